This design comes from an exercise in tuning for small area and a short achievable clock period on the open sky130 flow, not from production work.
Only simulation tests tie the RTL to the original design; equivalence was not proved.
Order is by start time. A run may have started before the one above it ended, and the first run may already hold edits.
The series may have gaps, and a smaller design here may also do less where the tests do not look.

## flow/run.sh

```bash
#!/bin/bash
# synth_recipe.tcl (not shown) runs the flow's synth.tcl, then flattens the netlist and writes it again
# the make line also repeats each setting of config.mk as NAME=value (left out here)
make -C /OpenROAD-flow-scripts/flow DESIGN_CONFIG=/design/flow/config.mk WORK_HOME=/design/flow/orfs CLKGATE_MAP_FILE= SYNTH_SCRIPT=/design/flow/synth_recipe.tcl finish
```

## flow/config.mk

```make
export PLATFORM = sky130hd
export DESIGN_NAME = systolic_array
export DESIGN_NICKNAME = systolic_array
export VERILOG_FILES = /design/flow/design.v
export SDC_FILE = /design/flow/constraint.sdc
export NUM_CORES = 4
export LEC_CHECK = 0
export CAP_MARGIN = 20
export CORE_MARGIN = 2
export CORE_UTILIZATION = 45
export PLACE_DENSITY = 0.6
export SLEW_MARGIN = 20
```

## flow/constraint.sdc

```tcl
create_clock -name core_clock -period 7.5 [get_ports {clk}]
set_input_delay 1.5000 -clock core_clock [delete_from_list [all_inputs] [get_ports {clk}]]
set_output_delay 1.5000 -clock core_clock [all_outputs]
set_load 0.01 [all_outputs]
```

## flow/design.v

```verilog
module  Zero_detection #(
    parameter   WIDTH_A = 16,                      
    parameter   WIDTH_B = 16,                      
    parameter   WIDTH_T = 2                        
)(
    input   wire   [WIDTH_A-1:0]    A,             
    input   wire   [WIDTH_B-1:0]    B,             
    input   wire   [WIDTH_T-1:0]    Thres,         
    output  wire                    Zero
);
    parameter   EXP_W           = 5;                         
    parameter   exponent_max    = WIDTH_A-2;                 
    parameter   exponent_min    = WIDTH_A-EXP_W-1;           
    wire                                    Zero_exact;
    wire                                    a_chk, b_chk, neg_chk;
    reg     [WIDTH_A-1:0]                   A_zero, A_one;
    reg     [WIDTH_B-1:0]                   B_zero, B_one;
    reg     [exponent_max:exponent_min]     A_exp, B_exp;
    wire                                    Threshold;
    integer                                 i,j,k,m;
    assign  Zero_exact  =   ((A==0) || (B==0))  ? 1 : 0;
            always @(*) begin
                if (Thres != 0) begin
                    A_exp   = A[exponent_max:exponent_min];
                    B_exp   = B[exponent_max:exponent_min];
                    for (m = exponent_min; m <= exponent_max; m = m + 1) begin
                        if (m < exponent_min + Thres) begin
                            A_exp[m]    = 1'b0;
                            B_exp[m]    = 1'b0;
                        end
                    end
                end
                else begin
                    A_exp   = {(exponent_max-exponent_min+1){1'b1}};
                    B_exp   = {(exponent_max-exponent_min+1){1'b1}};
                end
            end
            assign  a_chk   = (A_exp == {(exponent_max-exponent_min+1){1'b0}});
            assign  b_chk   = (B_exp == {(exponent_max-exponent_min+1){1'b0}});
            assign  neg_chk = a_chk & b_chk;
        assign Zero = Zero_exact | neg_chk;
endmodule
module Adder_ideal #(
	parameter 	WIDTH_A = 16,
	parameter 	WIDTH_B = 16
)(
	input	wire	[WIDTH_A-1:0]					A,
	input	wire	[WIDTH_B-1:0]					B,
	input	wire									Carry,
	output	wire	[((WIDTH_A) > (WIDTH_B) ? (WIDTH_A) : (WIDTH_B))-1:0]	OUT
);
	parameter BITS = ((WIDTH_A) > (WIDTH_B) ? (WIDTH_A) : (WIDTH_B));
	wire	signed	[BITS-1:0]			a;
	wire	signed	[BITS-1:0]			b;
	wire	signed						carry;
	wire	signed	[BITS-1:0]			sum;
	assign	a = {{{BITS-WIDTH_A}{A[WIDTH_A-1]}}, A};	
	assign	b = {{{BITS-WIDTH_B}{B[WIDTH_B-1]}}, B};	
	assign	carry = Carry;
	assign 	sum = a + b + carry;
	assign	OUT = sum;
endmodule
module Adder_generic #(
    parameter   WIDTH_A         = 16,
    parameter   WIDTH_B         = 16,
    parameter   WIDTH_OUT       = 16,
    parameter   AA_APPROX       = 1,
    parameter   A_APPROX        = 1,
    parameter   ADD_TYPE        = 0,
    parameter   SIGNED          = 0
)(
    input   wire    [WIDTH_A-1:0]   A,
    input   wire    [WIDTH_B-1:0]   B,
    input   wire                    Carry,
    output  wire    [WIDTH_OUT-1:0] OUT
);
    generate
        if(ADD_TYPE == 0) begin
            Adder_ideal #(
                .WIDTH_A(WIDTH_A),
                .WIDTH_B(WIDTH_B)
            ) a0 (
                .A(A),
                .B(B),
                .Carry(Carry),
                .OUT(OUT)
            );
        end
    endgenerate
endmodule
module Multiplier_ideal #(
	parameter	SIGNED = 0,
	parameter	WIDTH_A = 16,
	parameter	WIDTH_B = 16,
	parameter	WIDTH_MUL = WIDTH_A + WIDTH_B,
	parameter	STAGE = 0
)(
	input	wire					clk,
	input	wire					rst_n,
	input	wire					pip_en,
	input	wire	[WIDTH_A-1:0]	A,
	input	wire	[WIDTH_B-1:0]	B,
	output	wire	[WIDTH_MUL-1:0]	OUT
);
	wire	signed	[WIDTH_A-1:0]			A_sign;
	wire	signed	[WIDTH_B-1:0]			B_sign;
	reg				[WIDTH_MUL-1:0]			Buffer [0:STAGE];
	reg		signed	[WIDTH_MUL-1:0]			OUT_sign;
	always @(*) begin
		if(SIGNED)
			Buffer[0] = $signed(A) * $signed(B);
		else 
			Buffer[0] = A * B;
	end
	genvar i;
	generate
		for(i=1; i<STAGE+1; i=i+1) begin
			always @(posedge clk or negedge rst_n) begin
				if(!rst_n) begin
					Buffer[i] <= '0;
				end
				else if(pip_en) begin
					Buffer[i] <= Buffer[i-1];
				end
			end
		end
	endgenerate
	assign OUT = Buffer[STAGE];
endmodule
module Multiplier_generic #(
    parameter   WIDTH_A     = 16,
    parameter   WIDTH_B     = 16,
    parameter   MM_APPROX   = 1,
    parameter   M_APPROX    = 1,
    parameter   MUL_TYPE    = 0,
    parameter   WIDTH_MUL   = WIDTH_A + WIDTH_B,
    parameter   SIGNED      = 0,
    parameter   STAGE       = 0
)(
    input   wire                    clk,
    input   wire                    rst_n,
    input   wire                    pipeline_en,
    input   wire    [WIDTH_A-1:0]   A,
    input   wire    [WIDTH_B-1:0]   B,
    output  wire    [WIDTH_MUL-1:0] OUT
);
    generate
        if(MUL_TYPE == 0) begin
            Multiplier_ideal #(
                .SIGNED(SIGNED),
                .WIDTH_A(WIDTH_A),
                .WIDTH_B(WIDTH_B),
                .WIDTH_MUL(WIDTH_MUL),
                .STAGE(STAGE)
            ) m0 (
                .clk(clk),
                .rst_n(rst_n),
                .pip_en(pipeline_en),
                .A(A),
                .B(B),
                .OUT(OUT)
            );
        end
    endgenerate
endmodule
module processing_element_os #(                          
    parameter   WIDTH_A             = 16,                
    parameter   WIDTH_B             = 16,                
    parameter   WIDTH_MAC           = 48,                
    parameter   WIDTH_T             = 2,                 
    parameter   ZERO_GATING_MULT    = 1,                 
    parameter   ZERO_GATING_ADD     = 1,                 
    parameter   MM_APPROX           = 1,                 
    parameter   M_APPROX            = 1,                 
    parameter   AA_APPROX           = 1,                 
    parameter   A_APPROX            = 1,                 
    parameter   MUL_TYPE            = 0,                 
    parameter   ADD_TYPE            = 0,                 
    parameter   STAGE               = 0,                 
    parameter   ARITHMETIC          = 0,                 
    parameter   SIGNED              = 0,                
    parameter   INTERMEDIATE_PIPELINE_STAGE = 0
)(
    input   wire                    clk,
    input   wire                    rst_n,
    input   wire    [WIDTH_A-1:0]   act,                 
    input   wire    [WIDTH_B-1:0]   wei,                 
    input   wire    [WIDTH_MAC-1:0] MAC_IN,              
    input   wire                    pipeline_en,         
    input   wire                    reg_clear,           
    input   wire                    cell_en,             
    input   wire                    cell_sc_en,          
    input   wire                    c_switch,            
    input   wire                    cscan_en,            
    input   wire    [WIDTH_T-1:0]   Thres,               
    output  wire                    cell_out,            
    output  wire                    c_switch_out,
    output  wire    [WIDTH_A-1:0]   wei_out,             
    output  wire    [WIDTH_B-1:0]   act_out,             
    output  wire    [WIDTH_MAC-1:0] MAC_out             
);
    parameter   ZERO_DETECTION  = ZERO_GATING_ADD | ZERO_GATING_MULT;
    parameter   MUL_W           = (ARITHMETIC==0)   ?   (WIDTH_A+WIDTH_B) : WIDTH_MAC;
    reg     [WIDTH_MAC-1:0]         mac_reg;             
    wire    [WIDTH_MAC-1:0]         mac_out_fma, mac_value, mac_out_adder;          
    wire    [WIDTH_A-1:0]           act_zd;
    wire    [WIDTH_B-1:0]           wei_zd;
    reg     [WIDTH_A-1:0]           act_reg;
    reg     [WIDTH_B-1:0]           wei_reg;
    reg                             cell_reg;
    wire                            pipeline_in;
    wire                            Zero_detected;
    wire    [MUL_W-1:0]             mul_value;
    reg                             mac_is_finish;
    wire                            zero, mac_is_valid;
    reg     [STAGE:0]               pipe_valid, zero_pipe;
    wire                            zero_chk;
    wire                            acc_read_en;
    reg     [WIDTH_MAC-1:0]         mac_buffer;
    integer                         i;
    assign  mac_value       = mac_reg;                           
    assign  pipeline_in     = pipeline_en && cell_en;            
    assign  c_switch_out    = 1'b0;                              
    assign  wei_out         = wei_reg;                           
    assign  act_out         = act_reg;                           
    assign  act_zd          = zero  ? {WIDTH_A{1'b0}} : act;
    assign  wei_zd          = zero  ? {WIDTH_B{1'b0}} : wei;
    assign  mac_is_valid    = pipe_valid[STAGE];                 
    assign  zero            = ZERO_DETECTION    ? Zero_detected : 1'b0;
    assign  acc_read_en     = mac_is_valid && ~zero_chk; 
    assign  zero_chk        = zero_pipe[STAGE];                  
    Zero_detection #(
        .WIDTH_A(WIDTH_A),
        .WIDTH_B(WIDTH_B),
        .WIDTH_T(WIDTH_T)
    ) zd0 (
        .A(act),
        .B(wei),
        .Thres(Thres),
        .Zero(Zero_detected)
    );
    generate
        begin                                                    
            Adder_generic #(
                .WIDTH_A(WIDTH_MAC),
                .WIDTH_B(MUL_W),
                .WIDTH_OUT(WIDTH_MAC),
                .AA_APPROX(AA_APPROX),
                .A_APPROX(A_APPROX),
                .ADD_TYPE(ADD_TYPE),
                .SIGNED(1'b1)
            ) a0 (
                .A(mac_reg),
                .B(mul_value),
                .Carry(0),
                .OUT(mac_out_adder)
            );
            Multiplier_generic #(
                .WIDTH_A(WIDTH_A),
                .WIDTH_B(WIDTH_B),
                .MM_APPROX(MM_APPROX),
                .M_APPROX(M_APPROX),
                .MUL_TYPE(MUL_TYPE),
                .WIDTH_MUL(WIDTH_A+WIDTH_B),
                .SIGNED(1'b1),
                .STAGE(STAGE)
            ) m0 (
                .clk(clk),
                .rst_n(rst_n),
                .pipeline_en(pipeline_in),
                .A(act_reg),
                .B(wei_reg),
                .OUT(mul_value)
            );
        end
    endgenerate
    always @(posedge clk or negedge rst_n) begin
        if(!rst_n) begin
            cell_reg        <= 1'b0;
        end
        else begin
            if(reg_clear)
                cell_reg    <= 1'b0;
            else 
                cell_reg    <= cell_en;
        end
    end
    assign cell_out = cell_reg;
    always @(posedge clk or negedge rst_n) begin
        if(!rst_n) begin
            mac_buffer        <= {WIDTH_MAC{1'b0}};
        end
        else begin
            if(reg_clear) 
                mac_buffer    <= {WIDTH_MAC{1'b0}};
            else if(cscan_en)
                mac_buffer    <= MAC_IN;
            else if(mac_is_valid && ~cscan_en && pipeline_in)                                        
                mac_buffer    <= mac_reg;
        end
    end
    assign  MAC_out = mac_buffer;
    always @(posedge clk or negedge rst_n) begin
        if(!rst_n) begin
            pipe_valid  <= {(STAGE+1){1'b0}};
        end 
        else begin
            if(reg_clear)
                pipe_valid  <= {(STAGE+1){1'b0}};
            else if(pipeline_in)
                pipe_valid  <= {pipe_valid[STAGE-1:0], pipeline_in};     
        end
    end
    always @(posedge clk or negedge rst_n) begin
        if(!rst_n) begin
            zero_pipe  <= {(STAGE+1){1'b0}};
        end
        else begin
            if(reg_clear)
                zero_pipe  <= {(STAGE+1){1'b0}};
            else if(pipeline_in)
                zero_pipe  <= {zero_pipe[STAGE-1:0], Zero_detected};         
        end
    end
    always @(posedge clk or negedge rst_n) begin
        if(!rst_n) begin
            mac_reg         <= {WIDTH_MAC{1'b0}};
            mac_is_finish   <= 1'b0; 
        end
        else begin
            if(reg_clear) begin
                mac_reg         <= {WIDTH_MAC{1'b0}};
                mac_is_finish   <= 1'b0; 
            end
            else if (acc_read_en && pipeline_in) begin
                mac_reg         <= mac_out_adder;     
                mac_is_finish   <= 1'b1;   
            end
        end
    end
    always @(posedge clk or negedge rst_n) begin
        if(!rst_n) begin
            act_reg       <= {WIDTH_A{1'b0}};
            wei_reg       <= {WIDTH_B{1'b0}};
        end
        else begin
            if(reg_clear) begin
                act_reg       <= {WIDTH_A{1'b0}};
                wei_reg       <= {WIDTH_B{1'b0}};
            end
            else if(pipeline_in) begin
                act_reg       <= act;                                    
                wei_reg       <= wei;                                    
            end
        end
    end
endmodule
module systolic_array #(
    parameter   WIDTH_A                     = 16,                
    parameter   WIDTH_B                     = 16,                
    parameter   WIDTH_MAC                   = 48,                
    parameter   WIDTH_T                     = 2,                 
    parameter   ZERO_GATING_MULT            = 1,                 
    parameter   ZERO_GATING_ADD             = 1,                 
    parameter   MM_APPROX                   = 1,                 
    parameter   M_APPROX                    = 1,                 
    parameter   AA_APPROX                   = 1,                 
    parameter   A_APPROX                    = 1,                 
    parameter   MUL_TYPE                    = 0,                 
    parameter   ADD_TYPE                    = 0,                 
    parameter   STAGE                       = 1,                 
    parameter   ARITHMETIC                  = 0,                 
    parameter   SIGNED                      = 0,                
    parameter   INTERMEDIATE_PIPELINE_STAGE = 1,
    parameter   x_axis                      = 3,                 
    parameter   y_axis                      = 3,                 
    parameter   PE_TYPE                     = 0
)(
    input   wire                    clk,
    input   wire                    rst_n,
    input   wire    [WIDTH_A*y_axis-1:0]            act_flat,    
    input   wire    [WIDTH_B*x_axis-1:0]            wei_flat,    
    input   wire                    pipeline_en,                 
    input   wire                    reg_clear,                   
    input   wire                    cell_en,                     
    input   wire                    cscan_en,                    
    input   wire    [WIDTH_T-1:0]   Thres,                       
    output  wire                    cell_out,                    
    output  wire    [WIDTH_MAC*y_axis*x_axis-1:0]   MAC_out_flat     
);
    wire    [WIDTH_A-1:0]       act [0:y_axis-1];
    wire    [WIDTH_B-1:0]       wei [0:x_axis-1];
    wire    [WIDTH_MAC-1:0]     MAC_IN  [0:y_axis-1];
    wire    [WIDTH_MAC-1:0]     MAC_out [0:y_axis-1][0:x_axis-1];
    wire                        cell_sc_en  = 1'b0;          
    wire                        c_switch    = 1'b0;          
    wire                        c_switch_out;
    genvar fx, fy;
    generate
        for(fy = 0; fy < y_axis; fy = fy + 1) begin : g_flat_y
            assign  act[fy]     = act_flat[WIDTH_A*fy +: WIDTH_A];
            assign  MAC_IN[fy]  = {WIDTH_MAC{1'b0}};         
            for(fx = 0; fx < x_axis; fx = fx + 1) begin : g_flat_x
                assign  MAC_out_flat[WIDTH_MAC*(fy*x_axis+fx) +: WIDTH_MAC] = MAC_out[fy][fx];
            end
        end
        for(fx = 0; fx < x_axis; fx = fx + 1) begin : g_flat_w
            assign  wei[fx]     = wei_flat[WIDTH_B*fx +: WIDTH_B];
        end
    endgenerate
    wire    [WIDTH_A-1:0]       act_in[0:y_axis-1][0:x_axis];
    wire    [WIDTH_B-1:0]       wei_in[0:y_axis][0:x_axis-1];    
    wire    [WIDTH_MAC-1:0]     mac_in[0:y_axis][0:x_axis];
    wire    [WIDTH_MAC-1:0]     mac_in_ws[0:y_axis][0:x_axis];
    wire    [WIDTH_MAC-1:0]     mac_in_is[0:y_axis][0:x_axis];
    wire                        cell_en_in[0:y_axis][0:x_axis-1];
    wire                        cell_sc_en_in[0:y_axis][0:x_axis-1];
     wire                       cell_en_in_is[0:y_axis-1][0:x_axis];
    wire                        c_switch_out_wire[0:y_axis-1][0:x_axis-1];
    assign  cell_out        =   cell_en_in[y_axis][x_axis-1];
    assign  c_switch_out    =   c_switch_out_wire[y_axis-1][x_axis-1];   
    genvar x;
    generate
        for(x = 0; x < x_axis; x = x + 1) begin
            assign  wei_in[0][x]            =   wei[x];
            assign  cell_en_in[0][x]        =   cell_en;
            assign  cell_sc_en_in[0][x]     =   cell_sc_en;
            assign  mac_in_ws[0][x]         =   MAC_IN[x];
        end
    endgenerate
    genvar y;
    generate
        for(y = 0; y < y_axis; y = y + 1) begin
            assign  act_in[y][0]            =   act[y];
            assign  mac_in[y][x_axis]       =   MAC_IN[y];
            assign  cell_en_in_is[y][0]     =   cell_sc_en;
            assign  mac_in_is[y][0]         =   MAC_IN[y];
        end
    endgenerate
    genvar ox,oy;
    generate
        for(oy = 0; oy < y_axis; oy = oy + 1) begin
            for(ox = 0; ox < x_axis; ox = ox + 1) begin
                assign  MAC_out[oy][ox] =   (PE_TYPE == 2)    ?   mac_in_ws[oy+1][ox]   :  
                                            (PE_TYPE == 1)    ?   mac_in_is[oy][ox+1]   :
                                            mac_in[oy][ox];
            end
        end
    endgenerate
    genvar i, j;
    generate
        if(PE_TYPE == 0) begin                   
            for(i = 0; i < y_axis; i = i + 1) begin
                for(j = 0; j < x_axis; j = j + 1) begin
                    processing_element_os #(
                        .WIDTH_A(WIDTH_A),
                        .WIDTH_B(WIDTH_B),
                        .WIDTH_MAC(WIDTH_MAC),
                        .WIDTH_T(WIDTH_T),
                        .ZERO_GATING_MULT(ZERO_GATING_MULT),
                        .ZERO_GATING_ADD(ZERO_GATING_ADD),
                        .MM_APPROX(MM_APPROX),
                        .M_APPROX(M_APPROX),
                        .AA_APPROX(AA_APPROX),
                        .A_APPROX(A_APPROX),
                        .MUL_TYPE(MUL_TYPE),
                        .ADD_TYPE(ADD_TYPE),
                        .STAGE(STAGE),
                        .ARITHMETIC(ARITHMETIC),
                        .SIGNED(SIGNED),
                        .INTERMEDIATE_PIPELINE_STAGE(INTERMEDIATE_PIPELINE_STAGE)
                    ) PE_OS (
                        .clk(clk),
                        .rst_n(rst_n),
                        .act(act_in[i][j]),
                        .wei(wei_in[i][j]),
                        .MAC_IN({WIDTH_MAC{1'b0}}),
                        .pipeline_en(pipeline_en),
                        .reg_clear(reg_clear),
                        .cell_en(cell_en_in[i][j]),
                        .cell_sc_en(cell_sc_en_in[i][j]),
                        .c_switch(c_switch),
                        .cscan_en(cscan_en),
                        .Thres(Thres),
                        .cell_out(cell_en_in[i+1][j]),
                        .c_switch_out(c_switch_out_wire[i][j]),
                        .wei_out(wei_in[i+1][j]),
                        .act_out(act_in[i][j+1]),
                        .MAC_out(mac_in[i][j])
                    );
                end
            end
        end
    endgenerate
endmodule
```

==> results_dict.tcl, run 1 <==
set metrics [dict create \
    fraction_of_final_layout_cells_with_drive_strength_greater_than_1_pct 4.16 \
    synth_fp_nets 21894 \
    grt_antenna_before_repair 18 \
    synth_top_cell_area_share_pct 28.9 \
    initial_core_util_pct 45.2 \
    critPathKind "reg2reg" \
    cts.htree.levels 4 \
    drv_slew 0 \
    num-fill-cells 34495 \
    grt_overflow 0 \
    critPathRequiredTime_ns 8.28 \
    synth-seq-cells 1467 \
    detail_route.wirelength_um 452000 \
    layoutNonFillerInstCount 23357 \
    via_count_of_the_first_global_routing_pass 127595 \
    detail_route.iter0.violations 7665 \
    tightest_slew_ns 1.15 \
    synth.lib_cells_used.distinct 91 \
    slew_headroom_pct 23.4 \
    yosys_warnings 6 \
    fin_crit_sh_pct 94.5 \
    asyncSetResetFlopFracSynth_pct 100 \
    drt-pass1-iter-count 6 \
    final_nets 22040 \
    cts_inserted_buffers 184 \
    routedWlPerCell_um 19.4 \
    critPathLaunchType "flip-flop" \
    fraction_of_the_yosys_area_taken_by_sequential_cells_pct 22.4 \
    port_buffers 536 \
    drv_cap 0 \
    critical_path_peak_fanout 15 \
    fp-row-count 221 \
    result_of_the_run "no timing/DRC/antenna violations" \
    post_drt_via_cell_ratio 5.31 \
    synth_cells 18262 \
    setup_repair_after_global_routing_missed_its_margin "no" \
    number_of_flops_mapped_to_enable_cells_by_yosys 0 \
    cts_buffer_depth 4 \
    numPlacedInstances 23015 \
    tritoncts "yes" \
    yosysTopAreaCell "fa_1" \
    design.die.area_um2 370000 \
    netlist_top_cells_area "fa_1 (29%), dfrtp_1 (22%), ha_1 (8.9%)" \
    insertion_delay_of_the_later_clocked_pin_in_the_worst_skew_pair_ns 0.92 \
    flow.area_growth_from_synthesis_pct 10.6 \
    finalHoldViolCount 0 \
    setup_viol 0 \
    hold_class "reg2reg" \
    multi_input_area_um2 114000 \
    largest_net_degree_at_the_start_of_global_routing 180 \
    post_synth.cell_area_avg_um2 8.99 \
    setup_tns_ns 0 \
    post-route-min-period_ns 7.09 \
    postRouteAntennaNets 0 \
    worst_setup_path_end_kind "flip-flop" \
    critPathArrivalTime_ns 7.87 \
    drc_errors 0 \
    io_pins 537 \
    die_w_um 608 \
    dp_hpwl_um 355000 \
    postCtsHoldBufs 0 \
    timing.clock.skew_ns 0.0460 \
    core_area_um2 363000 \
    path_clk_slew_ns 0.06 \
    max_clock_freq_ghz 0.141 \
    gp_congestion 0.916 \
    synth_ff_type "dfrtp_1" \
    wire_length_of_the_first_global_routing_pass_um 731000 \
    total_routing_usage_gr_pct 24.7 \
    seq_area_um2 36700 \
    tritoncts_num_sinks 1467 \
    clk_root_buffer_cell "clkbuf_16" \
    dr_total_vias 123949 \
    syn-cell-area_um2 164000 \
    floorplan.die.height_um 608 \
]
## metrics by stage
| stage | instance area (um2) | utilization, % | hold WS, ns | worst slack, ns |
|---|---|---|---|---|
| detailed placement | 175000 | 48.2 | 0.469 | 0.292 |
| global route | 182000 | 50.0 | 0.512 | 0.00881 |
| floorplan | 164000 | - | 0.443 | 0.731 |
| CTS | 181000 | 50.0 | 0.482 | 0.270 |
| global placement | 175000 | 48.2 | 0.462 | 0.462 |
| finish | 182000 | 50.0 | 0.473 | 0.415 |
## layout make-up
type | instances | share of cell area [%]
antenna | 12 | 0.0165
clock buffer | 239 | 2.86
clock inverter | 90 | 0.755
inverter | 2703 | 5.59
multi-input combinational | 13179 | 62.8
sequential | 1467 | 20.2
tap | 4794 | 3.30
timing repair buffer | 873 | 4.47
## worst paths after layout
kind                                                           startpoint        end  slack (ns)  cells after the start
min reg2reg                                                     flip-flop  flip-flop        0.47                      2
min                                                             flip-flop  flip-flop        0.47                      2
min in group asynchronous                                           rst_n  async pin        0.55                      1
max reg2reg                genblk6.genblk1[0].genblk1[1].PE_OS.act_reg[5]  flip-flop        0.41                     22
max in group asynchronous                                           rst_n  async pin        5.20                      3
max                        genblk6.genblk1[0].genblk1[1].PE_OS.act_reg[5]  flip-flop        0.41                     22
## layer usage
| metal | GRT usage [%] | wire, um | vias to the layer above | share of wire [%] |
|---|---|---|---|---|
| li1 | - | - | 58108 | - |
| met1 | 33.7 | 199000 | 62430 | 44 |
| met2 | 41.1 | 215000 | 2750 | 48 |
| met3 | 2.93 | 21800 | 655 | 4.8 |
| met4 | 7.97 | 16200 | 6 | 3.6 |
| met5 | 0 | 39 | - | 0.0086 |
## cell usage in the layout, fill, tap and decap left out, types with 68 or more instances in the layout
| master | n |
|---|---|
| a211oi_1 | 94 |
| a21o_1 | 335 |
| a21oi_1 | 1395 |
| a22o_1 | 182 |
| a31oi_1 | 68 |
| and2_1 | 1124 |
| buf_4 | 321 |
| clkbuf_16 | 186 |
| clkdlybuf4s50_1 | 532 |
| dfrtp_1 | 1464 |
| fa_1 | 2367 |
| ha_1 | 1161 |
| inv_1 | 2702 |
| nand2_1 | 3394 |
| nand2b_1 | 142 |
| nand3_1 | 132 |
| nor2_1 | 454 |
| nor3_1 | 93 |
| nor4_1 | 74 |
| o21a_1 | 83 |
| o21ai_0 | 560 |
| o21bai_1 | 104 |
| xnor2_1 | 442 |
| xor2_1 | 213 |
## critical path, stage by stage (launching register included)
cell and delay, ns:
dfrtp_1 0.81, buf_4 0.26, and2_1 0.15, fa_1 0.45
fa_1 0.50, ha_1 0.20, fa_1 0.49, inv_1 0.06
fa_1 0.49, fa_1 0.49, inv_1 0.05, ha_1 0.21
a2111oi_1 0.43, o31ai_1 0.23, o31ai_2 0.31, o2111ai_1 0.18
a21oi_1 0.34, o21ai_1 0.17, and4_1 0.23, a2111oi_1 0.50
a21oi_1 0.17, xnor2_1 0.19, o21ai_1 0.08
## cells by family (layout without fill, tap and decap cells)
logic type / after synthesis / count (layout) / synth area share, %
AO/OA/AOI/OAI: 3166 / 3166 / 11.8
XOR/XNOR: 655 / 655 / 3.50
adder cells (fa/ha/maj): 3528 / 3528 / 37.7
buffers and inverters: 3616 / 3905 / 8.28
flip-flops: 1467 / 1467 / 22.4
multiplexers: 20 / 20 / 0.133
other: 0 / 12 / 0
AND/OR/NAND/NOR: 5810 / 5810 / 16.2
## cell usage after synthesis (16+ instances only)
cell type,count
nand3_1,133
a31oi_1,68
xor2_1,213
o21bai_1,104
buf_1,48
fa_1,2367
or4_1,19
nor2b_1,67
a22o_1,182
o211ai_1,25
nor2_1,463
and3_1,70
o21ai_0,560
dfrtp_1,1467
a211oi_1,95
xnor2_1,442
a21oi_1,1396
or2_2,31
ha_1,1161
and2_1,1127
and4_1,16
a211o_1,33
nand2_1,3400
o21a_1,83
nand4_1,59
inv_1,2703
a2111oi_0,17
nor4_1,74
clkbuf_1,859
a21o_1,335
o31ai_1,59
nand2b_1,146
nor3_1,94
or3_1,60
## repair_timing
action                                  4_1_cts  5_1_grt
endpoints found under the setup margin        0        5
resized for setup                             0        4
setup buffers                                 0        1
Power of run 1 is not shown: the default activity estimate is doubtful for this run.
==> inputs of run 2 (changes only) <==
==> flow/design.v (replaced) <==
module Zero_detection (
    input  wire [15:0] A,
    input  wire [15:0] B,
    input  wire [1:0]  Thres,
    output wire        Zero
);
    wire a_hi = |A[14:13];
    wire b_hi = |B[14:13];
    wire a_e1 = a_hi | A[12] | A[11];
    wire a_e2 = a_hi | A[12];
    wire b_e1 = b_hi | B[12] | B[11];
    wire b_e2 = b_hi | B[12];
    wire neg  = (Thres == 2'd1) ? ~(a_e1 | b_e1) :
                (Thres == 2'd2) ? ~(a_e2 | b_e2) :
                (Thres == 2'd3) ? ~(a_hi | b_hi) : 1'b0;
    assign Zero = ~|A | ~|B | neg;
endmodule
module booth_mul_cs (
    input  wire [15:0] a,
    input  wire [15:0] b,
    output wire [31:0] s,
    output wire [31:0] c
);
    wire one0 = b[0] ^ 1'b0;
    wire two0 = (b[1] & ~b[0] & ~1'b0) | (~b[1] & b[0] & 1'b0);
    wire neg0 = b[1];
    wire pp0_0 = ((one0 & a[0]) | (two0 & 1'b0)) ^ neg0;
    wire pp0_1 = ((one0 & a[1]) | (two0 & a[0])) ^ neg0;
    wire pp0_2 = ((one0 & a[2]) | (two0 & a[1])) ^ neg0;
    wire pp0_3 = ((one0 & a[3]) | (two0 & a[2])) ^ neg0;
    wire pp0_4 = ((one0 & a[4]) | (two0 & a[3])) ^ neg0;
    wire pp0_5 = ((one0 & a[5]) | (two0 & a[4])) ^ neg0;
    wire pp0_6 = ((one0 & a[6]) | (two0 & a[5])) ^ neg0;
    wire pp0_7 = ((one0 & a[7]) | (two0 & a[6])) ^ neg0;
    wire pp0_8 = ((one0 & a[8]) | (two0 & a[7])) ^ neg0;
    wire pp0_9 = ((one0 & a[9]) | (two0 & a[8])) ^ neg0;
    wire pp0_10 = ((one0 & a[10]) | (two0 & a[9])) ^ neg0;
    wire pp0_11 = ((one0 & a[11]) | (two0 & a[10])) ^ neg0;
    wire pp0_12 = ((one0 & a[12]) | (two0 & a[11])) ^ neg0;
    wire pp0_13 = ((one0 & a[13]) | (two0 & a[12])) ^ neg0;
    wire pp0_14 = ((one0 & a[14]) | (two0 & a[13])) ^ neg0;
    wire pp0_15 = ((one0 & a[15]) | (two0 & a[14])) ^ neg0;
    wire pp0_16 = ~(((one0 | two0) & a[15]) ^ neg0);
    wire one1 = b[2] ^ b[1];
    wire two1 = (b[3] & ~b[2] & ~b[1]) | (~b[3] & b[2] & b[1]);
    wire neg1 = b[3];
    wire pp1_0 = ((one1 & a[0]) | (two1 & 1'b0)) ^ neg1;
    wire pp1_1 = ((one1 & a[1]) | (two1 & a[0])) ^ neg1;
    wire pp1_2 = ((one1 & a[2]) | (two1 & a[1])) ^ neg1;
    wire pp1_3 = ((one1 & a[3]) | (two1 & a[2])) ^ neg1;
    wire pp1_4 = ((one1 & a[4]) | (two1 & a[3])) ^ neg1;
    wire pp1_5 = ((one1 & a[5]) | (two1 & a[4])) ^ neg1;
    wire pp1_6 = ((one1 & a[6]) | (two1 & a[5])) ^ neg1;
    wire pp1_7 = ((one1 & a[7]) | (two1 & a[6])) ^ neg1;
    wire pp1_8 = ((one1 & a[8]) | (two1 & a[7])) ^ neg1;
    wire pp1_9 = ((one1 & a[9]) | (two1 & a[8])) ^ neg1;
    wire pp1_10 = ((one1 & a[10]) | (two1 & a[9])) ^ neg1;
    wire pp1_11 = ((one1 & a[11]) | (two1 & a[10])) ^ neg1;
    wire pp1_12 = ((one1 & a[12]) | (two1 & a[11])) ^ neg1;
    wire pp1_13 = ((one1 & a[13]) | (two1 & a[12])) ^ neg1;
    wire pp1_14 = ((one1 & a[14]) | (two1 & a[13])) ^ neg1;
    wire pp1_15 = ((one1 & a[15]) | (two1 & a[14])) ^ neg1;
    wire pp1_16 = ~(((one1 | two1) & a[15]) ^ neg1);
    wire one2 = b[4] ^ b[3];
    wire two2 = (b[5] & ~b[4] & ~b[3]) | (~b[5] & b[4] & b[3]);
    wire neg2 = b[5];
    wire pp2_0 = ((one2 & a[0]) | (two2 & 1'b0)) ^ neg2;
    wire pp2_1 = ((one2 & a[1]) | (two2 & a[0])) ^ neg2;
    wire pp2_2 = ((one2 & a[2]) | (two2 & a[1])) ^ neg2;
    wire pp2_3 = ((one2 & a[3]) | (two2 & a[2])) ^ neg2;
    wire pp2_4 = ((one2 & a[4]) | (two2 & a[3])) ^ neg2;
    wire pp2_5 = ((one2 & a[5]) | (two2 & a[4])) ^ neg2;
    wire pp2_6 = ((one2 & a[6]) | (two2 & a[5])) ^ neg2;
    wire pp2_7 = ((one2 & a[7]) | (two2 & a[6])) ^ neg2;
    wire pp2_8 = ((one2 & a[8]) | (two2 & a[7])) ^ neg2;
    wire pp2_9 = ((one2 & a[9]) | (two2 & a[8])) ^ neg2;
    wire pp2_10 = ((one2 & a[10]) | (two2 & a[9])) ^ neg2;
    wire pp2_11 = ((one2 & a[11]) | (two2 & a[10])) ^ neg2;
    wire pp2_12 = ((one2 & a[12]) | (two2 & a[11])) ^ neg2;
    wire pp2_13 = ((one2 & a[13]) | (two2 & a[12])) ^ neg2;
    wire pp2_14 = ((one2 & a[14]) | (two2 & a[13])) ^ neg2;
    wire pp2_15 = ((one2 & a[15]) | (two2 & a[14])) ^ neg2;
    wire pp2_16 = ~(((one2 | two2) & a[15]) ^ neg2);
    wire one3 = b[6] ^ b[5];
    wire two3 = (b[7] & ~b[6] & ~b[5]) | (~b[7] & b[6] & b[5]);
    wire neg3 = b[7];
    wire pp3_0 = ((one3 & a[0]) | (two3 & 1'b0)) ^ neg3;
    wire pp3_1 = ((one3 & a[1]) | (two3 & a[0])) ^ neg3;
    wire pp3_2 = ((one3 & a[2]) | (two3 & a[1])) ^ neg3;
    wire pp3_3 = ((one3 & a[3]) | (two3 & a[2])) ^ neg3;
    wire pp3_4 = ((one3 & a[4]) | (two3 & a[3])) ^ neg3;
    wire pp3_5 = ((one3 & a[5]) | (two3 & a[4])) ^ neg3;
    wire pp3_6 = ((one3 & a[6]) | (two3 & a[5])) ^ neg3;
    wire pp3_7 = ((one3 & a[7]) | (two3 & a[6])) ^ neg3;
    wire pp3_8 = ((one3 & a[8]) | (two3 & a[7])) ^ neg3;
    wire pp3_9 = ((one3 & a[9]) | (two3 & a[8])) ^ neg3;
    wire pp3_10 = ((one3 & a[10]) | (two3 & a[9])) ^ neg3;
    wire pp3_11 = ((one3 & a[11]) | (two3 & a[10])) ^ neg3;
    wire pp3_12 = ((one3 & a[12]) | (two3 & a[11])) ^ neg3;
    wire pp3_13 = ((one3 & a[13]) | (two3 & a[12])) ^ neg3;
    wire pp3_14 = ((one3 & a[14]) | (two3 & a[13])) ^ neg3;
    wire pp3_15 = ((one3 & a[15]) | (two3 & a[14])) ^ neg3;
    wire pp3_16 = ~(((one3 | two3) & a[15]) ^ neg3);
    wire one4 = b[8] ^ b[7];
    wire two4 = (b[9] & ~b[8] & ~b[7]) | (~b[9] & b[8] & b[7]);
    wire neg4 = b[9];
    wire pp4_0 = ((one4 & a[0]) | (two4 & 1'b0)) ^ neg4;
    wire pp4_1 = ((one4 & a[1]) | (two4 & a[0])) ^ neg4;
    wire pp4_2 = ((one4 & a[2]) | (two4 & a[1])) ^ neg4;
    wire pp4_3 = ((one4 & a[3]) | (two4 & a[2])) ^ neg4;
    wire pp4_4 = ((one4 & a[4]) | (two4 & a[3])) ^ neg4;
    wire pp4_5 = ((one4 & a[5]) | (two4 & a[4])) ^ neg4;
    wire pp4_6 = ((one4 & a[6]) | (two4 & a[5])) ^ neg4;
    wire pp4_7 = ((one4 & a[7]) | (two4 & a[6])) ^ neg4;
    wire pp4_8 = ((one4 & a[8]) | (two4 & a[7])) ^ neg4;
    wire pp4_9 = ((one4 & a[9]) | (two4 & a[8])) ^ neg4;
    wire pp4_10 = ((one4 & a[10]) | (two4 & a[9])) ^ neg4;
    wire pp4_11 = ((one4 & a[11]) | (two4 & a[10])) ^ neg4;
    wire pp4_12 = ((one4 & a[12]) | (two4 & a[11])) ^ neg4;
    wire pp4_13 = ((one4 & a[13]) | (two4 & a[12])) ^ neg4;
    wire pp4_14 = ((one4 & a[14]) | (two4 & a[13])) ^ neg4;
    wire pp4_15 = ((one4 & a[15]) | (two4 & a[14])) ^ neg4;
    wire pp4_16 = ~(((one4 | two4) & a[15]) ^ neg4);
    wire one5 = b[10] ^ b[9];
    wire two5 = (b[11] & ~b[10] & ~b[9]) | (~b[11] & b[10] & b[9]);
    wire neg5 = b[11];
    wire pp5_0 = ((one5 & a[0]) | (two5 & 1'b0)) ^ neg5;
    wire pp5_1 = ((one5 & a[1]) | (two5 & a[0])) ^ neg5;
    wire pp5_2 = ((one5 & a[2]) | (two5 & a[1])) ^ neg5;
    wire pp5_3 = ((one5 & a[3]) | (two5 & a[2])) ^ neg5;
    wire pp5_4 = ((one5 & a[4]) | (two5 & a[3])) ^ neg5;
    wire pp5_5 = ((one5 & a[5]) | (two5 & a[4])) ^ neg5;
    wire pp5_6 = ((one5 & a[6]) | (two5 & a[5])) ^ neg5;
    wire pp5_7 = ((one5 & a[7]) | (two5 & a[6])) ^ neg5;
    wire pp5_8 = ((one5 & a[8]) | (two5 & a[7])) ^ neg5;
    wire pp5_9 = ((one5 & a[9]) | (two5 & a[8])) ^ neg5;
    wire pp5_10 = ((one5 & a[10]) | (two5 & a[9])) ^ neg5;
    wire pp5_11 = ((one5 & a[11]) | (two5 & a[10])) ^ neg5;
    wire pp5_12 = ((one5 & a[12]) | (two5 & a[11])) ^ neg5;
    wire pp5_13 = ((one5 & a[13]) | (two5 & a[12])) ^ neg5;
    wire pp5_14 = ((one5 & a[14]) | (two5 & a[13])) ^ neg5;
    wire pp5_15 = ((one5 & a[15]) | (two5 & a[14])) ^ neg5;
    wire pp5_16 = ~(((one5 | two5) & a[15]) ^ neg5);
    wire one6 = b[12] ^ b[11];
    wire two6 = (b[13] & ~b[12] & ~b[11]) | (~b[13] & b[12] & b[11]);
    wire neg6 = b[13];
    wire pp6_0 = ((one6 & a[0]) | (two6 & 1'b0)) ^ neg6;
    wire pp6_1 = ((one6 & a[1]) | (two6 & a[0])) ^ neg6;
    wire pp6_2 = ((one6 & a[2]) | (two6 & a[1])) ^ neg6;
    wire pp6_3 = ((one6 & a[3]) | (two6 & a[2])) ^ neg6;
    wire pp6_4 = ((one6 & a[4]) | (two6 & a[3])) ^ neg6;
    wire pp6_5 = ((one6 & a[5]) | (two6 & a[4])) ^ neg6;
    wire pp6_6 = ((one6 & a[6]) | (two6 & a[5])) ^ neg6;
    wire pp6_7 = ((one6 & a[7]) | (two6 & a[6])) ^ neg6;
    wire pp6_8 = ((one6 & a[8]) | (two6 & a[7])) ^ neg6;
    wire pp6_9 = ((one6 & a[9]) | (two6 & a[8])) ^ neg6;
    wire pp6_10 = ((one6 & a[10]) | (two6 & a[9])) ^ neg6;
    wire pp6_11 = ((one6 & a[11]) | (two6 & a[10])) ^ neg6;
    wire pp6_12 = ((one6 & a[12]) | (two6 & a[11])) ^ neg6;
    wire pp6_13 = ((one6 & a[13]) | (two6 & a[12])) ^ neg6;
    wire pp6_14 = ((one6 & a[14]) | (two6 & a[13])) ^ neg6;
    wire pp6_15 = ((one6 & a[15]) | (two6 & a[14])) ^ neg6;
    wire pp6_16 = ~(((one6 | two6) & a[15]) ^ neg6);
    wire one7 = b[14] ^ b[13];
    wire two7 = (b[15] & ~b[14] & ~b[13]) | (~b[15] & b[14] & b[13]);
    wire neg7 = b[15];
    wire pp7_0 = ((one7 & a[0]) | (two7 & 1'b0)) ^ neg7;
    wire pp7_1 = ((one7 & a[1]) | (two7 & a[0])) ^ neg7;
    wire pp7_2 = ((one7 & a[2]) | (two7 & a[1])) ^ neg7;
    wire pp7_3 = ((one7 & a[3]) | (two7 & a[2])) ^ neg7;
    wire pp7_4 = ((one7 & a[4]) | (two7 & a[3])) ^ neg7;
    wire pp7_5 = ((one7 & a[5]) | (two7 & a[4])) ^ neg7;
    wire pp7_6 = ((one7 & a[6]) | (two7 & a[5])) ^ neg7;
    wire pp7_7 = ((one7 & a[7]) | (two7 & a[6])) ^ neg7;
    wire pp7_8 = ((one7 & a[8]) | (two7 & a[7])) ^ neg7;
    wire pp7_9 = ((one7 & a[9]) | (two7 & a[8])) ^ neg7;
    wire pp7_10 = ((one7 & a[10]) | (two7 & a[9])) ^ neg7;
    wire pp7_11 = ((one7 & a[11]) | (two7 & a[10])) ^ neg7;
    wire pp7_12 = ((one7 & a[12]) | (two7 & a[11])) ^ neg7;
    wire pp7_13 = ((one7 & a[13]) | (two7 & a[12])) ^ neg7;
    wire pp7_14 = ((one7 & a[14]) | (two7 & a[13])) ^ neg7;
    wire pp7_15 = ((one7 & a[15]) | (two7 & a[14])) ^ neg7;
    wire pp7_16 = ~(((one7 | two7) & a[15]) ^ neg7);
    wire s0 = neg5 ^ pp0_10;
    wire k0 = neg5 & pp0_10;
    wire s1 = pp0_11 ^ pp1_9;
    wire k1 = pp0_11 & pp1_9;
    wire s2 = neg6 ^ pp0_12 ^ pp1_10;
    wire k2 = (neg6 & pp0_12) | (neg6 & pp1_10) | (pp0_12 & pp1_10);
    wire s3 = pp2_8 ^ pp3_6;
    wire k3 = pp2_8 & pp3_6;
    wire s4 = pp0_13 ^ pp1_11 ^ pp2_9;
    wire k4 = (pp0_13 & pp1_11) | (pp0_13 & pp2_9) | (pp1_11 & pp2_9);
    wire s5 = pp3_7 ^ pp4_5;
    wire k5 = pp3_7 & pp4_5;
    wire s6 = neg7 ^ pp0_14 ^ pp1_12;
    wire k6 = (neg7 & pp0_14) | (neg7 & pp1_12) | (pp0_14 & pp1_12);
    wire s7 = pp2_10 ^ pp3_8 ^ pp4_6;
    wire k7 = (pp2_10 & pp3_8) | (pp2_10 & pp4_6) | (pp3_8 & pp4_6);
    wire s8 = pp5_4 ^ pp6_2;
    wire k8 = pp5_4 & pp6_2;
    wire s9 = pp0_15 ^ pp1_13 ^ pp2_11;
    wire k9 = (pp0_15 & pp1_13) | (pp0_15 & pp2_11) | (pp1_13 & pp2_11);
    wire s10 = pp3_9 ^ pp4_7 ^ pp5_5;
    wire k10 = (pp3_9 & pp4_7) | (pp3_9 & pp5_5) | (pp4_7 & pp5_5);
    wire s11 = pp6_3 ^ pp7_1;
    wire k11 = pp6_3 & pp7_1;
    wire s12 = ~(pp0_16 ^ pp1_14);
    wire k12 = pp0_16 | pp1_14;
    wire s13 = pp2_12 ^ pp3_10 ^ pp4_8;
    wire k13 = (pp2_12 & pp3_10) | (pp2_12 & pp4_8) | (pp3_10 & pp4_8);
    wire s14 = pp5_6 ^ pp6_4 ^ pp7_2;
    wire k14 = (pp5_6 & pp6_4) | (pp5_6 & pp7_2) | (pp6_4 & pp7_2);
    wire s15 = ~(pp1_15 ^ pp2_13);
    wire k15 = pp1_15 | pp2_13;
    wire s16 = pp3_11 ^ pp4_9 ^ pp5_7;
    wire k16 = (pp3_11 & pp4_9) | (pp3_11 & pp5_7) | (pp4_9 & pp5_7);
    wire s17 = pp6_5 ^ pp7_3;
    wire k17 = pp6_5 & pp7_3;
    wire s18 = pp1_16 ^ pp2_14 ^ pp3_12;
    wire k18 = (pp1_16 & pp2_14) | (pp1_16 & pp3_12) | (pp2_14 & pp3_12);
    wire s19 = pp4_10 ^ pp5_8 ^ pp6_6;
    wire k19 = (pp4_10 & pp5_8) | (pp4_10 & pp6_6) | (pp5_8 & pp6_6);
    wire s20 = ~(pp2_15 ^ pp3_13);
    wire k20 = pp2_15 | pp3_13;
    wire s21 = pp4_11 ^ pp5_9;
    wire k21 = pp4_11 & pp5_9;
    wire s22 = pp2_16 ^ pp3_14 ^ pp4_12;
    wire k22 = (pp2_16 & pp3_14) | (pp2_16 & pp4_12) | (pp3_14 & pp4_12);
    wire s23 = ~pp3_15;
    wire k23 = pp3_15;
    wire s24 = neg3 ^ pp0_6;
    wire k24 = neg3 & pp0_6;
    wire s25 = pp0_7 ^ pp1_5;
    wire k25 = pp0_7 & pp1_5;
    wire s26 = neg4 ^ pp0_8 ^ pp1_6;
    wire k26 = (neg4 & pp0_8) | (neg4 & pp1_6) | (pp0_8 & pp1_6);
    wire s27 = pp2_4 ^ pp3_2;
    wire k27 = pp2_4 & pp3_2;
    wire s28 = pp0_9 ^ pp1_7 ^ pp2_5;
    wire k28 = (pp0_9 & pp1_7) | (pp0_9 & pp2_5) | (pp1_7 & pp2_5);
    wire s29 = pp3_3 ^ pp4_1;
    wire k29 = pp3_3 & pp4_1;
    wire s30 = pp1_8 ^ pp2_6 ^ pp3_4;
    wire k30 = (pp1_8 & pp2_6) | (pp1_8 & pp3_4) | (pp2_6 & pp3_4);
    wire s31 = pp4_2 ^ pp5_0 ^ s0;
    wire k31 = (pp4_2 & pp5_0) | (pp4_2 & s0) | (pp5_0 & s0);
    wire s32 = pp2_7 ^ pp3_5 ^ pp4_3;
    wire k32 = (pp2_7 & pp3_5) | (pp2_7 & pp4_3) | (pp3_5 & pp4_3);
    wire s33 = pp5_1 ^ k0 ^ s1;
    wire k33 = (pp5_1 & k0) | (pp5_1 & s1) | (k0 & s1);
    wire s34 = pp4_4 ^ pp5_2 ^ pp6_0;
    wire k34 = (pp4_4 & pp5_2) | (pp4_4 & pp6_0) | (pp5_2 & pp6_0);
    wire s35 = k1 ^ s2 ^ s3;
    wire k35 = (k1 & s2) | (k1 & s3) | (s2 & s3);
    wire s36 = pp5_3 ^ pp6_1 ^ k2;
    wire k36 = (pp5_3 & pp6_1) | (pp5_3 & k2) | (pp6_1 & k2);
    wire s37 = k3 ^ s4 ^ s5;
    wire k37 = (k3 & s4) | (k3 & s5) | (s4 & s5);
    wire s38 = pp7_0 ^ k4 ^ k5;
    wire k38 = (pp7_0 & k4) | (pp7_0 & k5) | (k4 & k5);
    wire s39 = s6 ^ s7 ^ s8;
    wire k39 = (s6 & s7) | (s6 & s8) | (s7 & s8);
    wire s40 = k6 ^ k7 ^ k8;
    wire k40 = (k6 & k7) | (k6 & k8) | (k7 & k8);
    wire s41 = s9 ^ s10 ^ s11;
    wire k41 = (s9 & s10) | (s9 & s11) | (s10 & s11);
    wire s42 = k9 ^ k10 ^ k11;
    wire k42 = (k9 & k10) | (k9 & k11) | (k10 & k11);
    wire s43 = s12 ^ s13 ^ s14;
    wire k43 = (s12 & s13) | (s12 & s14) | (s13 & s14);
    wire s44 = k12 ^ k13 ^ k14;
    wire k44 = (k12 & k13) | (k12 & k14) | (k13 & k14);
    wire s45 = s15 ^ s16 ^ s17;
    wire k45 = (s15 & s16) | (s15 & s17) | (s16 & s17);
    wire s46 = pp7_4 ^ k15 ^ k16;
    wire k46 = (pp7_4 & k15) | (pp7_4 & k16) | (k15 & k16);
    wire s47 = k17 ^ s18 ^ s19;
    wire k47 = (k17 & s18) | (k17 & s19) | (s18 & s19);
    wire s48 = pp6_7 ^ pp7_5 ^ k18;
    wire k48 = (pp6_7 & pp7_5) | (pp6_7 & k18) | (pp7_5 & k18);
    wire s49 = k19 ^ s20 ^ s21;
    wire k49 = (k19 & s20) | (k19 & s21) | (s20 & s21);
    wire s50 = pp5_10 ^ pp6_8 ^ pp7_6;
    wire k50 = (pp5_10 & pp6_8) | (pp5_10 & pp7_6) | (pp6_8 & pp7_6);
    wire s51 = k20 ^ k21 ^ s22;
    wire k51 = (k20 & k21) | (k20 & s22) | (k21 & s22);
    wire s52 = pp4_13 ^ pp5_11 ^ pp6_9;
    wire k52 = (pp4_13 & pp5_11) | (pp4_13 & pp6_9) | (pp5_11 & pp6_9);
    wire s53 = pp7_7 ^ k22 ^ s23;
    wire k53 = (pp7_7 & k22) | (pp7_7 & s23) | (k22 & s23);
    wire s54 = pp3_16 ^ pp4_14 ^ pp5_12;
    wire k54 = (pp3_16 & pp4_14) | (pp3_16 & pp5_12) | (pp4_14 & pp5_12);
    wire s55 = pp6_10 ^ pp7_8 ^ k23;
    wire k55 = (pp6_10 & pp7_8) | (pp6_10 & k23) | (pp7_8 & k23);
    wire s56 = ~(pp4_15 ^ pp5_13);
    wire k56 = pp4_15 | pp5_13;
    wire s57 = pp6_11 ^ pp7_9;
    wire k57 = pp6_11 & pp7_9;
    wire s58 = pp4_16 ^ pp5_14 ^ pp6_12;
    wire k58 = (pp4_16 & pp5_14) | (pp4_16 & pp6_12) | (pp5_14 & pp6_12);
    wire s59 = ~pp5_15;
    wire k59 = pp5_15;
    wire s60 = neg2 ^ pp0_4;
    wire k60 = neg2 & pp0_4;
    wire s61 = pp0_5 ^ pp1_3;
    wire k61 = pp0_5 & pp1_3;
    wire s62 = pp1_4 ^ pp2_2 ^ pp3_0;
    wire k62 = (pp1_4 & pp2_2) | (pp1_4 & pp3_0) | (pp2_2 & pp3_0);
    wire s63 = pp2_3 ^ pp3_1 ^ k24;
    wire k63 = (pp2_3 & pp3_1) | (pp2_3 & k24) | (pp3_1 & k24);
    wire s64 = pp4_0 ^ k25 ^ s26;
    wire k64 = (pp4_0 & k25) | (pp4_0 & s26) | (k25 & s26);
    wire s65 = k26 ^ k27 ^ s28;
    wire k65 = (k26 & k27) | (k26 & s28) | (k27 & s28);
    wire s66 = k28 ^ k29 ^ s30;
    wire k66 = (k28 & k29) | (k28 & s30) | (k29 & s30);
    wire s67 = k30 ^ s32 ^ k31;
    wire k67 = (k30 & s32) | (k30 & k31) | (s32 & k31);
    wire s68 = k32 ^ s34 ^ k33;
    wire k68 = (k32 & s34) | (k32 & k33) | (s34 & k33);
    wire s69 = k34 ^ k35 ^ s36;
    wire k69 = (k34 & k35) | (k34 & s36) | (k35 & s36);
    wire s70 = k36 ^ k37 ^ s38;
    wire k70 = (k36 & k37) | (k36 & s38) | (k37 & s38);
    wire s71 = k38 ^ k39 ^ s40;
    wire k71 = (k38 & k39) | (k38 & s40) | (k39 & s40);
    wire s72 = k40 ^ k41 ^ s42;
    wire k72 = (k40 & k41) | (k40 & s42) | (k41 & s42);
    wire s73 = k42 ^ k43 ^ s44;
    wire k73 = (k42 & k43) | (k42 & s44) | (k43 & s44);
    wire s74 = k44 ^ k45 ^ s46;
    wire k74 = (k44 & k45) | (k44 & s46) | (k45 & s46);
    wire s75 = k46 ^ k47 ^ s48;
    wire k75 = (k46 & k47) | (k46 & s48) | (k47 & s48);
    wire s76 = s50 ^ k48 ^ k49;
    wire k76 = (s50 & k48) | (s50 & k49) | (k48 & k49);
    wire s77 = k50 ^ s52 ^ k51;
    wire k77 = (k50 & s52) | (k50 & k51) | (s52 & k51);
    wire s78 = k52 ^ s54 ^ k53;
    wire k78 = (k52 & s54) | (k52 & k53) | (s54 & k53);
    wire s79 = k54 ^ s56 ^ s57;
    wire k79 = (k54 & s56) | (k54 & s57) | (s56 & s57);
    wire s80 = pp7_10 ^ k56 ^ k57;
    wire k80 = (pp7_10 & k56) | (pp7_10 & k57) | (k56 & k57);
    wire s81 = pp6_13 ^ pp7_11 ^ k58;
    wire k81 = (pp6_13 & pp7_11) | (pp6_13 & k58) | (pp7_11 & k58);
    wire s82 = pp5_16 ^ pp6_14 ^ pp7_12;
    wire k82 = (pp5_16 & pp6_14) | (pp5_16 & pp7_12) | (pp6_14 & pp7_12);
    wire s83 = ~pp6_15;
    wire k83 = pp6_15;
    wire s84 = neg1 ^ pp0_2;
    wire k84 = neg1 & pp0_2;
    wire s85 = pp0_3 ^ pp1_1;
    wire k85 = pp0_3 & pp1_1;
    wire s86 = pp1_2 ^ pp2_0 ^ s60;
    wire k86 = (pp1_2 & pp2_0) | (pp1_2 & s60) | (pp2_0 & s60);
    wire s87 = pp2_1 ^ k60 ^ s61;
    wire k87 = (pp2_1 & k60) | (pp2_1 & s61) | (k60 & s61);
    wire s88 = k61 ^ s62 ^ s24;
    wire k88 = (k61 & s62) | (k61 & s24) | (s62 & s24);
    wire s89 = k62 ^ s25 ^ s63;
    wire k89 = (k62 & s25) | (k62 & s63) | (s25 & s63);
    wire s90 = s27 ^ k63 ^ s64;
    wire k90 = (s27 & k63) | (s27 & s64) | (k63 & s64);
    wire s91 = s29 ^ k64 ^ s65;
    wire k91 = (s29 & k64) | (s29 & s65) | (k64 & s65);
    wire s92 = k65 ^ s66 ^ s31;
    wire k92 = (k65 & s66) | (k65 & s31) | (s66 & s31);
    wire s93 = k66 ^ s33 ^ s67;
    wire k93 = (k66 & s33) | (k66 & s67) | (s33 & s67);
    wire s94 = s35 ^ k67 ^ s68;
    wire k94 = (s35 & k67) | (s35 & s68) | (k67 & s68);
    wire s95 = s37 ^ k68 ^ s69;
    wire k95 = (s37 & k68) | (s37 & s69) | (k68 & s69);
    wire s96 = s39 ^ k69 ^ s70;
    wire k96 = (s39 & k69) | (s39 & s70) | (k69 & s70);
    wire s97 = s41 ^ k70 ^ s71;
    wire k97 = (s41 & k70) | (s41 & s71) | (k70 & s71);
    wire s98 = s43 ^ k71 ^ s72;
    wire k98 = (s43 & k71) | (s43 & s72) | (k71 & s72);
    wire s99 = s45 ^ k72 ^ s73;
    wire k99 = (s45 & k72) | (s45 & s73) | (k72 & s73);
    wire s100 = s47 ^ k73 ^ s74;
    wire k100 = (s47 & k73) | (s47 & s74) | (k73 & s74);
    wire s101 = s49 ^ k74 ^ s75;
    wire k101 = (s49 & k74) | (s49 & s75) | (k74 & s75);
    wire s102 = s51 ^ k75 ^ s76;
    wire k102 = (s51 & k75) | (s51 & s76) | (k75 & s76);
    wire s103 = s53 ^ k76 ^ s77;
    wire k103 = (s53 & k76) | (s53 & s77) | (k76 & s77);
    wire s104 = s55 ^ k77 ^ s78;
    wire k104 = (s55 & k77) | (s55 & s78) | (k77 & s78);
    wire s105 = k55 ^ s79 ^ k78;
    wire k105 = (k55 & s79) | (k55 & k78) | (s79 & k78);
    wire s106 = s58 ^ k79 ^ s80;
    wire k106 = (s58 & k79) | (s58 & s80) | (k79 & s80);
    wire s107 = s59 ^ k80 ^ s81;
    wire k107 = (s59 & k80) | (s59 & s81) | (k80 & s81);
    wire s108 = k59 ^ s82 ^ k81;
    wire k108 = (k59 & s82) | (k59 & k81) | (s82 & k81);
    wire s109 = pp7_13 ^ k82 ^ s83;
    wire k109 = (pp7_13 & k82) | (pp7_13 & s83) | (k82 & s83);
    wire s110 = pp6_16 ^ pp7_14 ^ k83;
    wire k110 = (pp6_16 & pp7_14) | (pp6_16 & k83) | (pp7_14 & k83);
    wire s111 = ~pp7_15;
    wire k111 = pp7_15;
    assign s = {1'b0, pp7_16, s111, k109, s109, k107, k106, s106, k104, k103, k102, k101, k100, k99, k98, k97, k96, k95, k94, k93, k92, k91, k90, k89, k88, k87, k86, k85, k84, pp1_0, pp0_1, neg0};
    assign c = {1'b0, k111, k110, s110, k108, s108, s107, k105, s105, s104, s103, s102, s101, s100, s99, s98, s97, s96, s95, s94, s93, s92, s91, s90, s89, s88, s87, s86, s85, s84, 1'b0, pp0_0};
endmodule
module processing_element_os (
    input  wire        clk,
    input  wire        rst_n,
    input  wire [15:0] a_in,
    input  wire [15:0] w_in,
    input  wire        step,       
    input  wire        clr,        
    input  wire        bclr,       
    input  wire        valid1,     
    input  wire        aval,       
    input  wire        wval,       
    input  wire [1:0]  thr,        
    output reg  [15:0] act,
    output reg  [15:0] wei,
    output reg  [47:0] buf_q
);
    reg  [31:0] ps, pc;
    reg         zf;
    reg  [47:0] mac;
    wire [31:0] s, c;
    booth_mul_cs m0 (.a(act), .b(wei), .s(s), .c(c));
    wire zero;
    Zero_detection zd0 (.A(act), .B(wei), .Thres(thr), .Zero(zero));
    always @(posedge clk) begin
        if (step) begin
            act <= a_in;
            wei <= w_in;
            ps  <= s;
            pc  <= c;
            zf  <= zero | ~aval | ~wval;
        end
    end
    wire [31:0] x  = mac[31:0] ^ ps ^ pc;
    wire [32:0] y  = {(mac[31:0] & ps) | (mac[31:0] & pc) | (ps & pc), 1'b0};
    wire        inc = y[32] & x[31];
    wire        dec = ~y[32] & ~x[31];
    wire [47:0] opa = {mac[47:32], ~x[31], x[30:0]};
    wire [47:0] opb = {{15{dec}}, inc | dec, y[31:0]};
    wire [47:0] sum = opa + opb;
    always @(posedge clk or negedge rst_n) begin
        if (!rst_n)
            mac <= 48'd0;
        else if (clr)
            mac <= 48'd0;
        else if (step & valid1 & ~zf)
            mac <= sum;
    end
    always @(posedge clk or negedge rst_n) begin
        if (!rst_n)
            buf_q <= 48'd0;
        else if (bclr)
            buf_q <= 48'd0;
        else if (step & valid1)
            buf_q <= mac;
    end
endmodule
module systolic_array (
    input  wire         clk,
    input  wire         rst_n,
    input  wire [47:0]  act_flat,
    input  wire [47:0]  wei_flat,
    input  wire         pipeline_en,
    input  wire         reg_clear,
    input  wire         cell_en,
    input  wire         cscan_en,
    input  wire [1:0]   Thres,
    output wire         cell_out,
    output wire [431:0] MAC_out_flat
);
    wire [2:0] cel;            
    wire [2:0] wv;             
    wire [2:0] c_in = {cel[1], cel[0], cell_en};
    wire [2:0] step = c_in & {3{pipeline_en}};
    wire       bclr = reg_clear | cscan_en;
    wire [15:0] act [0:2][0:2];
    wire [15:0] wei [0:2][0:2];
    genvar y, x;
    generate
        for (y = 0; y < 3; y = y + 1) begin : g_row
            reg       cell_r;
            reg [2:0] v;           
            reg [1:0] thr;         
            always @(posedge clk or negedge rst_n) begin
                if (!rst_n) begin
                    cell_r <= 1'b0;
                    v      <= 3'b000;
                end else if (reg_clear) begin
                    cell_r <= 1'b0;
                    v      <= 3'b000;
                end else begin
                    cell_r <= c_in[y];
                    if (step[y])
                        v <= {v[1:0], 1'b1};
                end
            end
            assign cel[y] = cell_r;
            always @(posedge clk) begin
                if (step[y])
                    thr <= Thres;
            end
            if (y == 0) begin : g_w0
                assign wv[0] = v[0];
            end else begin : g_wn
                reg wv_r;
                always @(posedge clk or negedge rst_n) begin
                    if (!rst_n)
                        wv_r <= 1'b0;
                    else if (reg_clear)
                        wv_r <= 1'b0;
                    else if (step[y])
                        wv_r <= wv[y-1];
                end
                assign wv[y] = wv_r;
            end
            for (x = 0; x < 3; x = x + 1) begin : g_col
                processing_element_os pe (
                    .clk    (clk),
                    .rst_n  (rst_n),
                    .a_in   (x == 0 ? act_flat[16*y +: 16] : act[y][x-1]),
                    .w_in   (y == 0 ? wei_flat[16*x +: 16] : wei[y-1][x]),
                    .step   (step[y]),
                    .clr    (reg_clear),
                    .bclr   (bclr),
                    .valid1 (v[1]),
                    .aval   (v[x]),
                    .wval   (wv[y]),
                    .thr    (thr),
                    .act    (act[y][x]),
                    .wei    (wei[y][x]),
                    .buf_q  (MAC_out_flat[48*(3*y+x) +: 48])
                );
            end
        end
    endgenerate
    assign cell_out = cel[2];
endmodule
==> results_dict.tcl, run 2 <==
set metrics [dict create \
    post_dp_cell_area_um2 149000 \
    synth_ff_type "dfrtp_1" \
    slowest_delay_ns 0.75 \
    fin_crit_sh_pct 63.5 \
    most-common-layout-cells "nand2_1 (3081), a21oi_1 (1673), fa_1 (1062), dfrtp_1 (878), inv_1 (872)" \
    num-fill-cells 28761 \
    grt_antenna_before_repair 26 \
    fp-row-count 204 \
    timing.critical_path.slowest_stage_cell "a211oi_1" \
    cts_inserted_buffers 201 \
    max_clock_freq_ghz 0.210 \
    finalHoldViolCount 0 \
    dr_total_vias 114129 \
    post_synth.cell_area_avg_um2 9.04 \
    timing.clock.skew_ns 0.0591 \
    setup_repair_after_global_routing_missed_its_margin "no" \
    critPathRequiredTime_ns 8.29 \
    floorplan.die.height_um 562 \
    gp_congestion 0.900 \
    dp_hpwl_um 303000 \
    synth_top_cell_area_share_pct 18.3 \
    critPathArrivalTime_ns 5.56 \
    crit_path_cell_trace "fa_1 > ha_1 > fa_1 > a21oi_1 > o21bai_1 > a2111oi_0 > o21bai_1 > a211oi_1 > o21ai_0 > a21oi_1 > o21ai_0 > a21oi_1 > xnor2_1 > a21oi_1 > o22ai_1" \
    setup_viol 0 \
    yosys_warnings 2 \
    design.die.area_um2 316000 \
    path_clk_slew_ns 0.06 \
    synth.lib_cells_used.distinct 95 \
    slew_headroom_pct 24.2 \
    total_routing_usage_gr_pct 26.6 \
    fraction_of_final_layout_cells_with_drive_strength_greater_than_1_pct 5.48 \
    detail_route.wirelength_um 428000 \
    yosysTopAreaCell "edfxtp_1" \
    postCtsHoldBufs 0 \
    tritoncts "yes" \
    postRouteAntennaNets 0 \
    post_drt_via_cell_ratio 5.86 \
    setup_tns_ns 0 \
    drv_slew 0 \
    fin_ws_ns 2.73 \
    final_area_um2 156000 \
    synth-seq-cells 1730 \
    die_w_um 562 \
    wire_length_of_the_first_global_routing_pass_um 664000 \
    ctsResizeCount 0 \
    critPathMostFrequentCell "a21oi_1" \
    critPathLaunchType "flip-flop" \
    result_of_the_run "no timing/DRC/antenna violations" \
    insertion_delay_of_the_later_clocked_pin_in_the_worst_skew_pair_ns 0.91 \
    worst_setup_path_end_kind "flip-flop" \
    initial_core_util_pct 45.3 \
    clk_root_buffer_cell "clkbuf_16" \
    drv_cap 0 \
    flow.area_growth_from_synthesis_pct 11.1 \
    hold_class "reg2reg" \
    cts_buffer_depth 4 \
    core_area_um2 309000 \
    critical_path_peak_fanout 5 \
    routedWlPerCell_um 21.9 \
    synth_fp_nets 17285 \
    syn-cell-area_um2 140000 \
    drc_errors 0 \
    grt_overflow 0 \
    tritoncts_num_sinks 1730 \
    detail_route.iter0.violations 11929 \
    synth_cells 15498 \
    fraction_of_the_yosys_area_taken_by_sequential_cells_pct 33.9 \
    layout_commonest_cell "nand2_1" \
    tightest_slew_ns 1.14 \
    worst_setup_slack_post_dpl_ns 2.20 \
    critical_path.n_buffers_inverters 0 \
    cts_setup_buffers 0 \
    critPathKind "reg2reg" \
    port_buffers 536 \
    io_pins 537 \
    most_common_cell_in_the_netlist "nand2_1" \
    post-route-min-period_ns 4.77 \
    synth.top_cells.by_count "nand2_1 (3084), a21oi_1 (1673), clkbuf_1 (1363)" \
    asyncSetResetFlopFracSynth_pct 50.8 \
    netlist_top_cells_area "edfxtp_1 (18%), dfrtp_1 (16%), fa_1 (15%)" \
    cts.htree.levels 4 \
    worst_path_dominant_cell_family "compound AO/OA/AOI/OAI gates" \
    via_count_of_the_first_global_routing_pass 107907 \
    largest_net_degree_at_the_start_of_global_routing 168 \
    final_nets 16971 \
    drt-pass1-iter-count 7 \
    number_of_flops_mapped_to_enable_cells_by_yosys 852 \
]
==> run 2: cell families (layout without fill, tap and decap cells) <==
family                     after synthesis  in the layout  synth area share, %
DFF                                   1730           1730                 33.9
xor gates and xnor gates               642            642                 4.01
AOI/OAI and AO/OA                     4479           4479                 20.6
buffers and inverters                 2293           2151                 6.14
muxes                                  183            183                 1.32
adders and majority gates             1734           1734                 21.1
and+or+nand+nor                       4437           4437                 12.9
other                                    0              7                    0
==> run 2: metrics by stage <==
| step | util (%) | instances | hold slack [ns] |
|---|---|---|---|
| floorplan | - | 15498 | 0.424 |
| global placement | 48.0 | 19096 | 0.492 |
| detailed placement | 48.0 | 19099 | 0.504 |
| CTS | 50.3 | 19474 | 0.518 |
| global route | 50.3 | 19483 | 0.536 |
| finish | 50.3 | 19483 | 0.515 |
==> run 2: area by class of cell <==
cell class	instances	area, um2	area share, %
multi-input combinational	11475	84300	54.1
clock inverter	108	1280	0.822
sequential	1730	47600	30.6
inverter	875	3300	2.12
antenna	7	17.5	0.0113
clock buffer	267	5770	3.71
tap	4120	5150	3.31
timing repair buffer	901	8300	5.33
==> run 2: metal layers <==
metal	part of all wire (%)	vias up	GRT usage, %
met2	44	4526	40.2
li1	-	53136	-
met4	3.7	14	9.02
met1	45	55810	39.0
met3	7.6	643	3.75
met5	0.022	-	0
==> run 2: tightest hold or removal path: stages, from the launching register on <==
cell	delay (ns)
dfrtp_1	0.37
nand2_1	0.05
o21ai_0	0.06
==> run 2: final timing paths <==
check | slack (ns) | endpoint | start | cells after the start
setup / recovery | 2.73 | g_row[0].g_col[2].pe.mac[47] | g_row[0].g_col[2].pe.mac[0] | 15
hold / removal | 0.51 | g_row[1].g_col[2].pe.mac[43] | g_row[1].g_col[2].pe.mac[43] | 2
setup reg to reg | 2.73 | g_row[0].g_col[2].pe.mac[47] | g_row[0].g_col[2].pe.mac[0] | 15
hold reg to reg | 0.51 | g_row[1].g_col[2].pe.mac[43] | g_row[1].g_col[2].pe.mac[43] | 2
max in group asynchronous | 5.20 | g_row[0].g_col[0].pe.buf_q[31] | rst_n | 3
min in group asynchronous | 0.67 | g_row[1].g_col[2].pe.mac[19] | rst_n | 1
Power of run 2 is not shown: the default activity estimate is doubtful for this run.
==> inputs of run 3 (changes only) <==
--- a/flow/config.mk
+++ b/flow/config.mk
@@ -6,7 +6,9 @@
 export NUM_CORES = 4
 export LEC_CHECK = 0
+export ABC_CLOCK_PERIOD_IN_PS = 3000
 export CAP_MARGIN = 20
 export CORE_MARGIN = 2
 export CORE_UTILIZATION = 45
 export PLACE_DENSITY = 0.6
+export SETUP_SLACK_MARGIN = 4.3
 export SLEW_MARGIN = 20
==> results_dict.tcl, run 3 <==
set metrics [dict create \
    die_w_um 562 \
    io_pins 537 \
    most_common_cell_in_the_netlist "nand2_1" \
    slowest_delay_ns 0.51 \
    dp_hpwl_um 299000 \
    reg2reg_to "g_row[1].g_col[0].pe.mac[35]" \
    wire_length_of_the_first_global_routing_pass_um 740000 \
    layout_commonest_cell "nand2_1" \
    timing.critical_path.slowest_stage_cell "fa_1" \
    synthSimpleGateAreaFrac_pct 12.9 \
    drc_errors 0 \
    fraction_of_final_layout_cells_with_drive_strength_greater_than_1_pct 29.0 \
    via_count_of_the_first_global_routing_pass 121124 \
    postRouteAntennaNets 0 \
    clk_root_buffer_cell "clkbuf_16" \
    worst_path_dominant_cell_family "compound AO/OA/AOI/OAI gates" \
    hold_class "reg2reg" \
    tightest_slew_ns 1.18 \
    synth_top_cell_area_share_pct 18.3 \
    asyncSetResetFlopFracSynth_pct 50.8 \
    largest_family_of_logic_cells_by_synthesized_area "adder cells" \
    met1_usage_pct 41.7 \
    slew_headroom_pct 21.5 \
    grt_use_met3_pct 6.27 \
    cts.htree.levels 4 \
    netlist_top_cells_area "edfxtp_1 (18%), dfrtp_1 (16%), fa_1 (15%)" \
    drv_cap 0 \
    reg2reg_depth 17 \
    synthAdderAreaFrac_pct 21.1 \
    timing.clock.skew_ns 0.0731 \
    synth-xor-area-share_pct 4.01 \
    finalHoldViolCount 0 \
    synth.top_cells.by_count "nand2_1 (3084), a21oi_1 (1673), clkbuf_1 (1363)" \
    worst-r2r-setup-slack_ns 3.47 \
    gp_congestion 0.895 \
    synth_fp_nets 17285 \
    detail_route.iter0.violations 15506 \
    critPathLaunchType "flip-flop" \
    worst_setup_path_end_kind "flip-flop" \
    crit_path_cell_trace "fa_1 > buf_6 > fa_2 > a211oi_2 > o21bai_1 > or2_4 > nand4_1 > nand2_1 > a2111o_1 > a31oi_4 > buf_6 > buf_6 > buf_4 > buf_6 > o31ai_2 > xor2_1 > a22o_1" \
    reg2reg_from "g_row[1].g_col[0].pe.mac[2]" \
    setup_viol 0 \
    insertion_delay_of_the_later_clocked_pin_in_the_worst_skew_pair_ns 0.95 \
    flow.area_growth_from_synthesis_pct 33.1 \
    synth.lib_cells_used.distinct 95 \
    total_routing_usage_gr_pct 29.8 \
    cts_inserted_buffers 203 \
    critPathArrivalTime_ns 4.81 \
    post-route-min-period_ns 4.03 \
    largest_net_degree_at_the_start_of_global_routing 141 \
    critical_path_depth 17 \
    most-common-layout-cells "nand2_1 (2899), a21oi_1 (1482), buf_4 (1334), edfxtp_1 (852), dfrtp_1 (834)" \
    dr_total_vias 127834 \
    fin_crit_sh_pct 53.7 \
    yosys_warnings 2 \
    grt.busiest_layer "met2" \
    tritoncts_num_sinks 1730 \
    yosysTopAreaCell "edfxtp_1" \
    synth_cells 15498 \
    muxShareOfSynthArea_pct 1.32 \
    num-fill-cells 25415 \
    seq_area_um2 47600 \
    crit_path_end "g_row[1].g_col[0].pe.mac[35]" \
    initial_core_util_pct 45.3 \
    synth_ff_type "dfrtp_1" \
    routedWlPerCell_um 23.4 \
    critical_path.n_buffers_inverters 5 \
    synth-seq-cells 1730 \
    cts_buffer_depth 4 \
    port_buffers 536 \
    startpoint "g_row[1].g_col[0].pe.mac[2]" \
    critical_path_peak_fanout 3 \
    final_nets 18784 \
    postCtsHoldBufs 0 \
    critPathKind "reg2reg" \
    met2_usage_pct 45.3 \
    critPathRequiredTime_ns 8.28 \
    detail_route.wirelength_um 498000 \
    tritoncts "yes" \
    floorplan.die.height_um 562 \
    path_clk_slew_ns 0.06 \
    design.die.area_um2 316000 \
    syn-cell-area_um2 140000 \
    fraction_of_the_yosys_area_taken_by_sequential_cells_pct 33.9 \
    grt_antenna_before_repair 35 \
    drv_slew 0 \
    grt_overflow 0 \
    multi_input_area_um2 96300 \
    setup_repair_after_global_routing_missed_its_margin "yes" \
    drt-pass1-iter-count 7 \
    fp-row-count 204 \
    critPathMostFrequentCell "buf_6" \
    post_synth.cell_area_avg_um2 9.04 \
    result_of_the_run "no timing/DRC/antenna violations" \
    max_clock_freq_ghz 0.248 \
    post_drt_via_cell_ratio 6.00 \
    number_of_flops_mapped_to_enable_cells_by_yosys 852 \
    core_area_um2 309000 \
    synth_compound_area_share_pct 20.6 \
    setup_tns_ns 0 \
]
==> run 3: cell counts after synthesis <==
Identical to the previous run, type by type.
==> run 3: stage by stage <==
step | area [um2] | setup slack [ns] | hold slack [ns] | cells | utilization [%]
after floorplan | 141000 | 0.753 | 0.424 | 15498 | -
final | 187000 | 3.47 | 0.516 | 21303 | 60.3
after detailed placement | 149000 | 2.49 | 0.511 | 19066 | 48.0
after global placement | 149000 | 2.52 | 0.498 | 19066 | 48.0
after CTS | 178000 | 3.49 | 0.520 | 20813 | 57.6
after global routing | 187000 | 3.33 | 0.534 | 21295 | 60.3
==> run 3: final cells by class <==
class | count | share of cell area [%]
Sequential cell | 1730 | 25.5
Multi-Input combinational cell | 11520 | 51.6
Antenna cell | 12 | 0.0161
Timing Repair Buffer | 2667 | 14.6
Clock buffer | 267 | 3.06
Tap cell | 4120 | 2.76
Inverter | 875 | 1.79
Clock inverter | 112 | 0.637
==> run 3: how the worst min path moves through the flow <==
stage                                               from                        endpoint  slack (ns)  cells after the start
after floorplan             g_row[0].g_col[0].pe.act[15]    g_row[0].g_col[1].pe.act[15]        0.42                      0
after global placement      g_row[1].g_col[2].pe.mac[34]    g_row[1].g_col[2].pe.mac[34]        0.50                      2
after detailed placement    g_row[0].g_col[2].pe.mac[32]    g_row[0].g_col[2].pe.mac[32]        0.51                      2
after CTS                 g_row[0].g_col[0].pe.buf_q[12]  g_row[0].g_col[0].pe.buf_q[12]        0.52                      2
after global routing       g_row[0].g_col[0].pe.buf_q[7]   g_row[0].g_col[0].pe.buf_q[7]        0.53                      2
final                     g_row[0].g_col[0].pe.buf_q[12]  g_row[0].g_col[0].pe.buf_q[12]        0.52                      2
==> run 3: worst min-delay path, delay by kind of cell, from the launching register on <==
| family | cells | cell delay [ns] |
|---|---|---|
| flip-flops | 1 | 0.37 |
| AND/OR/NAND/NOR | 1 | 0.05 |
| AO/OA/AOI/OAI | 1 | 0.05 |
==> run 3: cells by family after synthesis <==
family / Yosys count
adder cells (fa/ha/maj): 1734
buffers and inverters: 2293
AO/OA/AOI/OAI: 4479
XOR/XNOR: 642
multiplexers: 183
flip-flops: 1730
AND/OR/NAND/NOR: 4437
==> run 3: per-layer routing <==
layer	up-vias	share of wire [%]	routed length [um]
met2	6810	44	219000
met4	38	5.2	25900
li1	57004	-	-
met5	-	0.049	245
met3	1563	10	49900
met1	62419	41	204000
==> run 3: repair_timing <==
action / 4_1_cts / 5_1_grt
pin swaps: 1238 / 956
resized for setup: 3266 / 1236
setup endpoints to repair: 2035 / 910
setup buffers: 1254 / 455
cloned: 114 / 23
Power of run 3 is not shown: the default activity estimate is doubtful for this run.
==> inputs of run 4 (changes only) <==
==> flow/design.v (replaced) <==
module Zero_detection (
    input  wire [15:0] A,
    input  wire [15:0] B,
    input  wire [1:0]  Thres,
    output wire        Zero
);
    wire a_hi = |A[14:13];
    wire b_hi = |B[14:13];
    wire a_e1 = a_hi | A[12] | A[11];
    wire a_e2 = a_hi | A[12];
    wire b_e1 = b_hi | B[12] | B[11];
    wire b_e2 = b_hi | B[12];
    wire neg  = (Thres == 2'd1) ? ~(a_e1 | b_e1) :
                (Thres == 2'd2) ? ~(a_e2 | b_e2) :
                (Thres == 2'd3) ? ~(a_hi | b_hi) : 1'b0;
    assign Zero = ~|A | ~|B | neg;
endmodule
module booth_mul_cs (
    input  wire [15:0] a,
    input  wire [7:0]  bone,    
    input  wire [7:0]  btwo,    
    input  wire [7:0]  bneg,    
    output wire [31:0] r0,
    output wire [31:0] r1
);
    wire one0 = bone[0];
    wire two0 = btwo[0];
    wire neg0 = bneg[0];
    wire nz0 = one0 | two0;
    wire pp0_0 = ((one0 & a[0]) | (two0 & 1'b0)) ^ neg0;
    wire pp0_1 = ((one0 & a[1]) | (two0 & a[0])) ^ neg0;
    wire pp0_2 = ((one0 & a[2]) | (two0 & a[1])) ^ neg0;
    wire pp0_3 = ((one0 & a[3]) | (two0 & a[2])) ^ neg0;
    wire pp0_4 = ((one0 & a[4]) | (two0 & a[3])) ^ neg0;
    wire pp0_5 = ((one0 & a[5]) | (two0 & a[4])) ^ neg0;
    wire pp0_6 = ((one0 & a[6]) | (two0 & a[5])) ^ neg0;
    wire pp0_7 = ((one0 & a[7]) | (two0 & a[6])) ^ neg0;
    wire pp0_8 = ((one0 & a[8]) | (two0 & a[7])) ^ neg0;
    wire pp0_9 = ((one0 & a[9]) | (two0 & a[8])) ^ neg0;
    wire pp0_10 = ((one0 & a[10]) | (two0 & a[9])) ^ neg0;
    wire pp0_11 = ((one0 & a[11]) | (two0 & a[10])) ^ neg0;
    wire pp0_12 = ((one0 & a[12]) | (two0 & a[11])) ^ neg0;
    wire pp0_13 = ((one0 & a[13]) | (two0 & a[12])) ^ neg0;
    wire pp0_14 = ((one0 & a[14]) | (two0 & a[13])) ^ neg0;
    wire pp0_15 = ((one0 & a[15]) | (two0 & a[14])) ^ neg0;
    wire pp0_16 = ~(((one0 | two0) & a[15]) ^ neg0);
    wire one1 = bone[1];
    wire two1 = btwo[1];
    wire neg1 = bneg[1];
    wire nz1 = one1 | two1;
    wire pp1_0 = ((one1 & a[0]) | (two1 & 1'b0)) ^ neg1;
    wire pp1_1 = ((one1 & a[1]) | (two1 & a[0])) ^ neg1;
    wire pp1_2 = ((one1 & a[2]) | (two1 & a[1])) ^ neg1;
    wire pp1_3 = ((one1 & a[3]) | (two1 & a[2])) ^ neg1;
    wire pp1_4 = ((one1 & a[4]) | (two1 & a[3])) ^ neg1;
    wire pp1_5 = ((one1 & a[5]) | (two1 & a[4])) ^ neg1;
    wire pp1_6 = ((one1 & a[6]) | (two1 & a[5])) ^ neg1;
    wire pp1_7 = ((one1 & a[7]) | (two1 & a[6])) ^ neg1;
    wire pp1_8 = ((one1 & a[8]) | (two1 & a[7])) ^ neg1;
    wire pp1_9 = ((one1 & a[9]) | (two1 & a[8])) ^ neg1;
    wire pp1_10 = ((one1 & a[10]) | (two1 & a[9])) ^ neg1;
    wire pp1_11 = ((one1 & a[11]) | (two1 & a[10])) ^ neg1;
    wire pp1_12 = ((one1 & a[12]) | (two1 & a[11])) ^ neg1;
    wire pp1_13 = ((one1 & a[13]) | (two1 & a[12])) ^ neg1;
    wire pp1_14 = ((one1 & a[14]) | (two1 & a[13])) ^ neg1;
    wire pp1_15 = ((one1 & a[15]) | (two1 & a[14])) ^ neg1;
    wire pp1_16 = ~(((one1 | two1) & a[15]) ^ neg1);
    wire one2 = bone[2];
    wire two2 = btwo[2];
    wire neg2 = bneg[2];
    wire nz2 = one2 | two2;
    wire pp2_0 = ((one2 & a[0]) | (two2 & 1'b0)) ^ neg2;
    wire pp2_1 = ((one2 & a[1]) | (two2 & a[0])) ^ neg2;
    wire pp2_2 = ((one2 & a[2]) | (two2 & a[1])) ^ neg2;
    wire pp2_3 = ((one2 & a[3]) | (two2 & a[2])) ^ neg2;
    wire pp2_4 = ((one2 & a[4]) | (two2 & a[3])) ^ neg2;
    wire pp2_5 = ((one2 & a[5]) | (two2 & a[4])) ^ neg2;
    wire pp2_6 = ((one2 & a[6]) | (two2 & a[5])) ^ neg2;
    wire pp2_7 = ((one2 & a[7]) | (two2 & a[6])) ^ neg2;
    wire pp2_8 = ((one2 & a[8]) | (two2 & a[7])) ^ neg2;
    wire pp2_9 = ((one2 & a[9]) | (two2 & a[8])) ^ neg2;
    wire pp2_10 = ((one2 & a[10]) | (two2 & a[9])) ^ neg2;
    wire pp2_11 = ((one2 & a[11]) | (two2 & a[10])) ^ neg2;
    wire pp2_12 = ((one2 & a[12]) | (two2 & a[11])) ^ neg2;
    wire pp2_13 = ((one2 & a[13]) | (two2 & a[12])) ^ neg2;
    wire pp2_14 = ((one2 & a[14]) | (two2 & a[13])) ^ neg2;
    wire pp2_15 = ((one2 & a[15]) | (two2 & a[14])) ^ neg2;
    wire pp2_16 = ~(((one2 | two2) & a[15]) ^ neg2);
    wire one3 = bone[3];
    wire two3 = btwo[3];
    wire neg3 = bneg[3];
    wire nz3 = one3 | two3;
    wire pp3_0 = ((one3 & a[0]) | (two3 & 1'b0)) ^ neg3;
    wire pp3_1 = ((one3 & a[1]) | (two3 & a[0])) ^ neg3;
    wire pp3_2 = ((one3 & a[2]) | (two3 & a[1])) ^ neg3;
    wire pp3_3 = ((one3 & a[3]) | (two3 & a[2])) ^ neg3;
    wire pp3_4 = ((one3 & a[4]) | (two3 & a[3])) ^ neg3;
    wire pp3_5 = ((one3 & a[5]) | (two3 & a[4])) ^ neg3;
    wire pp3_6 = ((one3 & a[6]) | (two3 & a[5])) ^ neg3;
    wire pp3_7 = ((one3 & a[7]) | (two3 & a[6])) ^ neg3;
    wire pp3_8 = ((one3 & a[8]) | (two3 & a[7])) ^ neg3;
    wire pp3_9 = ((one3 & a[9]) | (two3 & a[8])) ^ neg3;
    wire pp3_10 = ((one3 & a[10]) | (two3 & a[9])) ^ neg3;
    wire pp3_11 = ((one3 & a[11]) | (two3 & a[10])) ^ neg3;
    wire pp3_12 = ((one3 & a[12]) | (two3 & a[11])) ^ neg3;
    wire pp3_13 = ((one3 & a[13]) | (two3 & a[12])) ^ neg3;
    wire pp3_14 = ((one3 & a[14]) | (two3 & a[13])) ^ neg3;
    wire pp3_15 = ((one3 & a[15]) | (two3 & a[14])) ^ neg3;
    wire pp3_16 = ~(((one3 | two3) & a[15]) ^ neg3);
    wire one4 = bone[4];
    wire two4 = btwo[4];
    wire neg4 = bneg[4];
    wire nz4 = one4 | two4;
    wire pp4_0 = ((one4 & a[0]) | (two4 & 1'b0)) ^ neg4;
    wire pp4_1 = ((one4 & a[1]) | (two4 & a[0])) ^ neg4;
    wire pp4_2 = ((one4 & a[2]) | (two4 & a[1])) ^ neg4;
    wire pp4_3 = ((one4 & a[3]) | (two4 & a[2])) ^ neg4;
    wire pp4_4 = ((one4 & a[4]) | (two4 & a[3])) ^ neg4;
    wire pp4_5 = ((one4 & a[5]) | (two4 & a[4])) ^ neg4;
    wire pp4_6 = ((one4 & a[6]) | (two4 & a[5])) ^ neg4;
    wire pp4_7 = ((one4 & a[7]) | (two4 & a[6])) ^ neg4;
    wire pp4_8 = ((one4 & a[8]) | (two4 & a[7])) ^ neg4;
    wire pp4_9 = ((one4 & a[9]) | (two4 & a[8])) ^ neg4;
    wire pp4_10 = ((one4 & a[10]) | (two4 & a[9])) ^ neg4;
    wire pp4_11 = ((one4 & a[11]) | (two4 & a[10])) ^ neg4;
    wire pp4_12 = ((one4 & a[12]) | (two4 & a[11])) ^ neg4;
    wire pp4_13 = ((one4 & a[13]) | (two4 & a[12])) ^ neg4;
    wire pp4_14 = ((one4 & a[14]) | (two4 & a[13])) ^ neg4;
    wire pp4_15 = ((one4 & a[15]) | (two4 & a[14])) ^ neg4;
    wire pp4_16 = ~(((one4 | two4) & a[15]) ^ neg4);
    wire one5 = bone[5];
    wire two5 = btwo[5];
    wire neg5 = bneg[5];
    wire nz5 = one5 | two5;
    wire pp5_0 = ((one5 & a[0]) | (two5 & 1'b0)) ^ neg5;
    wire pp5_1 = ((one5 & a[1]) | (two5 & a[0])) ^ neg5;
    wire pp5_2 = ((one5 & a[2]) | (two5 & a[1])) ^ neg5;
    wire pp5_3 = ((one5 & a[3]) | (two5 & a[2])) ^ neg5;
    wire pp5_4 = ((one5 & a[4]) | (two5 & a[3])) ^ neg5;
    wire pp5_5 = ((one5 & a[5]) | (two5 & a[4])) ^ neg5;
    wire pp5_6 = ((one5 & a[6]) | (two5 & a[5])) ^ neg5;
    wire pp5_7 = ((one5 & a[7]) | (two5 & a[6])) ^ neg5;
    wire pp5_8 = ((one5 & a[8]) | (two5 & a[7])) ^ neg5;
    wire pp5_9 = ((one5 & a[9]) | (two5 & a[8])) ^ neg5;
    wire pp5_10 = ((one5 & a[10]) | (two5 & a[9])) ^ neg5;
    wire pp5_11 = ((one5 & a[11]) | (two5 & a[10])) ^ neg5;
    wire pp5_12 = ((one5 & a[12]) | (two5 & a[11])) ^ neg5;
    wire pp5_13 = ((one5 & a[13]) | (two5 & a[12])) ^ neg5;
    wire pp5_14 = ((one5 & a[14]) | (two5 & a[13])) ^ neg5;
    wire pp5_15 = ((one5 & a[15]) | (two5 & a[14])) ^ neg5;
    wire pp5_16 = ~(((one5 | two5) & a[15]) ^ neg5);
    wire one6 = bone[6];
    wire two6 = btwo[6];
    wire neg6 = bneg[6];
    wire nz6 = one6 | two6;
    wire pp6_0 = ((one6 & a[0]) | (two6 & 1'b0)) ^ neg6;
    wire pp6_1 = ((one6 & a[1]) | (two6 & a[0])) ^ neg6;
    wire pp6_2 = ((one6 & a[2]) | (two6 & a[1])) ^ neg6;
    wire pp6_3 = ((one6 & a[3]) | (two6 & a[2])) ^ neg6;
    wire pp6_4 = ((one6 & a[4]) | (two6 & a[3])) ^ neg6;
    wire pp6_5 = ((one6 & a[5]) | (two6 & a[4])) ^ neg6;
    wire pp6_6 = ((one6 & a[6]) | (two6 & a[5])) ^ neg6;
    wire pp6_7 = ((one6 & a[7]) | (two6 & a[6])) ^ neg6;
    wire pp6_8 = ((one6 & a[8]) | (two6 & a[7])) ^ neg6;
    wire pp6_9 = ((one6 & a[9]) | (two6 & a[8])) ^ neg6;
    wire pp6_10 = ((one6 & a[10]) | (two6 & a[9])) ^ neg6;
    wire pp6_11 = ((one6 & a[11]) | (two6 & a[10])) ^ neg6;
    wire pp6_12 = ((one6 & a[12]) | (two6 & a[11])) ^ neg6;
    wire pp6_13 = ((one6 & a[13]) | (two6 & a[12])) ^ neg6;
    wire pp6_14 = ((one6 & a[14]) | (two6 & a[13])) ^ neg6;
    wire pp6_15 = ((one6 & a[15]) | (two6 & a[14])) ^ neg6;
    wire pp6_16 = ~(((one6 | two6) & a[15]) ^ neg6);
    wire one7 = bone[7];
    wire two7 = btwo[7];
    wire neg7 = bneg[7];
    wire nz7 = one7 | two7;
    wire pp7_0 = ((one7 & a[0]) | (two7 & 1'b0)) ^ neg7;
    wire pp7_1 = ((one7 & a[1]) | (two7 & a[0])) ^ neg7;
    wire pp7_2 = ((one7 & a[2]) | (two7 & a[1])) ^ neg7;
    wire pp7_3 = ((one7 & a[3]) | (two7 & a[2])) ^ neg7;
    wire pp7_4 = ((one7 & a[4]) | (two7 & a[3])) ^ neg7;
    wire pp7_5 = ((one7 & a[5]) | (two7 & a[4])) ^ neg7;
    wire pp7_6 = ((one7 & a[6]) | (two7 & a[5])) ^ neg7;
    wire pp7_7 = ((one7 & a[7]) | (two7 & a[6])) ^ neg7;
    wire pp7_8 = ((one7 & a[8]) | (two7 & a[7])) ^ neg7;
    wire pp7_9 = ((one7 & a[9]) | (two7 & a[8])) ^ neg7;
    wire pp7_10 = ((one7 & a[10]) | (two7 & a[9])) ^ neg7;
    wire pp7_11 = ((one7 & a[11]) | (two7 & a[10])) ^ neg7;
    wire pp7_12 = ((one7 & a[12]) | (two7 & a[11])) ^ neg7;
    wire pp7_13 = ((one7 & a[13]) | (two7 & a[12])) ^ neg7;
    wire pp7_14 = ((one7 & a[14]) | (two7 & a[13])) ^ neg7;
    wire pp7_15 = ((one7 & a[15]) | (two7 & a[14])) ^ neg7;
    wire pp7_16 = ~(((one7 | two7) & a[15]) ^ neg7);
    wire pp0_16_n = ~pp0_16;
    wire pp1_15_n = ~pp1_15;
    wire pp2_15_n = ~pp2_15;
    wire pp3_15_n = ~pp3_15;
    wire pp4_15_n = ~pp4_15;
    wire pp5_15_n = ~pp5_15;
    wire pp6_15_n = ~pp6_15;
    wire pp7_15_n = ~pp7_15;
    wire s0 = neg5 ^ pp0_10;
    wire k0 = neg5 & pp0_10;
    wire s1 = pp0_11 ^ pp1_9;
    wire k1 = pp0_11 & pp1_9;
    wire s2 = neg6 ^ pp0_12 ^ pp1_10;
    wire k2 = (neg6 & pp0_12) | (neg6 & pp1_10) | (pp0_12 & pp1_10);
    wire s3 = pp2_8 ^ pp3_6;
    wire k3 = pp2_8 & pp3_6;
    wire s4 = pp0_13 ^ pp1_11 ^ pp2_9;
    wire k4 = (pp0_13 & pp1_11) | (pp0_13 & pp2_9) | (pp1_11 & pp2_9);
    wire s5 = pp3_7 ^ pp4_5;
    wire k5 = pp3_7 & pp4_5;
    wire s6 = neg7 ^ pp0_14 ^ pp1_12;
    wire k6 = (neg7 & pp0_14) | (neg7 & pp1_12) | (pp0_14 & pp1_12);
    wire s7 = pp2_10 ^ pp3_8 ^ pp4_6;
    wire k7 = (pp2_10 & pp3_8) | (pp2_10 & pp4_6) | (pp3_8 & pp4_6);
    wire s8 = pp5_4 ^ pp6_2;
    wire k8 = pp5_4 & pp6_2;
    wire s9 = pp0_15 ^ pp1_13 ^ pp2_11;
    wire k9 = (pp0_15 & pp1_13) | (pp0_15 & pp2_11) | (pp1_13 & pp2_11);
    wire s10 = pp3_9 ^ pp4_7 ^ pp5_5;
    wire k10 = (pp3_9 & pp4_7) | (pp3_9 & pp5_5) | (pp4_7 & pp5_5);
    wire s11 = pp6_3 ^ pp7_1;
    wire k11 = pp6_3 & pp7_1;
    wire s12 = pp1_14 ^ pp2_12 ^ pp3_10;
    wire k12 = (pp1_14 & pp2_12) | (pp1_14 & pp3_10) | (pp2_12 & pp3_10);
    wire s13 = pp4_8 ^ pp5_6 ^ pp6_4;
    wire k13 = (pp4_8 & pp5_6) | (pp4_8 & pp6_4) | (pp5_6 & pp6_4);
    wire s14 = pp7_2 ^ pp0_16_n;
    wire k14 = pp7_2 & pp0_16_n;
    wire s15 = pp2_13 ^ pp3_11 ^ pp4_9;
    wire k15 = (pp2_13 & pp3_11) | (pp2_13 & pp4_9) | (pp3_11 & pp4_9);
    wire s16 = pp5_7 ^ pp6_5 ^ pp7_3;
    wire k16 = (pp5_7 & pp6_5) | (pp5_7 & pp7_3) | (pp6_5 & pp7_3);
    wire s17 = pp0_16 ^ pp1_15_n;
    wire k17 = pp0_16 & pp1_15_n;
    wire s18 = pp1_16 ^ pp2_14 ^ pp3_12;
    wire k18 = (pp1_16 & pp2_14) | (pp1_16 & pp3_12) | (pp2_14 & pp3_12);
    wire s19 = pp4_10 ^ pp5_8 ^ pp6_6;
    wire k19 = (pp4_10 & pp5_8) | (pp4_10 & pp6_6) | (pp5_8 & pp6_6);
    wire s20 = pp7_4 ^ pp1_15;
    wire k20 = pp7_4 & pp1_15;
    wire s21 = pp3_13 ^ pp4_11 ^ pp5_9;
    wire k21 = (pp3_13 & pp4_11) | (pp3_13 & pp5_9) | (pp4_11 & pp5_9);
    wire s22 = pp6_7 ^ pp7_5;
    wire k22 = pp6_7 & pp7_5;
    wire s23 = pp2_16 ^ pp3_14 ^ pp4_12;
    wire k23 = (pp2_16 & pp3_14) | (pp2_16 & pp4_12) | (pp3_14 & pp4_12);
    wire s24 = pp5_10 ^ pp6_8;
    wire k24 = pp5_10 & pp6_8;
    wire s25 = pp4_13 ^ pp5_11;
    wire k25 = pp4_13 & pp5_11;
    wire s26 = pp3_16 ^ pp4_14;
    wire k26 = pp3_16 & pp4_14;
    wire s27 = neg3 ^ pp0_6;
    wire k27 = neg3 & pp0_6;
    wire s28 = pp0_7 ^ pp1_5;
    wire k28 = pp0_7 & pp1_5;
    wire s29 = neg4 ^ pp0_8 ^ pp1_6;
    wire k29 = (neg4 & pp0_8) | (neg4 & pp1_6) | (pp0_8 & pp1_6);
    wire s30 = pp2_4 ^ pp3_2;
    wire k30 = pp2_4 & pp3_2;
    wire s31 = pp0_9 ^ pp1_7 ^ pp2_5;
    wire k31 = (pp0_9 & pp1_7) | (pp0_9 & pp2_5) | (pp1_7 & pp2_5);
    wire s32 = pp3_3 ^ pp4_1;
    wire k32 = pp3_3 & pp4_1;
    wire s33 = pp1_8 ^ pp2_6 ^ pp3_4;
    wire k33 = (pp1_8 & pp2_6) | (pp1_8 & pp3_4) | (pp2_6 & pp3_4);
    wire s34 = pp4_2 ^ pp5_0 ^ s0;
    wire k34 = (pp4_2 & pp5_0) | (pp4_2 & s0) | (pp5_0 & s0);
    wire s35 = pp2_7 ^ pp3_5 ^ pp4_3;
    wire k35 = (pp2_7 & pp3_5) | (pp2_7 & pp4_3) | (pp3_5 & pp4_3);
    wire s36 = pp5_1 ^ k0 ^ s1;
    wire k36 = (pp5_1 & k0) | (pp5_1 & s1) | (k0 & s1);
    wire s37 = pp4_4 ^ pp5_2 ^ pp6_0;
    wire k37 = (pp4_4 & pp5_2) | (pp4_4 & pp6_0) | (pp5_2 & pp6_0);
    wire s38 = k1 ^ s2 ^ s3;
    wire k38 = (k1 & s2) | (k1 & s3) | (s2 & s3);
    wire s39 = pp5_3 ^ pp6_1 ^ k2;
    wire k39 = (pp5_3 & pp6_1) | (pp5_3 & k2) | (pp6_1 & k2);
    wire s40 = k3 ^ s4 ^ s5;
    wire k40 = (k3 & s4) | (k3 & s5) | (s4 & s5);
    wire s41 = pp7_0 ^ k4 ^ k5;
    wire k41 = (pp7_0 & k4) | (pp7_0 & k5) | (k4 & k5);
    wire s42 = s6 ^ s7 ^ s8;
    wire k42 = (s6 & s7) | (s6 & s8) | (s7 & s8);
    wire s43 = k6 ^ k7 ^ k8;
    wire k43 = (k6 & k7) | (k6 & k8) | (k7 & k8);
    wire s44 = s9 ^ s10 ^ s11;
    wire k44 = (s9 & s10) | (s9 & s11) | (s10 & s11);
    wire s45 = k9 ^ k10 ^ k11;
    wire k45 = (k9 & k10) | (k9 & k11) | (k10 & k11);
    wire s46 = s12 ^ s13 ^ s14;
    wire k46 = (s12 & s13) | (s12 & s14) | (s13 & s14);
    wire s47 = k12 ^ k13 ^ k14;
    wire k47 = (k12 & k13) | (k12 & k14) | (k13 & k14);
    wire s48 = s15 ^ s16 ^ s17;
    wire k48 = (s15 & s16) | (s15 & s17) | (s16 & s17);
    wire s49 = k15 ^ k16 ^ k17;
    wire k49 = (k15 & k16) | (k15 & k17) | (k16 & k17);
    wire s50 = s18 ^ s19 ^ s20;
    wire k50 = (s18 & s19) | (s18 & s20) | (s19 & s20);
    wire s51 = pp2_15_n ^ k18 ^ k19;
    wire k51 = (pp2_15_n & k18) | (pp2_15_n & k19) | (k18 & k19);
    wire s52 = k20 ^ s21 ^ s22;
    wire k52 = (k20 & s21) | (k20 & s22) | (s21 & s22);
    wire s53 = pp7_6 ^ pp2_15 ^ k21;
    wire k53 = (pp7_6 & pp2_15) | (pp7_6 & k21) | (pp2_15 & k21);
    wire s54 = k22 ^ s23 ^ s24;
    wire k54 = (k22 & s23) | (k22 & s24) | (s23 & s24);
    wire s55 = pp6_9 ^ pp7_7 ^ pp3_15_n;
    wire k55 = (pp6_9 & pp7_7) | (pp6_9 & pp3_15_n) | (pp7_7 & pp3_15_n);
    wire s56 = k23 ^ k24 ^ s25;
    wire k56 = (k23 & k24) | (k23 & s25) | (k24 & s25);
    wire s57 = pp5_12 ^ pp6_10 ^ pp7_8;
    wire k57 = (pp5_12 & pp6_10) | (pp5_12 & pp7_8) | (pp6_10 & pp7_8);
    wire s58 = pp3_15 ^ k25 ^ s26;
    wire k58 = (pp3_15 & k25) | (pp3_15 & s26) | (k25 & s26);
    wire s59 = pp5_13 ^ pp6_11 ^ pp7_9;
    wire k59 = (pp5_13 & pp6_11) | (pp5_13 & pp7_9) | (pp6_11 & pp7_9);
    wire s60 = pp4_15_n ^ k26;
    wire k60 = pp4_15_n & k26;
    wire s61 = pp4_16 ^ pp5_14 ^ pp6_12;
    wire k61 = (pp4_16 & pp5_14) | (pp4_16 & pp6_12) | (pp5_14 & pp6_12);
    wire s62 = pp7_10 ^ pp4_15;
    wire k62 = pp7_10 & pp4_15;
    wire s63 = pp6_13 ^ pp7_11;
    wire k63 = pp6_13 & pp7_11;
    wire s64 = pp5_16 ^ pp6_14;
    wire k64 = pp5_16 & pp6_14;
    wire s65 = neg2 ^ pp0_4;
    wire k65 = neg2 & pp0_4;
    wire s66 = pp0_5 ^ pp1_3;
    wire k66 = pp0_5 & pp1_3;
    wire s67 = pp1_4 ^ pp2_2 ^ pp3_0;
    wire k67 = (pp1_4 & pp2_2) | (pp1_4 & pp3_0) | (pp2_2 & pp3_0);
    wire s68 = pp2_3 ^ pp3_1 ^ k27;
    wire k68 = (pp2_3 & pp3_1) | (pp2_3 & k27) | (pp3_1 & k27);
    wire s69 = pp4_0 ^ k28 ^ s29;
    wire k69 = (pp4_0 & k28) | (pp4_0 & s29) | (k28 & s29);
    wire s70 = k29 ^ k30 ^ s31;
    wire k70 = (k29 & k30) | (k29 & s31) | (k30 & s31);
    wire s71 = k31 ^ k32 ^ s33;
    wire k71 = (k31 & k32) | (k31 & s33) | (k32 & s33);
    wire s72 = k33 ^ s35 ^ k34;
    wire k72 = (k33 & s35) | (k33 & k34) | (s35 & k34);
    wire s73 = k35 ^ s37 ^ k36;
    wire k73 = (k35 & s37) | (k35 & k36) | (s37 & k36);
    wire s74 = k37 ^ k38 ^ s39;
    wire k74 = (k37 & k38) | (k37 & s39) | (k38 & s39);
    wire s75 = k39 ^ k40 ^ s41;
    wire k75 = (k39 & k40) | (k39 & s41) | (k40 & s41);
    wire s76 = k41 ^ k42 ^ s43;
    wire k76 = (k41 & k42) | (k41 & s43) | (k42 & s43);
    wire s77 = k43 ^ k44 ^ s45;
    wire k77 = (k43 & k44) | (k43 & s45) | (k44 & s45);
    wire s78 = k45 ^ k46 ^ s47;
    wire k78 = (k45 & k46) | (k45 & s47) | (k46 & s47);
    wire s79 = k47 ^ k48 ^ s49;
    wire k79 = (k47 & k48) | (k47 & s49) | (k48 & s49);
    wire s80 = k49 ^ k50 ^ s51;
    wire k80 = (k49 & k50) | (k49 & s51) | (k50 & s51);
    wire s81 = k51 ^ k52 ^ s53;
    wire k81 = (k51 & k52) | (k51 & s53) | (k52 & s53);
    wire s82 = s55 ^ k53 ^ k54;
    wire k82 = (s55 & k53) | (s55 & k54) | (k53 & k54);
    wire s83 = k55 ^ s57 ^ k56;
    wire k83 = (k55 & s57) | (k55 & k56) | (s57 & k56);
    wire s84 = k57 ^ s59 ^ k58;
    wire k84 = (k57 & s59) | (k57 & k58) | (s59 & k58);
    wire s85 = k59 ^ s61 ^ s62;
    wire k85 = (k59 & s61) | (k59 & s62) | (s61 & s62);
    wire s86 = pp5_15_n ^ k61 ^ k62;
    wire k86 = (pp5_15_n & k61) | (pp5_15_n & k62) | (k61 & k62);
    wire s87 = pp7_12 ^ pp5_15 ^ k63;
    wire k87 = (pp7_12 & pp5_15) | (pp7_12 & k63) | (pp5_15 & k63);
    wire s88 = pp7_13 ^ pp6_15_n;
    wire k88 = pp7_13 & pp6_15_n;
    wire s89 = pp6_16 ^ pp7_14;
    wire k89 = pp6_16 & pp7_14;
    wire s90 = neg1 ^ pp0_2;
    wire k90 = neg1 & pp0_2;
    wire s91 = pp0_3 ^ pp1_1;
    wire k91 = pp0_3 & pp1_1;
    wire s92 = pp1_2 ^ pp2_0 ^ s65;
    wire k92 = (pp1_2 & pp2_0) | (pp1_2 & s65) | (pp2_0 & s65);
    wire s93 = pp2_1 ^ k65 ^ s66;
    wire k93 = (pp2_1 & k65) | (pp2_1 & s66) | (k65 & s66);
    wire s94 = k66 ^ s67 ^ s27;
    wire k94 = (k66 & s67) | (k66 & s27) | (s67 & s27);
    wire s95 = k67 ^ s28 ^ s68;
    wire k95 = (k67 & s28) | (k67 & s68) | (s28 & s68);
    wire s96 = s30 ^ k68 ^ s69;
    wire k96 = (s30 & k68) | (s30 & s69) | (k68 & s69);
    wire s97 = s32 ^ k69 ^ s70;
    wire k97 = (s32 & k69) | (s32 & s70) | (k69 & s70);
    wire s98 = k70 ^ s71 ^ s34;
    wire k98 = (k70 & s71) | (k70 & s34) | (s71 & s34);
    wire s99 = k71 ^ s36 ^ s72;
    wire k99 = (k71 & s36) | (k71 & s72) | (s36 & s72);
    wire s100 = s38 ^ k72 ^ s73;
    wire k100 = (s38 & k72) | (s38 & s73) | (k72 & s73);
    wire s101 = s40 ^ k73 ^ s74;
    wire k101 = (s40 & k73) | (s40 & s74) | (k73 & s74);
    wire s102 = s42 ^ k74 ^ s75;
    wire k102 = (s42 & k74) | (s42 & s75) | (k74 & s75);
    wire s103 = s44 ^ k75 ^ s76;
    wire k103 = (s44 & k75) | (s44 & s76) | (k75 & s76);
    wire s104 = s46 ^ k76 ^ s77;
    wire k104 = (s46 & k76) | (s46 & s77) | (k76 & s77);
    wire s105 = s48 ^ k77 ^ s78;
    wire k105 = (s48 & k77) | (s48 & s78) | (k77 & s78);
    wire s106 = s50 ^ k78 ^ s79;
    wire k106 = (s50 & k78) | (s50 & s79) | (k78 & s79);
    wire s107 = s52 ^ k79 ^ s80;
    wire k107 = (s52 & k79) | (s52 & s80) | (k79 & s80);
    wire s108 = s54 ^ k80 ^ s81;
    wire k108 = (s54 & k80) | (s54 & s81) | (k80 & s81);
    wire s109 = s56 ^ k81 ^ s82;
    wire k109 = (s56 & k81) | (s56 & s82) | (k81 & s82);
    wire s110 = s58 ^ k82 ^ s83;
    wire k110 = (s58 & k82) | (s58 & s83) | (k82 & s83);
    wire s111 = s60 ^ k83 ^ s84;
    wire k111 = (s60 & k83) | (s60 & s84) | (k83 & s84);
    wire s112 = k60 ^ s85 ^ k84;
    wire k112 = (k60 & s85) | (k60 & k84) | (s85 & k84);
    wire s113 = s63 ^ k85 ^ s86;
    wire k113 = (s63 & k85) | (s63 & s86) | (k85 & s86);
    wire s114 = s64 ^ k86 ^ s87;
    wire k114 = (s64 & k86) | (s64 & s87) | (k86 & s87);
    wire s115 = k64 ^ s88 ^ k87;
    wire k115 = (k64 & s88) | (k64 & k87) | (s88 & k87);
    wire s116 = pp6_15 ^ k88 ^ s89;
    wire k116 = (pp6_15 & k88) | (pp6_15 & s89) | (k88 & s89);
    wire s117 = pp7_15_n ^ k89;
    wire k117 = pp7_15_n & k89;
    wire s118 = pp7_16 ^ pp7_15;
    wire k118 = pp7_16 & pp7_15;
    assign r0 = {k118, s118, k116, s116, k114, k113, s113, k111, k110, k109, k108, k107, k106, k105, k104, k103, k102, k101, k100, k99, k98, k97, k96, k95, k94, k93, k92, k91, k90, pp1_0, pp0_1, neg0};
    assign r1 = {1'b0, k117, s117, k115, s115, s114, k112, s112, s111, s110, s109, s108, s107, s106, s105, s104, s103, s102, s101, s100, s99, s98, s97, s96, s95, s94, s93, s92, s91, s90, 1'b0, pp0_0};
endmodule
module processing_element_os (
    input  wire        clk,
    input  wire        rst_n,
    input  wire [15:0] a_in,
    input  wire [23:0] w_in,       
    input  wire        step,       
    input  wire        clr,        
    input  wire        bclr,       
    input  wire        valid1,     
    input  wire        aval,       
    input  wire        wval,       
    input  wire [1:0]  thr,        
    output reg  [15:0] act,
    output reg  [23:0] wei,
    output reg  [47:0] buf_q
);
    reg  [31:0] q0, q1;
    reg         zf;
    reg  [23:0] mh;
    reg  [23:0] ml;
    reg         k;
    wire [7:0] one = wei[7:0];
    wire [7:0] two = wei[15:8];
    wire [7:0] neg = wei[23:16];
    wire [15:0] wdec;
    genvar i;
    generate
        for (i = 0; i < 8; i = i + 1) begin : g_dec
            assign wdec[2*i+1] = neg[i];
            if (i == 0) begin : g0
                assign wdec[0] = one[0];
            end else begin : gi
                assign wdec[2*i] = one[i] ^ neg[i-1];
            end
        end
    endgenerate
    wire [31:0] r0, r1;
    booth_mul_cs m0 (.a(act), .bone(one), .btwo(two), .bneg(neg), .r0(r0), .r1(r1));
    wire zero;
    Zero_detection zd0 (.A(act), .B(wdec), .Thres(thr), .Zero(zero));
    always @(posedge clk) begin
        if (step) begin
            act <= a_in;
            wei <= w_in;
            q0 <= r0;
            q1 <= r1;
            zf  <= zero | ~aval | ~wval;
        end
    end
    wire [31:0] m32 = {mh[7:0], ml};
    wire [31:0] x  = m32 ^ q0 ^ q1;
    wire [32:0] y  = {(m32 & q0) | (m32 & q1) | (q0 & q1), 1'b0};
    wire [1:0]  t  = y[32] + x[31];
    wire [2:0]  d  = {1'b0, t} - 3'd1;     
    wire [47:0] opa = {mh[23:8], ~x[31], x[30:0]};
    wire [47:0] opb = {{13{d[2]}}, d, y[31:0]};
    wire [24:0] lo = opa[23:0] + opb[23:0];
    wire [23:0] hi = opa[47:24] + opb[47:24] + k;
    always @(posedge clk or negedge rst_n) begin
        if (!rst_n) begin
            ml <= 24'd0;
            mh <= 24'd0;
            k  <= 1'b0;
        end else if (clr) begin
            ml <= 24'd0;
            mh <= 24'd0;
            k  <= 1'b0;
        end else if (step & valid1 & ~zf) begin
            ml <= lo[23:0];
            mh <= hi;
            k  <= lo[24];
        end
    end
    always @(posedge clk or negedge rst_n) begin
        if (!rst_n)
            buf_q <= 48'd0;
        else if (bclr)
            buf_q <= 48'd0;
        else if (step & valid1)
            buf_q <= {mh + k, ml};
    end
endmodule
module systolic_array (
    input  wire         clk,
    input  wire         rst_n,
    input  wire [47:0]  act_flat,
    input  wire [47:0]  wei_flat,
    input  wire         pipeline_en,
    input  wire         reg_clear,
    input  wire         cell_en,
    input  wire         cscan_en,
    input  wire [1:0]   Thres,
    output wire         cell_out,
    output wire [431:0] MAC_out_flat
);
    wire [2:0] cel;            
    wire [2:0] wv;             
    wire [2:0] c_in = {cel[1], cel[0], cell_en};
    wire [2:0] step = c_in & {3{pipeline_en}};
    wire       bclr = reg_clear | cscan_en;
    wire [15:0] act [0:2][0:2];
    wire [23:0] wei [0:2][0:2];    
    wire [23:0] wenc [0:2];
    genvar e, d;
    generate
        for (e = 0; e < 3; e = e + 1) begin : g_enc
            wire [15:0] b = wei_flat[16*e +: 16];
            for (d = 0; d < 8; d = d + 1) begin : g_dig
                wire bm = (d == 0) ? 1'b0 : b[(d == 0) ? 0 : 2*d-1];
                assign wenc[e][d]      = b[2*d] ^ bm;
                assign wenc[e][8 + d]  = (b[2*d+1] & ~b[2*d] & ~bm) | (~b[2*d+1] & b[2*d] & bm);
                assign wenc[e][16 + d] = b[2*d+1];
            end
        end
    endgenerate
    genvar y, x;
    generate
        for (y = 0; y < 3; y = y + 1) begin : g_row
            reg       cell_r;
            reg [2:0] v;           
            reg [1:0] thr;         
            always @(posedge clk or negedge rst_n) begin
                if (!rst_n) begin
                    cell_r <= 1'b0;
                    v      <= 3'b000;
                end else if (reg_clear) begin
                    cell_r <= 1'b0;
                    v      <= 3'b000;
                end else begin
                    cell_r <= c_in[y];
                    if (step[y])
                        v <= {v[1:0], 1'b1};
                end
            end
            assign cel[y] = cell_r;
            always @(posedge clk) begin
                if (step[y])
                    thr <= Thres;
            end
            if (y == 0) begin : g_w0
                assign wv[0] = v[0];
            end else begin : g_wn
                reg wv_r;
                always @(posedge clk or negedge rst_n) begin
                    if (!rst_n)
                        wv_r <= 1'b0;
                    else if (reg_clear)
                        wv_r <= 1'b0;
                    else if (step[y])
                        wv_r <= wv[y-1];
                end
                assign wv[y] = wv_r;
            end
            for (x = 0; x < 3; x = x + 1) begin : g_col
                processing_element_os pe (
                    .clk    (clk),
                    .rst_n  (rst_n),
                    .a_in   (x == 0 ? act_flat[16*y +: 16] : act[y][x-1]),
                    .w_in   (y == 0 ? wenc[x] : wei[y-1][x]),
                    .step   (step[y]),
                    .clr    (reg_clear),
                    .bclr   (bclr),
                    .valid1 (v[1]),
                    .aval   (v[x]),
                    .wval   (wv[y]),
                    .thr    (thr),
                    .act    (act[y][x]),
                    .wei    (wei[y][x]),
                    .buf_q  (MAC_out_flat[48*(3*y+x) +: 48])
                );
            end
        end
    endgenerate
    assign cell_out = cel[2];
endmodule
--- a/flow/config.mk
+++ b/flow/config.mk
@@ -6,9 +6,8 @@
 export NUM_CORES = 4
 export LEC_CHECK = 0
-export ABC_CLOCK_PERIOD_IN_PS = 3000
 export CAP_MARGIN = 20
 export CORE_MARGIN = 2
 export CORE_UTILIZATION = 45
 export PLACE_DENSITY = 0.6
-export SETUP_SLACK_MARGIN = 4.3
+export SETUP_SLACK_MARGIN = 4.2
 export SLEW_MARGIN = 20
==> results_dict.tcl, run 4 <==
set metrics [dict create \
    layoutNonFillerInstCount 18671 \
    cts.htree.levels 4 \
    worst_setup_slack_post_dpl_ns 2.03 \
    critPathRequiredTime_ns 8.28 \
    synthAdderAreaFrac_pct 22.7 \
    timing.critical_path.slowest_stage_cell "fa_1" \
    gp_congestion 0.903 \
    floorplan.die.height_um 556 \
    synth_top_cell_area_share_pct 20.5 \
    muxShareOfSynthArea_pct 0.0466 \
    numPlacedInstances 16886 \
    routedWlPerCell_um 24.1 \
    fin_crit_sh_pct 49.5 \
    worst-r2r-setup-slack_ns 3.79 \
    synth-seq-cells 1820 \
    critPathKind "reg2reg" \
    max_clock_freq_ghz 0.269 \
    yosysTopAreaCell "edfxtp_1" \
    tightest_slew_ns 1.16 \
    detail_route.iter0.violations 11399 \
    drv_slew 0 \
    cts_inserted_buffers 215 \
    drt-pass1-iter-count 9 \
    cts_buffer_depth 4 \
    io_pins 537 \
    synth_compound_area_share_pct 15.5 \
    number_of_flops_mapped_to_enable_cells_by_yosys 933 \
    synth_fp_nets 15078 \
    initial_core_util_pct 45.2 \
    largest_family_of_logic_cells_by_synthesized_area "adder cells" \
    top_layer_used "met5" \
    netlist_top_cells_area "edfxtp_1 (20%), dfrtp_1 (16%), fa_1 (16%)" \
    slowest_delay_ns 0.49 \
    drv_cap 0 \
    final_nets 16421 \
    most-common-layout-cells "nand2_1 (1246), buf_4 (1178), xnor2_1 (1068), inv_1 (1053), edfxtp_1 (933)" \
    synthSimpleGateAreaFrac_pct 8.30 \
    wire_length_of_the_first_global_routing_pass_um 675000 \
    synth_ff_type "edfxtp_1" \
    routedLengthMet1_um 182000 \
    critPathArrivalTime_ns 4.50 \
    fraction_of_final_layout_cells_with_drive_strength_greater_than_1_pct 21.0 \
    setup_viol 0 \
    drc_errors 0 \
    synth_cells 13147 \
    largest_register_ff_count 432 \
    dr_total_vias 109367 \
    largest-register "g_row.g_col.pe.buf_q" \
    hold_slack_ns 0.463 \
    synth.top_cells.by_count "nand2_1 (1255), inv_1 (1137), xnor2_1 (1123)" \
    detailroute.wirelength.met2_um 207000 \
    grt_antenna_before_repair 31 \
    fin_ws_ns 3.79 \
    die_w_um 556 \
    timing.hold.worst_path_depth 0 \
    via_count_of_the_first_global_routing_pass 111595 \
    slew_headroom_pct 22.7 \
    postRouteAntennaNets 0 \
    crit_path_cell_trace "fa_1 > inv_1 > fa_2 > inv_2 > fa_2 > a211oi_2 > o211ai_1 > a41oi_2 > o21bai_1 > a21o_1 > a21o_1 > a221o_1 > buf_4 > xor2_1 > a22o_1" \
    path_clk_slew_ns 0.06 \
    tritoncts "yes" \
    dp_hpwl_um 292000 \
    fraction_of_the_yosys_area_taken_by_sequential_cells_pct 36.7 \
    syn-cell-area_um2 137000 \
    flow.area_growth_from_synthesis_pct 24.7 \
    clk_root_buffer_cell "clkbuf_16" \
    synth-xor-area-share_pct 11.1 \
    finalHoldViolCount 0 \
    result_of_the_run "no timing/DRC/antenna violations" \
    fp-row-count 202 \
    asyncSetResetFlopFracSynth_pct 48.7 \
    most_common_cell_in_the_netlist "nand2_1" \
    timing.clock.skew_ns 0.0542 \
    setup_repair_after_global_routing_missed_its_margin "yes" \
    worst_setup_path_end_kind "flip-flop" \
    met3RoutedLength_um 41300 \
    critical_path_peak_fanout 2 \
    detail_route.wirelength_um 451000 \
    grt_overflow 0 \
    design.die.area_um2 309000 \
    insertion_delay_of_the_later_clocked_pin_in_the_worst_skew_pair_ns 0.94 \
    port_buffers 536 \
    post-route-min-period_ns 3.71 \
    critPathLaunchType "flip-flop" \
    total_routing_usage_gr_pct 28.1 \
    largest_net_degree_at_the_start_of_global_routing 186 \
    tritoncts_num_sinks 1820 \
    core_area_um2 303000 \
    synth.lib_cells_used.distinct 86 \
    hold_class "reg2reg" \
    reg2reg_depth 15 \
    post_drt_via_cell_ratio 5.86 \
    yosys_warnings 2 \
    layout_commonest_cell "nand2_1" \
    post_synth.cell_area_avg_um2 10.4 \
]
## run 4: per-stage QoR
step / cell area (um2) / utilization [%] / setup TNS [ns]
floorplan: 137000 / - / -8.25
finish: 171000 / 56.4 / 0
CTS: 165000 / 54.6 / 0
detailed placement: 145000 / 48.0 / 0
global route: 171000 / 56.4 / 0
global placement: 145000 / 48.0 / 0
## run 4: worst paths after layout
check / startpoint / to
hold / removal: g_row[0].g_col[2].pe.wei[17] / g_row[1].g_col[2].pe.wei[17]
setup reg to reg: g_row[0].g_col[2].pe.q1[24] / g_row[0].g_col[2].pe.mh[20]
setup / recovery: g_row[0].g_col[2].pe.q1[24] / g_row[0].g_col[2].pe.mh[20]
min in group asynchronous: rst_n / g_row[2].g_col[2].pe.buf_q[2]
hold reg to reg: g_row[0].g_col[2].pe.wei[17] / g_row[1].g_col[2].pe.wei[17]
max in group asynchronous: rst_n / g_row[0].g_col[2].pe.ml[9]
## run 4: layout make-up
| type | count | area (um2) |
|---|---|---|
| multi-input cells | 9259 | 84500 |
| repair buffers | 2038 | 19200 |
| clock buffers | 273 | 6070 |
| repair inverters | 1 | 5.00 |
| clock inverters | 129 | 1440 |
| flip-flops and latches | 1820 | 50300 |
| fillers | 25461 | 132000 |
| inverters | 1155 | 4380 |
| well taps | 3978 | 4980 |
| diodes | 18 | 45.0 |
## run 4: kinds of logic after synthesis
logic type	count (synthesis)
XOR/XNOR	1738
flip-flops	1820
adder cells (fa/ha/maj)	1827
AND/OR/NAND/NOR	2546
buffers and inverters	2083
multiplexers	6
AO/OA/AOI/OAI	3127
## run 4: metal layers
layer | up-vias | track usage, %
met1 | 54825 | 37.2
li1 | 48058 | -
met2 | 5227 | 44.4
met4 | 26 | 11.5
met5 | - | 0
met3 | 1231 | 6.62
## run 4: repair_timing
action,CTS,global route
setup endpoints to repair,1940,490
pin swaps,419,756
gates cloned,13,15
gates resized for setup,1029,858
hold buffers,0,0
buffers inserted,1118,219
## run 4: worst max-delay path, delay by kind of cell, from the launching register on
family / cells / cell delay, ns
adders and majority gates: 3 / 1.08
buffers and inverters: 3 / 0.29
xor gates and xnor gates: 1 / 0.13
AOI/OAI and AO/OA: 8 / 1.66
DFF: 1 / 0.42
Power of run 4 is not shown: the default activity estimate is doubtful for this run.
==> inputs of run 5 (changes only) <==
--- a/flow/design.v
+++ b/flow/design.v
@@ -22,5 +22,6 @@
     input  wire [7:0]  bneg,    
     output wire [31:0] r0,
-    output wire [31:0] r1
+    output wire [31:0] r1,
+    output wire [31:0] r2
 );
     wire one0 = bone[0];
@@ -380,64 +381,7 @@
     wire s89 = pp6_16 ^ pp7_14;
     wire k89 = pp6_16 & pp7_14;
-    wire s90 = neg1 ^ pp0_2;
-    wire k90 = neg1 & pp0_2;
-    wire s91 = pp0_3 ^ pp1_1;
-    wire k91 = pp0_3 & pp1_1;
-    wire s92 = pp1_2 ^ pp2_0 ^ s65;
-    wire k92 = (pp1_2 & pp2_0) | (pp1_2 & s65) | (pp2_0 & s65);
-    wire s93 = pp2_1 ^ k65 ^ s66;
-    wire k93 = (pp2_1 & k65) | (pp2_1 & s66) | (k65 & s66);
-    wire s94 = k66 ^ s67 ^ s27;
-    wire k94 = (k66 & s67) | (k66 & s27) | (s67 & s27);
-    wire s95 = k67 ^ s28 ^ s68;
-    wire k95 = (k67 & s28) | (k67 & s68) | (s28 & s68);
-    wire s96 = s30 ^ k68 ^ s69;
-    wire k96 = (s30 & k68) | (s30 & s69) | (k68 & s69);
-    wire s97 = s32 ^ k69 ^ s70;
-    wire k97 = (s32 & k69) | (s32 & s70) | (k69 & s70);
-    wire s98 = k70 ^ s71 ^ s34;
-    wire k98 = (k70 & s71) | (k70 & s34) | (s71 & s34);
-    wire s99 = k71 ^ s36 ^ s72;
-    wire k99 = (k71 & s36) | (k71 & s72) | (s36 & s72);
-    wire s100 = s38 ^ k72 ^ s73;
-    wire k100 = (s38 & k72) | (s38 & s73) | (k72 & s73);
-    wire s101 = s40 ^ k73 ^ s74;
-    wire k101 = (s40 & k73) | (s40 & s74) | (k73 & s74);
-    wire s102 = s42 ^ k74 ^ s75;
-    wire k102 = (s42 & k74) | (s42 & s75) | (k74 & s75);
-    wire s103 = s44 ^ k75 ^ s76;
-    wire k103 = (s44 & k75) | (s44 & s76) | (k75 & s76);
-    wire s104 = s46 ^ k76 ^ s77;
-    wire k104 = (s46 & k76) | (s46 & s77) | (k76 & s77);
-    wire s105 = s48 ^ k77 ^ s78;
-    wire k105 = (s48 & k77) | (s48 & s78) | (k77 & s78);
-    wire s106 = s50 ^ k78 ^ s79;
-    wire k106 = (s50 & k78) | (s50 & s79) | (k78 & s79);
-    wire s107 = s52 ^ k79 ^ s80;
-    wire k107 = (s52 & k79) | (s52 & s80) | (k79 & s80);
-    wire s108 = s54 ^ k80 ^ s81;
-    wire k108 = (s54 & k80) | (s54 & s81) | (k80 & s81);
-    wire s109 = s56 ^ k81 ^ s82;
-    wire k109 = (s56 & k81) | (s56 & s82) | (k81 & s82);
-    wire s110 = s58 ^ k82 ^ s83;
-    wire k110 = (s58 & k82) | (s58 & s83) | (k82 & s83);
-    wire s111 = s60 ^ k83 ^ s84;
-    wire k111 = (s60 & k83) | (s60 & s84) | (k83 & s84);
-    wire s112 = k60 ^ s85 ^ k84;
-    wire k112 = (k60 & s85) | (k60 & k84) | (s85 & k84);
-    wire s113 = s63 ^ k85 ^ s86;
-    wire k113 = (s63 & k85) | (s63 & s86) | (k85 & s86);
-    wire s114 = s64 ^ k86 ^ s87;
-    wire k114 = (s64 & k86) | (s64 & s87) | (k86 & s87);
-    wire s115 = k64 ^ s88 ^ k87;
-    wire k115 = (k64 & s88) | (k64 & k87) | (s88 & k87);
-    wire s116 = pp6_15 ^ k88 ^ s89;
-    wire k116 = (pp6_15 & k88) | (pp6_15 & s89) | (k88 & s89);
-    wire s117 = pp7_15_n ^ k89;
-    wire k117 = pp7_15_n & k89;
-    wire s118 = pp7_16 ^ pp7_15;
-    wire k118 = pp7_16 & pp7_15;
-    assign r0 = {k118, s118, k116, s116, k114, k113, s113, k111, k110, k109, k108, k107, k106, k105, k104, k103, k102, k101, k100, k99, k98, k97, k96, k95, k94, k93, k92, k91, k90, pp1_0, pp0_1, neg0};
-    assign r1 = {1'b0, k117, s117, k115, s115, s114, k112, s112, s111, s110, s109, s108, s107, s106, s105, s104, s103, s102, s101, s100, s99, s98, s97, s96, s95, s94, s93, s92, s91, s90, 1'b0, pp0_0};
+    assign r0 = {1'b0, pp7_16, pp7_15_n, pp6_15, k64, s64, s63, k60, s60, s58, s56, s54, s52, s50, s48, s46, s44, s42, s40, s38, k71, k70, s32, s30, k67, k66, pp2_1, pp1_2, pp0_3, neg1, pp0_1, neg0};
+    assign r1 = {1'b0, pp7_15, k89, k88, s88, k86, k85, s85, k83, k82, k81, k80, k79, k78, k77, k76, k75, k74, k73, k72, s36, s71, k69, k68, s28, s67, k65, pp2_0, pp1_1, pp0_2, 1'b0, pp0_0};
+    assign r2 = {1'b0, 1'b0, 1'b0, s89, k87, s87, s86, k84, s84, s83, s82, s81, s80, s79, s78, s77, s76, s75, s74, s73, s72, s34, s70, s69, s68, s27, s66, s65, 1'b0, pp1_0, 1'b0, 1'b0};
 endmodule
 module processing_element_os (
@@ -457,5 +401,5 @@
     output reg  [47:0] buf_q
 );
-    reg  [31:0] q0, q1;
+    reg  [31:0] q0, q1, q2;
     reg         zf;
     reg  [23:0] mh;
@@ -477,6 +421,6 @@
         end
     endgenerate
-    wire [31:0] r0, r1;
-    booth_mul_cs m0 (.a(act), .bone(one), .btwo(two), .bneg(neg), .r0(r0), .r1(r1));
+    wire [31:0] r0, r1, r2;
+    booth_mul_cs m0 (.a(act), .bone(one), .btwo(two), .bneg(neg), .r0(r0), .r1(r1), .r2(r2));
     wire zero;
     Zero_detection zd0 (.A(act), .B(wdec), .Thres(thr), .Zero(zero));
@@ -487,11 +431,14 @@
             q0 <= r0;
             q1 <= r1;
+            q2 <= r2;
             zf  <= zero | ~aval | ~wval;
         end
     end
     wire [31:0] m32 = {mh[7:0], ml};
-    wire [31:0] x  = m32 ^ q0 ^ q1;
-    wire [32:0] y  = {(m32 & q0) | (m32 & q1) | (q0 & q1), 1'b0};
-    wire [1:0]  t  = y[32] + x[31];
+    wire [31:0] x1 = m32 ^ q0 ^ q1;
+    wire [32:0] y1 = {(m32 & q0) | (m32 & q1) | (q0 & q1), 1'b0};
+    wire [31:0] x  = x1 ^ y1[31:0] ^ q2;
+    wire [32:0] y  = {(x1 & y1[31:0]) | (x1 & q2) | (y1[31:0] & q2), 1'b0};
+    wire [1:0]  t  = y1[32] + y[32] + x[31];
     wire [2:0]  d  = {1'b0, t} - 3'd1;     
     wire [47:0] opa = {mh[23:8], ~x[31], x[30:0]};
--- a/flow/config.mk
+++ b/flow/config.mk
@@ -10,4 +10,5 @@
 export CORE_UTILIZATION = 45
 export PLACE_DENSITY = 0.6
-export SETUP_SLACK_MARGIN = 4.2
+export SETUP_SLACK_MARGIN = 4.4
 export SLEW_MARGIN = 20
+export TNS_END_PERCENT = 10
==> results_dict.tcl, run 5 <==
set metrics [dict create \
    finalCoreUtilization_pct 53.0 \
    fraction_of_final_layout_cells_with_drive_strength_greater_than_1_pct 12.8 \
    fp-row-count 208 \
    synth.lib_cells_used.distinct 88 \
    setup_repair_after_global_routing_missed_its_margin "yes" \
    fin_ws_ns 3.25 \
    numPlacedInstances 17831 \
    design.die.area_um2 327000 \
    cts_buffer_depth 4 \
    critical_path_peak_fanout 2 \
    dr_total_vias 105979 \
    synth_ff_type "edfxtp_1" \
    largest_register_ff_count 432 \
    grt_overflow 0 \
    slew_headroom_pct 17.3 \
    netlist_top_cells_area "edfxtp_1 (24%), fa_1 (15%), dfrtp_1 (15%)" \
    routedWlPerCell_um 23.3 \
    layoutNonFillerInstCount 18742 \
    postCtsHoldBufs 0 \
    synth_cells 13721 \
    finalHoldViolCount 0 \
    fraction_of_the_yosys_area_taken_by_sequential_cells_pct 39.3 \
    critPathKind "reg2reg" \
    floorplan.die.height_um 572 \
    post-route-min-period_ns 4.25 \
    initial_core_util_pct 45.2 \
    tritoncts "yes" \
    most-common-layout-cells "inv_1 (1483), nand2_1 (1189), xnor2_1 (1176), edfxtp_1 (1158), a22oi_1 (1083)" \
    hold_slack_ns 0.462 \
    port_buffers 536 \
    critPathLaunchType "flip-flop" \
    drt-pass1-iter-count 8 \
    syn-cell-area_um2 145000 \
    path_clk_slew_ns 0.07 \
    drv_cap 0 \
    yosysTopAreaCell "edfxtp_1" \
    critPathRequiredTime_ns 8.27 \
    detail_route.iter0.violations 9726 \
    postRouteAntennaNets 0 \
    max_clock_freq_ghz 0.235 \
    gp_congestion 0.886 \
    die_w_um 572 \
    post_synth.cell_area_avg_um2 10.6 \
    most_common_cell_in_the_netlist "inv_1" \
    asyncSetResetFlopFracSynth_pct 43.4 \
    synth_fp_nets 15652 \
    number_of_flops_mapped_to_enable_cells_by_yosys 1158 \
    detail_route.wirelength_um 437000 \
    synth-seq-cells 2045 \
    dp_hpwl_um 300000 \
    core_area_um2 321000 \
    via_count_of_the_first_global_routing_pass 104234 \
    hold_class "reg2reg" \
    post_drt_via_cell_ratio 5.65 \
    insertion_delay_of_the_later_clocked_pin_in_the_worst_skew_pair_ns 0.94 \
    result_of_the_run "no timing/DRC/antenna violations" \
    wire_length_of_the_first_global_routing_pass_um 657000 \
    tightest_slew_ns 1.24 \
    clk_root_buffer_cell "clkbuf_16" \
    io_pins 537 \
    timing.clock.skew_ns 0.0704 \
    flow.area_growth_from_synthesis_pct 17.4 \
    setup_viol 0 \
    tritoncts_num_sinks 2045 \
    critPathArrivalTime_ns 5.02 \
    yosys_warnings 2 \
    total_routing_usage_gr_pct 26.1 \
    worst_setup_slack_post_dpl_ns 1.86 \
    synth_top_cell_area_share_pct 24.0 \
    cts_inserted_buffers 235 \
    largest-register "g_row.g_col.pe.buf_q" \
    final_nets 16153 \
    drc_errors 0 \
    layout_commonest_cell "inv_1" \
    drv_slew 0 \
    fin_crit_sh_pct 56.7 \
    cts.htree.levels 4 \
    synth.top_cells.by_count "inv_1 (1586), nand2_1 (1199), xnor2_1 (1186)" \
    grt_antenna_before_repair 27 \
    largest_net_degree_at_the_start_of_global_routing 193 \
    worst_setup_path_end_kind "flip-flop" \
]
[run 5: cell count changes after synthesis, moves of 19 or more]
cell	previous run	this run
inv_1	1137	1586
edfxtp_1	933	1158
xor2_1	615	508
xnor2_1	1123	1186
nand2_1	1255	1199
a21oi_1	757	706
a21o_1	234	193
o21ai_0	334	368
a22o_1	89	60
and3_1	74	94
clkinv_1	0	19
o21bai_1	65	46
[run 5: cells by family after synthesis]
logic type | after synthesis | share of synthesized area [%]
AO/OA/AOI/OAI | 3087 | 14.4
buffers and inverters | 2543 | 6.58
adder cells (fa/ha/maj) | 1827 | 21.5
multiplexers | 21 | 0.151
AND/OR/NAND/NOR | 2504 | 7.81
XOR/XNOR | 1694 | 10.2
flip-flops | 2045 | 39.3
[run 5: routing by layer]
metal	wire (um)	global-route usage, %	up-vias
li1	-	-	47915
met1	189000	37.4	53049
met2	192000	39.2	4285
met3	37300	5.16	726
met4	18100	9.87	4
met5	25	0	-
[run 5: metrics by stage]
step	setup TNS, ns	instance area [um2]
6_report	0	170000
4_1_cts	0	166000
3_3_place_gp	0	154000
2_1_floorplan	-745.01	145000
5_1_grt	0	170000
3_5_place_dp	0	154000
[run 5: cell type report]
| type | count | area (um2) |
|---|---|---|
| Antenna cell | 12 | 30.0 |
| Clock buffer | 305 | 6600 |
| Clock inverter | 135 | 1400 |
| Fill cell | 28259 | 151000 |
| Inverter | 1605 | 6050 |
| Multi-Input combinational cell | 9137 | 82500 |
| Sequential cell | 2045 | 57000 |
| Tap cell | 4305 | 5390 |
| Timing Repair Buffer | 1197 | 11100 |
| Timing Repair inverter | 1 | 5.00 |
[run 5: path summary, 6_finish.rpt]
path	startpoint	to	slack, ns	cells after the start
min in group asynchronous	rst_n	g_row[2].g_col[2].pe.buf_q[9]	0.60	1
worst max-delay path	g_row[1].g_col[2].pe.q0[24]	g_row[1].g_col[2].pe.mh[20]	3.25	15
worst max register to register	g_row[1].g_col[2].pe.q0[24]	g_row[1].g_col[2].pe.mh[20]	3.25	15
worst min-delay path	g_row[1].g_col[1].pe.act[0]	g_row[1].g_col[2].pe.act[0]	0.46	0
worst min register to register	g_row[1].g_col[1].pe.act[0]	g_row[1].g_col[2].pe.act[0]	0.46	0
max in group asynchronous	rst_n	g_row[0].g_col[0].pe.buf_q[44]	5.24	3
[run 5: worst max-delay path, cell delays in order, from the launching register on]
cell	delay (ns)
edfxtp_1	0.40
fa_1	0.57
fa_1	0.42
inv_2	0.07
fa_2	0.21
inv_2	0.04
fa_2	0.37
a21o_1	0.17
a21o_1	0.20
a2111oi_4	0.35
o211ai_1	0.19
a31o_2	0.31
a41o_1	0.21
o31ai_2	0.25
xor2_1	0.20
o22ai_1	0.10
[run 5: timing repair]
action                                  in CTS  in global routing
endpoints found under the setup margin    2561               1639
gates cloned                                 4                  1
buffers inserted                           199                249
pin swaps                                  332                388
gates resized for setup                    451                550
Power of run 5 is not shown: the default activity estimate is doubtful for this run.
==> inputs of run 6 (changes only) <==
--- a/flow/design.v
+++ b/flow/design.v
@@ -22,6 +22,5 @@
     input  wire [7:0]  bneg,    
     output wire [31:0] r0,
-    output wire [31:0] r1,
-    output wire [31:0] r2
+    output wire [31:0] r1
 );
     wire one0 = bone[0];
@@ -381,7 +380,64 @@
     wire s89 = pp6_16 ^ pp7_14;
     wire k89 = pp6_16 & pp7_14;
-    assign r0 = {1'b0, pp7_16, pp7_15_n, pp6_15, k64, s64, s63, k60, s60, s58, s56, s54, s52, s50, s48, s46, s44, s42, s40, s38, k71, k70, s32, s30, k67, k66, pp2_1, pp1_2, pp0_3, neg1, pp0_1, neg0};
-    assign r1 = {1'b0, pp7_15, k89, k88, s88, k86, k85, s85, k83, k82, k81, k80, k79, k78, k77, k76, k75, k74, k73, k72, s36, s71, k69, k68, s28, s67, k65, pp2_0, pp1_1, pp0_2, 1'b0, pp0_0};
-    assign r2 = {1'b0, 1'b0, 1'b0, s89, k87, s87, s86, k84, s84, s83, s82, s81, s80, s79, s78, s77, s76, s75, s74, s73, s72, s34, s70, s69, s68, s27, s66, s65, 1'b0, pp1_0, 1'b0, 1'b0};
+    wire s90 = neg1 ^ pp0_2;
+    wire k90 = neg1 & pp0_2;
+    wire s91 = pp0_3 ^ pp1_1;
+    wire k91 = pp0_3 & pp1_1;
+    wire s92 = pp1_2 ^ pp2_0 ^ s65;
+    wire k92 = (pp1_2 & pp2_0) | (pp1_2 & s65) | (pp2_0 & s65);
+    wire s93 = pp2_1 ^ k65 ^ s66;
+    wire k93 = (pp2_1 & k65) | (pp2_1 & s66) | (k65 & s66);
+    wire s94 = k66 ^ s67 ^ s27;
+    wire k94 = (k66 & s67) | (k66 & s27) | (s67 & s27);
+    wire s95 = k67 ^ s28 ^ s68;
+    wire k95 = (k67 & s28) | (k67 & s68) | (s28 & s68);
+    wire s96 = s30 ^ k68 ^ s69;
+    wire k96 = (s30 & k68) | (s30 & s69) | (k68 & s69);
+    wire s97 = s32 ^ k69 ^ s70;
+    wire k97 = (s32 & k69) | (s32 & s70) | (k69 & s70);
+    wire s98 = k70 ^ s71 ^ s34;
+    wire k98 = (k70 & s71) | (k70 & s34) | (s71 & s34);
+    wire s99 = k71 ^ s36 ^ s72;
+    wire k99 = (k71 & s36) | (k71 & s72) | (s36 & s72);
+    wire s100 = s38 ^ k72 ^ s73;
+    wire k100 = (s38 & k72) | (s38 & s73) | (k72 & s73);
+    wire s101 = s40 ^ k73 ^ s74;
+    wire k101 = (s40 & k73) | (s40 & s74) | (k73 & s74);
+    wire s102 = s42 ^ k74 ^ s75;
+    wire k102 = (s42 & k74) | (s42 & s75) | (k74 & s75);
+    wire s103 = s44 ^ k75 ^ s76;
+    wire k103 = (s44 & k75) | (s44 & s76) | (k75 & s76);
+    wire s104 = s46 ^ k76 ^ s77;
+    wire k104 = (s46 & k76) | (s46 & s77) | (k76 & s77);
+    wire s105 = s48 ^ k77 ^ s78;
+    wire k105 = (s48 & k77) | (s48 & s78) | (k77 & s78);
+    wire s106 = s50 ^ k78 ^ s79;
+    wire k106 = (s50 & k78) | (s50 & s79) | (k78 & s79);
+    wire s107 = s52 ^ k79 ^ s80;
+    wire k107 = (s52 & k79) | (s52 & s80) | (k79 & s80);
+    wire s108 = s54 ^ k80 ^ s81;
+    wire k108 = (s54 & k80) | (s54 & s81) | (k80 & s81);
+    wire s109 = s56 ^ k81 ^ s82;
+    wire k109 = (s56 & k81) | (s56 & s82) | (k81 & s82);
+    wire s110 = s58 ^ k82 ^ s83;
+    wire k110 = (s58 & k82) | (s58 & s83) | (k82 & s83);
+    wire s111 = s60 ^ k83 ^ s84;
+    wire k111 = (s60 & k83) | (s60 & s84) | (k83 & s84);
+    wire s112 = k60 ^ s85 ^ k84;
+    wire k112 = (k60 & s85) | (k60 & k84) | (s85 & k84);
+    wire s113 = s63 ^ k85 ^ s86;
+    wire k113 = (s63 & k85) | (s63 & s86) | (k85 & s86);
+    wire s114 = s64 ^ k86 ^ s87;
+    wire k114 = (s64 & k86) | (s64 & s87) | (k86 & s87);
+    wire s115 = k64 ^ s88 ^ k87;
+    wire k115 = (k64 & s88) | (k64 & k87) | (s88 & k87);
+    wire s116 = pp6_15 ^ k88 ^ s89;
+    wire k116 = (pp6_15 & k88) | (pp6_15 & s89) | (k88 & s89);
+    wire s117 = pp7_15_n ^ k89;
+    wire k117 = pp7_15_n & k89;
+    wire s118 = pp7_16 ^ pp7_15;
+    wire k118 = pp7_16 & pp7_15;
+    assign r0 = {k118, s118, k116, s116, k114, k113, s113, k111, k110, k109, k108, k107, k106, k105, k104, k103, k102, k101, k100, k99, k98, k97, k96, k95, k94, k93, k92, k91, k90, pp1_0, pp0_1, neg0};
+    assign r1 = {1'b0, k117, s117, k115, s115, s114, k112, s112, s111, s110, s109, s108, s107, s106, s105, s104, s103, s102, s101, s100, s99, s98, s97, s96, s95, s94, s93, s92, s91, s90, 1'b0, pp0_0};
 endmodule
 module processing_element_os (
@@ -401,9 +457,8 @@
     output reg  [47:0] buf_q
 );
-    reg  [31:0] q0, q1, q2;
+    reg  [31:0] q0, q1;
     reg         zf;
-    reg  [23:0] mh;
-    reg  [23:0] ml;
-    reg         k;
+    reg  [47:0] mac;
+    reg  [5:1] k;       
     wire [7:0] one = wei[7:0];
     wire [7:0] two = wei[15:8];
@@ -421,6 +476,6 @@
         end
     endgenerate
-    wire [31:0] r0, r1, r2;
-    booth_mul_cs m0 (.a(act), .bone(one), .btwo(two), .bneg(neg), .r0(r0), .r1(r1), .r2(r2));
+    wire [31:0] r0, r1;
+    booth_mul_cs m0 (.a(act), .bone(one), .btwo(two), .bneg(neg), .r0(r0), .r1(r1));
     wire zero;
     Zero_detection zd0 (.A(act), .B(wdec), .Thres(thr), .Zero(zero));
@@ -431,32 +486,41 @@
             q0 <= r0;
             q1 <= r1;
-            q2 <= r2;
             zf  <= zero | ~aval | ~wval;
         end
     end
-    wire [31:0] m32 = {mh[7:0], ml};
-    wire [31:0] x1 = m32 ^ q0 ^ q1;
-    wire [32:0] y1 = {(m32 & q0) | (m32 & q1) | (q0 & q1), 1'b0};
-    wire [31:0] x  = x1 ^ y1[31:0] ^ q2;
-    wire [32:0] y  = {(x1 & y1[31:0]) | (x1 & q2) | (y1[31:0] & q2), 1'b0};
-    wire [1:0]  t  = y1[32] + y[32] + x[31];
+    wire [31:0] m32 = mac[31:0];
+    wire [31:0] x  = m32 ^ q0 ^ q1;
+    wire [32:0] y  = {(m32 & q0) | (m32 & q1) | (q0 & q1), 1'b0};
+    wire [1:0]  t  = y[32] + x[31];
     wire [2:0]  d  = {1'b0, t} - 3'd1;     
-    wire [47:0] opa = {mh[23:8], ~x[31], x[30:0]};
+    wire [47:0] opa = {mac[47:32], ~x[31], x[30:0]};
     wire [47:0] opb = {{13{d[2]}}, d, y[31:0]};
-    wire [24:0] lo = opa[23:0] + opb[23:0];
-    wire [23:0] hi = opa[47:24] + opb[47:24] + k;
+    wire [8:0] sg0 = opa[7:0] + opb[7:0] + 1'b0;
+    wire [8:0] sg1 = opa[15:8] + opb[15:8] + k[1];
+    wire [8:0] sg2 = opa[23:16] + opb[23:16] + k[2];
+    wire [8:0] sg3 = opa[31:24] + opb[31:24] + k[3];
+    wire [8:0] sg4 = opa[39:32] + opb[39:32] + k[4];
+    wire [8:0] sg5 = opa[47:40] + opb[47:40] + k[5];
+    wire [47:0] kpend = (48'd1 << 8) & {48{k[1]}} | (48'd1 << 16) & {48{k[2]}} | (48'd1 << 24) & {48{k[3]}} | (48'd1 << 32) & {48{k[4]}} | (48'd1 << 40) & {48{k[5]}};
+    wire [47:0] macv  = mac + kpend;
     always @(posedge clk or negedge rst_n) begin
         if (!rst_n) begin
-            ml <= 24'd0;
-            mh <= 24'd0;
-            k  <= 1'b0;
+            mac <= 48'd0;
+            k   <= 5'd0;
         end else if (clr) begin
-            ml <= 24'd0;
-            mh <= 24'd0;
-            k  <= 1'b0;
+            mac <= 48'd0;
+            k   <= 5'd0;
         end else if (step & valid1 & ~zf) begin
-            ml <= lo[23:0];
-            mh <= hi;
-            k  <= lo[24];
+            mac[7:0] <= sg0[7:0];
+            k[1] <= sg0[8];
+            mac[15:8] <= sg1[7:0];
+            k[2] <= sg1[8];
+            mac[23:16] <= sg2[7:0];
+            k[3] <= sg2[8];
+            mac[31:24] <= sg3[7:0];
+            k[4] <= sg3[8];
+            mac[39:32] <= sg4[7:0];
+            k[5] <= sg4[8];
+            mac[47:40] <= sg5[7:0];
         end
     end
@@ -467,5 +531,5 @@
             buf_q <= 48'd0;
         else if (step & valid1)
-            buf_q <= {mh + k, ml};
+            buf_q <= macv;
     end
 endmodule
--- a/flow/config.mk
+++ b/flow/config.mk
@@ -10,5 +10,4 @@
 export CORE_UTILIZATION = 45
 export PLACE_DENSITY = 0.6
-export SETUP_SLACK_MARGIN = 4.4
+export SETUP_SLACK_MARGIN = 4.2
 export SLEW_MARGIN = 20
-export TNS_END_PERCENT = 10
==> results_dict.tcl, run 6 <==
set metrics [dict create \
    result_of_the_run "no timing/DRC/antenna violations" \
    drv_slew 0 \
    timing.clock.skew_ns 0.0489 \
    synth.top_cells.by_count "inv_1 (1204), fa_1 (1170), xnor2_1 (1158)" \
    met2_usage_pct 41.6 \
    reg2reg_depth 10 \
    critPathRequiredTime_ns 8.13 \
    grt.busiest_layer "met2" \
    gp_congestion 0.897 \
    finalHoldViolCount 0 \
    postRouteAntennaNets 0 \
    grt_overflow 0 \
    hold_class "reg2reg" \
    design.die.area_um2 314000 \
    asyncSetResetFlopFracSynth_pct 49.7 \
    core_area_um2 308000 \
    insertion_delay_of_the_later_clocked_pin_in_the_worst_skew_pair_ns 0.92 \
    setup_repair_after_global_routing_missed_its_margin "yes" \
    setup_viol 0 \
    layout_commonest_cell "inv_1" \
    critPathLaunchType "flip-flop" \
    largest_net_degree_at_the_start_of_global_routing 154 \
    synth_ff_type "edfxtp_1" \
    initial_core_util_pct 45.1 \
    fraction_of_final_layout_cells_with_drive_strength_greater_than_1_pct 16.4 \
    grt_antenna_before_repair 36 \
    post_drt_via_cell_ratio 5.88 \
    critPathArrivalTime_ns 3.99 \
    tritoncts_num_sinks 1856 \
    synth_cells 13001 \
    dr_total_vias 108189 \
    cts.htree.levels 4 \
    seq_area_um2 51200 \
    post_synth.cell_area_avg_um2 10.7 \
    drv_cap 0 \
    timing.hold.worst_path_depth 2 \
    yosysTopAreaCell "edfxtp_1" \
    fin_crit_sh_pct 44.8 \
    drc_errors 0 \
    dp_hpwl_um 293000 \
    critical_path_peak_fanout 4 \
    most_common_cell_in_the_netlist "inv_1" \
    detail_route.iter0.violations 10468 \
    detail_route.wirelength_um 441000 \
    final_nets 16081 \
    die_w_um 560 \
    routedWlPerCell_um 24.0 \
    synth_top_cell_area_share_pct 20.1 \
    netlist_top_cells_area "edfxtp_1 (20%), fa_1 (17%), dfrtp_1 (17%)" \
    syn-cell-area_um2 139000 \
    synth.lib_cells_used.distinct 92 \
    most-common-layout-cells "inv_1 (1122), xnor2_1 (1105), fa_1 (1031), buf_4 (966), edfxtp_1 (933)" \
    drt-pass1-iter-count 10 \
    fraction_of_the_yosys_area_taken_by_sequential_cells_pct 36.7 \
    critPathKind "reg2reg" \
    tritoncts "yes" \
    grt_use_met3_pct 5.21 \
    met1_usage_pct 38.5 \
    slew_headroom_pct 30.9 \
    cts_buffer_depth 4 \
    tightest_slew_ns 1.04 \
    synth_fp_nets 15004 \
    cts_inserted_buffers 214 \
    synth-seq-cells 1856 \
    flow.area_growth_from_synthesis_pct 20.6 \
    post-route-min-period_ns 3.36 \
    port_buffers 536 \
    multi_input_area_um2 82500 \
    worst_setup_path_end_kind "flip-flop" \
    clk_root_buffer_cell "clkbuf_16" \
    via_count_of_the_first_global_routing_pass 110008 \
    max_clock_freq_ghz 0.297 \
    total_routing_usage_gr_pct 27.5 \
    setup_tns_ns 0 \
    path_clk_slew_ns 0.06 \
    floorplan.die.height_um 560 \
    num-fill-cells 26381 \
    wire_length_of_the_first_global_routing_pass_um 675000 \
    number_of_flops_mapped_to_enable_cells_by_yosys 933 \
    fp-row-count 204 \
    io_pins 537 \
    yosys_warnings 2 \
]
==> run 6: cell families (layout without fill, tap and decap cells) <==
logic type | Yosys count | in the layout | synth area share (%)
AO/OA/AOI/OAI | 3149 | 3149 | 15.7
XOR/XNOR | 1661 | 1661 | 10.5
adder cells (fa/ha/maj) | 1899 | 1899 | 23.4
buffers and inverters | 2156 | 3408 | 5.83
flip-flops | 1856 | 1856 | 36.7
multiplexers | 13 | 13 | 0.0953
other | 0 | 15 | 0
AND/OR/NAND/NOR | 2267 | 2275 | 7.81
==> run 6: area by class of cell <==
| class | instances | area share, % |
|---|---|---|
| multi-input combinational | 8997 | 49.1 |
| sequential | 1856 | 30.5 |
| timing repair buffer | 1787 | 10.3 |
| clock buffer | 296 | 3.64 |
| tap | 4120 | 3.07 |
| inverter | 1222 | 2.75 |
| clock inverter | 103 | 0.637 |
| antenna | 15 | 0.0224 |
==> run 6: stage by stage <==
| step | util, % | std cells | worst slack [ns] | cell area, um2 | hold WS (ns) |
|---|---|---|---|---|---|
| 2_1_floorplan | - | 13001 | 0.732 | 139000 | 0.424 |
| 3_3_place_gp | 47.9 | 16876 | 2.66 | 148000 | 0.479 |
| 5_1_grt | 54.4 | 18384 | 4.07 | 168000 | 0.531 |
| 6_report | 54.4 | 18396 | 4.14 | 168000 | 0.500 |
| 4_1_cts | 53.4 | 18263 | 4.02 | 165000 | 0.501 |
| 3_5_place_dp | 47.9 | 16879 | 2.63 | 148000 | 0.493 |
==> run 6: layer usage <==
layer / vias to the layer above / wire length [um] / share of wire [%]
met2: 5412 / 194000 / 44
li1: 47582 / - / -
met3: 1235 / 40000 / 9.1
met4: 30 / 22200 / 5.0
met5: - / 241 / 0.055
met1: 53930 / 185000 / 42
==> run 6: what timing repair did <==
| item | CTS | global route |
|---|---|---|
| hold buffers | 0 | 0 |
| buffers inserted | 979 | 110 |
| setup endpoints to repair | 905 | 384 |
| gates cloned | 6 | 8 |
| resized for setup | 660 | 611 |
| hold endpoints to repair | 0 | 0 |
| pin swaps | 54 | 323 |
==> run 6: path summary, 6_finish.rpt <==
check	start	end	slack, ns
worst min register to register	g_row[2].g_col[2].pe.buf_q[41]	g_row[2].g_col[2].pe.buf_q[41]	0.50
worst min-delay path	g_row[2].g_col[2].pe.buf_q[41]	g_row[2].g_col[2].pe.buf_q[41]	0.50
max in group asynchronous	rst_n	g_row[0].g_col[2].pe.buf_q[19]	4.98
min in group asynchronous	rst_n	g_row[2].g_col[0].pe.buf_q[32]	0.57
worst max register to register	g_row[1].g_col[0].pe.wei[2]	g_row[1].g_col[0].pe.q1[15]	4.14
worst max-delay path	g_row[1].g_col[0].pe.wei[2]	g_row[1].g_col[0].pe.q1[15]	4.14
==> run 6: critical path, cell delays in order, from the launching register on <==
cell	delay, ns
edfxtp_1	0.50
buf_4	0.19
buf_6	0.10
a22oi_2	0.19
xnor2_2	0.12
fa_2	0.43
fa_1	0.51
inv_1	0.05
fa_1	0.49
inv_1	0.07
fa_2	0.45
Power of run 6 is not shown: the default activity estimate is doubtful for this run.
==> inputs of run 7 (changes only) <==
--- a/flow/design.v
+++ b/flow/design.v
@@ -22,5 +22,6 @@
     input  wire [7:0]  bneg,    
     output wire [31:0] r0,
-    output wire [31:0] r1
+    output wire [31:0] r1,
+    output wire [31:0] r2
 );
     wire one0 = bone[0];
@@ -380,64 +381,7 @@
     wire s89 = pp6_16 ^ pp7_14;
     wire k89 = pp6_16 & pp7_14;
-    wire s90 = neg1 ^ pp0_2;
-    wire k90 = neg1 & pp0_2;
-    wire s91 = pp0_3 ^ pp1_1;
-    wire k91 = pp0_3 & pp1_1;
-    wire s92 = pp1_2 ^ pp2_0 ^ s65;
-    wire k92 = (pp1_2 & pp2_0) | (pp1_2 & s65) | (pp2_0 & s65);
-    wire s93 = pp2_1 ^ k65 ^ s66;
-    wire k93 = (pp2_1 & k65) | (pp2_1 & s66) | (k65 & s66);
-    wire s94 = k66 ^ s67 ^ s27;
-    wire k94 = (k66 & s67) | (k66 & s27) | (s67 & s27);
-    wire s95 = k67 ^ s28 ^ s68;
-    wire k95 = (k67 & s28) | (k67 & s68) | (s28 & s68);
-    wire s96 = s30 ^ k68 ^ s69;
-    wire k96 = (s30 & k68) | (s30 & s69) | (k68 & s69);
-    wire s97 = s32 ^ k69 ^ s70;
-    wire k97 = (s32 & k69) | (s32 & s70) | (k69 & s70);
-    wire s98 = k70 ^ s71 ^ s34;
-    wire k98 = (k70 & s71) | (k70 & s34) | (s71 & s34);
-    wire s99 = k71 ^ s36 ^ s72;
-    wire k99 = (k71 & s36) | (k71 & s72) | (s36 & s72);
-    wire s100 = s38 ^ k72 ^ s73;
-    wire k100 = (s38 & k72) | (s38 & s73) | (k72 & s73);
-    wire s101 = s40 ^ k73 ^ s74;
-    wire k101 = (s40 & k73) | (s40 & s74) | (k73 & s74);
-    wire s102 = s42 ^ k74 ^ s75;
-    wire k102 = (s42 & k74) | (s42 & s75) | (k74 & s75);
-    wire s103 = s44 ^ k75 ^ s76;
-    wire k103 = (s44 & k75) | (s44 & s76) | (k75 & s76);
-    wire s104 = s46 ^ k76 ^ s77;
-    wire k104 = (s46 & k76) | (s46 & s77) | (k76 & s77);
-    wire s105 = s48 ^ k77 ^ s78;
-    wire k105 = (s48 & k77) | (s48 & s78) | (k77 & s78);
-    wire s106 = s50 ^ k78 ^ s79;
-    wire k106 = (s50 & k78) | (s50 & s79) | (k78 & s79);
-    wire s107 = s52 ^ k79 ^ s80;
-    wire k107 = (s52 & k79) | (s52 & s80) | (k79 & s80);
-    wire s108 = s54 ^ k80 ^ s81;
-    wire k108 = (s54 & k80) | (s54 & s81) | (k80 & s81);
-    wire s109 = s56 ^ k81 ^ s82;
-    wire k109 = (s56 & k81) | (s56 & s82) | (k81 & s82);
-    wire s110 = s58 ^ k82 ^ s83;
-    wire k110 = (s58 & k82) | (s58 & s83) | (k82 & s83);
-    wire s111 = s60 ^ k83 ^ s84;
-    wire k111 = (s60 & k83) | (s60 & s84) | (k83 & s84);
-    wire s112 = k60 ^ s85 ^ k84;
-    wire k112 = (k60 & s85) | (k60 & k84) | (s85 & k84);
-    wire s113 = s63 ^ k85 ^ s86;
-    wire k113 = (s63 & k85) | (s63 & s86) | (k85 & s86);
-    wire s114 = s64 ^ k86 ^ s87;
-    wire k114 = (s64 & k86) | (s64 & s87) | (k86 & s87);
-    wire s115 = k64 ^ s88 ^ k87;
-    wire k115 = (k64 & s88) | (k64 & k87) | (s88 & k87);
-    wire s116 = pp6_15 ^ k88 ^ s89;
-    wire k116 = (pp6_15 & k88) | (pp6_15 & s89) | (k88 & s89);
-    wire s117 = pp7_15_n ^ k89;
-    wire k117 = pp7_15_n & k89;
-    wire s118 = pp7_16 ^ pp7_15;
-    wire k118 = pp7_16 & pp7_15;
-    assign r0 = {k118, s118, k116, s116, k114, k113, s113, k111, k110, k109, k108, k107, k106, k105, k104, k103, k102, k101, k100, k99, k98, k97, k96, k95, k94, k93, k92, k91, k90, pp1_0, pp0_1, neg0};
-    assign r1 = {1'b0, k117, s117, k115, s115, s114, k112, s112, s111, s110, s109, s108, s107, s106, s105, s104, s103, s102, s101, s100, s99, s98, s97, s96, s95, s94, s93, s92, s91, s90, 1'b0, pp0_0};
+    assign r0 = {1'b0, pp7_16, pp7_15_n, pp6_15, k64, s64, s63, k60, s60, s58, s56, s54, s52, s50, s48, s46, s44, s42, s40, s38, k71, k70, s32, s30, k67, k66, pp2_1, pp1_2, pp0_3, neg1, pp0_1, neg0};
+    assign r1 = {1'b0, pp7_15, k89, k88, s88, k86, k85, s85, k83, k82, k81, k80, k79, k78, k77, k76, k75, k74, k73, k72, s36, s71, k69, k68, s28, s67, k65, pp2_0, pp1_1, pp0_2, 1'b0, pp0_0};
+    assign r2 = {1'b0, 1'b0, 1'b0, s89, k87, s87, s86, k84, s84, s83, s82, s81, s80, s79, s78, s77, s76, s75, s74, s73, s72, s34, s70, s69, s68, s27, s66, s65, 1'b0, pp1_0, 1'b0, 1'b0};
 endmodule
 module processing_element_os (
@@ -457,5 +401,5 @@
     output reg  [47:0] buf_q
 );
-    reg  [31:0] q0, q1;
+    reg  [31:0] q0, q1, q2;
     reg         zf;
     reg  [47:0] mac;
@@ -476,6 +420,6 @@
         end
     endgenerate
-    wire [31:0] r0, r1;
-    booth_mul_cs m0 (.a(act), .bone(one), .btwo(two), .bneg(neg), .r0(r0), .r1(r1));
+    wire [31:0] r0, r1, r2;
+    booth_mul_cs m0 (.a(act), .bone(one), .btwo(two), .bneg(neg), .r0(r0), .r1(r1), .r2(r2));
     wire zero;
     Zero_detection zd0 (.A(act), .B(wdec), .Thres(thr), .Zero(zero));
@@ -486,11 +430,14 @@
             q0 <= r0;
             q1 <= r1;
+            q2 <= r2;
             zf  <= zero | ~aval | ~wval;
         end
     end
     wire [31:0] m32 = mac[31:0];
-    wire [31:0] x  = m32 ^ q0 ^ q1;
-    wire [32:0] y  = {(m32 & q0) | (m32 & q1) | (q0 & q1), 1'b0};
-    wire [1:0]  t  = y[32] + x[31];
+    wire [31:0] x1 = m32 ^ q0 ^ q1;
+    wire [32:0] y1 = {(m32 & q0) | (m32 & q1) | (q0 & q1), 1'b0};
+    wire [31:0] x  = x1 ^ y1[31:0] ^ q2;
+    wire [32:0] y  = {(x1 & y1[31:0]) | (x1 & q2) | (y1[31:0] & q2), 1'b0};
+    wire [1:0]  t  = y1[32] + y[32] + x[31];
     wire [2:0]  d  = {1'b0, t} - 3'd1;     
     wire [47:0] opa = {mac[47:32], ~x[31], x[30:0]};
==> results_dict.tcl, run 7 <==
set metrics [dict create \
    result_of_the_run "no timing/DRC/antenna violations" \
    setup_viol 0 \
    post_synth.cell_area_avg_um2 11.1 \
    cts_inserted_buffers 236 \
    synth_top_cell_area_share_pct 24.3 \
    largest_net_degree_at_the_start_of_global_routing 234 \
    fraction_of_final_layout_cells_with_drive_strength_greater_than_1_pct 10.1 \
    number_of_flops_mapped_to_enable_cells_by_yosys 1158 \
    post_dp_cell_area_um2 152000 \
    port_buffers 536 \
    synth-seq-cells 2081 \
    most_common_cell_in_the_netlist "xnor2_1" \
    tightest_slew_ns 1.16 \
    yosys_warnings 2 \
    slew_headroom_pct 22.9 \
    synth_cells 12856 \
    detail_route.wirelength_um 432000 \
    netlist_top_cells_area "edfxtp_1 (24%), fa_1 (17%), dfrtp_1 (16%)" \
    worst_hold_startpoint "g_row[1].g_col[1].pe.buf_q[40]" \
    most-common-layout-cells "xnor2_1 (1286), edfxtp_1 (1158), inv_1 (1126), a22oi_1 (1116), fa_1 (1116)" \
    timing.critical_path.slowest_stage_cell "fa_1" \
    reg2reg_from "g_row[1].g_col[0].pe.mac[8]" \
    grt_overflow 0 \
    min_delay_worst_endpoint "g_row[1].g_col[1].pe.buf_q[40]" \
    critPathArrivalTime_ns 4.12 \
    io_pins 537 \
    gp_congestion 0.884 \
    routedWlPerCell_um 24.4 \
    drt-pass1-iter-count 6 \
    postRouteAntennaNets 0 \
    layout_commonest_cell "xnor2_1" \
    critPathKind "reg2reg" \
    drv_slew 0 \
    timing.clock.skew_ns 0.0792 \
    finalHoldViolCount 0 \
    numPlacedInstances 16852 \
    cts_buffer_depth 4 \
    grt_antenna_before_repair 34 \
    critical_path.n_buffers_inverters 1 \
    fin_crit_sh_pct 44.1 \
    drc_errors 0 \
    synth_ff_type "edfxtp_1" \
    slowest_delay_ns 0.52 \
    worst_path_dominant_cell_family "adder cells" \
    core_area_um2 317000 \
    worst-r2r-setup-slack_ns 4.19 \
    reg2reg_to "g_row[1].g_col[0].pe.mac[14]" \
    detail_route.iter0.violations 9536 \
    critPathLaunchType "flip-flop" \
    synth.lib_cells_used.distinct 78 \
    hold_class "reg2reg" \
    drv_cap 0 \
    fraction_of_the_yosys_area_taken_by_sequential_cells_pct 40.4 \
    critical_path_peak_fanout 2 \
    layoutNonFillerInstCount 17700 \
    tritoncts "yes" \
    timing.hold.worst_path_depth 2 \
    setup_repair_after_global_routing_missed_its_margin "yes" \
    dp_hpwl_um 299000 \
    via_count_of_the_first_global_routing_pass 104333 \
    critPathRequiredTime_ns 8.32 \
    path_clk_slew_ns 0.06 \
    initial_core_util_pct 45.1 \
    reg2reg_depth 12 \
    cts.htree.levels 4 \
    wire_length_of_the_first_global_routing_pass_um 655000 \
    syn-cell-area_um2 143000 \
    fp-row-count 207 \
    hold_slack_ns 0.485 \
    clk_root_buffer_cell "clkbuf_16" \
    post-route-min-period_ns 3.31 \
    postCtsHoldBufs 0 \
    dr_total_vias 102366 \
    insertion_delay_of_the_later_clocked_pin_in_the_worst_skew_pair_ns 0.95 \
    floorplan.die.height_um 568 \
    crit_path_cell_trace "inv_2 > fa_1 > fa_1 > fa_2 > fa_2 > nor2b_2 > o21ai_2 > a21boi_2 > o21a_1 > nor2_2 > xnor2_2 > a22o_1" \
    total_routing_usage_gr_pct 26.4 \
    asyncSetResetFlopFracSynth_pct 44.4 \
    die_w_um 568 \
    max_clock_freq_ghz 0.302 \
    synth.top_cells.by_count "xnor2_1 (1289), fa_1 (1188), inv_1 (1168)" \
    yosysTopAreaCell "edfxtp_1" \
    final_area_um2 164000 \
    worst_setup_path_end_kind "flip-flop" \
    tritoncts_num_sinks 2081 \
    flow.area_growth_from_synthesis_pct 14.9 \
    final_nets 15304 \
    post_drt_via_cell_ratio 5.78 \
    synth_fp_nets 14859 \
    setup_tns_ns 0 \
    design.die.area_um2 323000 \
]
==> run 7: worst max-delay path by stage <==
| stage | startpoint | to | slack [ns] | cells after the start |
|---|---|---|---|---|
| after global placement | pipeline_en | g_row[1].g_col[0].pe.k[4] | 1.86 | 8 |
| after detailed placement | pipeline_en | g_row[1].g_col[0].pe.k[5] | 1.78 | 8 |
| after floorplan | pipeline_en | g_row[2].g_col[0].pe.mac[40] | -0.74 | 8 |
| after global routing | g_row[0].g_col[2].pe.mac[23] | g_row[0].g_col[2].pe.mac[30] | 4.01 | 12 |
| after CTS | g_row[1].g_col[1].pe.mac[24] | g_row[1].g_col[1].pe.mac[30] | 4.05 | 12 |
| final | g_row[1].g_col[0].pe.mac[8] | g_row[1].g_col[0].pe.mac[14] | 4.19 | 12 |
==> run 7: timing repair <==
| item | 4_1_cts | 5_1_grt |
|---|---|---|
| pin swaps | 74 | 200 |
| cloned | 3 | 2 |
| endpoints found under the hold margin | 0 | 0 |
| gates resized for setup | 674 | 290 |
| setup endpoints to repair | 1948 | 482 |
| buffers inserted | 160 | 222 |
==> run 7: worst min-delay path: stages, from the launching register on <==
cell,delay [ns]
dfrtp_1,0.34
nand2_1,0.04
o21ai_0,0.06
==> run 7: area by class of cell <==
cell class / instances / area (um2)
Clock buffer: 327 / 6920
Inverter: 1169 / 4420
Timing Repair inverter: 2 / 13.8
Fill cell: 27507 / 153000
Antenna cell: 14 / 35.0
Timing Repair Buffer: 1106 / 10100
Tap cell: 4180 / 5230
Multi-Input combinational cell: 8705 / 78500
Sequential cell: 2081 / 57900
Clock inverter: 116 / 1300
==> run 7: routing by layer <==
layer / up-vias / routed length [um] / global-route usage, %
met4: 29 / 18800 / 10.8
met3: 872 / 34800 / 4.68
met5: - / 215 / 0
met2: 4526 / 196000 / 41.1
li1: 45207 / - / -
met1: 51732 / 183000 / 36.5
==> run 7: kinds of logic (layout without fill, tap and decap cells) <==
logic type      after synthesis  in the layout  synth area share, %
xor+xnor                   1744           1744                 10.7
simple gates               2159           2161                 6.97
other cells                   0             14                    0
mux                           2              2               0.0140
compound gates             2899           2899                 13.6
buf+inv                    2072           2720                 5.44
flops                      2081           2081                 40.4
fa+ha+maj                  1899           1899                 22.8
==> run 7: through the flow <==
stage                     utilization [%]  setup slack, ns
after floorplan                         -           -0.741
after global placement               47.9             1.86
after detailed placement             48.0             1.78
after CTS                            50.9             4.05
after global routing                 51.8             4.01
final                                51.8             4.19
Power of run 7 is not shown: the default activity estimate is doubtful for this run.
==> inputs of run 8 (changes only) <==
--- a/flow/config.mk
+++ b/flow/config.mk
@@ -8,6 +8,6 @@
 export CAP_MARGIN = 20
 export CORE_MARGIN = 2
-export CORE_UTILIZATION = 45
-export PLACE_DENSITY = 0.6
+export CORE_UTILIZATION = 60
+export PLACE_DENSITY = 0.75
 export SETUP_SLACK_MARGIN = 4.2
 export SLEW_MARGIN = 20
==> results_dict.tcl, run 8 <==
set metrics [dict create \
    largest_net_degree_at_the_start_of_global_routing 234 \
    yosysTopAreaCell "edfxtp_1" \
    fin_crit_sh_pct 44.9 \
    cts_inserted_buffers 221 \
    die_w_um 492 \
    yosys_warnings 2 \
    path_clk_slew_ns 0.07 \
    post_dp_cell_area_um2 151000 \
    critical_path_peak_fanout 2 \
    grt_overflow 0 \
    seq_area_um2 57900 \
    cts_buffer_depth 3 \
    result_of_the_run "no timing/DRC/antenna violations" \
    drt-pass1-iter-count 6 \
    critPathLaunchType "flip-flop" \
    via_count_of_the_first_global_routing_pass 106413 \
    post_synth.cell_area_avg_um2 11.1 \
    design.die.area_um2 242000 \
    num-fill-cells 17191 \
    netlist_top_cells_area "edfxtp_1 (24%), fa_1 (17%), dfrtp_1 (16%)" \
    drv_cap 0 \
    most-common-layout-cells "xnor2_1 (1288), edfxtp_1 (1158), inv_1 (1130), fa_1 (1123), a22oi_1 (1116)" \
    setup_repair_after_global_routing_missed_its_margin "yes" \
    tritoncts_num_sinks 2081 \
    critPathRequiredTime_ns 8.28 \
    fraction_of_final_layout_cells_with_drive_strength_greater_than_1_pct 9.48 \
    total_routing_usage_gr_pct 33.7 \
    reg2reg_depth 13 \
    synth.lib_cells_used.distinct 78 \
    detail_route.wirelength_um 415000 \
    reg2reg_to "g_row[0].g_col[0].pe.mac[15]" \
    core_area_um2 238000 \
    timing.clock.skew_ns 0.0484 \
    synth_ff_type "edfxtp_1" \
    final_area_um2 162000 \
    dp_hpwl_um 281000 \
    post-route-min-period_ns 3.37 \
    worst-r2r-setup-slack_ns 4.13 \
    io_pins 537 \
    drc_errors 0 \
    fp-row-count 179 \
    detail_route.iter0.violations 10972 \
    asyncSetResetFlopFracSynth_pct 44.4 \
    insertion_delay_of_the_later_clocked_pin_in_the_worst_skew_pair_ns 0.90 \
    synth.top_cells.by_count "xnor2_1 (1289), fa_1 (1188), inv_1 (1168)" \
    most_common_cell_in_the_netlist "xnor2_1" \
    port_buffers 536 \
    wire_length_of_the_first_global_routing_pass_um 633000 \
    number_of_flops_mapped_to_enable_cells_by_yosys 1158 \
    multi_input_area_um2 78600 \
    slew_headroom_pct 12.3 \
    max_clock_freq_ghz 0.297 \
    synth-seq-cells 2081 \
    synth_fp_nets 14859 \
    initial_core_util_pct 60.2 \
    routedWlPerCell_um 25.0 \
    finalHoldViolCount 0 \
    postCtsHoldBufs 0 \
    critPathArrivalTime_ns 4.15 \
    worst_setup_path_end_kind "flip-flop" \
    hold_class "in2async" \
    final_nets 15225 \
    syn-cell-area_um2 143000 \
    setup_viol 0 \
    tightest_slew_ns 1.32 \
    cts.htree.levels 4 \
    clk_root_buffer_cell "clkbuf_16" \
    grt_antenna_before_repair 22 \
    synth_cells 12856 \
    floorplan.die.height_um 492 \
    drv_slew 0 \
    critPathKind "reg2reg" \
    postRouteAntennaNets 0 \
    dr_total_vias 104686 \
    synth_top_cell_area_share_pct 24.3 \
    layout_commonest_cell "xnor2_1" \
    fraction_of_the_yosys_area_taken_by_sequential_cells_pct 40.4 \
    flow.area_growth_from_synthesis_pct 13.3 \
    post_drt_via_cell_ratio 6.31 \
    gp_congestion 0.925 \
    reg2reg_from "g_row[0].g_col[0].pe.mac[8]" \
    tritoncts "yes" \
]
==> run 8: changes by cell type in the layout (fill, tap and decap cells not counted), moves of 8 or more <==
cell,previous run,this run
buf_12,59,44
buf_4,476,410
buf_6,21,31
clkbuf_1,42,34
clkbuf_16,253,229
clkbuf_8,34,22
clkinv_1,12,25
o21ai_0,581,571
==> run 8: cell families (layout without fill, tap and decap cells) <==
group                    after synthesis  in the layout  synth area share (%)
AO/OA/AOI/OAI                       2899           2899                  13.6
XOR/XNOR                            1744           1744                  10.7
adder cells (fa/ha/maj)             1899           1899                  22.8
buffers and inverters               2072           2632                  5.44
flip-flops                          2081           2081                  40.4
multiplexers                           2              2                0.0140
other                                  0              8                     0
AND/OR/NAND/NOR                     2159           2165                  6.97
==> run 8: how the worst max path moves through the flow <==
stage,from,to,cells after the start
global placement,pipeline_en,g_row[1].g_col[1].pe.mac[35],6
global route,g_row[0].g_col[2].pe.q1[16],g_row[0].g_col[2].pe.mac[22],12
CTS,g_row[0].g_col[0].pe.mac[8],g_row[0].g_col[0].pe.mac[14],12
floorplan,pipeline_en,g_row[2].g_col[0].pe.mac[40],8
finish,g_row[0].g_col[0].pe.mac[8],g_row[0].g_col[0].pe.mac[15],13
detailed placement,pipeline_en,g_row[1].g_col[2].pe.mac[11],6
==> run 8: timing repair <==
item	in CTS	in global routing
gates cloned	9	1
setup endpoints to repair	1990	603
resized for setup	665	316
buffers inserted	147	202
pin swaps	81	188
==> run 8: layout make-up <==
cell class              count  area share (%)
repair buffers           1037            5.85
diodes                      8          0.0124
repair inverters            3          0.0139
multi-input cells        8709            48.5
well taps                3167            2.44
inverters                1169            2.73
clock inverters           139           0.916
clock buffers             284            3.79
flip-flops and latches   2081            35.7
==> run 8: per-stage QoR <==
| stage | TNS, ns | util (%) | setup slack [ns] | hold slack, ns | instances |
|---|---|---|---|---|---|
| detailed placement | 0 | 63.4 | 1.66 | 0.480 | 15801 |
| CTS | 0 | 67.1 | 4.17 | 0.450 | 16380 |
| floorplan | -472.77 | - | -0.741 | 0.424 | 12856 |
| finish | 0 | 68.2 | 4.13 | 0.497 | 16597 |
| global placement | 0 | 63.3 | 1.81 | 0.478 | 15795 |
| global route | 0 | 68.2 | 4.03 | 0.490 | 16595 |
==> run 8: critical path, cell delays in order (launching register included) <==
cell,delay [ns]
dfrtp_1,0.37
inv_2,0.05
fa_1,0.54
fa_1,0.45
fa_2,0.42
buf_4,0.15
buf_6,0.11
nor2b_4,0.12
o21ai_2,0.07
a21boi_2,0.20
o21ai_2,0.13
a211oi_2,0.27
o21ai_1,0.10
a32o_1,0.25
==> run 8: layer usage <==
metal | global-route usage (%) | vias up | share of wire (%)
met3 | 6.85 | 1187 | 10
li1 | - | 45012 | -
met2 | 51.9 | 6199 | 46
met5 | 0 | - | 0.0077
met1 | 45.6 | 52282 | 38
met4 | 17.4 | 6 | 5.7
Power of run 8 is not shown: the default activity estimate is doubtful for this run.
==> inputs of run 9 (changes only) <==
--- a/flow/config.mk
+++ b/flow/config.mk
@@ -8,6 +8,6 @@
 export CAP_MARGIN = 20
 export CORE_MARGIN = 2
-export CORE_UTILIZATION = 60
-export PLACE_DENSITY = 0.75
-export SETUP_SLACK_MARGIN = 4.2
+export CORE_UTILIZATION = 45
+export PLACE_DENSITY = 0.6
+export SETUP_SLACK_MARGIN = 4.4
 export SLEW_MARGIN = 20
==> results_dict.tcl, run 9 <==
set metrics [dict create \
    cts_buffer_depth 4 \
    synth-seq-cells 2081 \
    detail_route.iter0.violations 10258 \
    fp-row-count 207 \
    netlist_top_cells_area "edfxtp_1 (24%), fa_1 (17%), dfrtp_1 (16%)" \
    post_drt_via_cell_ratio 5.75 \
    critPathKind "reg2reg" \
    critPathRequiredTime_ns 8.28 \
    tritoncts "yes" \
    detail_route.wirelength_um 444000 \
    initial_core_util_pct 45.1 \
    postCtsHoldBufs 0 \
    final_nets 15912 \
    yosysTopAreaCell "edfxtp_1" \
    hold_slack_ns 0.487 \
    worst-r2r-setup-slack_ns 4.22 \
    core_area_um2 317000 \
    gp_congestion 0.884 \
    critPathArrivalTime_ns 4.06 \
    tritoncts_num_sinks 2081 \
    asyncSetResetFlopFracSynth_pct 44.4 \
    fraction_of_final_layout_cells_with_drive_strength_greater_than_1_pct 18.1 \
    io_pins 537 \
    tightest_slew_ns 1.15 \
    syn-cell-area_um2 143000 \
    number_of_flops_mapped_to_enable_cells_by_yosys 1158 \
    floorplan.die.height_um 568 \
    routedWlPerCell_um 24.2 \
    max_clock_freq_ghz 0.305 \
    synth_compound_area_share_pct 13.6 \
    synth.top_cells.by_count "xnor2_1 (1289), fa_1 (1188), inv_1 (1168)" \
    hold_class "reg2reg" \
    critical_path_peak_fanout 2 \
    fin_ws_ns 4.22 \
    via_count_of_the_first_global_routing_pass 106658 \
    drv_slew 0 \
    synth_top_cell_area_share_pct 24.3 \
    worst_setup_path_end_kind "flip-flop" \
    clk_root_buffer_cell "clkbuf_16" \
    slew_headroom_pct 23.0 \
    setup_viol 0 \
    reg2reg_depth 12 \
    post-route-min-period_ns 3.28 \
    synthSimpleGateAreaFrac_pct 6.97 \
    insertion_delay_of_the_later_clocked_pin_in_the_worst_skew_pair_ns 0.96 \
    synth.lib_cells_used.distinct 78 \
    fraction_of_the_yosys_area_taken_by_sequential_cells_pct 40.4 \
    finalHoldViolCount 0 \
    cts_inserted_buffers 236 \
    worst_setup_slack_post_dpl_ns 1.78 \
    setup_repair_after_global_routing_missed_its_margin "yes" \
    drv_cap 0 \
    postRouteAntennaNets 0 \
    dr_total_vias 105332 \
    critPathLaunchType "flip-flop" \
    post_synth.cell_area_avg_um2 11.1 \
    die_w_um 568 \
    flow.area_growth_from_synthesis_pct 18.8 \
    reg2reg_to "g_row[0].g_col[2].pe.mac[22]" \
    design.die.area_um2 323000 \
    synth-xor-area-share_pct 10.7 \
    finalCoreUtilization_pct 53.6 \
    most_common_cell_in_the_netlist "xnor2_1" \
    drc_errors 0 \
    total_routing_usage_gr_pct 27.0 \
    multi_input_area_um2 79200 \
    largest_family_of_logic_cells_by_synthesized_area "adder cells" \
    num-fill-cells 27015 \
    synth_fp_nets 14859 \
    muxShareOfSynthArea_pct 0.0140 \
    worst_hold_startpoint "g_row[1].g_col[1].pe.buf_q[40]" \
    reg2reg_from "g_row[0].g_col[2].pe.q0[16]" \
    seq_area_um2 58000 \
    wire_length_of_the_first_global_routing_pass_um 668000 \
    fin_crit_sh_pct 43.8 \
    port_buffers 536 \
    result_of_the_run "no timing/DRC/antenna violations" \
    min_delay_worst_endpoint "g_row[1].g_col[1].pe.buf_q[40]" \
    most-common-layout-cells "xnor2_1 (1279), edfxtp_1 (1158), a22oi_1 (1116), inv_1 (1104), fa_1 (1094)" \
    synth_ff_type "edfxtp_1" \
    cts.htree.levels 4 \
    layout_commonest_cell "xnor2_1" \
    synthAdderAreaFrac_pct 22.8 \
    synth_cells 12856 \
    timing.hold.worst_path_depth 2 \
    yosys_warnings 2 \
    largest_net_degree_at_the_start_of_global_routing 234 \
    grt_antenna_before_repair 19 \
    timing.clock.skew_ns 0.0796 \
    drt-pass1-iter-count 7 \
    grt_overflow 0 \
    path_clk_slew_ns 0.07 \
    dp_hpwl_um 299000 \
]
-- run 9: cell counts after synthesis --
Identical to the previous run, type by type.
-- run 9: worst max path at each step --
stage | startpoint | end | cells past startpoint
after global routing | g_row[2].g_col[0].pe.mac[8] | g_row[2].g_col[0].pe.mac[14] | 12
after detailed placement | pipeline_en | g_row[1].g_col[0].pe.k[5] | 8
after floorplan | pipeline_en | g_row[2].g_col[0].pe.mac[40] | 8
after global placement | pipeline_en | g_row[1].g_col[0].pe.k[4] | 8
after CTS | g_row[1].g_col[0].pe.mac[24] | g_row[1].g_col[0].pe.mac[30] | 12
final | g_row[0].g_col[2].pe.q0[16] | g_row[0].g_col[2].pe.mac[22] | 12
-- run 9: metrics by stage --
stage,setup TNS [ns],instances,cell area [um2]
5_1_grt,0,18296,170000
4_1_cts,0,17949,166000
3_5_place_dp,0,16852,152000
6_report,0,18305,170000
2_1_floorplan,-472.77,12856,143000
3_3_place_gp,0,16845,152000
-- run 9: what timing repair did --
action,4_1_cts,5_1_grt
setup endpoints to repair,2122,428
cloned,5,1
pin swaps,282,250
setup buffers,649,343
gates resized for setup,2116,345
-- run 9: logic make-up after synthesis --
logic type      Yosys count
compound gates         2899
fa+ha+maj              1899
flops                  2081
buf+inv                2072
simple gates           2159
mux                       2
xor+xnor               1744
-- run 9: routing by layer --
metal / share of wire [%] / global-route usage, % / up-vias
li1: - / - / 46445
met1: 42 / 37.1 / 53052
met2: 46 / 42.2 / 4851
met3: 8.2 / 4.79 / 960
met4: 4.5 / 10.8 / 24
met5: 0.037 / 0 / -
-- run 9: cell type report --
cell class	instances	share of cell area [%]
clock buffers	327	4.07
diodes	11	0.0162
well taps	4180	3.08
inverters	1169	2.60
repair inverters	2	0.00810
clock inverters	116	0.765
multi-input cells	8706	46.6
repair buffers	1713	8.77
flip-flops and latches	2081	34.1
-- run 9: worst max-delay path: stages, from the launching register on --
cell	delay [ns]
edfxtp_1	0.39
inv_2	0.07
fa_1	0.43
fa_1	0.49
fa_2	0.41
fa_2	0.38
nor2b_1	0.13
o21ai_1	0.09
a21boi_1	0.20
o21a_1	0.13
nor2_1	0.05
xnor2_1	0.14
a22o_1	0.18
Power of run 9 is not shown: the default activity estimate is doubtful for this run.
==> inputs of run 10 (changes only) <==
--- a/flow/design.v
+++ b/flow/design.v
@@ -443,10 +443,15 @@
     wire [47:0] opa = {mac[47:32], ~x[31], x[30:0]};
     wire [47:0] opb = {{13{d[2]}}, d, y[31:0]};
-    wire [8:0] sg0 = opa[7:0] + opb[7:0] + 1'b0;
-    wire [8:0] sg1 = opa[15:8] + opb[15:8] + k[1];
-    wire [8:0] sg2 = opa[23:16] + opb[23:16] + k[2];
-    wire [8:0] sg3 = opa[31:24] + opb[31:24] + k[3];
-    wire [8:0] sg4 = opa[39:32] + opb[39:32] + k[4];
-    wire [8:0] sg5 = opa[47:40] + opb[47:40] + k[5];
+    wire [8:0] sg0 = opa[7:0] + opb[7:0];
+    wire [9:0] sx1 = {opa[15:8], 1'b1} + {opb[15:8], k[1]};
+    wire [8:0] sg1 = sx1[9:1];
+    wire [9:0] sx2 = {opa[23:16], 1'b1} + {opb[23:16], k[2]};
+    wire [8:0] sg2 = sx2[9:1];
+    wire [9:0] sx3 = {opa[31:24], 1'b1} + {opb[31:24], k[3]};
+    wire [8:0] sg3 = sx3[9:1];
+    wire [9:0] sx4 = {opa[39:32], 1'b1} + {opb[39:32], k[4]};
+    wire [8:0] sg4 = sx4[9:1];
+    wire [9:0] sx5 = {opa[47:40], 1'b1} + {opb[47:40], k[5]};
+    wire [8:0] sg5 = sx5[9:1];
     wire [47:0] kpend = (48'd1 << 8) & {48{k[1]}} | (48'd1 << 16) & {48{k[2]}} | (48'd1 << 24) & {48{k[3]}} | (48'd1 << 32) & {48{k[4]}} | (48'd1 << 40) & {48{k[5]}};
     wire [47:0] macv  = mac + kpend;
--- a/flow/config.mk
+++ b/flow/config.mk
@@ -8,6 +8,6 @@
 export CAP_MARGIN = 20
 export CORE_MARGIN = 2
-export CORE_UTILIZATION = 45
-export PLACE_DENSITY = 0.6
-export SETUP_SLACK_MARGIN = 4.4
+export CORE_UTILIZATION = 60
+export PLACE_DENSITY = 0.75
+export SETUP_SLACK_MARGIN = 4.3
 export SLEW_MARGIN = 20
==> results_dict.tcl, run 10 <==
set metrics [dict create \
    dp_hpwl_um 280000 \
    drt-pass1-iter-count 9 \
    most-common-layout-cells "xnor2_1 (1169), inv_1 (1165), edfxtp_1 (1158), fa_1 (1125), a22oi_1 (1091)" \
    drv_slew 0 \
    num-fill-cells 17252 \
    cts_buffer_depth 3 \
    grt_use_met3_pct 8.05 \
    cts_inserted_buffers 221 \
    result_of_the_run "no timing/DRC/antenna violations" \
    crit_path_cell_trace "fa_1 > fa_1 > ha_1 > a21oi_4 > o21bai_2 > a21o_1 > a31o_4 > or4b_4 > nand3_2" \
    synth_ff_type "edfxtp_1" \
    grt_antenna_before_repair 31 \
    largest_net_degree_at_the_start_of_global_routing 171 \
    post_drt_via_cell_ratio 6.26 \
    drv_cap 0 \
    number_of_flops_mapped_to_enable_cells_by_yosys 1158 \
    floorplan.die.height_um 496 \
    postRouteAntennaNets 0 \
    tightest_slew_ns 1.14 \
    met1_usage_pct 45.4 \
    setup_repair_after_global_routing_missed_its_margin "yes" \
    cts.htree.levels 4 \
    most_common_cell_in_the_netlist "inv_1" \
    grt.busiest_layer "met2" \
    timing.clock.skew_ns 0.0298 \
    critPathArrivalTime_ns 4.11 \
    timing.critical_path.slowest_stage_cell "fa_1" \
    io_pins 537 \
    detail_route.iter0.violations 11382 \
    slowest_delay_ns 0.59 \
    reg2reg_from "g_row[0].g_col[2].pe.mac[9]" \
    insertion_delay_of_the_later_clocked_pin_in_the_worst_skew_pair_ns 0.87 \
    yosys_warnings 2 \
    synth_top_cell_area_share_pct 24.0 \
    asyncSetResetFlopFracSynth_pct 44.4 \
    synth.lib_cells_used.distinct 72 \
    met2_usage_pct 51.8 \
    layout_commonest_cell "xnor2_1" \
    fraction_of_the_yosys_area_taken_by_sequential_cells_pct 39.9 \
    detail_route.wirelength_um 417000 \
    syn-cell-area_um2 145000 \
    synth_cells 13168 \
    critical_path_peak_fanout 6 \
    yosysTopAreaCell "edfxtp_1" \
    tritoncts_num_sinks 2081 \
    core_area_um2 241000 \
    fin_crit_sh_pct 44.2 \
    synth_fp_nets 15171 \
    max_clock_freq_ghz 0.302 \
    worst_setup_path_end_kind "flip-flop" \
    fp-row-count 180 \
    startpoint "g_row[0].g_col[2].pe.mac[9]" \
    final_nets 15766 \
    grt_overflow 0 \
    total_routing_usage_gr_pct 33.4 \
    worst_hold_startpoint "g_row[0].g_col[2].pe.wei[16]" \
    die_w_um 496 \
    setup_tns_ns 0 \
    final_area_um2 167000 \
    post_synth.cell_area_avg_um2 11.0 \
    dr_total_vias 107384 \
    synth.top_cells.by_count "inv_1 (1185), xnor2_1 (1169), edfxtp_1 (1158)" \
    critical_path.n_buffers_inverters 0 \
    clk_root_buffer_cell "clkbuf_16" \
    flow.area_growth_from_synthesis_pct 14.8 \
    finalHoldViolCount 0 \
    critPathKind "reg2reg" \
    critPathLaunchType "flip-flop" \
    critPathMostFrequentCell "fa_1" \
    multi_input_area_um2 80200 \
    setup_viol 0 \
    post_dp_cell_area_um2 153000 \
    path_clk_slew_ns 0.06 \
    drc_errors 0 \
    via_count_of_the_first_global_routing_pass 108867 \
    port_buffers 536 \
    synth-seq-cells 2081 \
    hold_class "reg2reg" \
    seq_area_um2 58000 \
    worst_path_dominant_cell_family "adder cells" \
    netlist_top_cells_area "edfxtp_1 (24%), dfrtp_1 (16%), fa_1 (16%)" \
    routedWlPerCell_um 24.3 \
    critPathRequiredTime_ns 8.29 \
    post-route-min-period_ns 3.32 \
    wire_length_of_the_first_global_routing_pass_um 638000 \
    design.die.area_um2 246000 \
    tritoncts "yes" \
    fraction_of_final_layout_cells_with_drive_strength_greater_than_1_pct 10.6 \
    gp_congestion 0.920 \
    slew_headroom_pct 24.2 \
    initial_core_util_pct 60.3 \
]
## run 10: layout make-up
cell class / count / share of cell area (%)
Inverter: 1195 / 2.71
Tap cell: 3185 / 2.39
Sequential cell: 2081 / 34.8
Antenna cell: 8 / 0.0120
Multi-Input combinational cell: 8986 / 48.1
Timing Repair Buffer: 1275 / 7.28
Timing Repair inverter: 3 / 0.0158
Clock buffer: 279 / 3.70
Clock inverter: 145 / 0.951
## run 10: per-layer routing
| metal | up-vias | part of all wire [%] |
|---|---|---|
| met2 | 6068 | 45 |
| met1 | 53227 | 39 |
| met3 | 1266 | 11 |
| met5 | - | 0.050 |
| met4 | 32 | 4.6 |
| li1 | 46791 | - |
## run 10: logic make-up after synthesis
family / Yosys count / share of synthesized area (%)
AO/OA/AOI/OAI: 3079 / 14.1
buffers and inverters: 2104 / 5.45
multiplexers: 25 / 0.172
adder cells (fa/ha/maj): 1899 / 22.3
XOR/XNOR: 1843 / 11.1
AND/OR/NAND/NOR: 2137 / 7.00
flip-flops: 2081 / 39.9
## run 10: stage by stage
stage	std cells	setup WS, ns	hold slack (ns)	util (%)
after floorplan	13168	-0.518	0.424	-
after global placement	16118	1.66	0.435	63.4
after detailed placement	16124	1.57	0.436	63.4
after CTS	16726	4.09	0.458	67.4
after global routing	17152	4.12	0.466	69.3
final	17157	4.18	0.458	69.3
## run 10: worst paths after layout
kind | endpoint | slack [ns] | cells after the start
min in group asynchronous | g_row[2].g_col[0].pe.mac[25] | 0.61 | 1
min reg2reg | g_row[1].g_col[2].pe.wei[16] | 0.46 | 0
min | g_row[1].g_col[2].pe.wei[16] | 0.46 | 0
max | g_row[0].g_col[2].pe.mac[15] | 4.18 | 9
max reg2reg | g_row[0].g_col[2].pe.mac[15] | 4.18 | 9
max in group asynchronous | g_row[0].g_col[1].pe.mac[1] | 5.25 | 3
## run 10: worst register-to-register path, delay by kind of cell (launching register included)
kind                     cells  cell delay, ns
AO/OA/AOI/OAI                4            0.77
adder cells (fa/ha/maj)      3            1.45
flip-flops                   1            0.48
AND/OR/NAND/NOR              2            0.55
## run 10: repair_timing
action / 4_1_cts / 5_1_grt
hold endpoints to repair: 0 / 0
gates resized for setup: 652 / 176
hold buffers: 0 / 0
cloned: 7 / 0
setup buffers: 171 / 416
setup endpoints to repair: 2095 / 443
pin swaps: 51 / 201
Power of run 10 is not shown: the default activity estimate is doubtful for this run.
==> inputs of run 11 (changes only) <==
--- a/flow/config.mk
+++ b/flow/config.mk
@@ -9,4 +9,6 @@
 export CORE_MARGIN = 2
 export CORE_UTILIZATION = 60
+export CTS_CLUSTER_DIAMETER = 100
+export CTS_CLUSTER_SIZE = 30
 export PLACE_DENSITY = 0.75
 export SETUP_SLACK_MARGIN = 4.3
==> results_dict.tcl, run 11 <==
set metrics [dict create \
    final_nets 15655 \
    design.die.area_um2 246000 \
    port_buffers 536 \
    critPathMostFrequentCell "fa_1" \
    detail_route.iter0.violations 11405 \
    critPathLaunchType "flip-flop" \
    finalHoldViolCount 0 \
    fin_crit_sh_pct 44.4 \
    synth.top_cells.by_count "inv_1 (1185), xnor2_1 (1169), edfxtp_1 (1158)" \
    dr_total_vias 106298 \
    insertion_delay_of_the_later_clocked_pin_in_the_worst_skew_pair_ns 0.81 \
    synth_cells 13168 \
    postCtsHoldBufs 0 \
    wire_length_of_the_first_global_routing_pass_um 628000 \
    asyncSetResetFlopFracSynth_pct 44.4 \
    clk_root_buffer_cell "clkbuf_16" \
    synth_ff_type "edfxtp_1" \
    drc_errors 0 \
    tritoncts_num_sinks 2081 \
    layout_commonest_cell "xnor2_1" \
    synth_fp_nets 15171 \
    grt_overflow 0 \
    post_drt_via_cell_ratio 6.28 \
    tightest_slew_ns 1.10 \
    tritoncts "yes" \
    fraction_of_the_yosys_area_taken_by_sequential_cells_pct 39.9 \
    total_routing_usage_gr_pct 32.8 \
    worst_path_dominant_cell_family "adder cells" \
    yosys_warnings 2 \
    netlist_top_cells_area "edfxtp_1 (24%), dfrtp_1 (16%), fa_1 (16%)" \
    hold_class "reg2reg" \
    post-route-min-period_ns 3.33 \
    critPathArrivalTime_ns 4.05 \
    grt_antenna_before_repair 36 \
    postRouteAntennaNets 0 \
    timing.clock.skew_ns 0.0349 \
    num-fill-cells 17781 \
    worst-r2r-setup-slack_ns 4.17 \
    drv_slew 0 \
    dp_hpwl_um 280000 \
    cts.htree.levels 3 \
    critPathKind "reg2reg" \
    largest_net_degree_at_the_start_of_global_routing 171 \
    critical_path_peak_fanout 6 \
    setup_repair_after_global_routing_missed_its_margin "yes" \
    number_of_flops_mapped_to_enable_cells_by_yosys 1158 \
    routedWlPerCell_um 24.2 \
    setup_viol 0 \
    crit_path_cell_trace "fa_1 > fa_1 > ha_1 > a21oi_2 > o21bai_1 > a21o_1 > a31o_4 > or4b_4 > nand3_2" \
    critical_path.n_buffers_inverters 0 \
    gp_congestion 0.920 \
    yosysTopAreaCell "edfxtp_1" \
    floorplan.die.height_um 496 \
    fraction_of_final_layout_cells_with_drive_strength_greater_than_1_pct 9.03 \
    core_area_um2 241000 \
    initial_core_util_pct 60.3 \
    via_count_of_the_first_global_routing_pass 106521 \
    slowest_delay_ns 0.62 \
    path_clk_slew_ns 0.11 \
    most_common_cell_in_the_netlist "inv_1" \
    result_of_the_run "no timing/DRC/antenna violations" \
    worst_setup_path_end_kind "flip-flop" \
    most-common-layout-cells "xnor2_1 (1169), inv_1 (1168), edfxtp_1 (1158), fa_1 (1126), a22oi_1 (1091)" \
    post_synth.cell_area_avg_um2 11.0 \
    detail_route.wirelength_um 410000 \
    critPathRequiredTime_ns 8.23 \
    setup_tns_ns 0 \
    cts_inserted_buffers 93 \
    timing.critical_path.slowest_stage_cell "fa_1" \
    synth_top_cell_area_share_pct 24.0 \
    synth.lib_cells_used.distinct 72 \
    cts_buffer_depth 3 \
    max_clock_freq_ghz 0.301 \
    die_w_um 496 \
    synth-seq-cells 2081 \
    fp-row-count 180 \
    drv_cap 0 \
    io_pins 537 \
    flow.area_growth_from_synthesis_pct 11.7 \
    drt-pass1-iter-count 7 \
    syn-cell-area_um2 145000 \
    slew_headroom_pct 26.7 \
]
[run 11: cell count changes in the layout (fill, tap and decap cells not counted), sizes merged]
cell | previous run | this run
bufinv | 28 | 3
diode | 8 | 15
clkdlybuf4s15 | 31 | 13
inv | 1202 | 1219
clkdlybuf4s18 | 1 | 0
buf | 740 | 756
clkinvlp | 24 | 7
nand2 | 852 | 853
dlygate4sd2 | 383 | 418
clkbuf | 300 | 128
clkinv | 89 | 20
[run 11: cell type report]
class                           instances  area, um2  area share (%)
Multi-Input combinational cell       8987      80200            49.5
Inverter                             1195       4520            2.79
Timing Repair Buffer                 1291      12200            7.52
Sequential cell                      2081      58000            35.8
Tap cell                             3185       3990            2.46
Timing Repair inverter                  3       26.3          0.0162
Clock buffer                          123       2560            1.58
Clock inverter                         51        619           0.382
Antenna cell                           15       37.5          0.0232
[run 11: worst reg2reg max path, cell delays in order, from the launching register on]
cell	delay [ns]
dfrtp_1	0.51
fa_1	0.62
fa_1	0.46
ha_1	0.38
a21oi_2	0.19
o21bai_1	0.11
a21o_1	0.19
a31o_4	0.25
or4b_4	0.49
nand3_2	0.07
[run 11: what timing repair did]
item | in CTS | in global routing
pin swaps | 46 | 215
setup buffers | 173 | 432
resized for setup | 616 | 147
setup endpoints to repair | 2235 | 468
gates cloned | 8 | 0
[run 11: final timing paths]
path,from,endpoint,cells past startpoint
hold / removal,g_row[0].g_col[2].pe.wei[16],g_row[1].g_col[2].pe.wei[16],0
setup / recovery,g_row[0].g_col[2].pe.mac[9],g_row[0].g_col[2].pe.mac[15],9
hold reg to reg,g_row[0].g_col[2].pe.wei[16],g_row[1].g_col[2].pe.wei[16],0
setup reg to reg,g_row[0].g_col[2].pe.mac[9],g_row[0].g_col[2].pe.mac[15],9
min in group asynchronous,rst_n,g_row[2].g_col[0].pe.mac[25],1
max in group asynchronous,rst_n,g_row[0].g_col[1].pe.k[1],3
[run 11: stage by stage]
step                      cell area [um2]  hold WS [ns]  instances  util [%]  setup WS (ns)
after floorplan                    146000         0.424      13168         -         -0.518
final                              162000         0.460      16931      67.4           4.17
after detailed placement           153000         0.436      16124      63.4           1.57
after global routing               162000         0.470      16922      67.4           4.07
after global placement             152000         0.435      16118      63.4           1.66
after CTS                          157000         0.462      16479      65.4           4.10
[run 11: routing by layer]
metal	global-route usage, %	share of wire (%)
met5	0.0965	0.055
met4	12.5	4.4
met3	7.04	11
met2	51.1	45
met1	45.5	39
[run 11: cell families (layout without fill, tap and decap cells)]
group / Yosys count / in the layout / share of synthesized area [%]
mux: 25 / 25 / 0.172
flops: 2081 / 2081 / 39.9
compound gates: 3079 / 3079 / 14.1
fa+ha+maj: 1899 / 1899 / 22.3
buf+inv: 2104 / 2663 / 5.45
simple gates: 2137 / 2141 / 7.00
xor+xnor: 1843 / 1843 / 11.1
other cells: 0 / 15 / 0
Power of run 11 is not shown: the default activity estimate is doubtful for this run.
==> inputs of run 12 (changes only) <==
--- a/flow/design.v
+++ b/flow/design.v
@@ -404,5 +404,5 @@
     reg         zf;
     reg  [47:0] mac;
-    reg  [5:1] k;       
+    reg  [7:1] k;       
     wire [7:0] one = wei[7:0];
     wire [7:0] two = wei[15:8];
@@ -443,36 +443,44 @@
     wire [47:0] opa = {mac[47:32], ~x[31], x[30:0]};
     wire [47:0] opb = {{13{d[2]}}, d, y[31:0]};
-    wire [8:0] sg0 = opa[7:0] + opb[7:0];
-    wire [9:0] sx1 = {opa[15:8], 1'b1} + {opb[15:8], k[1]};
-    wire [8:0] sg1 = sx1[9:1];
-    wire [9:0] sx2 = {opa[23:16], 1'b1} + {opb[23:16], k[2]};
-    wire [8:0] sg2 = sx2[9:1];
-    wire [9:0] sx3 = {opa[31:24], 1'b1} + {opb[31:24], k[3]};
-    wire [8:0] sg3 = sx3[9:1];
-    wire [9:0] sx4 = {opa[39:32], 1'b1} + {opb[39:32], k[4]};
-    wire [8:0] sg4 = sx4[9:1];
-    wire [9:0] sx5 = {opa[47:40], 1'b1} + {opb[47:40], k[5]};
-    wire [8:0] sg5 = sx5[9:1];
-    wire [47:0] kpend = (48'd1 << 8) & {48{k[1]}} | (48'd1 << 16) & {48{k[2]}} | (48'd1 << 24) & {48{k[3]}} | (48'd1 << 32) & {48{k[4]}} | (48'd1 << 40) & {48{k[5]}};
+    wire [6:0] sg0 = opa[5:0] + opb[5:0];
+    wire [7:0] sx1 = {opa[11:6], 1'b1} + {opb[11:6], k[1]};
+    wire [6:0] sg1 = sx1[7:1];
+    wire [7:0] sx2 = {opa[17:12], 1'b1} + {opb[17:12], k[2]};
+    wire [6:0] sg2 = sx2[7:1];
+    wire [7:0] sx3 = {opa[23:18], 1'b1} + {opb[23:18], k[3]};
+    wire [6:0] sg3 = sx3[7:1];
+    wire [7:0] sx4 = {opa[29:24], 1'b1} + {opb[29:24], k[4]};
+    wire [6:0] sg4 = sx4[7:1];
+    wire [7:0] sx5 = {opa[35:30], 1'b1} + {opb[35:30], k[5]};
+    wire [6:0] sg5 = sx5[7:1];
+    wire [7:0] sx6 = {opa[41:36], 1'b1} + {opb[41:36], k[6]};
+    wire [6:0] sg6 = sx6[7:1];
+    wire [7:0] sx7 = {opa[47:42], 1'b1} + {opb[47:42], k[7]};
+    wire [6:0] sg7 = sx7[7:1];
+    wire [47:0] kpend = (48'd1 << 6) & {48{k[1]}} | (48'd1 << 12) & {48{k[2]}} | (48'd1 << 18) & {48{k[3]}} | (48'd1 << 24) & {48{k[4]}} | (48'd1 << 30) & {48{k[5]}} | (48'd1 << 36) & {48{k[6]}} | (48'd1 << 42) & {48{k[7]}};
     wire [47:0] macv  = mac + kpend;
     always @(posedge clk or negedge rst_n) begin
         if (!rst_n) begin
             mac <= 48'd0;
-            k   <= 5'd0;
+            k   <= 7'd0;
         end else if (clr) begin
             mac <= 48'd0;
-            k   <= 5'd0;
+            k   <= 7'd0;
         end else if (step & valid1 & ~zf) begin
-            mac[7:0] <= sg0[7:0];
-            k[1] <= sg0[8];
-            mac[15:8] <= sg1[7:0];
-            k[2] <= sg1[8];
-            mac[23:16] <= sg2[7:0];
-            k[3] <= sg2[8];
-            mac[31:24] <= sg3[7:0];
-            k[4] <= sg3[8];
-            mac[39:32] <= sg4[7:0];
-            k[5] <= sg4[8];
-            mac[47:40] <= sg5[7:0];
+            mac[5:0] <= sg0[5:0];
+            k[1] <= sg0[6];
+            mac[11:6] <= sg1[5:0];
+            k[2] <= sg1[6];
+            mac[17:12] <= sg2[5:0];
+            k[3] <= sg2[6];
+            mac[23:18] <= sg3[5:0];
+            k[4] <= sg3[6];
+            mac[29:24] <= sg4[5:0];
+            k[5] <= sg4[6];
+            mac[35:30] <= sg5[5:0];
+            k[6] <= sg5[6];
+            mac[41:36] <= sg6[5:0];
+            k[7] <= sg6[6];
+            mac[47:42] <= sg7[5:0];
         end
     end
--- a/flow/config.mk
+++ b/flow/config.mk
@@ -8,8 +8,8 @@
 export CAP_MARGIN = 20
 export CORE_MARGIN = 2
-export CORE_UTILIZATION = 60
-export CTS_CLUSTER_DIAMETER = 100
+export CORE_UTILIZATION = 45
+export CTS_CLUSTER_DIAMETER = 60
 export CTS_CLUSTER_SIZE = 30
-export PLACE_DENSITY = 0.75
+export PLACE_DENSITY = 0.6
 export SETUP_SLACK_MARGIN = 4.3
 export SLEW_MARGIN = 20
==> results_dict.tcl, run 12 <==
set metrics [dict create \
    synth.top_cells.by_count "fa_1 (1161), edfxtp_1 (1158), xnor2_1 (1153)" \
    syn-cell-area_um2 143000 \
    fin_crit_sh_pct 42.3 \
    met3RoutedLength_um 37600 \
    synth.lib_cells_used.distinct 77 \
    detailroute.wirelength.met2_um 197000 \
    synth_ff_type "edfxtp_1" \
    top_layer_used "met5" \
    wire_length_of_the_first_global_routing_pass_um 662000 \
    max_clock_freq_ghz 0.316 \
    post_drt_via_cell_ratio 5.87 \
    core_area_um2 318000 \
    num-fill-cells 27370 \
    synth_fp_nets 14679 \
    fraction_of_the_yosys_area_taken_by_sequential_cells_pct 40.7 \
    total_routing_usage_gr_pct 26.6 \
    critPathRequiredTime_ns 8.12 \
    most-common-layout-cells "fa_1 (1161), edfxtp_1 (1158), xnor2_1 (1150), a22oi_1 (1137), dfrtp_1 (909)" \
    seq_area_um2 58400 \
    worst-r2r-setup-slack_ns 4.33 \
    routedWlPerCell_um 24.9 \
    number_of_flops_mapped_to_enable_cells_by_yosys 1158 \
    cts_inserted_buffers 207 \
    final_nets 15242 \
    dp_hpwl_um 301000 \
    drt-pass1-iter-count 6 \
    port_buffers 536 \
    tritoncts "yes" \
    gp_congestion 0.902 \
    tightest_slew_ns 1.38 \
    finalHoldViolCount 0 \
    asyncSetResetFlopFracSynth_pct 44.8 \
    clk_root_buffer_cell "clkbuf_16" \
    largest_net_degree_at_the_start_of_global_routing 168 \
    critPathLaunchType "flip-flop" \
    critPathArrivalTime_ns 3.79 \
    via_count_of_the_first_global_routing_pass 104691 \
    drv_cap 0 \
    routedLengthMet1_um 183000 \
    layoutNonFillerInstCount 17571 \
    die_w_um 568 \
    insertion_delay_of_the_later_clocked_pin_in_the_worst_skew_pair_ns 0.94 \
    netlist_top_cells_area "edfxtp_1 (24%), dfrtp_1 (16%), fa_1 (16%)" \
    worst_setup_path_end_kind "flip-flop" \
    synth-seq-cells 2099 \
    timing.clock.skew_ns 0.0595 \
    postRouteAntennaNets 0 \
    yosysTopAreaCell "edfxtp_1" \
    finalCoreUtilization_pct 52.3 \
    setup_tns_ns 0 \
    design.die.area_um2 323000 \
    fp-row-count 207 \
    path_clk_slew_ns 0.08 \
    numPlacedInstances 16620 \
    detail_route.wirelength_um 437000 \
    grt_antenna_before_repair 29 \
    yosys_warnings 2 \
    detail_route.iter0.violations 10441 \
    multi_input_area_um2 79000 \
    setup_repair_after_global_routing_missed_its_margin "yes" \
    critPathKind "reg2reg" \
    flow.area_growth_from_synthesis_pct 15.7 \
    cts_buffer_depth 4 \
    critical_path_peak_fanout 17 \
    post-route-min-period_ns 3.17 \
    slew_headroom_pct 8.31 \
    tritoncts_num_sinks 2099 \
    grt_overflow 0 \
    synth_top_cell_area_share_pct 24.3 \
    floorplan.die.height_um 568 \
    post_synth.cell_area_avg_um2 11.3 \
    fraction_of_final_layout_cells_with_drive_strength_greater_than_1_pct 9.92 \
    dr_total_vias 103165 \
    initial_core_util_pct 45.2 \
    setup_viol 0 \
    synth_cells 12640 \
    layout_commonest_cell "fa_1" \
    most_common_cell_in_the_netlist "fa_1" \
    drv_slew 0 \
    result_of_the_run "no timing/DRC/antenna violations" \
    cts.htree.levels 4 \
    drc_errors 0 \
    io_pins 537 \
    hold_class "reg2reg" \
    postCtsHoldBufs 0 \
]
## run 12: cell count changes in the layout (fill, tap and decap cells not counted), sizes merged, moves of 73 or more
cell,previous run,this run
clkdlybuf4s15,13,89
clkbuf,128,229
inv,1219,966
a21oi,430,548
dlygate4sd2,418,328
nor3b,86,13
nor2,469,311
## run 12: cell families (layout without fill, tap and decap cells)
kind of cell / count (synthesis) / after routing / share of synthesized area, %
AO/OA/AOI/OAI: 3113 / 3113 / 14.2
flip-flops: 2099 / 2099 / 40.7
adder cells (fa/ha/maj): 1935 / 1935 / 23.0
XOR/XNOR: 1890 / 1890 / 11.5
AND/OR/NAND/NOR: 1797 / 1806 / 5.83
buffers and inverters: 1797 / 2531 / 4.71
multiplexers: 9 / 9 / 0.0628
other: 0 / 8 / 0
## run 12: through the flow
stage / hold slack, ns / setup WS, ns / cell area, um2
after floorplan: 0.424 / -0.754 / 144000
after global placement: 0.491 / 1.95 / 152000
after detailed placement: 0.489 / 1.81 / 152000
after CTS: 0.514 / 4.24 / 163000
after global routing: 0.536 / 4.17 / 166000
final: 0.517 / 4.33 / 166000
## run 12: path summary, 6_finish.rpt
kind,end,start,cells past startpoint
worst max-delay path,g_row[1].g_col[1].pe.q2[17],g_row[1].g_col[1].pe.wei[14],6
worst min-delay path,g_row[1].g_col[1].pe.buf_q[36],g_row[1].g_col[1].pe.buf_q[36],2
worst max register to register,g_row[1].g_col[1].pe.q2[17],g_row[1].g_col[1].pe.wei[14],6
worst min register to register,g_row[1].g_col[1].pe.buf_q[36],g_row[1].g_col[1].pe.buf_q[36],2
max in group asynchronous,g_row[0].g_col[2].pe.buf_q[45],rst_n,3
min in group asynchronous,g_row[2].g_col[0].pe.buf_q[20],rst_n,1
## run 12: worst max-delay path: stages, from the launching register on
cell,delay (ns)
edfxtp_1,0.95
a22oi_1,0.20
xnor2_1,0.21
fa_1,0.55
inv_1,0.06
fa_1,0.43
fa_1,0.50
## run 12: layout make-up
type,instances,share of cell area (%)
repair buffers,1254,7.44
repair inverters,1,0.00528
inverters,887,2.02
clock inverters,162,1.34
flip-flops and latches,2099,35.2
diodes,8,0.0121
well taps,4180,3.15
multi-input cells,8753,47.6
clock buffers,227,3.26
## run 12: what timing repair did
| action | 4_1_cts | 5_1_grt |
|---|---|---|
| pin swaps | 6 | 7 |
| resized for setup | 670 | 79 |
| gates cloned | 10 | 4 |
| endpoints found under the setup margin | 2248 | 622 |
| setup buffers | 294 | 245 |
## run 12: routing by layer
metal  track usage (%)  vias up
met5             0.342        -
met1              37.0    51995
met4              10.7       26
met2              41.2     4934
met3              4.90     1027
li1                  -    45183
Power of run 12 is not shown: the default activity estimate is doubtful for this run.
==> inputs of run 13 (changes only) <==
--- a/flow/config.mk
+++ b/flow/config.mk
@@ -9,6 +9,4 @@
 export CORE_MARGIN = 2
 export CORE_UTILIZATION = 45
-export CTS_CLUSTER_DIAMETER = 60
-export CTS_CLUSTER_SIZE = 30
 export PLACE_DENSITY = 0.6
 export SETUP_SLACK_MARGIN = 4.3
==> results_dict.tcl, run 13 <==
set metrics [dict create \
    result_of_the_run "no timing/DRC/antenna violations" \
    detail_route.iter0.violations 10967 \
    slowest_delay_ns 0.97 \
    fraction_of_the_yosys_area_taken_by_sequential_cells_pct 40.7 \
    synthAdderAreaFrac_pct 23.0 \
    drv_cap 0 \
    yosys_warnings 2 \
    finalHoldViolCount 0 \
    flow.area_growth_from_synthesis_pct 16.2 \
    port_buffers 536 \
    path_clk_slew_ns 0.06 \
    tritoncts_num_sinks 2099 \
    multi_input_area_um2 79000 \
    critical_path_peak_fanout 19 \
    synth_compound_area_share_pct 14.2 \
    postRouteAntennaNets 0 \
    setup_viol 0 \
    layout_commonest_cell "fa_1" \
    reg2reg_to "g_row[1].g_col[0].pe.q2[16]" \
    timing.hold.worst_path_depth 2 \
    worst_setup_path_end_kind "flip-flop" \
    core_area_um2 318000 \
    tritoncts "yes" \
    via_count_of_the_first_global_routing_pass 104983 \
    hold_slack_ns 0.515 \
    final_nets 15251 \
    gp_congestion 0.902 \
    grt_antenna_before_repair 30 \
    dp_hpwl_um 301000 \
    synth_ff_type "edfxtp_1" \
    most_common_cell_in_the_netlist "fa_1" \
    syn-cell-area_um2 143000 \
    muxShareOfSynthArea_pct 0.0628 \
    total_routing_usage_gr_pct 26.5 \
    synth_cells 12640 \
    floorplan.die.height_um 568 \
    worst_path_dominant_cell_family "adder cells" \
    worst-r2r-setup-slack_ns 4.30 \
    die_w_um 568 \
    synth-seq-cells 2099 \
    critPathKind "reg2reg" \
    synth_top_cell_area_share_pct 24.3 \
    critPathRequiredTime_ns 8.14 \
    synthSimpleGateAreaFrac_pct 5.83 \
    dr_total_vias 103081 \
    reg2reg_from "g_row[1].g_col[0].pe.wei[0]" \
    drv_slew 0 \
    synth.lib_cells_used.distinct 77 \
    detail_route.wirelength_um 437000 \
    timing.clock.skew_ns 0.0594 \
    yosysTopAreaCell "edfxtp_1" \
    critPathMostFrequentCell "fa_1" \
    synth_fp_nets 14679 \
    asyncSetResetFlopFracSynth_pct 44.8 \
    drt-pass1-iter-count 10 \
    critPathArrivalTime_ns 3.84 \
    num-fill-cells 27356 \
    min_delay_worst_endpoint "g_row[1].g_col[1].pe.buf_q[36]" \
    setup_repair_after_global_routing_missed_its_margin "yes" \
    synth.top_cells.by_count "fa_1 (1161), edfxtp_1 (1158), xnor2_1 (1153)" \
    synth-xor-area-share_pct 11.5 \
    cts_inserted_buffers 237 \
    seq_area_um2 58400 \
    routedWlPerCell_um 24.8 \
    post_drt_via_cell_ratio 5.85 \
    cts_buffer_depth 4 \
    design.die.area_um2 323000 \
    hold_class "reg2reg" \
    timing.critical_path.slowest_stage_cell "edfxtp_1" \
    critPathLaunchType "flip-flop" \
    most-common-layout-cells "fa_1 (1161), edfxtp_1 (1158), xnor2_1 (1149), a22oi_1 (1137), dfrtp_1 (910)" \
    cts.htree.levels 4 \
    clk_root_buffer_cell "clkbuf_16" \
    fin_crit_sh_pct 42.7 \
    tightest_slew_ns 1.29 \
    number_of_flops_mapped_to_enable_cells_by_yosys 1158 \
    largest_family_of_logic_cells_by_synthesized_area "adder cells" \
    worst_hold_startpoint "g_row[1].g_col[1].pe.buf_q[36]" \
    wire_length_of_the_first_global_routing_pass_um 660000 \
    crit_path_cell_trace "a22oi_1 > xor2_1 > fa_1 > inv_1 > fa_1 > fa_1" \
    critical_path_depth 6 \
    initial_core_util_pct 45.2 \
    reg2reg_depth 6 \
    fp-row-count 207 \
    io_pins 537 \
    max_clock_freq_ghz 0.312 \
    post-route-min-period_ns 3.20 \
    postCtsHoldBufs 0 \
    largest_net_degree_at_the_start_of_global_routing 168 \
    grt_overflow 0 \
    slew_headroom_pct 14.2 \
    post_synth.cell_area_avg_um2 11.3 \
    insertion_delay_of_the_later_clocked_pin_in_the_worst_skew_pair_ns 0.93 \
    drc_errors 0 \
    netlist_top_cells_area "edfxtp_1 (24%), dfrtp_1 (16%), fa_1 (16%)" \
    critical_path.n_buffers_inverters 1 \
    fraction_of_final_layout_cells_with_drive_strength_greater_than_1_pct 9.87 \
]
run 13: cell types whose count changed in the layout (fill, tap and decap cells not counted), moves of 5 or more:
cell,delta
clkbuf_16,+40
clkinv_2,+35
clkbuf_1,+32
clkinv_8,-31
inv_12,-25
bufinv_16,+21
clkbuf_8,+21
inv_8,-19
inv_6,-16
buf_4,-10
inv_16,-9
buf_12,-8
clkinv_1,+5
clkinv_4,-5
run 13: area by class of cell:
class | instances | area share [%]
multi-input cells | 8750 | 47.4
inverters | 887 | 2.01
repair buffers | 1236 | 7.26
clock inverters | 127 | 1.02
diodes | 5 | 0.00751
clock buffers | 321 | 4.08
flip-flops and latches | 2099 | 35.0
repair inverters | 1 | 0.00526
well taps | 4180 | 3.14
run 13: how the worst max path moves through the flow:
stage                                              start                           end  slack (ns)
after floorplan                              pipeline_en  g_row[1].g_col[0].pe.mac[37]       -0.75
after global placement                       pipeline_en     g_row[2].g_col[1].pe.k[5]        1.95
after detailed placement                     pipeline_en   g_row[2].g_col[0].pe.q2[19]        1.81
after CTS                 g_row[1].g_col[1].pe.buf_q[13]             MAC_out_flat[205]        4.30
after global routing        g_row[0].g_col[0].pe.mac[18]     g_row[0].g_col[0].pe.k[4]        4.17
final                        g_row[1].g_col[0].pe.wei[0]   g_row[1].g_col[0].pe.q2[16]        4.30
run 13: what timing repair did:
item	4_1_cts	5_1_grt
setup endpoints to repair	2242	540
cloned	7	4
pin swaps	6	6
gates resized for setup	664	80
setup buffers	298	221
run 13: layer usage:
layer	vias to the layer above	routed length (um)	track usage [%]
met2	5088	196000	40.7
li1	45204	-	-
met4	26	20400	10.7
met1	51676	181000	36.8
met5	-	180	0
met3	1087	39500	5.26
run 13: worst register-to-register path, delay by kind of cell (launching register included):
family | cells | cell delay, ns
flops | 1 | 0.97
compound gates | 1 | 0.24
fa+ha+maj | 3 | 1.44
xor+xnor | 1 | 0.22
buf+inv | 1 | 0.05
run 13: cell families after synthesis:
| kind of cell | Yosys count |
|---|---|
| flops | 2099 |
| compound gates | 3113 |
| buf+inv | 1797 |
| xor+xnor | 1890 |
| fa+ha+maj | 1935 |
| mux | 9 |
| simple gates | 1797 |
run 13: through the flow:
stage | worst slack, ns | cell area (um2) | TNS (ns) | utilization, % | instances
final | 4.30 | 167000 | 0 | 52.4 | 17606
after global routing | 4.17 | 167000 | 0 | 52.4 | 17604
after CTS | 4.30 | 164000 | 0 | 51.6 | 17373
after floorplan | -0.754 | 144000 | -490.77 | - | 12640
after global placement | 1.95 | 152000 | 0 | 47.9 | 16614
after detailed placement | 1.81 | 152000 | 0 | 48.0 | 16620
Power of run 13 is not shown: the default activity estimate is doubtful for this run.
==> inputs of run 14 (changes only) <==
--- a/flow/config.mk
+++ b/flow/config.mk
@@ -9,5 +9,7 @@
 export CORE_MARGIN = 2
 export CORE_UTILIZATION = 45
+export CTS_CLUSTER_DIAMETER = 60
+export CTS_CLUSTER_SIZE = 30
 export PLACE_DENSITY = 0.6
-export SETUP_SLACK_MARGIN = 4.3
+export SETUP_SLACK_MARGIN = 4.4
 export SLEW_MARGIN = 20
==> results_dict.tcl, run 14 <==
set metrics [dict create \
    slew_headroom_pct 13.4 \
    fraction_of_final_layout_cells_with_drive_strength_greater_than_1_pct 14.8 \
    crit_path_cell_trace "clkdlybuf4s50_1 > nand2_8 > clkinvlp_4 > nand2_4 > buf_6 > nor2_4 > a32o_1 > nand3b_1" \
    synth_top_cell_area_share_pct 24.3 \
    routedWlPerCell_um 24.6 \
    layoutNonFillerInstCount 17871 \
    synth.top_cells.by_count "fa_1 (1161), edfxtp_1 (1158), xnor2_1 (1153)" \
    post_synth.cell_area_avg_um2 11.3 \
    gp_congestion 0.902 \
    tightest_slew_ns 1.30 \
    post-route-min-period_ns 3.12 \
    initial_core_util_pct 45.2 \
    postCtsHoldBufs 0 \
    drv_cap 0 \
    synth-xor-area-share_pct 11.5 \
    wire_length_of_the_first_global_routing_pass_um 666000 \
    syn-cell-area_um2 143000 \
    drt-pass1-iter-count 6 \
    slowest_delay_ns 0.57 \
    worst-r2r-setup-slack_ns 4.42 \
    timing.clock.skew_ns 0.0587 \
    grt_overflow 0 \
    dp_hpwl_um 301000 \
    path_clk_slew_ns 0.07 \
    timing.hold.worst_path_depth 2 \
    timing.critical_path.slowest_stage_cell "clkdlybuf4s50_1" \
    floorplan.die.height_um 568 \
    cts.htree.levels 4 \
    critPathArrivalTime_ns 3.93 \
    netlist_top_cells_area "edfxtp_1 (24%), dfrtp_1 (16%), fa_1 (16%)" \
    fp-row-count 207 \
    post_drt_via_cell_ratio 5.85 \
    tritoncts "yes" \
    synth-seq-cells 2099 \
    cts_buffer_depth 4 \
    fraction_of_the_yosys_area_taken_by_sequential_cells_pct 40.7 \
    grt_antenna_before_repair 24 \
    postRouteAntennaNets 0 \
    fin_ws_ns 4.38 \
    setup_tns_ns 0 \
    critPathRequiredTime_ns 8.31 \
    setup_repair_after_global_routing_missed_its_margin "yes" \
    flow.area_growth_from_synthesis_pct 17.2 \
    critical_path.n_buffers_inverters 3 \
    io_pins 537 \
    die_w_um 568 \
    worst_setup_path_end_kind "flip-flop" \
    drc_errors 0 \
    setup_viol 0 \
    yosys_warnings 2 \
    max_clock_freq_ghz 0.321 \
    synth_cells 12640 \
    insertion_delay_of_the_later_clocked_pin_in_the_worst_skew_pair_ns 0.94 \
    via_count_of_the_first_global_routing_pass 105791 \
    finalHoldViolCount 0 \
    muxShareOfSynthArea_pct 0.0628 \
    synthAdderAreaFrac_pct 23.0 \
    cts_inserted_buffers 207 \
    worst_path_dominant_cell_family "buffers and inverters" \
    detail_route.wirelength_um 440000 \
    design.die.area_um2 323000 \
    core_area_um2 318000 \
    worst_setup_slack_post_dpl_ns 1.81 \
    reg2reg_to "g_row[1].g_col[1].pe.q2[17]" \
    crit_path_end "g_row[0].g_col[0].pe.buf_q[42]" \
    final_nets 15545 \
    synth_fp_nets 14679 \
    detail_route.iter0.violations 10723 \
    critPathKind "in2reg" \
    most-common-layout-cells "fa_1 (1158), edfxtp_1 (1158), xnor2_1 (1148), a22oi_1 (1137), dfrtp_1 (883)" \
    most_common_cell_in_the_netlist "fa_1" \
    drv_slew 0 \
    reg2reg_from "g_row[1].g_col[1].pe.wei[6]" \
    port_buffers 536 \
    result_of_the_run "no timing/DRC/antenna violations" \
    reg2reg_depth 6 \
    synthSimpleGateAreaFrac_pct 5.83 \
    tritoncts_num_sinks 2099 \
    critPathLaunchType "input port" \
    dr_total_vias 104540 \
    synth.lib_cells_used.distinct 77 \
    largest_net_degree_at_the_start_of_global_routing 168 \
    critical_path_depth 8 \
    asyncSetResetFlopFracSynth_pct 44.8 \
    yosysTopAreaCell "edfxtp_1" \
    startpoint "cell_en" \
    synth_compound_area_share_pct 14.2 \
    fin_crit_sh_pct 41.6 \
    hold_class "reg2reg" \
    largest_family_of_logic_cells_by_synthesized_area "adder cells" \
    clk_root_buffer_cell "clkbuf_16" \
    total_routing_usage_gr_pct 26.7 \
    synth_ff_type "edfxtp_1" \
    number_of_flops_mapped_to_enable_cells_by_yosys 1158 \
    numPlacedInstances 16620 \
    critical_path_peak_fanout 43 \
]
## run 14: layout make-up
type / count / area [um2]
inverter: 887 / 3360
multi-input combinational: 8751 / 79100
clock inverter: 162 / 2230
tap: 4180 / 5230
timing repair buffer: 1559 / 14200
fill: 27087 / 150000
clock buffer: 227 / 5400
timing repair inverter: 1 / 8.76
antenna: 5 / 12.5
sequential: 2099 / 58400
## run 14: per-layer routing
metal  share of wire, %  global-route usage [%]  vias to the layer above
met5              0.030                       0                        -
met4                4.6                    11.0                       20
met3                8.8                    5.00                     1149
met2                 45                    41.2                     5144
met1                 42                    37.2                    52459
li1                   -                       -                    45768
## run 14: worst reg2reg max path: stages (launching register included)
cell and delay [ns]:
edfxtp_1 0.85, a22oi_1 0.23, xnor2_1 0.19, fa_1 0.54
inv_1 0.06, fa_1 0.43, fa_1 0.50
## run 14: logic make-up after synthesis
logic type,Yosys count
xor gates and xnor gates,1890
buffers and inverters,1797
muxes,9
and+or+nand+nor,1797
DFF,2099
AOI/OAI and AO/OA,3113
adders and majority gates,1935
## run 14: what timing repair did
item                                     CTS  global route
buffers inserted                         548           296
resized for setup                       1687           131
cloned                                     8             4
pin swaps                                  7            53
endpoints found under the setup margin  2452           388
## run 14: through the flow
step / instance area, um2 / hold slack, ns / utilization [%]
after floorplan: 144000 / 0.424 / -
after global placement: 152000 / 0.491 / 47.9
after detailed placement: 152000 / 0.489 / 48.0
after CTS: 165000 / 0.509 / 51.8
after global routing: 168000 / 0.541 / 52.9
final: 168000 / 0.516 / 52.9
## run 14: worst min path at each step
| stage | start | endpoint | slack (ns) |
|---|---|---|---|
| floorplan | g_row[0].g_col[0].pe.act[0] | g_row[0].g_col[1].pe.act[0] | 0.42 |
| global placement | g_row[1].g_col[2].pe.buf_q[37] | g_row[1].g_col[2].pe.buf_q[37] | 0.49 |
| detailed placement | g_row[0].g_col[2].pe.buf_q[42] | g_row[0].g_col[2].pe.buf_q[42] | 0.49 |
| CTS | g_row[1].g_col[1].pe.buf_q[36] | g_row[1].g_col[1].pe.buf_q[36] | 0.51 |
| global route | g_row[0].g_col[2].pe.buf_q[42] | g_row[0].g_col[2].pe.buf_q[42] | 0.54 |
| finish | g_row[0].g_col[2].pe.buf_q[36] | g_row[0].g_col[2].pe.buf_q[36] | 0.52 |
Power of run 14 is not shown: the default activity estimate is doubtful for this run.
==> inputs of run 15 (changes only) <==
--- a/flow/config.mk
+++ b/flow/config.mk
@@ -9,7 +9,7 @@
 export CORE_MARGIN = 2
 export CORE_UTILIZATION = 45
-export CTS_CLUSTER_DIAMETER = 60
+export CTS_CLUSTER_DIAMETER = 80
 export CTS_CLUSTER_SIZE = 30
 export PLACE_DENSITY = 0.6
-export SETUP_SLACK_MARGIN = 4.4
+export SETUP_SLACK_MARGIN = 4.3
 export SLEW_MARGIN = 20
==> results_dict.tcl, run 15 <==
set metrics [dict create \
    path_clk_slew_ns 0.11 \
    critPathArrivalTime_ns 3.79 \
    startpoint "g_row[1].g_col[0].pe.act[10]" \
    number_of_flops_mapped_to_enable_cells_by_yosys 1158 \
    clk_root_buffer_cell "clkbuf_16" \
    layoutNonFillerInstCount 17451 \
    synth-seq-cells 2099 \
    hold_class "reg2reg" \
    worst_path_dominant_cell_family "adder cells" \
    reg2reg_depth 6 \
    tritoncts_num_sinks 2099 \
    crit_path_end "g_row[1].g_col[0].pe.q2[17]" \
    seq_area_um2 58400 \
    synth.top_cells.by_count "fa_1 (1161), edfxtp_1 (1158), xnor2_1 (1153)" \
    numPlacedInstances 16620 \
    design.die.area_um2 323000 \
    grt_overflow 0 \
    critPathLaunchType "flip-flop" \
    largest_net_degree_at_the_start_of_global_routing 168 \
    most_common_cell_in_the_netlist "fa_1" \
    hold_slack_ns 0.519 \
    reg2reg_from "g_row[1].g_col[0].pe.act[10]" \
    cts.htree.levels 4 \
    postRouteAntennaNets 0 \
    finalHoldViolCount 0 \
    layout_commonest_cell "fa_1" \
    timing.hold.worst_path_depth 2 \
    post-route-min-period_ns 3.18 \
    result_of_the_run "no timing/DRC/antenna violations" \
    io_pins 537 \
    drc_errors 0 \
    total_routing_usage_gr_pct 26.5 \
    drv_cap 0 \
    port_buffers 536 \
    insertion_delay_of_the_later_clocked_pin_in_the_worst_skew_pair_ns 0.92 \
    cts_buffer_depth 4 \
    drv_slew 0 \
    synth_fp_nets 14679 \
    worst_setup_path_end_kind "flip-flop" \
    num-fill-cells 27700 \
    die_w_um 568 \
    timing.clock.skew_ns 0.0761 \
    syn-cell-area_um2 143000 \
    tritoncts "yes" \
    gp_congestion 0.902 \
    most-common-layout-cells "fa_1 (1160), edfxtp_1 (1158), xnor2_1 (1150), a22oi_1 (1137), dfrtp_1 (902)" \
    synth_cells 12640 \
    floorplan.die.height_um 568 \
    slew_headroom_pct 12.2 \
    post_synth.cell_area_avg_um2 11.3 \
    critical_path_depth 6 \
    dr_total_vias 102803 \
    wire_length_of_the_first_global_routing_pass_um 658000 \
    fraction_of_the_yosys_area_taken_by_sequential_cells_pct 40.7 \
    synth.lib_cells_used.distinct 77 \
    fraction_of_final_layout_cells_with_drive_strength_greater_than_1_pct 9.04 \
    reg2reg_to "g_row[1].g_col[0].pe.q2[17]" \
    netlist_top_cells_area "edfxtp_1 (24%), dfrtp_1 (16%), fa_1 (16%)" \
    setup_tns_ns 0 \
    detail_route.wirelength_um 436000 \
    critPathKind "reg2reg" \
    worst-r2r-setup-slack_ns 4.32 \
    max_clock_freq_ghz 0.314 \
    slowest_delay_ns 0.94 \
    tightest_slew_ns 1.32 \
    critPathRequiredTime_ns 8.11 \
    fp-row-count 207 \
    initial_core_util_pct 45.2 \
    routedWlPerCell_um 25.0 \
    crit_path_cell_trace "a22oi_1 > xor2_1 > fa_1 > inv_1 > fa_1 > fa_1" \
    flow.area_growth_from_synthesis_pct 14.0 \
    setup_repair_after_global_routing_missed_its_margin "yes" \
    setup_viol 0 \
    yosysTopAreaCell "edfxtp_1" \
    grt_antenna_before_repair 24 \
    dp_hpwl_um 301000 \
    final_nets 15190 \
    critPathMostFrequentCell "fa_1" \
    via_count_of_the_first_global_routing_pass 103894 \
    yosys_warnings 2 \
    cts_inserted_buffers 139 \
    core_area_um2 318000 \
    critical_path_peak_fanout 18 \
    drt-pass1-iter-count 9 \
    post_drt_via_cell_ratio 5.89 \
    synth_top_cell_area_share_pct 24.3 \
    multi_input_area_um2 79000 \
    fin_crit_sh_pct 42.4 \
    detail_route.iter0.violations 10843 \
    critical_path.n_buffers_inverters 1 \
    timing.critical_path.slowest_stage_cell "edfxtp_1" \
    synth_ff_type "edfxtp_1" \
    asyncSetResetFlopFracSynth_pct 44.8 \
]
## run 15: worst min path at each step
stage	endpoint	start
finish	g_row[0].g_col[2].pe.buf_q[42]	g_row[0].g_col[2].pe.buf_q[42]
global route	g_row[0].g_col[2].pe.buf_q[42]	g_row[0].g_col[2].pe.buf_q[42]
CTS	g_row[1].g_col[1].pe.buf_q[36]	g_row[1].g_col[1].pe.buf_q[36]
detailed placement	g_row[0].g_col[2].pe.buf_q[42]	g_row[0].g_col[2].pe.buf_q[42]
global placement	g_row[1].g_col[2].pe.buf_q[37]	g_row[1].g_col[2].pe.buf_q[37]
floorplan	g_row[0].g_col[1].pe.act[0]	g_row[0].g_col[0].pe.act[0]
## run 15: area by class of cell
cell class,instances,area share (%)
diodes,14,0.0214
repair inverters,1,0.00536
inverters,887,2.05
well taps,4180,3.20
clock inverters,95,0.830
clock buffers,152,2.25
flip-flops and latches,2099,35.7
repair buffers,1269,7.60
multi-input cells,8754,48.3
## run 15: worst register-to-register path: stages (launching register included)
cell	delay (ns)
edfxtp_1	0.94
a22oi_1	0.26
xor2_1	0.23
fa_1	0.56
inv_1	0.05
fa_1	0.40
fa_1	0.47
## run 15: kinds of logic (layout without fill, tap and decap cells)
logic type / Yosys count / in the layout / share of synthesized area [%]
other: 0 / 14 / 0
muxes: 9 / 9 / 0.0628
AOI/OAI and AO/OA: 3113 / 3113 / 14.2
xor gates and xnor gates: 1890 / 1890 / 11.5
buffers and inverters: 1797 / 2404 / 4.71
adders and majority gates: 1935 / 1935 / 23.0
and+or+nand+nor: 1797 / 1807 / 5.83
DFF: 2099 / 2099 / 40.7
## run 15: stage by stage
step | setup slack (ns) | util [%] | area, um2
2_1_floorplan | -0.754 | - | 144000
3_3_place_gp | 1.95 | 47.9 | 152000
3_5_place_dp | 1.81 | 48.0 | 152000
4_1_cts | 4.24 | 50.5 | 160000
5_1_grt | 4.22 | 51.5 | 163000
6_report | 4.32 | 51.5 | 163000
## run 15: metal layers
metal	up-vias	wire (um)	track usage [%]
li1	44963	-	-
met1	51885	183000	36.9
met2	4958	196000	41.0
met3	979	37900	4.81
met4	18	18600	10.4
met5	-	122	0
## run 15: repair_timing
item,CTS,global route
endpoints found under the setup margin,2383,635
pin swaps,7,11
hold buffers,0,0
cloned,11,4
buffers inserted,300,253
gates resized for setup,583,85
Power of run 15 is not shown: the default activity estimate is doubtful for this run.

-- static timing again, ports no longer ideal --
Ports are ideal in the flow. The routed layouts listed here were re-timed in OpenROAD. Step 1: set_driving_cell puts a clkbuf_16 on clk and a buf_2 on each other input, an assumption about the parent block. Step 2 adds t to the input delays and takes it off the output delays; t is the mean of the earliest and latest rising clock arrival at the registers after step 1. Input paths then give back, and output paths get back, about the clock's delay inside the block. a / b / c = ideal / step 1 / step 2; a / b = the first two.
| run | shift t [ns] | setup WS [ns] | hold slack, ns | worst setup path at the end | worst slew at a driven data input, ns |
|---|---|---|---|---|---|
| run 1 | 1.000 | 0.415 / 0.415 / 0.415 | 0.473 / 0.473 / 0.473 | register to register | 0.17 |
| run 2 | 0.989 | 2.734 / 2.734 / 2.078 | 0.515 / 0.515 / 0.515 | input to register | 0.21 |
| run 3 | 1.015 | 3.470 / 3.470 / 3.130 | 0.516 / 0.505 / 0.516 | input to register | 0.21 |
| run 4 | 1.025 | 3.787 / 3.787 / 3.262 | 0.463 / 0.463 / 0.463 | input to register | 0.22 |
| run 5 | 1.014 | 3.246 / 3.246 / 2.895 | 0.462 / 0.462 / 0.462 | input to register | 0.22 |
| run 6 | 0.994 | 4.138 / 4.135 / 3.313 | 0.500 / 0.500 / 0.500 | input to register | 0.20 |
| run 7 | 1.022 | 4.191 / 4.116 / 3.221 | 0.485 / 0.485 / 0.485 | input to register | 0.21 |
| run 8 | 0.980 | 4.130 / 4.130 / 3.218 | 0.497 / 0.456 / 0.497 | input to register | 0.19 |
| run 9 | 1.028 | 4.218 / 4.218 / 3.422 | 0.487 / 0.487 / 0.487 | input to register | 0.21 |
| run 10 | 0.953 | 4.184 / 4.184 / 3.323 | 0.458 / 0.458 / 0.458 | input to register | 0.18 |
| run 11 | 0.905 | 4.172 / 4.172 / 3.385 | 0.460 / 0.460 / 0.460 | input to register | 0.18 |
| run 12 | 1.011 | 4.330 / 4.235 / 3.373 | 0.517 / 0.514 / 0.517 | input to register | 0.22 |
| run 13 | 1.006 | 4.297 / 4.247 / 3.364 | 0.515 / 0.515 / 0.515 | input to register | 0.22 |
| run 14 | 1.008 | 4.383 / 4.308 / 3.379 | 0.516 / 0.512 / 0.516 | input to register | 0.22 |
| run 15 | 0.985 | 4.316 / 4.216 / 3.302 | 0.519 / 0.519 / 0.519 | input to register | 0.20 |
After both steps setup and hold are still met in every run listed. For run 15, which loses most, drivers alone change the setup slack by -0.100 ns; drivers and shift together by -1.014 ns.
